Source: an optimization exercise on an open RTL-to-GDS flow (aim: small area). Production flows keep margins and buffers that such runs may drop. RTL that was checked went through simulation tests only; none was proved equivalent to the original. Order is by start time. A run may have started before the one above it ended, and the first run may already hold edits. The series may have gaps, and a smaller design here may also do less where the tests do not look. Function not checked in runs 5 and 6: the RTL went through the layout flow alone. The flow treats the clock pin as an ideal source, which a real chip does not have. Power and IR drop assume default switching activity.

<file path="config.mk">
export PLATFORM = sky130hd
export DESIGN_NAME = mnemonic_device
export DESIGN_NICKNAME = mnemonic_device
export VERILOG_FILES = /design/flow/design.v
export SDC_FILE = /design/flow/constraint.sdc
export NUM_CORES = 4
export LEC_CHECK = 0
export CAP_MARGIN = 20
export CORE_MARGIN = 2
export CORE_UTILIZATION = 40
export PLACE_DENSITY = 0.6
export SLEW_MARGIN = 20
</file>
<file path="constraint.sdc">
create_clock -name core_clock -period 6.5 [get_ports {clk}]
set_input_delay 1.3000 -clock core_clock [delete_from_list [all_inputs] [get_ports {clk}]]
set_output_delay 1.3000 -clock core_clock [all_outputs]
set_load 0.01 [all_outputs]
</file>
<file path="design.v">
`timescale 1ns / 1ps
module mnemonic_device(
    input wire clk,
    input wire reset,
    input wire switch,
    input wire change_but,
    output wire sequence_o,
    output wire sequence_oe
    );
    parameter WIDTH = 16;  
    reg [WIDTH-1:0] count_clks;  
    reg [5:0] count_regs;  
    reg [WIDTH-1:0] sequence_reg[31:0];  
    reg previous_state;  
    reg [31:0] sequence_count;
    reg send_sequence;
    reg sequence_holder;
    integer i;
    always @(posedge clk) begin
        if (reset == 1) begin
            previous_state <= 0;
            count_clks <= 0;
            count_regs <= 0;
            sequence_count <= 0;
            sequence_holder <= 0;
            send_sequence <= 0;
            for(i = 0; i < 32; i = i + 1) begin
                sequence_reg[i] <= {WIDTH{1'b0}};
            end
        end
        else begin
            if (switch == 1) begin  
                send_sequence <= 0;
                if (previous_state != change_but) begin  
                    previous_state <= change_but;  
                    if (count_regs < 32) begin  
                        sequence_reg[count_regs[4:0]] <= count_clks;  
                        count_regs <= count_regs + 1;
                    end
                    count_clks <= 1;  
                end else begin
                    count_clks <= count_clks + 1;
                end
             end else begin  
                if (sequence_count < count_regs) begin
                    if (sequence_reg[sequence_count[4:0]] > 0 && sequence_count == 0) begin
                        sequence_reg[sequence_count[4:0]] <= sequence_reg[sequence_count[4:0]] - 1;
                    end
                    else if (sequence_reg[sequence_count[4:0]] > 1 && sequence_count > 0) begin
                        sequence_reg[sequence_count[4:0]] <= sequence_reg[sequence_count[4:0]] - 1;
                    end
                    else begin
                        sequence_count <= sequence_count + 1;
                        sequence_holder <= ~sequence_holder;
                    end
                    if (sequence_reg[0] != 0) begin
                        send_sequence <= 1;
                    end
                end
                else begin
                    send_sequence <= 0;
                    count_regs <= 0;
                    sequence_count <= 0;
                end
             end
        end
    end
    assign sequence_o = (send_sequence == 1) ? sequence_holder : 1'b0;
    assign sequence_oe = send_sequence;
endmodule
</file>
<file path="run.sh">
#!/bin/bash
# synth_recipe.tcl (not shown) runs the flow's synth.tcl, then flattens the netlist and writes it again
# the make line also repeats each setting of config.mk as NAME=value (left out here)
make -C /OpenROAD-flow-scripts/flow DESIGN_CONFIG=/design/flow/config.mk WORK_HOME=/design/flow/orfs CLKGATE_MAP_FILE= SYNTH_SCRIPT=/design/flow/synth_recipe.tcl finish
</file>
==> results of run 1 <==
-- logic make-up after synthesis --
kind of cell               after synthesis  share of synthesized area
and+or+nand+nor                        824                     0.1366
xor gates and xnor gates                36                    0.01215
DFF                                    574                     0.6403
adders and majority gates               12                   0.005786
buffers and inverters                  180                    0.03264
AOI/OAI and AO/OA                      229                    0.06071
muxes                                  264                     0.1118
-- power breakdown --
part	switching (W)	total [W]	internal (W)	leakage, nW
combinational	0.000239	0.000338	0.0000983	2.62
clock	0.00143	0.00331	0.00188	0.927
sequential	0.0000384	0.00416	0.00412	5.79
total	0.00171	0.00781	0.00610	9.34
-- worst paths after layout --
kind	cells past startpoint	endpoint	start	slack, ns
worst min-delay path	1	sequence_count[28]	sequence_count[28]	0.46
worst min register to register	1	sequence_count[28]	sequence_count[28]	0.46
worst max register to register	17	sequence_reg[18][4]	flop	0.93
worst max-delay path	17	sequence_reg[18][4]	flop	0.93
-- final cells by class --
type                    instances  area [sq um]  share of cell area
clock buffers                  79          1637             0.05570
clock inverters                36         242.7            0.008261
inverters                      17         63.81            0.002172
multi-input cells            1365          8696              0.2960
flip-flops and latches        574         16620              0.5656
well taps                     855          1070             0.03641
repair buffers                126          1054             0.03586
-- metrics by stage --
stage               area (sq um)  hold slack (ns)  std cells  worst slack (ns)
floorplan                  25950           0.4307       2119             1.543
global placement           27500           0.4446       2937             1.121
detailed placement         27500           0.4531       2937            0.9917
CTS                        29380           0.4674       3052            0.9842
global route               29380           0.4898       3052            0.6487
finish                     29380           0.4611       3052            0.9313
-- routing by layer --
layer | vias up | GRT usage | part of all wire
li1 | 7702 | - | -
met3 | 135 | 0.03531 | 0.076
met1 | 8666 | 0.3115 | 0.43
met5 | - | 0 | 0.00022
met2 | 710 | 0.3356 | 0.45
met4 | 2 | 0.08590 | 0.039
-- cells in the mapped netlist, drive strengths merged, types with 21 or more instances --
cell type    n  area share
nor2       577       0.084
edfxtp     512        0.59
mux2i      208       0.081
buf        100       0.021
a22oi       71       0.021
a21oi       64       0.015
clkbuf      63      0.0091
dfxtp       62       0.048
nand2       57      0.0082
mux2        42       0.018
nor3        41      0.0083
nand2b      37      0.0089
a211oi      29      0.0094
o22ai       29      0.0070
and2        25      0.0060
nand3       23      0.0044
nor4        21      0.0056
-- critical path, cell delays in order, from the launching register on --
cell and delay [ns]:
dfxtp_1 0.73, buf_4 0.23, nand2b_1 0.63, o21ai_0 0.20
a211oi_1 0.39, a211oi_2 0.10, buf_4 0.19, ha_1 0.17
or4_1 0.52, o31ai_1 0.10, nor2_1 0.08, nand4bb_1 0.19
nor4_4 0.09, nor2_4 0.50, buf_4 0.40, mux2i_4 0.28
buf_4 0.36, nor2_1 0.09
==> impl_metrics.env, run 1 <==
export IMPL_status="timing/DRC/antenna clean"
export IMPL_worstPathArrival_ns=5.93
export IMPL_initial_utilization=0.4033
export IMPL_core_sq_mm=0.06435
export IMPL_dpl_hpwl_mm=46.92
export IMPL_synth_flop_cell="edfxtp_1"
export IMPL_pin_count=6
export IMPL_critical_path_class="reg -> reg"
export IMPL_hold_class="reg -> reg"
export IMPL_synthesis_nets=2135
export IMPL_drt_total_wl_mm=73.27
export IMPL_largest_reg_flops=512
export IMPL_postCtsSetupRepairBufs=0
export IMPL_drive_gt1_frac=0.1361
export IMPL_grt_pass1_vias=16915
export IMPL_num_antenna_cells=0
export IMPL_die_h_microns=258.7
export IMPL_maxCapViolCount=0
export IMPL_async_flop_share=0
export IMPL_synth_avg_cell_area_sq_um=12.25
export IMPL_syn_cell_area_sq_mm=0.02595
export IMPL_gp_congestion=0.9228
export IMPL_synthCells=2119
export IMPL_hold_buffers=0
export IMPL_finalPower_w=0.007807
export IMPL_setup_viol=0
export IMPL_die_w_microns=258.7
export IMPL_maxSlewViolCount=0
export IMPL_cts_buffer_depth=3
export IMPL_cts_buffers=61
export IMPL_power_per_cell_area_mw_per_mm2=265.7
export IMPL_route_detailed_drc=0
export IMPL_cp_max_fo=24
export IMPL_cts_tree="yes"
export IMPL_antenna_found_initial=1
export IMPL_ant_nets=0
export IMPL_yosys_register_bits=574
export IMPL_hold_viol=0
export IMPL_ys_warn_count=1
export IMPL_overflow=0
export IMPL_syn_to_final_growth_pct=13.23
export IMPL_vias=17215
export IMPL_rsz0062_at_grt="no"
export IMPL_rows=93
export IMPL_fin_nets=2161
export IMPL_max_slew_margin=0.2535
export IMPL_drt_initial_drc_count=2035
export IMPL_final_common_cell="nor2_1"
export IMPL_tns_ns=0
export IMPL_grt_max_degree=57
export IMPL_clock_root_buffer="clkbuf_16"
export IMPL_ctsHtreeMaxLevel=2
export IMPL_synth_edf_count=512
export IMPL_first_pass_iters=6
export IMPL_p_leak_nw=9.341
export IMPL_fmax_mhz=179.6
export IMPL_clk_pin_slew_ns=0.06
export IMPL_required_ns=6.86
export IMPL_avgRoutedWirePerCell_microns=24.01
export IMPL_worstMarginPinSlew_ns=1.120
export IMPL_fillCellCount=5765
export IMPL_final_util=0.4566
export IMPL_grt_pass1_wl_mm=109.6
export IMPL_avgViaCountPerCell=5.641
export IMPL_fin_crit_ns=5.569
export IMPL_fin_crit_sh=0.8567
export IMPL_ctsResizeCount=0
export IMPL_die_area_sq_mm=0.06693
export IMPL_endpoint_kind="flop"
export IMPL_seq_area_frac_synth=0.6403
export IMPL_fin_skew_ns=0.01883
export IMPL_clock_sinks=574
export IMPL_synth_cell_type_count=58
export IMPL_grt_usage=0.2187
export IMPL_final_cell_mix="573 x nor2_1, 512 x edfxtp_1, 193 x mux2i_1"
export IMPL_startpoint_type="flop"
export IMPL_vdd_drop_max_mv=0.2235
export IMPL_clk_latency_ns=0.63
export IMPL_io_buffers=5
==> run 2: changes to the inputs <==
==> design.v (replaced) <==
module mnemonic_device(
    input wire clk,
    input wire reset,
    input wire switch,
    input wire change_but,
    output wire sequence_o,
    output wire sequence_oe
    );
    parameter WIDTH = 16;
    reg [WIDTH-1:0] count_clks;
    reg [5:0] count_regs;
    reg [5:0] sequence_count;    
    reg previous_state;
    reg send_sequence;
    reg sequence_holder;
    wire transition = previous_state != change_but;
    wire playing = sequence_count != count_regs;    
    wire seq_zero = sequence_count == 6'd0;
    wire [4:0] addr = switch ? count_regs[4:0] : sequence_count[4:0];
    wire [31:0] sel = 32'd1 << addr;
    wire [WIDTH-1:0] mem_q [0:31];
    reg  [WIDTH-1:0] rd;
    integer j;
    always @(*) begin
        rd = {WIDTH{1'b0}};
        for (j = 0; j < 32; j = j + 1)
            rd = rd | (mem_q[j] & {WIDTH{sel[j]}});
    end
    wire rd_nz  = |rd;
    wire rd_gt1 = |rd[WIDTH-1:1];
    wire dec = rd_gt1 | (seq_zero & rd[0]);
    wire [WIDTH-1:0] wdata = switch ? count_clks : rd - 1'b1;
    wire wen = switch ? (transition & ~count_regs[5]) : (playing & dec);
    genvar k;
    generate
        for (k = 0; k < 32; k = k + 1) begin : entry
            reg [WIDTH-1:0] q;
            always @(posedge clk)
                if (wen & sel[k]) q <= wdata;
            assign mem_q[k] = q;
        end
    endgenerate
    always @(posedge clk) begin
        if (reset) begin
            previous_state <= 1'b0;
            count_clks <= {WIDTH{1'b0}};
            count_regs <= 6'd0;
            sequence_count <= 6'd0;
            sequence_holder <= 1'b0;
            send_sequence <= 1'b0;
        end else if (switch) begin
            send_sequence <= 1'b0;
            if (transition) begin
                previous_state <= change_but;
                if (~count_regs[5])
                    count_regs <= count_regs + 1'b1;
                count_clks <= {{(WIDTH-1){1'b0}}, 1'b1};
            end else begin
                count_clks <= count_clks + 1'b1;
            end
        end else if (playing) begin
            if (~dec) begin
                sequence_count <= sequence_count + 1'b1;
                sequence_holder <= ~sequence_holder;
            end
            if (seq_zero & rd_nz)
                send_sequence <= 1'b1;
        end else begin
            send_sequence <= 1'b0;
            count_regs <= 6'd0;
            sequence_count <= 6'd0;
        end
    end
    assign sequence_o = send_sequence & sequence_holder;
    assign sequence_oe = send_sequence;
endmodule
==> run 2 against run 1 <==
Die area is 14% lower. Synthesized cell count decreased by 30%. Via count down 10%. Cell area down 9.5%. Maximum frequency down 0.38%. Cell count fell by 20%. Clock skew up 0.0054 ns. First-iteration DRC count increased by 15%.
==> impl_metrics.env, run 2 <==
export IMPL_status="timing/DRC/antenna clean"
export IMPL_dpl_hpwl_mm=53.94
export IMPL_place_area_sq_mm=0.02482
export IMPL_vdd_drop_max_mv=0.2184
export IMPL_synthTopCellsByCount="512 x edfxtp_1, 76 x nor2_1, 72 x nand2_1, 63 x o21ai_0, 59 x a22oi_1"
export IMPL_power_per_cell_area_mw_per_mm2=287.4
export IMPL_synth_most_common_cell="edfxtp_1"
export IMPL_endpoint_kind="flop"
export IMPL_drt_total_wl_mm=78.92
export IMPL_yosys_register_bits=543
export IMPL_pre_cts_slack_ns=0.4998
export IMPL_critical_path_class="in -> reg"
export IMPL_p_leak_nw=8.646
export IMPL_hold_viol=0
export IMPL_clock_sinks=543
export IMPL_final_cell_mix="512 x edfxtp_1, 155 x buf_4, 72 x nand2_1"
export IMPL_clock_root_buffer="clkbuf_16"
export IMPL_ctsResizeCount=0
export IMPL_final_common_cell="edfxtp_1"
export IMPL_avgViaCountPerCell=6.366
export IMPL_seq_area_frac_synth=0.7197
export IMPL_fin_area_sq_mm=0.02660
export IMPL_io_buffers=5
export IMPL_cts_buffers=55
export IMPL_final_util=0.4837
export IMPL_synth_area_leader_cell="edfxtp_1"
export IMPL_antenna_found_initial=0
export IMPL_gp_congestion=0.9762
export IMPL_grt_usage=0.2750
export IMPL_hold_class="reg -> reg"
export IMPL_synth_avg_cell_area_sq_um=14.93
export IMPL_worstPathArrival_ns=5.93
export IMPL_overflow=0
export IMPL_startpoint_type="primary input"
export IMPL_die_h_microns=239.7
export IMPL_vias=15489
export IMPL_cts_buffer_depth=3
export IMPL_num_antenna_cells=0
export IMPL_drt_initial_drc_count=2350
export IMPL_maxSlewViolCount=0
export IMPL_cp_max_fo=32
export IMPL_initial_utilization=0.4042
export IMPL_async_flop_share=0
export IMPL_synth_edf_count=512
export IMPL_grt_pass1_vias=14660
export IMPL_max_slew_margin=0.2394
export IMPL_postCtsSetupRepairBufs=0
export IMPL_syn_cell_area_sq_mm=0.02223
export IMPL_avgRoutedWirePerCell_microns=32.44
export IMPL_required_ns=6.84
export IMPL_grt_pass1_wl_mm=110.0
export IMPL_maxCapViolCount=0
export IMPL_synth_flop_cell="edfxtp_1"
export IMPL_tns_ns=0
export IMPL_die_w_microns=239.7
export IMPL_fin_nets=1652
export IMPL_clk_pin_slew_ns=0.06
export IMPL_synthesis_nets=1499
export IMPL_first_pass_iters=8
export IMPL_worstMarginPinSlew_ns=1.137
export IMPL_core_sq_mm=0.05499
export IMPL_rows=86
export IMPL_ys_top_cells_by_area="edfxtp_1 69%, dfxtp_1 2.8%, a22oi_1 2.0%, mux2i_1 1.7%, o21ai_0 1.4%"
export IMPL_setup_viol=0
export IMPL_largest_reg_flops=512
export IMPL_pin_count=6
export IMPL_fmax_mhz=178.9
export IMPL_fin_crit_sh=0.8600
export IMPL_fin_skew_ns=0.02422
export IMPL_syn_to_final_growth_pct=19.66
export IMPL_synth_cell_type_count=90
export IMPL_cts_tree="yes"
export IMPL_ctsHtreeMaxLevel=2
export IMPL_fin_crit_ns=5.590
export IMPL_post_synth_top_area_fraction=0.6918
export IMPL_hold_buffers=0
export IMPL_die_area_sq_mm=0.05746
export IMPL_ant_nets=0
export IMPL_setup_slack_ns=0.9099
export IMPL_synthCells=1489
export IMPL_drive_gt1_frac=0.2142
export IMPL_ys_warn_count=1
export IMPL_clk_latency_ns=0.62
export IMPL_grt_max_degree=40
export IMPL_route_detailed_drc=0
export IMPL_rsz0062_at_grt="no"
[run 2: power by group]
part | switching, W | total, W | leakage [nW] | internal, W
clock | 0.00135 | 0.00315 | 0.871 | 0.00180
combinational | 0.000400 | 0.000571 | 2.83 | 0.000172
sequential | 0.0000114 | 0.00392 | 4.94 | 0.00391
[run 2: layer usage]
| layer | global-route usage | share of wire | up-vias |
|---|---|---|---|
| met4 | 0.1545 | 0.067 | 0 |
| met2 | 0.4201 | 0.45 | 1173 |
| met3 | 0.06292 | 0.12 | 236 |
| met5 | 0 | 0 | - |
| li1 | - | - | 6362 |
| met1 | 0.3625 | 0.37 | 7718 |
[run 2: cell families (layout without fill, tap and decap cells)]
group	after synthesis	in the layout	share of synthesized area
flip-flops	543	543	0.7197
AO/OA/AOI/OAI	376	376	0.1253
AND/OR/NAND/NOR	369	369	0.09278
buffers and inverters	118	314	0.02539
multiplexers	45	45	0.02083
XOR/XNOR	32	32	0.01261
adder cells (fa/ha/maj)	6	6	0.003378
[run 2: path summary, 6_finish.rpt]
path | start | to | slack, ns | cells after the start
setup / recovery | switch | entry[8].q[14] | 0.91 | 15
hold / removal | count_clks[9] | count_clks[9] | 0.50 | 2
setup reg to reg | count_regs[1] | entry[8].q[14] | 1.29 | 14
hold reg to reg | count_clks[9] | count_clks[9] | 0.50 | 2
[run 2: cell type report]
cell class                      count  area (sq um)
Sequential cell                   543         16000
Clock buffer                       66          1460
Clock inverter                     34         316.6
Multi-Input combinational cell    828          5907
Tap cell                          748         935.9
Inverter                           19         71.32
Timing Repair Buffer              195          1909
Fill cell                        4651         28390
[run 2: stage by stage]
stage               std cells  hold WS, ns  power (W)
global placement         2333       0.4803   0.004550
CTS                      2433       0.5025   0.007662
global route             2433       0.5137   0.007808
finish                   2433       0.5006   0.007643
detailed placement       2333       0.4968   0.004557
floorplan                1489       0.4668   0.004244
[run 2: worst max-delay path, cell delays in order]
cell	delay (ns)
buf_2	0.39
nor3b_1	0.19
or2_2	0.54
a222oi_1	0.86
o22ai_1	0.15
or3_1	0.47
nor3_2	0.51
ha_1	0.26
inv_1	0.06
nor2_1	0.17
nand2_1	0.13
nor3_1	0.27
xnor2_1	0.08
mux2_2	0.30
buf_12	0.17
==> run 3: changes to the inputs <==
--- a/config.mk
+++ b/config.mk
@@ -6,7 +6,9 @@
 export NUM_CORES = 4
 export LEC_CHECK = 0
-export CAP_MARGIN = 20
+export CAP_MARGIN = 0
 export CORE_MARGIN = 2
 export CORE_UTILIZATION = 40
+export CTS_BUF_LIST = sky130_fd_sc_hd__clkbuf_4
+export GPL_TIMING_DRIVEN = 0
 export PLACE_DENSITY = 0.6
-export SLEW_MARGIN = 20
+export SLEW_MARGIN = 0
==> run 3 against run 2 <==
The layout now fails its checks (capacitance limit, slew limit, setup timing). Clock power up 3%. Sequential cell count unchanged. Clock-buffer cell count up 143. Non-clock buffer count down 13. Synthesized cell count unchanged. Die area unchanged. Utilization about the same. Critical endpoint is now entry[2].q[10]. Largest power group unchanged.
==> impl_metrics.env, run 3 <==
export IMPL_status="finished with violations"
export IMPL_violations="capacitance limit, slew limit, setup timing"
export IMPL_maxSlewViolCount=8
export IMPL_grt_pass1_vias=15240
export IMPL_dpl_hpwl_mm=54.93
export IMPL_ys_warn_count=1
export IMPL_clk_latency_ns=1.03
export IMPL_fin_nets=1725
export IMPL_fillCellCount=4745
export IMPL_drive_gt1_frac=0.2497
export IMPL_cts_buffers=141
export IMPL_clkPwrFrac=0.424
export IMPL_worstMarginPinSlew_ns=1.635
export IMPL_reg2reg_from="sequence_count[0]"
export IMPL_pin_count=6
export IMPL_startpoint_type="primary input"
export IMPL_min_from="send_sequence"
export IMPL_cp_max_fo=10
export IMPL_cts_tree="yes"
export IMPL_gp_congestion=0.9099
export IMPL_grt_pass1_wl_mm=111.7
export IMPL_cts_buffer_depth=3
export IMPL_synthTopCellsByCount="512 x edfxtp_1, 76 x nor2_1, 72 x nand2_1, 63 x o21ai_0, 59 x a22oi_1"
export IMPL_switching_share=0.2329
export IMPL_drt_total_wl_mm=80.26
export IMPL_clock_sinks=543
export IMPL_fin_crit_ns=6.596
export IMPL_worstPathArrival_ns=7.34
export IMPL_synth_avg_cell_area_sq_um=14.93
export IMPL_max_slew_margin=-0.09384
export IMPL_vdd_drop_max_mv=0.1562
export IMPL_clock_root_buffer="clkbuf_4"
export IMPL_fin_crit_sh=1.015
export IMPL_grt_max_degree=33
export IMPL_hold_path_end="send_sequence"
export IMPL_route_detailed_drc=0
export IMPL_synthesis_nets=1499
export IMPL_die_w_microns=239.7
export IMPL_hold_path_depth=1
export IMPL_seq_area_frac_synth=0.7197
export IMPL_die_area_sq_mm=0.05746
export IMPL_die_h_microns=239.7
export IMPL_rows=86
export IMPL_clk_pin_slew_ns=0.06
export IMPL_power_internal_w=0.005901
export IMPL_setup_viol=59
export IMPL_fin_skew_ns=0.05757
export IMPL_async_flop_share=0
export IMPL_required_ns=7.25
export IMPL_vias=16178
export IMPL_initial_utilization=0.4042
export IMPL_yosys_register_bits=543
export IMPL_maxCapViolCount=1
export IMPL_final_common_cell="edfxtp_1"
export IMPL_synthCells=1489
export IMPL_r2r_end="entry[2].q[10]"
export IMPL_io_buffers=5
export IMPL_synth_area_leader_cell="edfxtp_1"
export IMPL_antenna_found_initial=3
export IMPL_fmax_mhz=151.6
export IMPL_hold_class="reg -> reg"
export IMPL_hold_viol=0
export IMPL_syn_cell_area_sq_mm=0.02223
export IMPL_setup_slack_ns=-0.09603
export IMPL_endpoint_kind="flop"
export IMPL_overflow=0
export IMPL_switchingPower_w=0.001792
export IMPL_ctsHtreeMaxLevel=4
export IMPL_ant_nets=0
export IMPL_power_per_cell_area_mw_per_mm2=289.4
export IMPL_synth_most_common_cell="edfxtp_1"
export IMPL_ys_top_cells_by_area="edfxtp_1 69%, dfxtp_1 2.8%, a22oi_1 2.0%, mux2i_1 1.7%, o21ai_0 1.4%"
export IMPL_power_frac_seq=0.509
export IMPL_synth_flop_cell="edfxtp_1"
export IMPL_grt_usage=0.2821
export IMPL_drt_initial_drc_count=2854
export IMPL_final_cell_mix="512 x edfxtp_1, 209 x clkbuf_4, 72 x nand2_1"
export IMPL_post_synth_top_area_fraction=0.6918
export IMPL_avgRoutedWirePerCell_microns=31.38
export IMPL_p_leak_nw=8.765
export IMPL_avgViaCountPerCell=6.324
export IMPL_reg2reg_depth=18
export IMPL_tns_ns=-1.247
export IMPL_syn_to_final_growth_pct=19.59
export IMPL_hold_ws_ns=0.4956
export IMPL_core_sq_mm=0.05499
export IMPL_first_pass_iters=9
export IMPL_p_comb_frac=0.067
export IMPL_r2r_slack_ns=0.29
export IMPL_synth_edf_count=512
export IMPL_largest_reg_flops=512
export IMPL_critical_path_class="in -> reg"
export IMPL_synth_cell_type_count=90
-- run 3: worst max path at each step --
stage,cells after the start,start,slack [ns],endpoint
after floorplan,16,switch,0.75,entry[0].q[10]
after global placement,15,switch,-4.15,entry[0].q[2]
after detailed placement,19,switch,-1.55,entry[2].q[2]
after CTS,20,switch,0.02,entry[2].q[8]
after global routing,19,switch,-0.09,entry[2].q[8]
final,20,switch,-0.1,entry[2].q[10]
-- run 3: cells by family after synthesis --
group,Yosys count,share of synthesized area
flip-flops,543,0.7197
AND/OR/NAND/NOR,369,0.09278
multiplexers,45,0.02083
XOR/XNOR,32,0.01261
AO/OA/AOI/OAI,376,0.1253
buffers and inverters,118,0.02539
adder cells (fa/ha/maj),6,0.003378
-- run 3: power groups by stage --
stage,clock network [W],registers (W),logic (W)
2_1_floorplan,0,0.00400,0.000248
3_3_place_gp,0,0.00401,0.000417
3_5_place_dp,0,0.00399,0.000483
4_1_cts,0.00326,0.00392,0.000485
5_1_grt,0.00346,0.00391,0.000530
6_report,0.00326,0.00392,0.000516
-- run 3: repair_timing --
action | CTS | global route
gates resized for setup | 10 | 37
pin swaps | 0 | 2
endpoints found under the hold margin | 0 | 0
endpoints found under the setup margin | 744 | 466
buffers inserted | 0 | 3
hold buffers | 0 | 0
-- run 3: cell type report --
| type | instances | area, sq um | area share |
|---|---|---|---|
| antenna | 4 | 10.01 | 0.0003766 |
| buffer | 98 | 506.7 | 0.01907 |
| clock buffer | 209 | 1569 | 0.05903 |
| clock inverter | 25 | 362.8 | 0.01365 |
| inverter | 19 | 71.32 | 0.002683 |
| multi-input combinational | 828 | 6086 | 0.2290 |
| sequential | 543 | 16000 | 0.6018 |
| tap | 748 | 935.9 | 0.03521 |
| timing repair buffer | 84 | 1041 | 0.03917 |
-- run 3: per-layer routing --
metal	vias up	routed length, microns	track usage
li1	6572	-	-
met1	7989	29020	0.3676
met2	1344	35000	0.4125
met3	271	11490	0.09093
met4	2	4746	0.1657
met5	-	9	0
-- run 3: worst max-delay path, stage by stage --
cell	delay (ns)
clkdlybuf4s50_1	0.67
buf_6	0.19
buf_2	0.25
nor4b_1	0.13
nor2_1	0.48
clkbuf_2	0.55
nor2_1	0.26
a221oi_1	0.71
o2111ai_2	0.43
a211oi_4	0.37
buf_12	0.16
o211ai_1	0.12
nor4_4	0.39
or2_1	0.17
buf_6	0.19
buf_6	0.24
nor3_2	0.12
buf_6	0.23
buf_8	0.16
buf_6	0.15
-- run 3: stage by stage --
step / area [sq um] / utilization / total power, W / setup slack [ns] / instances
floorplan: 22230 / - / 0.004244 / 0.7525 / 1489
global placement: 23210 / 0.4221 / 0.004428 / -4.152 / 2242
detailed placement: 24410 / 0.4439 / 0.004474 / -1.547 / 2317
CTS: 26380 / 0.4798 / 0.007664 / 0.01885 / 2550
global route: 26580 / 0.4834 / 0.007904 / -0.08709 / 2558
finish: 26580 / 0.4834 / 0.007693 / -0.09603 / 2558
==> run 4: changes to the inputs <==
--- a/design.v
+++ b/design.v
@@ -20,11 +20,7 @@
     wire [31:0] sel = 32'd1 << addr;
     wire [WIDTH-1:0] mem_q [0:31];
-    reg  [WIDTH-1:0] rd;
-    integer j;
-    always @(*) begin
-        rd = {WIDTH{1'b0}};
-        for (j = 0; j < 32; j = j + 1)
-            rd = rd | (mem_q[j] & {WIDTH{sel[j]}});
-    end
+    wire [32*WIDTH-1:0] mem_flat;
+    wire [WIDTH-1:0] rd;
+    md_rdmux #(.WIDTH(WIDTH)) u_rd (.m(mem_flat), .sel(sel), .y(rd));
     wire rd_nz  = |rd;
     wire rd_gt1 = |rd[WIDTH-1:1];
@@ -39,4 +35,5 @@
                 if (wen & sel[k]) q <= wdata;
             assign mem_q[k] = q;
+            assign mem_flat[k*WIDTH +: WIDTH] = q;
         end
     endgenerate
@@ -75,2 +72,14 @@
     assign sequence_oe = send_sequence;
 endmodule
+module md_rdmux #(parameter WIDTH = 16) (
+    input wire [32*WIDTH-1:0] m,
+    input wire [31:0] sel,
+    output reg [WIDTH-1:0] y
+    );
+    integer j;
+    always @(*) begin
+        y = {WIDTH{1'b0}};
+        for (j = 0; j < 32; j = j + 1)
+            y = y | (m[j*WIDTH +: WIDTH] & {WIDTH{sel[j]}});
+    end
+endmodule
--- a/config.mk
+++ b/config.mk
@@ -6,9 +6,8 @@
 export NUM_CORES = 4
 export LEC_CHECK = 0
-export CAP_MARGIN = 0
+export CAP_MARGIN = 20
 export CORE_MARGIN = 2
 export CORE_UTILIZATION = 40
-export CTS_BUF_LIST = sky130_fd_sc_hd__clkbuf_4
-export GPL_TIMING_DRIVEN = 0
 export PLACE_DENSITY = 0.6
-export SLEW_MARGIN = 0
+export SLEW_MARGIN = 20
+export SYNTH_HIERARCHICAL = 1
==> run 4 against run 3 <==
Now clean on timing, DRC and antenna. Cell area down 11%. Sequential power about the same. Clock-buffer cell count down 145. Cell count shrank 18%. Sequential cell count stayed put.
==> impl_metrics.env, run 4 <==
export IMPL_synthTopCellsByCount="512 x edfxtp_1, 256 x a22oi_1, 98 x nor2_1, 75 x nand4_1, 42 x nand2_1"
export IMPL_power_per_cell_area_mw_per_mm2=302.8
export IMPL_syn_cell_area_sq_mm=0.02080
export IMPL_required_ns=6.91
export IMPL_synthesis_nets=1294
export IMPL_cpLargestDelayFamily="simple AND/OR/NAND/NOR gates"
export IMPL_grt_pass1_vias=11827
export IMPL_initial_utilization=0.4047
export IMPL_fin_crit_sh=0.9176
export IMPL_final_cell_mix="512 x edfxtp_1, 256 x a22oi_1, 96 x nor2_1, 96 x buf_4, 75 x nand4_1"
export IMPL_rows=83
export IMPL_dp_cells=1986
export IMPL_worstPathArrival_ns=6.37
export IMPL_p_leak_nw=7.488
export IMPL_synth_area_leader_cell="edfxtp_1"
export IMPL_grt_pass1_wl_mm=76.84
export IMPL_die_w_microns=232.1
export IMPL_drive_gt1_frac=0.1453
export IMPL_yosys_register_bits=543
export IMPL_gp_congestion=0.9730
export IMPL_fmax_mhz=167.7
export IMPL_crit_cells=15
export IMPL_fin_nets=1371
export IMPL_ys_warn_count=8
export IMPL_pin_count=6
export IMPL_postCtsSetupRepairBufs=0
export IMPL_crit_buf_inv=3
export IMPL_ctsResizeCount=0
export IMPL_avgRoutedWirePerCell_microns=25.03
export IMPL_largest_reg_flops=512
export IMPL_hold_viol=0
export IMPL_overflow=0
export IMPL_status="timing/DRC/antenna clean"
export IMPL_post_synth_top_area_fraction=0.7390
export IMPL_crit_top_cell="nand2_1"
export IMPL_core_sq_mm=0.05141
export IMPL_antenna_found_initial=3
export IMPL_ctsHtreeMaxLevel=2
export IMPL_crit_slowest_cell="or4_1"
export IMPL_reg2reg_depth=15
export IMPL_synth_cell_type_count=51
export IMPL_gr_usage_met2=0.2964
export IMPL_ant_nets=0
export IMPL_die_area_sq_mm=0.05385
export IMPL_syn_to_final_growth_pct=13.63
export IMPL_vdd_drop_max_mv=0.1855
export IMPL_rsz0062_at_grt="no"
export IMPL_grt_max_degree=40
export IMPL_route_detailed_drc=0
export IMPL_fin_skew_ns=0.03278
export IMPL_grt_busiest_layer="met2"
export IMPL_startpoint_type="primary input"
export IMPL_final_common_cell="edfxtp_1"
export IMPL_maxCapViolCount=0
export IMPL_grt_usage=0.1938
export IMPL_final_util=0.4599
export IMPL_hold_buffers=0
export IMPL_io_buffers=5
export IMPL_synth_edf_count=512
export IMPL_clock_root_buffer="clkbuf_16"
export IMPL_first_pass_iters=7
export IMPL_tns_ns=0
export IMPL_dpl_hpwl_mm=33.70
export IMPL_maxSlewViolCount=0
export IMPL_seq_area_frac_synth=0.7688
export IMPL_critical_path_class="in -> reg"
export IMPL_vias=12000
export IMPL_async_flop_share=0
export IMPL_endpoint_kind="flop"
export IMPL_synth_flop_cell="edfxtp_1"
export IMPL_clk_pin_slew_ns=0.06
export IMPL_hold_class="reg -> reg"
export IMPL_met3_usage=0.03806
export IMPL_fin_crit_ns=5.965
export IMPL_worstPathCellList="buf_2 > nand2_1 > a21boi_0 > nand2_1 > nor2_1 > buf_4 > a22oi_1 > nand4_1 > or4_1 > nor3_1 > nand2_1 > or3_1 > xor2_1 > o21ai_2 > buf_4"
export IMPL_setup_viol=0
export IMPL_finalPower_w=0.007157
export IMPL_clock_sinks=543
export IMPL_hold_ws_ns=0.5052
export IMPL_avgViaCountPerCell=5.753
export IMPL_stdcell_count=2086
export IMPL_hold_path_depth=2
export IMPL_cts_buffer_depth=3
export IMPL_cts_buffers=54
export IMPL_drt_total_wl_mm=52.21
export IMPL_worstMarginPinSlew_ns=1.132
export IMPL_synth_most_common_cell="edfxtp_1"
export IMPL_die_h_microns=232.1
export IMPL_cp_max_fo=22
export IMPL_synthCells=1285
export IMPL_use_met1=0.2744
export IMPL_cts_tree="yes"
export IMPL_drt_initial_drc_count=1212
export IMPL_ys_top_cells_by_area="edfxtp_1 74%, a22oi_1 9.2%, dfxtp_1 3.0%, nand4_1 2.3%, nor2_1 1.8%"
export IMPL_cp_slowest_stage_delay_ns=0.76
export IMPL_synth_avg_cell_area_sq_um=16.19
export IMPL_clk_latency_ns=0.61
export IMPL_max_slew_margin=0.2456
-- run 4: cell types whose count changed after synthesis, moves of 23 or more --
cell and change:
a21oi_1 -24, a222oi_1 -28, a22oi_1 +197, clkbuf_1 -24, mux2i_1 -37, nand2_1 -30
nand3_1 -23, nand4_1 +61, nor3_1 -41, o21ai_0 -44, o22ai_1 -35
-- run 4: layer usage --
metal | routed length, microns | vias up
met5 | 0 | -
met4 | 1842 | 0
met3 | 3901 | 98
met2 | 23720 | 464
met1 | 22740 | 6072
li1 | - | 5366
-- run 4: area by class of cell --
| class | instances | area [sq um] |
|---|---|---|
| Fill cell | 4389 | 27770 |
| Sequential cell | 543 | 16000 |
| Multi-Input combinational cell | 645 | 4242 |
| Clock buffer | 64 | 1410 |
| Tap cell | 680 | 850.8 |
| Timing Repair Buffer | 104 | 825.8 |
| Clock inverter | 34 | 259.0 |
| Inverter | 14 | 52.55 |
| Antenna cell | 2 | 5.005 |
-- run 4: final timing paths --
kind                                 startpoint               to  slack, ns
worst min register to register  sequence_holder  sequence_holder       0.51
worst min-delay path            sequence_holder  sequence_holder       0.51
worst max register to register    count_regs[1]   entry[26].q[7]       1.10
worst max-delay path                     switch   entry[26].q[7]       0.54
-- run 4: logic make-up after synthesis --
logic type,after synthesis,share of synthesized area
and+or+nand+nor,294,0.07313
muxes,3,0.001564
AOI/OAI and AO/OA,307,0.1079
DFF,543,0.7688
xor gates and xnor gates,36,0.01516
buffers and inverters,97,0.03043
adders and majority gates,5,0.003007
-- run 4: metrics by stage --
step	area, sq um	worst slack (ns)
3_5_place_dp	21960	0.1367
6_report	23640	0.5355
2_1_floorplan	20810	0.1159
5_1_grt	23640	0.3759
4_1_cts	23630	0.7546
3_3_place_gp	21960	0.1690
-- run 4: worst reg2reg max path, delay by kind of cell (launching register included) --
kind	cells	cell delay [ns]
compound gates	3	1.23
flops	1	0.57
xor+xnor	1	0.19
simple gates	7	2.28
buf+inv	4	0.93
-- run 4: report_power, final --
| part | internal (W) | switching [W] | total, W | leakage [nW] |
|---|---|---|---|---|
| sequential | 0.00389 | 0.00000632 | 0.00390 | 4.94 |
| clock | 0.00167 | 0.00129 | 0.00296 | 0.811 |
| combinational | 0.0000691 | 0.000229 | 0.000298 | 1.74 |
| total | 0.00563 | 0.00153 | 0.00716 | 7.49 |
==> run 5: changes to the inputs <==
--- a/design.v
+++ b/design.v
@@ -14,4 +14,12 @@
     reg send_sequence;
     reg sequence_holder;
+    function [WIDTH-1:0] cnt_inc;
+        input [WIDTH-1:0] s;
+        cnt_inc = {s[14:0], s[15] ^ s[13] ^ s[12] ^ s[10] ^ ~|s[14:0]};
+    endfunction
+    function [WIDTH-1:0] cnt_dec;
+        input [WIDTH-1:0] t;
+        cnt_dec = {t[0] ^ t[14] ^ t[13] ^ t[11] ^ ~|t[15:1], t[15:1]};
+    endfunction
     wire transition = previous_state != change_but;
     wire playing = sequence_count != count_regs;    
@@ -26,5 +34,5 @@
     wire rd_gt1 = |rd[WIDTH-1:1];
     wire dec = rd_gt1 | (seq_zero & rd[0]);
-    wire [WIDTH-1:0] wdata = switch ? count_clks : rd - 1'b1;
+    wire [WIDTH-1:0] wdata = switch ? count_clks : cnt_dec(rd);
     wire wen = switch ? (transition & ~count_regs[5]) : (playing & dec);
     genvar k;
@@ -54,5 +62,5 @@
                 count_clks <= {{(WIDTH-1){1'b0}}, 1'b1};
             end else begin
-                count_clks <= count_clks + 1'b1;
+                count_clks <= cnt_inc(count_clks);
             end
         end else if (playing) begin
==> flow/run.sh (new file) <==
#!/bin/bash
# Own flow: the standard layout, with clock tree synthesis told not to add
# dummy loads and to use smaller clock buffers.
set -o pipefail
export CTS_ARGS="-sink_clustering_enable -repair_clock_nets -dont_use_dummy_load -buf_list {sky130_fd_sc_hd__clkbuf_16} -sink_clustering_size 30 -sink_clustering_max_diameter 60"
bash standard.sh > standard.log 2>&1
==> standard.sh (new file) <==
#!/bin/bash
# synth_recipe.tcl (not shown) runs the flow's synth.tcl, then flattens the netlist and writes it again
# the make line also repeats each setting of config.mk as NAME=value (left out here)
make -C /OpenROAD-flow-scripts/flow DESIGN_CONFIG=/design/flow/config.mk WORK_HOME=/design/flow/orfs CLKGATE_MAP_FILE= SYNTH_SCRIPT=/design/flow/synth_recipe.tcl "${@:-finish}"
--- a/config.mk
+++ b/config.mk
@@ -8,6 +8,6 @@
 export CAP_MARGIN = 20
 export CORE_MARGIN = 2
-export CORE_UTILIZATION = 40
-export PLACE_DENSITY = 0.6
+export CORE_UTILIZATION = 65
+export PLACE_DENSITY = 0.75
 export SLEW_MARGIN = 20
 export SYNTH_HIERARCHICAL = 1
removed: run.sh
==> run 5 against run 4 <==
First-iteration DRC count up 80%. Sequential power about the same. Cell area down 7.5%. Non-clock buffer count down 48. Highest routed layer unchanged.
==> impl_metrics.env, run 5 <==
export IMPL_rows=65
export IMPL_drt_initial_drc_count=2177
export IMPL_final_cell_mix="512 x edfxtp_1, 270 x a22oi_1, 68 x nand4_1"
export IMPL_grt_pass1_vias=11049
export IMPL_place_area_sq_mm=0.02099
export IMPL_synthCells=1215
export IMPL_critPathLaunch="switch"
export IMPL_drive_gt1_frac=0.1106
export IMPL_clk_pin_slew_ns=0.07
export IMPL_syn_to_final_growth_pct=6.191
export IMPL_fin_area_sq_mm=0.02187
export IMPL_grt_usage=0.3180
export IMPL_route_detailed_drc=0
export IMPL_cts_buffer_depth=3
export IMPL_min_from="previous_state"
export IMPL_yosys_register_bits=543
export IMPL_crit_buf_inv=5
export IMPL_reg2reg_depth=14
export IMPL_pre_cts_slack_ns=-0.4203
export IMPL_hold_viol=0
export IMPL_required_ns=6.73
export IMPL_vdd_drop_max_mv=0.2728
export IMPL_first_pass_iters=6
export IMPL_r2r_slack_ns=1.10
export IMPL_overflow=0
export IMPL_clock_root_buffer="clkbuf_16"
export IMPL_final_common_cell="edfxtp_1"
export IMPL_critical_path_class="in -> reg"
export IMPL_setup_viol=0
export IMPL_p_leak_nw=6.816
export IMPL_synthTopCellsByCount="512 x edfxtp_1, 270 x a22oi_1, 89 x nor2_1, 68 x nand4_1, 34 x buf_6"
export IMPL_synth_cell_type_count=57
export IMPL_endpoint="entry[20].q[15]"
export IMPL_synth_edf_count=512
export IMPL_ys_top_cells_by_area="edfxtp_1 75%, a22oi_1 9.8%, dfxtp_1 3.0%, nand4_1 2.1%, buf_6 1.9%"
export IMPL_fmax_mhz=162.1
export IMPL_avgViaCountPerCell=7.371
export IMPL_crit_top_cell="buf_4"
export IMPL_synth_flop_cell="edfxtp_1"
export IMPL_synth_area_leader_cell="edfxtp_1"
export IMPL_io_buffers=5
export IMPL_ys_warn_count=8
export IMPL_cts_tree="yes"
export IMPL_cts_buffers=34
export IMPL_cp_slowest_stage_delay_ns=0.85
export IMPL_post_synth_top_area_fraction=0.7466
export IMPL_synth_most_common_cell="edfxtp_1"
export IMPL_cpLargestDelayFamily="simple AND/OR/NAND/NOR gates"
export IMPL_maxCapViolCount=0
export IMPL_antenna_found_initial=0
export IMPL_clk_latency_ns=0.54
export IMPL_ant_nets=0
export IMPL_fin_crit_sh=0.9491
export IMPL_syn_cell_area_sq_mm=0.02059
export IMPL_die_w_microns=182.0
export IMPL_fin_crit_ns=6.169
export IMPL_max_slew_margin=0.2713
export IMPL_postCtsSetupRepairBufs=0
export IMPL_die_area_sq_mm=0.03312
export IMPL_setup_slack_ns=0.3307
export IMPL_avgRoutedWirePerCell_microns=31.97
export IMPL_cp_max_fo=17
export IMPL_reg2reg_from="sequence_count[3]"
export IMPL_pin_count=6
export IMPL_synth_avg_cell_area_sq_um=16.95
export IMPL_vias=11970
export IMPL_maxSlewViolCount=0
export IMPL_die_h_microns=182.0
export IMPL_status="timing/DRC/antenna clean"
export IMPL_worstPathArrival_ns=6.39
export IMPL_fin_nets=1230
export IMPL_hold_class="reg -> reg"
export IMPL_grt_pass1_wl_mm=75.31
export IMPL_endpoint_kind="flop"
export IMPL_core_sq_mm=0.03139
export IMPL_hold_buffers=0
export IMPL_async_flop_share=0
export IMPL_power_per_cell_area_mw_per_mm2=278.3
export IMPL_initial_utilization=0.6560
export IMPL_ctsResizeCount=0
export IMPL_rsz0062_at_grt="no"
export IMPL_dpl_hpwl_mm=33.59
export IMPL_crit_cells=16
export IMPL_hold_path_depth=2
export IMPL_crit_slowest_cell="nor2_1"
export IMPL_largest_reg_flops=512
export IMPL_startpoint_type="primary input"
export IMPL_synthesis_nets=1222
export IMPL_seq_area_frac_synth=0.7768
export IMPL_worstMarginPinSlew_ns=1.089
export IMPL_grt_max_degree=33
export IMPL_fin_skew_ns=0.05934
export IMPL_drt_total_wl_mm=51.91
export IMPL_worstPathCellList="clkdlybuf4s50_1 > buf_4 > o32ai_1 > buf_4 > nand2_1 > nor2_1 > a22oi_1 > nand4_1 > or4_1 > nor4_1 > and4_1 > a32oi_2 > nand3_2 > buf_4 > nor2_1 > buf_4"
export IMPL_r2r_end="entry[20].q[15]"
export IMPL_gp_congestion=1.065
export IMPL_clock_sinks=543
export IMPL_ctsHtreeMaxLevel=2
-- run 5: report_power, final --
part           leakage (nW)  internal [W]  switching (W)  total (W)
logic                  1.44     0.0000601       0.000208   0.000268
clock network         0.419      0.000932        0.00101    0.00194
registers              4.96       0.00387     0.00000711    0.00388
-- run 5: worst min-delay path by stage --
stage | slack [ns] | end
after global routing | 0.58 | previous_state
after floorplan | 0.48 | previous_state
after global placement | 0.50 | previous_state
final | 0.52 | previous_state
after CTS | 0.53 | previous_state
after detailed placement | 0.52 | previous_state
-- run 5: layer usage --
layer	up-vias	routed length [microns]	GRT usage	share of wire
li1	4957	-	-	-
met1	5940	19610	0.4785	0.38
met2	923	22880	0.4624	0.44
met3	150	7259	0.08063	0.14
met4	0	2163	0.1087	0.042
met5	-	0	0	0
-- run 5: metrics by stage --
stage / power [W] / setup TNS, ns / cells / utilization / hold slack [ns]
after floorplan: 0.004088 / 0 / 1215 / - / 0.4819
after global placement: 0.004210 / -109.34 / 1589 / 0.6674 / 0.4962
after detailed placement: 0.004219 / -47.24 / 1589 / 0.6685 / 0.5155
after CTS: 0.006092 / 0 / 1623 / 0.6956 / 0.5316
after global routing: 0.006239 / 0 / 1623 / 0.6965 / 0.5756
final: 0.006086 / 0 / 1624 / 0.6966 / 0.5244
-- run 5: cell type report --
class / count / area, sq um
diodes: 1 / 2.502
clock buffers: 34 / 850.8
fillers: 1984 / 9525
inverters: 7 / 26.28
multi-input cells: 581 / 4019
flip-flops and latches: 543 / 16000
well taps: 402 / 503.0
repair buffers: 56 / 470.5
-- run 5: cell families (layout without fill, tap and decap cells) --
logic type	count (synthesis)	in the layout	synth area share
and+or+nand+nor	240	240	0.06210
AOI/OAI and AO/OA	305	305	0.1120
DFF	543	543	0.7768
muxes	17	17	0.009236
buffers and inverters	91	97	0.03129
other	0	1	0
xor gates and xnor gates	16	16	0.006805
adders and majority gates	3	3	0.001823
-- run 5: worst min-delay path, delay by kind of cell (launching register included) --
kind             cells  cell delay [ns]
AND/OR/NAND/NOR      1             0.07
flip-flops           1             0.35
multiplexers         1             0.07
==> run 6: changes to the inputs <==
==> flow/run.sh (replaced) <==
#!/bin/bash
# Own flow: the standard layout, with clock tree synthesis told not to add
# dummy loads and to use smaller clock buffers.
set -o pipefail
export CTS_ARGS="-sink_clustering_enable -repair_clock_nets -dont_use_dummy_load -buf_list {sky130_fd_sc_hd__clkbuf_8} -sink_clustering_size 20 -sink_clustering_max_diameter 50"
bash standard.sh > standard.log 2>&1
==> run 6 against run 5 <==
Still clean. Synthesized cell count unchanged. Total power decreased by 6.1%. Utilization fell by 0.84 points. Non-clock buffer count grew 1. Sequential cell count is the same. Wire length is 0.18% lower. Clock power is about 20% lower. Critical path type unchanged. Critical endpoint is now entry[20].q[3].
==> impl_metrics.env, run 6 <==
export IMPL_status="timing/DRC/antenna clean"
export IMPL_hold_viol=0
export IMPL_antenna_found_initial=1
export IMPL_cp_max_fo=17
export IMPL_ctsResizeCount=0
export IMPL_regArea_sq_mm=0.01600
export IMPL_hold_path_depth=2
export IMPL_setup_slack_ns=0.4216
export IMPL_yosys_register_bits=543
export IMPL_gp_congestion=1.065
export IMPL_synthTopCellsByCount="512 x edfxtp_1, 270 x a22oi_1, 89 x nor2_1, 68 x nand4_1, 34 x buf_6"
export IMPL_dpl_hpwl_mm=33.59
export IMPL_grt_max_degree=33
export IMPL_synthCells=1215
export IMPL_fin_crit_sh=0.9351
export IMPL_synth_edf_count=512
export IMPL_grt_usage=0.3160
export IMPL_synth_area_leader_cell="edfxtp_1"
export IMPL_ys_top_cells_by_area="edfxtp_1 75%, a22oi_1 9.8%, dfxtp_1 3.0%, nand4_1 2.1%, buf_6 1.9%"
export IMPL_synthesis_nets=1222
export IMPL_synth_avg_cell_area_sq_um=16.95
export IMPL_rows=65
export IMPL_hold_class="reg -> reg"
export IMPL_r2r_slack_ns=1.07
export IMPL_clock_root_buffer="clkbuf_8"
export IMPL_clk_pin_slew_ns=0.10
export IMPL_ys_warn_count=8
export IMPL_first_pass_iters=8
export IMPL_reg2reg_from="sequence_count[2]"
export IMPL_fin_skew_ns=0.07590
export IMPL_pin_count=6
export IMPL_place_area_sq_mm=0.02099
export IMPL_worstMarginPinSlew_ns=1.051
export IMPL_clock_sinks=543
export IMPL_vdd_drop_max_mv=0.1892
export IMPL_syn_to_final_growth_pct=4.904
export IMPL_cts_tree="yes"
export IMPL_min_from="previous_state"
export IMPL_async_flop_share=0
export IMPL_pre_cts_slack_ns=-0.4203
export IMPL_synth_flop_cell="edfxtp_1"
export IMPL_critPathLaunch="switch"
export IMPL_rsz0062_at_grt="no"
export IMPL_multiInputGateArea_sq_mm=0.004019
export IMPL_maxSlewViolCount=0
export IMPL_seq_area_frac_synth=0.7768
export IMPL_fmax_mhz=164.5
export IMPL_io_buffers=5
export IMPL_fin_crit_ns=6.078
export IMPL_tns_ns=0
export IMPL_post_synth_top_area_fraction=0.7466
export IMPL_route_detailed_drc=0
export IMPL_drive_gt1_frac=0.1171
export IMPL_max_slew_margin=0.2968
export IMPL_drt_total_wl_mm=51.82
export IMPL_cts_buffer_depth=3
export IMPL_fin_nets=1239
export IMPL_critical_path_class="in -> reg"
export IMPL_clk_latency_ns=0.60
export IMPL_p_leak_nw=6.705
export IMPL_vias=12129
export IMPL_largest_reg_flops=512
export IMPL_overflow=0
export IMPL_synth_cell_type_count=57
export IMPL_final_util=0.6881
export IMPL_reg2reg_depth=14
export IMPL_grt_pass1_vias=11027
export IMPL_startpoint_type="primary input"
export IMPL_syn_cell_area_sq_mm=0.02059
export IMPL_avgRoutedWirePerCell_microns=31.73
export IMPL_ant_nets=0
export IMPL_finalPower_w=0.005712
export IMPL_fillCellCount=1998
export IMPL_fin_area_sq_mm=0.02160
export IMPL_setup_viol=0
export IMPL_initial_utilization=0.6560
export IMPL_drt_initial_drc_count=2296
export IMPL_hold_buffers=0
export IMPL_die_area_sq_mm=0.03312
export IMPL_cts_buffers=42
export IMPL_power_per_cell_area_mw_per_mm2=264.4
export IMPL_grt_pass1_wl_mm=74.74
export IMPL_hold_path_end="previous_state"
export IMPL_required_ns=6.78
export IMPL_ctsHtreeMaxLevel=2
export IMPL_endpoint_kind="flop"
export IMPL_avgViaCountPerCell=7.427
export IMPL_synth_most_common_cell="edfxtp_1"
export IMPL_die_h_microns=182.0
export IMPL_core_sq_mm=0.03139
export IMPL_final_cell_mix="512 x edfxtp_1, 270 x a22oi_1, 68 x nand4_1"
export IMPL_die_w_microns=182.0
export IMPL_r2r_end="entry[20].q[3]"
export IMPL_final_common_cell="edfxtp_1"
export IMPL_postCtsSetupRepairBufs=0
export IMPL_maxCapViolCount=0
export IMPL_worstPathArrival_ns=6.36
## run 6: critical path: stages
cell and delay [ns]:
clkdlybuf4s50_1 0.40, buf_4 0.20, o32ai_1 0.46, buf_4 0.21
nand2_1 0.23, nor2_1 0.82, a22oi_1 0.37, nand4_1 0.24
or4_1 0.21, nor4_1 0.08, and4_1 0.24, a32oi_2 0.30
nand3_2 0.12, buf_4 0.23, nor2_1 0.61, buf_4 0.32
## run 6: worst max path at each step
| stage | slack, ns | endpoint |
|---|---|---|
| final | 0.42 | entry[20].q[3] |
| after global routing | 0.16 | entry[20].q[0] |
| after CTS | 0.13 | entry[28].q[0] |
| after detailed placement | -0.42 | entry[6].q[11] |
| after global placement | -0.48 | entry[17].q[11] |
| after floorplan | 0.87 | entry[0].q[15] |
## run 6: routing by layer
layer | up-vias | track usage | part of all wire
met5 | - | 0 | 0
met4 | 0 | 0.1216 | 0.044
met3 | 169 | 0.08584 | 0.15
met2 | 998 | 0.4481 | 0.43
met1 | 6004 | 0.4763 | 0.37
li1 | 4958 | - | -
## run 6: layout make-up
| class | count | area share |
|---|---|---|
| sequential | 543 | 0.7405 |
| inverter | 7 | 0.001216 |
| tap | 402 | 0.02328 |
| multi-input combinational | 581 | 0.1860 |
| antenna | 1 | 0.0001158 |
| clock buffer | 42 | 0.02676 |
| timing repair buffer | 57 | 0.02213 |
## run 6: power breakdown
group	total, W	internal, W	leakage [nW]	switching, W
clock	0.00156	0.000580	0.302	0.000984
combinational	0.000267	0.0000601	1.45	0.000207
sequential	0.00388	0.00387	4.96	0.00000703
## run 6: kinds of logic after synthesis
logic type               Yosys count  share of synthesized area
flip-flops                       543                     0.7768
AO/OA/AOI/OAI                    305                     0.1120
AND/OR/NAND/NOR                  240                    0.06210
buffers and inverters             91                    0.03129
multiplexers                      17                   0.009236
XOR/XNOR                          16                   0.006805
adder cells (fa/ha/maj)            3                   0.001823
## run 6: per-stage QoR
stage          hold slack, ns  instances
3_5_place_dp           0.5155       1589
3_3_place_gp           0.4962       1589
4_1_cts                0.5399       1631
5_1_grt                0.5810       1632
6_report               0.5328       1633
2_1_floorplan          0.4819       1215
==> run 7: changes to the inputs <==
--- a/design.v
+++ b/design.v
@@ -26,5 +26,4 @@
     wire seq_zero = sequence_count == 6'd0;
     wire [4:0] addr = switch ? count_regs[4:0] : sequence_count[4:0];
-    wire [31:0] sel = 32'd1 << addr;
     wire [WIDTH-1:0] mem_q [0:31];
     wire [32*WIDTH-1:0] mem_flat;
@@ -35,5 +34,6 @@
     wire dec = rd_gt1 | (seq_zero & rd[0]);
     wire [WIDTH-1:0] wdata = switch ? count_clks : cnt_dec(rd);
-    wire wen = switch ? (transition & ~count_regs[5]) : (playing & dec);
+    wire wen = ~(switch & count_regs[5]);
+    wire [31:0] sel = {31'd0, wen} << addr;
     genvar k;
     generate
@@ -41,5 +41,5 @@
             reg [WIDTH-1:0] q;
             always @(posedge clk)
-                if (wen & sel[k]) q <= wdata;
+                if (sel[k]) q <= wdata;
             assign mem_q[k] = q;
             assign mem_flat[k*WIDTH +: WIDTH] = q;
@@ -83,11 +83,39 @@
     input wire [32*WIDTH-1:0] m,
     input wire [31:0] sel,
-    output reg [WIDTH-1:0] y
+    output wire [WIDTH-1:0] y
     );
-    integer j;
-    always @(*) begin
-        y = {WIDTH{1'b0}};
-        for (j = 0; j < 32; j = j + 1)
-            y = y | (m[j*WIDTH +: WIDTH] & {WIDTH{sel[j]}});
-    end
+    genvar b, g;
+    generate
+        for (b = 0; b < WIDTH; b = b + 1) begin : col
+            wire [10:0] t;       
+            for (g = 0; g < 10; g = g + 1) begin : grp
+                md_aoi222 u (.a0(m[(3*g)*WIDTH+b]), .s0(sel[3*g]),
+                             .a1(m[(3*g+1)*WIDTH+b]), .s1(sel[3*g+1]),
+                             .a2(m[(3*g+2)*WIDTH+b]), .s2(sel[3*g+2]),
+                             .y(t[g]));
+            end
+            md_aoi22 u_last (.a0(m[30*WIDTH+b]), .s0(sel[30]),
+                             .a1(m[31*WIDTH+b]), .s1(sel[31]), .y(t[10]));
+            wire [2:0] p;
+            md_nand4 u_n0 (.a(t[0]), .b(t[1]), .c(t[2]), .d(t[3]), .y(p[0]));
+            md_nand4 u_n1 (.a(t[4]), .b(t[5]), .c(t[6]), .d(t[7]), .y(p[1]));
+            md_nand3 u_n2 (.a(t[8]), .b(t[9]), .c(t[10]), .y(p[2]));
+            md_or3 u_o (.a(p[0]), .b(p[1]), .c(p[2]), .y(y[b]));
+        end
+    endgenerate
 endmodule
+module md_aoi222 (input wire a0, s0, a1, s1, a2, s2, output wire y);
+    assign y = ~((a0 & s0) | (a1 & s1) | (a2 & s2));
+endmodule
+module md_aoi22 (input wire a0, s0, a1, s1, output wire y);
+    assign y = ~((a0 & s0) | (a1 & s1));
+endmodule
+module md_nand4 (input wire a, b, c, d, output wire y);
+    assign y = ~(a & b & c & d);
+endmodule
+module md_nand3 (input wire a, b, c, output wire y);
+    assign y = ~(a & b & c);
+endmodule
+module md_or3 (input wire a, b, c, output wire y);
+    assign y = a | b | c;
+endmodule
==> flow/run.sh (replaced) <==
#!/bin/bash
# Own flow: the standard layout (standard.sh, unchanged synthesis), with
# clock tree synthesis set to insert no dummy loads and to cluster more
# flip-flops on each clock buffer. ORFS writes each step's full log under
# orfs/logs/; make's own output goes to standard.log.
set -o pipefail
export CTS_ARGS="-sink_clustering_enable -repair_clock_nets -dont_use_dummy_load -buf_list {sky130_fd_sc_hd__clkbuf_16} -sink_clustering_size 30 -sink_clustering_max_diameter 60"
bash standard.sh > standard.log 2>&1
==> run 7 against run 6 <==
Critical endpoint is now entry[28].q[15]. Utilization rose by 3.7 points. Synthesized cell count down 16%. Via count shrank 10%. Register-to-register slack improved by 0.90 ns. Still clean on timing, DRC and antenna. Cell count decreased by 9.2%. Die area decreased by 4.4%. First-iteration DRC count is 14% lower. Maximum frequency increased by 16%. Clock skew is 0.025 ns lower. Total power rose by 2.5%. Critical path type unchanged. Sequential share of layout area increased by 0.23 points.
==> impl_metrics.env, run 7 <==
export IMPL_synth_flop_cell="edfxtp_1"
export IMPL_core_sq_mm=0.02972
export IMPL_post_synth_top_area_fraction=0.7816
export IMPL_route_detailed_drc=0
export IMPL_rsz0062_at_grt="no"
export IMPL_max_slew_margin=0.3322
export IMPL_maxSlewViolCount=0
export IMPL_synth_most_common_cell="edfxtp_1"
export IMPL_first_pass_iters=10
export IMPL_io_buffers=5
export IMPL_hold_viol=0
export IMPL_seq_area_frac_synth=0.8131
export IMPL_ys_warn_count=7
export IMPL_dpl_hpwl_mm=23.70
export IMPL_maxCapViolCount=0
export IMPL_synth_area_leader_cell="edfxtp_1"
export IMPL_hold_class="reg -> reg"
export IMPL_r2r_slack_ns=1.97
export IMPL_clk_pin_slew_ns=0.07
export IMPL_fin_crit_ns=5.234
export IMPL_clock_sinks=543
export IMPL_fin_nets=1102
export IMPL_initial_utilization=0.6620
export IMPL_cp_max_fo=32
export IMPL_async_flop_share=0
export IMPL_finalPower_w=0.005853
export IMPL_tns_ns=0
export IMPL_grt_pass1_vias=10220
export IMPL_final_common_cell="edfxtp_1"
export IMPL_die_w_microns=178.0
export IMPL_vias=10881
export IMPL_grt_max_degree=35
export IMPL_worstPathArrival_ns=5.50
export IMPL_synth_avg_cell_area_sq_um=19.17
export IMPL_reg2reg_depth=12
export IMPL_synthCells=1026
export IMPL_ys_top_cells_by_area="edfxtp_1 78%, a222oi_1 8.1%, dfxtp_1 3.2%, nand4_1 1.1%, nor2_1 1.1%"
export IMPL_syn_to_final_growth_pct=9.477
export IMPL_ant_nets=0
export IMPL_synthesis_nets=1033
export IMPL_ctsHtreeMaxLevel=1
export IMPL_syn_cell_area_sq_mm=0.01967
export IMPL_postCtsSetupRepairBufs=0
export IMPL_num_antenna_cells=0
export IMPL_fin_crit_sh=0.8052
export IMPL_avgRoutedWirePerCell_microns=27.27
export IMPL_r2r_end="entry[28].q[15]"
export IMPL_cts_buffers=29
export IMPL_reg2reg_from="sequence_count[3]"
export IMPL_avgViaCountPerCell=7.337
export IMPL_pin_count=6
export IMPL_cts_tree="yes"
export IMPL_cts_buffer_depth=3
export IMPL_overflow=0
export IMPL_drt_initial_drc_count=1976
export IMPL_fmax_mhz=191.1
export IMPL_rows=63
export IMPL_fin_skew_ns=0.05116
export IMPL_clk_latency_ns=0.59
export IMPL_status="timing/DRC/antenna clean"
export IMPL_grt_pass1_wl_mm=61.53
export IMPL_antenna_found_initial=0
export IMPL_synth_edf_count=512
export IMPL_hold_path_end="previous_state"
export IMPL_ctsResizeCount=0
export IMPL_synthTopCellsByCount="512 x edfxtp_1, 160 x a222oi_1, 57 x nor2_1, 35 x nand4_1, 31 x dfxtp_1"
export IMPL_required_ns=6.77
export IMPL_min_from="previous_state"
export IMPL_die_area_sq_mm=0.03167
export IMPL_largest_reg_flops=512
export IMPL_p_leak_nw=6.763
export IMPL_yosys_register_bits=543
export IMPL_hold_ws_ns=0.5220
export IMPL_drt_total_wl_mm=40.44
export IMPL_drive_gt1_frac=0.1418
export IMPL_hold_path_depth=2
export IMPL_setup_viol=0
export IMPL_grt_usage=0.2602
export IMPL_final_cell_mix="512 x edfxtp_1, 160 x a222oi_1, 36 x buf_4"
export IMPL_gp_congestion=0.8806
export IMPL_synth_cell_type_count=51
export IMPL_hold_buffers=0
export IMPL_worstMarginPinSlew_ns=0.9994
export IMPL_critical_path_class="in -> reg"
export IMPL_clock_root_buffer="clkbuf_16"
export IMPL_startpoint_type="primary input"
export IMPL_endpoint_kind="flop"
export IMPL_vdd_drop_max_mv=0.2120
export IMPL_power_per_cell_area_mw_per_mm2=271.8
export IMPL_die_h_microns=178.0
run 7: cell types whose count changed after synthesis, sizes merged, moves of 4 or more:
cell,previous run,this run
a22oi,271,34
a222oi,0,160
buf,61,12
nand4,68,35
nor2,89,57
or3,2,20
clkbuf,23,8
or4,16,1
nand3,10,23
a21oi,3,11
nand3b,5,0
nand2b,4,0
run 7: logic make-up (layout without fill, tap and decap cells):
kind of cell / count (synthesis) / after routing / share of synthesized area
adder cells (fa/ha/maj): 3 / 3 / 0.001908
AO/OA/AOI/OAI: 235 / 235 / 0.1121
flip-flops: 543 / 543 / 0.8131
XOR/XNOR: 14 / 14 / 0.006233
multiplexers: 18 / 18 / 0.01018
buffers and inverters: 30 / 97 / 0.008395
AND/OR/NAND/NOR: 183 / 183 / 0.04802
run 7: final cells by class:
cell class,instances,area [sq um]
flip-flops and latches,543,16000
fillers,1763,8182
multi-input cells,453,3617
clock buffers,29,725.7
repair buffers,59,675.6
well taps,390,488.0
inverters,9,33.78
run 7: how the worst max path moves through the flow:
| stage | startpoint | to | slack (ns) |
|---|---|---|---|
| 2_1_floorplan | switch | entry[0].q[15] | 0.23 |
| 3_3_place_gp | switch | entry[18].q[15] | 0.71 |
| 3_5_place_dp | switch | entry[20].q[15] | 0.59 |
| 4_1_cts | switch | entry[12].q[15] | 1.15 |
| 5_1_grt | switch | entry[12].q[15] | 1.09 |
| 6_report | switch | entry[28].q[15] | 1.27 |
run 7: report_power, final:
group	switching [W]	leakage, nW	internal, W
Combinational	0.000160	1.42	0.0000522
Clock	0.000962	0.357	0.000789
Sequential	0.00000906	4.99	0.00388
Total	0.00113	6.76	0.00472
run 7: Yosys stat by module (local to each module, per instance), a selection:
| module | cells inside | times used | flip-flops and latches | cell area [sq um] |
|---|---|---|---|---|
| md_or3 | 1 | 16 | 0 | 6.256 |
| md_aoi22 | 1 | 16 | 0 | 12.51 |
| mnemonic_device | 786 | 1 | 543 | 17490 |
| md_nand4 | 1 | 32 | 0 | 6.256 |
| md_nand3 | 1 | 16 | 0 | 5.005 |
| md_aoi222 | 1 | 160 | 0 | 10.01 |
run 7: critical path: stages:
cell,delay (ns)
buf_2,0.22
buf_4,0.35
nor2_1,0.11
a22oi_1,0.20
buf_4,0.22
nor2_2,0.04
buf_4,0.24
buf_4,0.21
a222oi_1,0.35
nand4_1,0.14
or3_1,0.39
nor4_1,0.46
and4_1,0.49
xor2_1,0.16
o21ai_4,0.57
run 7: metal layers:
layer	vias to the layer above	GRT usage	wire (microns)
li1	4663	-	-
met1	5553	0.3789	16430
met2	591	0.4091	19070
met3	74	0.04434	3663
met4	0	0.08402	1285
met5	-	0	0
run 7: through the flow:
step	setup WS, ns	util	std cells	cell area [sq um]
2_1_floorplan	0.2263	-	1026	19670
3_3_place_gp	0.7142	0.7000	1454	20800
3_5_place_dp	0.5882	0.7000	1454	20800
4_1_cts	1.148	0.7244	1483	21530
5_1_grt	1.088	0.7247	1483	21540
6_report	1.266	0.7247	1483	21540
==> run 8: changes to the inputs <==
==> flow/run.sh (replaced) <==
#!/bin/bash
# Own flow: the standard layout (standard.sh, unchanged synthesis), with
# clock tree synthesis set to insert no dummy loads and to cluster more
# flip-flops on each clock buffer. ORFS writes each step's full log under
# orfs/logs/; make's own output goes to standard.log.
set -o pipefail
export CTS_ARGS="-sink_clustering_enable -repair_clock_nets -dont_use_dummy_load -buf_list {sky130_fd_sc_hd__clkbuf_8} -sink_clustering_size 18 -sink_clustering_max_diameter 45"
bash standard.sh > standard.log 2>&1
==> run 8 against run 7 <==
Area after synthesis stayed put. Total power is 3.2% lower. Sequential share of layout area is 0.42 points higher. Worst hold slack hardly changed. Wire length is 0.34% lower. Critical path type unchanged. Highest routed layer unchanged. Largest power group unchanged.
==> impl_metrics.env, run 8 <==
export IMPL_status="timing/DRC/antenna clean"
export IMPL_endpoint_kind="flop"
export IMPL_hold_path_end="previous_state"
export IMPL_antenna_found_initial=0
export IMPL_setup_viol=0
export IMPL_final_util=0.7206
export IMPL_dp_cells=1454
export IMPL_post_synth_top_area_fraction=0.7816
export IMPL_finalPower_w=0.005664
export IMPL_final_cell_mix="512 x edfxtp_1, 160 x a222oi_1, 44 x clkbuf_8"
export IMPL_grt_pass1_vias=10320
export IMPL_seq_area_frac_synth=0.8131
export IMPL_first_pass_iters=14
export IMPL_grt_pass1_wl_mm=61.25
export IMPL_cp_max_fo=32
export IMPL_crit_top_cell="buf_4"
export IMPL_fin_nets=1117
export IMPL_async_flop_share=0
export IMPL_avgViaCountPerCell=7.207
export IMPL_vdd_drop_max_mv=0.2131
export IMPL_clk_latency_ns=0.58
export IMPL_drt_total_wl_mm=40.30
export IMPL_synth_edf_count=512
export IMPL_synth_area_leader_cell="edfxtp_1"
export IMPL_switchingPower_w=0.001125
export IMPL_pin_count=6
export IMPL_power_internal_w=0.004539
export IMPL_tns_ns=0
export IMPL_reg2reg_depth=12
export IMPL_synth_flop_cell="edfxtp_1"
export IMPL_min_from="previous_state"
export IMPL_worstMarginPinSlew_ns=0.9929
export IMPL_route_detailed_drc=0
export IMPL_fin_crit_ns=5.249
export IMPL_place_area_sq_mm=0.02080
export IMPL_worstPathCellList="buf_2 > buf_4 > nor3_1 > a31oi_1 > buf_4 > nor2_2 > buf_4 > a222oi_1 > nand4_1 > or3_1 > nor4_1 > and4_1 > xor2_1 > o21ai_4"
export IMPL_clkPwrFrac=0.276
export IMPL_power_frac_seq=0.687
export IMPL_hold_path_depth=2
export IMPL_grt_max_degree=35
export IMPL_cts_buffer_depth=3
export IMPL_r2r_slack_ns=1.91
export IMPL_fin_skew_ns=0.05238
export IMPL_stdcell_count=1498
export IMPL_maxCapViolCount=0
export IMPL_rows=63
export IMPL_cts_tree="yes"
export IMPL_fin_area_sq_mm=0.02142
export IMPL_synthCells=1026
export IMPL_power_per_cell_area_mw_per_mm2=264.5
export IMPL_gp_congestion=0.8806
export IMPL_vias=10796
export IMPL_synth_cell_type_count=51
export IMPL_drt_initial_drc_count=1841
export IMPL_switching_share=0.1986
export IMPL_rsz0062_at_grt="no"
export IMPL_initial_utilization=0.6620
export IMPL_hold_viol=0
export IMPL_largest_reg_flops=512
export IMPL_hold_buffers=0
export IMPL_die_h_microns=178.0
export IMPL_ant_nets=0
export IMPL_r2r_end="entry[25].q[15]"
export IMPL_ys_warn_count=7
export IMPL_final_common_cell="edfxtp_1"
export IMPL_io_buffers=5
export IMPL_ctsHtreeMaxLevel=2
export IMPL_clk_pin_slew_ns=0.08
export IMPL_die_w_microns=178.0
export IMPL_clock_sinks=543
export IMPL_critical_path_class="in -> reg"
export IMPL_num_antenna_cells=0
export IMPL_fillCellCount=1770
export IMPL_required_ns=6.76
export IMPL_reg2reg_from="sequence_count[3]"
export IMPL_syn_to_final_growth_pct=8.866
export IMPL_dpl_hpwl_mm=23.70
export IMPL_cts_buffers=44
export IMPL_fmax_mhz=190.5
export IMPL_cp_slowest_stage_delay_ns=0.58
export IMPL_drive_gt1_frac=0.1534
export IMPL_core_sq_mm=0.02972
export IMPL_max_slew_margin=0.3365
export IMPL_crit_slowest_cell="o21ai_4"
export IMPL_worstPathArrival_ns=5.51
export IMPL_fin_crit_sh=0.8076
export IMPL_p_leak_nw=6.722
export IMPL_ctsResizeCount=0
export IMPL_synth_most_common_cell="edfxtp_1"
export IMPL_grt_usage=0.2596
export IMPL_hold_class="reg -> reg"
export IMPL_die_area_sq_mm=0.03167
export IMPL_synthTopCellsByCount="512 x edfxtp_1, 160 x a222oi_1, 57 x nor2_1, 35 x nand4_1, 31 x dfxtp_1"
export IMPL_p_comb_frac=0.037
export IMPL_synth_avg_cell_area_sq_um=19.17
export IMPL_avgRoutedWirePerCell_microns=26.90
export IMPL_yosys_register_bits=543
export IMPL_ys_top_cells_by_area="edfxtp_1 78%, a222oi_1 8.1%, dfxtp_1 3.2%, nand4_1 1.1%, nor2_1 1.1%"
export IMPL_overflow=0
export IMPL_startpoint_type="primary input"
export IMPL_clock_root_buffer="clkbuf_8"
export IMPL_maxSlewViolCount=0
export IMPL_synthesis_nets=1033
export IMPL_postCtsSetupRepairBufs=0
export IMPL_syn_cell_area_sq_mm=0.01967
==> run 8: cell counts after synthesis <==
No cell type changed its count.
==> run 8: worst max path at each step <==
stage	start	to	depth (start not counted)
floorplan	switch	entry[0].q[15]	12
global placement	switch	entry[18].q[15]	14
detailed placement	switch	entry[20].q[15]	14
CTS	switch	entry[25].q[15]	14
global route	switch	entry[25].q[15]	15
finish	switch	entry[25].q[15]	14
==> run 8: logic make-up (layout without fill, tap and decap cells) <==
family,after synthesis,after routing,synth area share
simple gates,183,183,0.04802
compound gates,235,235,0.1121
mux,18,18,0.01018
fa+ha+maj,3,3,0.001908
buf+inv,30,112,0.008395
xor+xnor,14,14,0.006233
flops,543,543,0.8131
==> run 8: per-stage QoR <==
step	hold WS, ns	worst slack (ns)
after detailed placement	0.5081	0.5882
after floorplan	0.4820	0.2263
after global routing	0.5458	1.091
after global placement	0.4961	0.7142
final	0.5225	1.251
after CTS	0.5280	1.112
==> run 8: final cells by class <==
| cell class | instances | area (sq um) | area share |
|---|---|---|---|
| Sequential cell | 543 | 16000 | 0.7469 |
| Multi-Input combinational cell | 453 | 3617 | 0.1689 |
| Timing Repair Buffer | 59 | 675.6 | 0.03155 |
| Clock buffer | 44 | 605.6 | 0.02828 |
| Tap cell | 390 | 488.0 | 0.02279 |
| Inverter | 9 | 33.78 | 0.001577 |
==> run 8: power groups by stage <==
stage                     Sequential, W  Clock (W)  Combinational (W)
after floorplan                 0.00396          0           0.000133
final                           0.00389    0.00156           0.000212
after global routing            0.00389    0.00170           0.000228
after detailed placement        0.00397          0           0.000208
after global placement          0.00397          0           0.000201
after CTS                       0.00389    0.00159           0.000208
==> run 8: per-layer routing <==
layer  share of wire  track usage
met4           0.032      0.09392
met5               0            0
met2            0.47       0.4015
met1            0.41       0.3787
met3           0.087      0.04584
==> run 8: per-module statistics from Yosys, one instance, submodules excluded, a selection <==
module	cells inside	cell area (sq um)
md_or3	1	6.256
md_aoi222	1	10.01
mnemonic_device	786	17490
md_nand3	1	5.005
md_nand4	1	6.256
md_aoi22	1	12.51
==> run 8: critical path: cells and delay by family <==
family | cells | cell delay [ns]
simple gates | 6 | 1.93
compound gates | 3 | 1.07
buf+inv | 4 | 1.04
xor+xnor | 1 | 0.16
==> run 9: changes to the inputs <==
--- a/config.mk
+++ b/config.mk
@@ -9,4 +9,5 @@
 export CORE_MARGIN = 2
 export CORE_UTILIZATION = 65
+export GPL_TIMING_DRIVEN = 0
 export PLACE_DENSITY = 0.75
 export SLEW_MARGIN = 20
==> run 9 against run 8 <==
Combinational power rose by 18%. Area after synthesis unchanged. Highest routed layer is now met5. Sequential share of layout area fell by 1.9 points. Critical endpoint is now entry[24].q[15].
==> impl_metrics.env, run 9 <==
export IMPL_overflow=0
export IMPL_clock_root_buffer="clkbuf_8"
export IMPL_synthCells=1026
export IMPL_die_h_microns=178.0
export IMPL_min_from="previous_state"
export IMPL_reg2reg_depth=13
export IMPL_synth_avg_cell_area_sq_um=19.17
export IMPL_power_per_cell_area_mw_per_mm2=259.5
export IMPL_cts_buffers=44
export IMPL_clock_sinks=543
export IMPL_ys_warn_count=7
export IMPL_synth_area_leader_cell="edfxtp_1"
export IMPL_fin_crit_ns=6.243
export IMPL_rsz0062_at_grt="no"
export IMPL_yosys_register_bits=543
export IMPL_num_antenna_cells=0
export IMPL_cts_buffer_depth=3
export IMPL_seq_area_frac_synth=0.8131
export IMPL_cts_tree="yes"
export IMPL_first_pass_iters=10
export IMPL_reg2reg_from="count_regs[0]"
export IMPL_rows=63
export IMPL_grt_pass1_wl_mm=64.02
export IMPL_avgRoutedWirePerCell_microns=28.05
export IMPL_grt_usage=0.2728
export IMPL_synth_cell_type_count=51
export IMPL_regArea_sq_mm=0.01600
export IMPL_avgViaCountPerCell=7.340
export IMPL_route_detailed_drc=0
export IMPL_die_w_microns=178.0
export IMPL_drt_total_wl_mm=42.07
export IMPL_vias=11010
export IMPL_clk_pin_slew_ns=0.07
export IMPL_hold_viol=0
export IMPL_fin_skew_ns=0.07128
export IMPL_vdd_drop_max_mv=0.2045
export IMPL_max_slew_margin=0.2300
export IMPL_cp_max_fo=32
export IMPL_worstPathArrival_ns=6.47
export IMPL_largest_reg_flops=512
export IMPL_initial_utilization=0.6620
export IMPL_fillCellCount=1658
export IMPL_ys_top_cells_by_area="edfxtp_1 78%, a222oi_1 8.1%, dfxtp_1 3.2%, nand4_1 1.1%, nor2_1 1.1%"
export IMPL_grt_pass1_vias=10339
export IMPL_required_ns=6.73
export IMPL_final_common_cell="edfxtp_1"
export IMPL_hold_path_depth=2
export IMPL_fmax_mhz=160.2
export IMPL_synth_flop_cell="edfxtp_1"
export IMPL_syn_to_final_growth_pct=11.64
export IMPL_drt_initial_drc_count=2019
export IMPL_clk_latency_ns=0.60
export IMPL_hold_path_end="previous_state"
export IMPL_io_buffers=4
export IMPL_status="timing/DRC/antenna clean"
export IMPL_core_sq_mm=0.02972
export IMPL_grt_max_degree=33
export IMPL_place_area_sq_mm=0.02132
export IMPL_multiInputGateArea_sq_mm=0.003794
export IMPL_hold_class="reg -> reg"
export IMPL_critical_path_class="in -> reg"
export IMPL_startpoint_type="primary input"
export IMPL_fin_crit_sh=0.9605
export IMPL_fin_nets=1119
export IMPL_async_flop_share=0
export IMPL_ant_nets=0
export IMPL_endpoint_kind="flop"
export IMPL_r2r_end="entry[24].q[15]"
export IMPL_worstMarginPinSlew_ns=1.151
export IMPL_r2r_slack_ns=1.29
export IMPL_p_leak_nw=6.840
export IMPL_synth_most_common_cell="edfxtp_1"
export IMPL_synthesis_nets=1033
export IMPL_maxCapViolCount=0
export IMPL_syn_cell_area_sq_mm=0.01967
export IMPL_die_area_sq_mm=0.03167
export IMPL_setup_viol=0
export IMPL_synth_edf_count=512
export IMPL_finalPower_w=0.005699
export IMPL_post_synth_top_area_fraction=0.7816
export IMPL_gp_congestion=0.9025
export IMPL_maxSlewViolCount=0
export IMPL_dpl_hpwl_mm=25.91
export IMPL_drive_gt1_frac=0.1495
export IMPL_ctsHtreeMaxLevel=2
export IMPL_pin_count=6
export IMPL_antenna_found_initial=2
export IMPL_fin_area_sq_mm=0.02196
export IMPL_synthTopCellsByCount="512 x edfxtp_1, 160 x a222oi_1, 57 x nor2_1, 35 x nand4_1, 31 x dfxtp_1"
export IMPL_final_cell_mix="512 x edfxtp_1, 160 x a222oi_1, 44 x clkbuf_8"
run 9: timing repair:
action | 4_1_cts | 5_1_grt
hold buffers | 0 | 0
gates resized for setup | 0 | 0
setup endpoints to repair | 0 | 8
setup buffers | 0 | 4
run 9: logic make-up after synthesis:
logic type               share of synthesized area
multiplexers                               0.01018
flip-flops                                  0.8131
adder cells (fa/ha/maj)                   0.001908
buffers and inverters                     0.008395
AO/OA/AOI/OAI                               0.1121
XOR/XNOR                                  0.006233
AND/OR/NAND/NOR                            0.04802
run 9: per-layer routing:
layer / GRT usage / routed length, microns / up-vias / share of wire
met1: 0.4063 / 17170 / 5601 / 0.41
li1: - / - / 4703 / -
met3: 0.03963 / 3540 / 102 / 0.084
met2: 0.4144 / 19680 / 602 / 0.47
met5: 0 / 11 / - / 0.00026
met4: 0.1103 / 1665 / 2 / 0.040
run 9: worst max-delay path by stage:
| stage | from | end | slack, ns | depth (start not counted) |
|---|---|---|---|---|
| 2_1_floorplan | switch | entry[0].q[15] | 0.23 | 12 |
| 6_report | switch | entry[24].q[15] | 0.26 | 14 |
| 3_3_place_gp | switch | entry[12].q[15] | -2.91 | 14 |
| 3_5_place_dp | switch | entry[15].q[15] | -0.20 | 14 |
| 4_1_cts | switch | entry[29].q[15] | 0.34 | 14 |
| 5_1_grt | switch | entry[29].q[15] | 0.03 | 14 |
run 9: final cells by class:
| class | instances | share of cell area |
|---|---|---|
| multi-input combinational | 453 | 0.1727 |
| tap | 390 | 0.02222 |
| sequential | 543 | 0.7283 |
| buffer | 21 | 0.005982 |
| timing repair buffer | 40 | 0.04159 |
| inverter | 9 | 0.001538 |
| clock buffer | 44 | 0.02758 |
run 9: critical path, stage by stage:
cell	delay [ns]
clkdlybuf4s50_1	0.57
buf_2	0.32
nor3_1	0.12
a31oi_2	0.90
nor2_4	0.21
buf_16	0.25
a222oi_1	0.32
nand4_1	0.29
or3_1	0.51
nor4_1	0.41
and4_1	0.26
buf_6	0.14
xor2_1	0.11
o21ai_4	0.73
run 9: where the power goes:
group	leakage, nW	internal (W)	switching, W
clock	0.316	0.000606	0.000955
sequential	4.99	0.00388	0.00000699
combinational	1.54	0.0000606	0.000190
run 9: modules after synthesis, one instance, submodules excluded, excerpt:
module | flops+latches | cells | cell area [sq um] | times used
md_or3 | 0 | 1 | 6.256 | 16
md_nand4 | 0 | 1 | 6.256 | 32
md_aoi222 | 0 | 1 | 10.01 | 160
mnemonic_device | 543 | 786 | 17490 | 1
md_aoi22 | 0 | 1 | 12.51 | 16
md_nand3 | 0 | 1 | 5.005 | 16
run 9: per-stage QoR:
| stage | std cells | hold WS [ns] | util | setup TNS, ns | worst slack, ns |
|---|---|---|---|---|---|
| global route | 1500 | 0.5537 | 0.7390 | 0 | 0.03406 |
| detailed placement | 1452 | 0.5163 | 0.7173 | -6.407 | -0.2019 |
| global placement | 1420 | 0.4994 | 0.6797 | -119.60 | -2.907 |
| floorplan | 1026 | 0.4820 | - | 0 | 0.2263 |
| CTS | 1496 | 0.5046 | 0.7377 | 0 | 0.3396 |
| finish | 1500 | 0.5296 | 0.7390 | 0 | 0.2569 |
==> run 10: changes to the inputs <==
--- a/config.mk
+++ b/config.mk
@@ -6,9 +6,9 @@
 export NUM_CORES = 4
 export LEC_CHECK = 0
-export CAP_MARGIN = 20
+export CAP_MARGIN = 10
 export CORE_MARGIN = 2
 export CORE_UTILIZATION = 65
 export GPL_TIMING_DRIVEN = 0
 export PLACE_DENSITY = 0.75
-export SLEW_MARGIN = 20
+export SLEW_MARGIN = 10
 export SYNTH_HIERARCHICAL = 1
==> run 10 against run 9 <==
Still clean. Sequential power is essentially flat. Critical path depth grew 1. Global-route usage shrank 0.24 points. First-iteration DRC count shrank 9.2%. Sequential share of layout area grew 0.38 points. Total power is essentially flat. Clock skew shrank 0.017 ns. Critical path type unchanged. Critical endpoint is now entry[27].q[15]. Highest routed layer is now met4.
==> impl_metrics.env, run 10 <==
export IMPL_worstMarginPinSlew_ns=1.272
export IMPL_vias=10945
export IMPL_cp_max_fo=20
export IMPL_grt_max_degree=33
export IMPL_vdd_drop_max_mv=0.1716
export IMPL_synth_most_common_cell="edfxtp_1"
export IMPL_synth_avg_cell_area_sq_um=19.17
export IMPL_postCtsSetupRepairBufs=0
export IMPL_synth_flop_cell="edfxtp_1"
export IMPL_avgViaCountPerCell=7.316
export IMPL_largest_reg_flops=512
export IMPL_worstPathCellList="clkdlybuf4s50_1 > buf_2 > nor3_1 > a31oi_2 > nor2_4 > buf_16 > a222oi_1 > nand4_1 > or3_1 > nor4_1 > and4_1 > buf_6 > xor2_1 > o21ai_2 > buf_8"
export IMPL_fin_crit_ns=6.241
export IMPL_grt_pass1_wl_mm=63.59
export IMPL_maxCapViolCount=0
export IMPL_worstPathArrival_ns=6.64
export IMPL_p_leak_nw=6.789
export IMPL_crit_buf_inv=5
export IMPL_io_buffers=4
export IMPL_hold_ws_ns=0.5296
export IMPL_drt_total_wl_mm=41.50
export IMPL_ctsResizeCount=0
export IMPL_clk_pin_slew_ns=0.08
export IMPL_yosys_register_bits=543
export IMPL_gp_congestion=0.9025
export IMPL_pin_count=6
export IMPL_syn_to_final_growth_pct=11.06
export IMPL_hold_buffers=0
export IMPL_first_pass_iters=8
export IMPL_post_synth_top_area_fraction=0.7816
export IMPL_clock_sinks=543
export IMPL_synth_cell_type_count=51
export IMPL_max_slew_margin=0.1494
export IMPL_synth_edf_count=512
export IMPL_core_sq_mm=0.02972
export IMPL_hold_class="reg -> reg"
export IMPL_cts_tree="yes"
export IMPL_drive_gt1_frac=0.1457
export IMPL_fin_crit_sh=0.9601
export IMPL_startpoint_type="primary input"
export IMPL_muxShareOfSynthArea=0.01018
export IMPL_avgRoutedWirePerCell_microns=27.74
export IMPL_fin_skew_ns=0.05409
export IMPL_status="timing/DRC/antenna clean"
export IMPL_rows=63
export IMPL_ant_nets=0
export IMPL_ys_warn_count=7
export IMPL_fin_nets=1114
export IMPL_final_cell_mix="512 x edfxtp_1, 160 x a222oi_1, 44 x clkbuf_8"
export IMPL_hold_viol=0
export IMPL_ctsHtreeMaxLevel=2
export IMPL_die_h_microns=178.0
export IMPL_async_flop_share=0
export IMPL_synth_top_family_by_area="compound AO/OA/AOI/OAI gates"
export IMPL_synthesis_nets=1033
export IMPL_maxSlewViolCount=0
export IMPL_required_ns=6.90
export IMPL_fmax_mhz=160.2
export IMPL_tns_ns=0
export IMPL_synth_area_leader_cell="edfxtp_1"
export IMPL_clock_root_buffer="clkbuf_8"
export IMPL_synth_xor_area_frac=0.006233
export IMPL_die_area_sq_mm=0.03167
export IMPL_antenna_found_initial=1
export IMPL_syn_cell_area_sq_mm=0.01967
export IMPL_synthCells=1026
export IMPL_power_per_cell_area_mw_per_mm2=260.7
export IMPL_endpoint_kind="flop"
export IMPL_seq_area_frac_synth=0.8131
export IMPL_critical_path_class="in -> reg"
export IMPL_cpLargestDelayFamily="simple AND/OR/NAND/NOR gates"
export IMPL_drt_initial_drc_count=1834
export IMPL_synthTopCellsByCount="512 x edfxtp_1, 160 x a222oi_1, 57 x nor2_1, 35 x nand4_1, 31 x dfxtp_1"
export IMPL_crit_slowest_cell="a31oi_2"
export IMPL_yosys_area_share_adder=0.001908
export IMPL_die_w_microns=178.0
export IMPL_rsz0062_at_grt="no"
export IMPL_route_detailed_drc=0
export IMPL_clk_latency_ns=0.59
export IMPL_initial_utilization=0.6620
export IMPL_ys_top_cells_by_area="edfxtp_1 78%, a222oi_1 8.1%, dfxtp_1 3.2%, nand4_1 1.1%, nor2_1 1.1%"
export IMPL_setup_viol=0
export IMPL_overflow=0
export IMPL_dpl_hpwl_mm=25.36
export IMPL_synth_compound_area_frac=0.1121
export IMPL_grt_pass1_vias=10408
export IMPL_cp_slowest_stage_delay_ns=0.98
export IMPL_cts_buffers=44
export IMPL_final_common_cell="edfxtp_1"
export IMPL_grt_usage=0.2704
export IMPL_synth_simple_area_share=0.04802
export IMPL_cts_buffer_depth=3
-- run 10: cell count changes in the layout (fill, tap and decap cells not counted), sizes merged --
cell   previous run  this run
buf              48        43
diode             0         1
-- run 10: layout make-up --
class	count	area (sq um)
Antenna cell	1	2.502
Buffer	21	131.4
Fill cell	1705	7870
Tap cell	390	488.0
Inverter	9	33.78
Multi-Input combinational cell	453	3777
Sequential cell	543	16000
Clock buffer	44	605.6
Timing Repair Buffer	35	813.3
-- run 10: layer usage --
metal  share of wire  global-route usage  vias up
met5               0                   0        -
met4           0.028             0.09495        0
met3           0.084             0.03513       77
met2            0.48              0.4173      612
met1            0.41              0.4063     5563
li1                -                   -     4693
-- run 10: worst reg2reg max path, cell delays in order, from the launching register on --
cell and delay [ns]:
dfxtp_1 0.39, inv_1 0.18, nor3_1 0.08, a31oi_2 0.98, nor2_4 0.32, buf_16 0.28, a222oi_1 0.37, nand4_1 0.22
or3_1 0.49, nor4_1 0.44, and4_1 0.28, buf_6 0.14, xor2_1 0.08, o21ai_2 0.50, buf_8 0.25
-- run 10: through the flow --
stage          cell area, sq um  instances  power (W)  setup slack, ns  utilization
2_1_floorplan             19670       1026   0.004098           0.2263            -
3_3_place_gp              20200       1420   0.004181           -2.907       0.6797
3_5_place_dp              21240       1451   0.004210          -0.2033       0.7147
4_1_cts                   21840       1495   0.005719           0.3749       0.7351
5_1_grt                   21840       1495   0.005854          0.09724       0.7351
6_report                  21850       1496   0.005695           0.2593       0.7352
-- run 10: modules after synthesis, one instance, submodules excluded, excerpt --
module           flip-flops and latches  cells inside  times used  area, sq um
md_nand3                              0             1          16        5.005
md_aoi22                              0             1          16        12.51
md_aoi222                             0             1         160        10.01
md_or3                                0             1          16        6.256
md_nand4                              0             1          32        6.256
mnemonic_device                     543           786           1        17490
-- run 10: final timing paths --
path,startpoint,to,slack (ns),cells past startpoint
worst min register to register,previous_state,previous_state,0.53,2
worst min-delay path,previous_state,previous_state,0.53,2
worst max-delay path,switch,entry[27].q[15],0.26,15
worst max register to register,sequence_count[0],entry[27].q[15],1.33,14
-- run 10: kinds of logic after synthesis --
logic type      count (synthesis)
fa+ha+maj                       3
simple gates                  183
compound gates                235
flops                         543
xor+xnor                       14
mux                            18
buf+inv                        30
-- run 10: where the power goes --
part	internal [W]	leakage, nW	switching [W]
combinational	0.0000621	1.48	0.000184
clock	0.000607	0.316	0.000955
sequential	0.00388	4.99	0.00000674
==> run 11: changes to the inputs <==
==> flow/run.sh (replaced) <==
#!/bin/bash
# Own flow: the standard layout (standard.sh, unchanged synthesis), with
#  - clock tree synthesis set to insert no dummy loads and to cluster more
#    flip-flops on each clock buffer;
#  - a hook before the post-placement repair that sizes up the drivers of
#    nets with many loads (upsize.tcl).
# ORFS writes each step's full log under orfs/logs/; make's output goes to
# standard.log.
set -o pipefail
here=$(cd "$(dirname "$0")" && pwd)
export CTS_ARGS="-sink_clustering_enable -repair_clock_nets -dont_use_dummy_load -buf_list {sky130_fd_sc_hd__clkbuf_8} -sink_clustering_size 18 -sink_clustering_max_diameter 45"
export PRE_RESIZE_TCL="$here/upsize.tcl"
bash standard.sh > standard.log 2>&1
==> flow/upsize.tcl (new file) <==
# Before repair_design: give the drivers of nets with many loads a stronger
# cell of the same function, so that repair_design does not split those nets
# with large buffers.
set db [ord::get_db]
set block [ord::get_db_block]
set n 0
foreach net [$block getNets] {
  if {[$net getSigType] ne "SIGNAL"} continue
  set loads 0
  set drv ""
  foreach it [$net getITerms] {
    if {[$it isOutputSignal]} {
      set drv $it
    } elseif {[$it isInputSignal]} {
      incr loads
    }
  }
  if {$drv eq "" || $loads < 12} continue
  set inst [$drv getInst]
  set m [[$inst getMaster] getName]
  if {![regexp {^sky130_fd_sc_hd__([a-z0-9]+)_([0-9]+)$} $m -> base sz]} continue
  if {[regexp {^(df|edf|sdf|dl|clk|conb)} $base]} continue
  set want [expr {$loads >= 20 ? 4 : 2}]
  foreach cand [list $want 4 2] {
    if {$cand <= $sz} continue
    set nm sky130_fd_sc_hd__${base}_$cand
    if {[$db findMaster $nm] ne "NULL"} {
      replace_cell [$inst getName] $nm
      incr n
      break
    }
  }
}
puts "upsize.tcl: upsized $n drivers"
--- a/config.mk
+++ b/config.mk
@@ -6,9 +6,9 @@
 export NUM_CORES = 4
 export LEC_CHECK = 0
-export CAP_MARGIN = 10
+export CAP_MARGIN = 20
 export CORE_MARGIN = 2
 export CORE_UTILIZATION = 65
 export GPL_TIMING_DRIVEN = 0
 export PLACE_DENSITY = 0.75
-export SLEW_MARGIN = 10
+export SLEW_MARGIN = 20
 export SYNTH_HIERARCHICAL = 1
==> run 11 against run 10 <==
Still clean on timing, DRC and antenna. Die area stayed put. Clock power hardly changed. Cell area is 2.8% lower. Clock skew is 0.0083 ns lower. Sequential cell count stayed put. Wire length is 2.0% lower. Sequential share of layout area is 2.1 points higher. Critical endpoint is now entry[5].q[15]. Largest cell class unchanged. Largest power group unchanged. Highest routed layer unchanged.
==> impl_metrics.env, run 11 <==
export IMPL_reg2reg_depth=13
export IMPL_synth_area_leader_cell="edfxtp_1"
export IMPL_fin_skew_ns=0.04583
export IMPL_syn_to_final_growth_pct=7.906
export IMPL_pre_cts_slack_ns=0.1876
export IMPL_synth_simple_area_share=0.04802
export IMPL_ant_nets=0
export IMPL_synthCells=1026
export IMPL_reg2reg_from="count_regs[5]"
export IMPL_async_flop_share=0
export IMPL_worstPathArrival_ns=6.20
export IMPL_synth_flop_cell="edfxtp_1"
export IMPL_core_sq_mm=0.02972
export IMPL_fin_nets=1089
export IMPL_final_util=0.7143
export IMPL_final_common_cell="edfxtp_1"
export IMPL_power_per_cell_area_mw_per_mm2=268.3
export IMPL_post_synth_top_area_fraction=0.7816
export IMPL_cts_tree="yes"
export IMPL_finalPower_w=0.005696
export IMPL_synthesis_nets=1033
export IMPL_setup_viol=0
export IMPL_final_cell_mix="512 x edfxtp_1, 160 x a222oi_1, 44 x clkbuf_8"
export IMPL_clk_pin_slew_ns=0.07
export IMPL_avgViaCountPerCell=7.233
export IMPL_grt_pass1_vias=10258
export IMPL_postCtsSetupRepairBufs=0
export IMPL_hold_ws_ns=0.5303
export IMPL_cts_buffer_depth=3
export IMPL_vias=10640
export IMPL_endpoint_kind="flop"
export IMPL_p_leak_nw=6.553
export IMPL_ys_top_cells_by_area="edfxtp_1 78%, a222oi_1 8.1%, dfxtp_1 3.2%, nand4_1 1.1%, nor2_1 1.1%"
export IMPL_status="timing/DRC/antenna clean"
export IMPL_tns_ns=0
export IMPL_largest_reg_flops=512
export IMPL_rsz0062_at_grt="no"
export IMPL_hold_path_depth=2
export IMPL_maxCapViolCount=0
export IMPL_max_slew_margin=0.3200
export IMPL_synthTopCellsByCount="512 x edfxtp_1, 160 x a222oi_1, 57 x nor2_1, 35 x nand4_1, 31 x dfxtp_1"
export IMPL_rows=63
export IMPL_synth_compound_area_frac=0.1121
export IMPL_clock_root_buffer="clkbuf_8"
export IMPL_antenna_found_initial=0
export IMPL_cp_max_fo=32
export IMPL_avgRoutedWirePerCell_microns=27.65
export IMPL_min_from="previous_state"
export IMPL_maxSlewViolCount=0
export IMPL_ctsResizeCount=0
export IMPL_r2r_end="entry[5].q[15]"
export IMPL_grt_usage=0.2614
export IMPL_fin_crit_ns=5.973
export IMPL_vdd_drop_max_mv=0.1907
export IMPL_fin_crit_sh=0.9189
export IMPL_fmax_mhz=167.4
export IMPL_synth_top_family_by_area="compound AO/OA/AOI/OAI gates"
export IMPL_setup_slack_ns=0.5269
export IMPL_r2r_slack_ns=1.59
export IMPL_syn_cell_area_sq_mm=0.01967
export IMPL_dpl_hpwl_mm=22.83
export IMPL_grt_max_degree=33
export IMPL_hold_viol=0
export IMPL_yosys_register_bits=543
export IMPL_hold_class="reg -> reg"
export IMPL_die_area_sq_mm=0.03167
export IMPL_startpoint_type="primary input"
export IMPL_seq_area_frac_synth=0.8131
export IMPL_die_w_microns=178.0
export IMPL_route_detailed_drc=0
export IMPL_synth_cell_type_count=51
export IMPL_clk_latency_ns=0.58
export IMPL_die_h_microns=178.0
export IMPL_fillCellCount=1788
export IMPL_hold_path_end="previous_state"
export IMPL_drive_gt1_frac=0.1259
export IMPL_io_buffers=4
export IMPL_synth_most_common_cell="edfxtp_1"
export IMPL_muxShareOfSynthArea=0.01018
export IMPL_ys_warn_count=7
export IMPL_clock_sinks=543
export IMPL_hold_buffers=0
export IMPL_pin_count=6
export IMPL_gp_congestion=0.9025
export IMPL_critical_path_class="in -> reg"
export IMPL_yosys_area_share_adder=0.001908
export IMPL_initial_utilization=0.6620
export IMPL_drt_initial_drc_count=1810
export IMPL_ctsHtreeMaxLevel=2
export IMPL_required_ns=6.72
export IMPL_cts_buffers=44
export IMPL_worstMarginPinSlew_ns=1.018
export IMPL_drt_total_wl_mm=40.67
export IMPL_grt_pass1_wl_mm=61.71
export IMPL_synth_xor_area_frac=0.006233
export IMPL_synth_edf_count=512
export IMPL_overflow=0
export IMPL_first_pass_iters=14
export IMPL_synth_avg_cell_area_sq_um=19.17
run 11: cell counts after synthesis:
Identical to the previous run, type by type.
run 11: area by class of cell:
class / count / area (sq um) / share of cell area
clock buffers: 44 / 605.6 / 0.02853
diodes: 1 / 2.502 / 0.0001179
well taps: 390 / 488.0 / 0.02299
inverters: 9 / 33.78 / 0.001592
flip-flops and latches: 543 / 16000 / 0.7535
repair buffers: 10 / 128.9 / 0.006071
multi-input cells: 453 / 3841 / 0.1810
plain buffers: 21 / 131.4 / 0.006189
run 11: worst max path at each step:
stage | startpoint | endpoint | slack (ns)
floorplan | switch | entry[0].q[15] | 0.23
global placement | switch | entry[12].q[15] | -2.91
detailed placement | switch | entry[7].q[15] | 0.19
CTS | switch | entry[5].q[15] | 0.68
global route | switch | entry[5].q[15] | 0.37
finish | switch | entry[5].q[15] | 0.53
run 11: critical path, cell delays in order:
cell             delay, ns
clkdlybuf4s50_1       0.57
buf_2                 0.31
nor3_1                0.11
a31oi_2               0.58
buf_6                 0.25
nor2_4                0.17
a222oi_1              0.49
nand4_1               0.23
or3_1                 0.49
nor4_1                0.42
and4_1                0.28
buf_6                 0.14
xor2_1                0.11
o21ai_4               0.71
run 11: stage by stage:
step	instance area, sq um	std cells
3_3_place_gp	20200	1420
2_1_floorplan	19670	1026
4_1_cts	21200	1469
5_1_grt	21220	1470
3_5_place_dp	20600	1425
6_report	21230	1471
run 11: cell families after synthesis:
group                      count (synthesis)
and+or+nand+nor                          183
AOI/OAI and AO/OA                        235
buffers and inverters                     30
xor gates and xnor gates                  14
DFF                                      543
muxes                                     18
adders and majority gates                  3
run 11: power breakdown:
group | leakage, nW | switching (W) | internal, W
clock | 0.316 | 0.000959 | 0.000607
sequential | 4.99 | 0.00000668 | 0.00388
combinational | 1.25 | 0.000184 | 0.0000594
total | 6.55 | 0.00115 | 0.00455
run 11: per-layer routing:
layer / track usage / vias up / share of wire
li1: - / 4636 / -
met1: 0.3931 / 5422 / 0.42
met2: 0.3945 / 506 / 0.46
met3: 0.04177 / 76 / 0.089
met4: 0.09699 / 0 / 0.034
met5: 0 / - / 0
run 11: modules after synthesis (local to each module, per instance), excerpt:
module	flip-flops and latches	area, sq um	times used
md_aoi222	0	10.01	160
md_nand4	0	6.256	32
md_or3	0	6.256	16
md_nand3	0	5.005	16
mnemonic_device	543	17490	1
md_aoi22	0	12.51	16
==> run 12: changes to the inputs <==
==> flow/run.sh (replaced) <==
#!/bin/bash
# Own flow: the standard layout (standard.sh, unchanged synthesis), with
#  - synthesis buffers removed before global placement (remove_buffers.tcl);
#  - ports buffered with the smallest buffer, sized later like other cells;
#  - clock tree synthesis set to insert no dummy loads and to cluster more
#    flip-flops on each clock buffer.
# ORFS writes each step's full log under orfs/logs/; make's output goes to
# standard.log.
set -o pipefail
here=$(cd "$(dirname "$0")" && pwd)
export PRE_GLOBAL_PLACE_TCL="$here/remove_buffers.tcl"
export BUFFER_PORTS_ARGS="-buffer_cell sky130_fd_sc_hd__buf_1"
export PRE_RESIZE_TCL="$here/size.tcl"
export CTS_ARGS="-sink_clustering_enable -repair_clock_nets -dont_use_dummy_load -buf_list {sky130_fd_sc_hd__clkbuf_8} -sink_clustering_size 18 -sink_clustering_max_diameter 45"
bash standard.sh > standard.log 2>&1
==> flow/cells.tcl (new file) <==
# Generated from the sky130hd liberty: cell footprint, area, max capacitance of the output
set ::cellinfo {
  a2111o_1 {a2111o 11.2608 0.17579}
  a2111o_2 {a2111o 12.5120 0.32411}
  a2111o_4 {a2111o 21.2704 0.53559}
  a2111oi_0 {a2111oi 8.7584 0.02107}
  a2111oi_1 {a2111oi 10.0096 0.03114}
  a2111oi_2 {a2111oi 15.0144 0.05677}
  a2111oi_4 {a2111oi 27.5264 0.10530}
  a211o_1 {a211o 8.7584 0.17671}
  a211o_2 {a211o 10.0096 0.32502}
  a211o_4 {a211o 17.5168 0.55940}
  a211oi_1 {a211oi 7.5072 0.04762}
  a211oi_2 {a211oi 12.5120 0.08882}
  a211oi_4 {a211oi 20.0192 0.14192}
  a21bo_1 {a21bo 10.0096 0.18311}
  a21bo_2 {a21bo 10.0096 0.28840}
  a21bo_4 {a21bo 16.2656 0.47517}
  a21boi_0 {a21boi 7.5072 0.04853}
  a21boi_1 {a21boi 7.5072 0.07600}
  a21boi_2 {a21boi 11.2608 0.12910}
  a21boi_4 {a21boi 18.7680 0.21516}
  a21o_1 {a21o 7.5072 0.17762}
  a21o_2 {a21o 8.7584 0.30946}
  a21o_4 {a21o 15.0144 0.56855}
  a21oi_1 {a21oi 5.0048 0.07417}
  a21oi_2 {a21oi 8.7584 0.12818}
  a21oi_4 {a21oi 16.2656 0.22157}
  a221o_1 {a221o 10.0096 0.15840}
  a221o_2 {a221o 11.2608 0.29939}
  a221o_4 {a221o 21.2704 0.53742}
  a221oi_1 {a221oi 8.7584 0.05494}
  a221oi_2 {a221oi 15.0144 0.09614}
  a221oi_4 {a221oi 26.2752 0.16664}
  a222oi_1 {a222oi 10.0096 0.06593}
  a22o_1 {a22o 8.7584 0.15931}
  a22o_2 {a22o 10.0096 0.30122}
  a22o_4 {a22o 17.5168 0.55665}
  a22oi_1 {a22oi 7.5072 0.08882}
  a22oi_2 {a22oi 12.5120 0.17030}
  a22oi_4 {a22oi 21.2704 0.29389}
  a2bb2o_1 {a2bb2o 10.0096 0.15840}
  a2bb2o_2 {a2bb2o 11.2608 0.30030}
  a2bb2o_4 {a2bb2o 20.0192 0.50263}
  a2bb2oi_1 {a2bb2oi 8.7584 0.06959}
  a2bb2oi_2 {a2bb2oi 15.0144 0.13001}
  a2bb2oi_4 {a2bb2oi 26.2752 0.22615}
  a311o_1 {a311o 10.0096 0.14283}
  a311o_2 {a311o 11.2608 0.29847}
  a311o_4 {a311o 20.0192 0.45320}
  a311oi_1 {a311oi 8.7584 0.04396}
  a311oi_2 {a311oi 15.0144 0.08424}
  a311oi_4 {a311oi 26.2752 0.13368}
  a31o_1 {a31o 8.7584 0.16023}
  a31o_2 {a31o 8.7584 0.27192}
  a31o_4 {a31o 17.5168 0.49897}
  a31oi_1 {a31oi 6.2560 0.06593}
  a31oi_2 {a31oi 12.5120 0.11811}
  a31oi_4 {a31oi 21.2704 0.21150}
  a32o_1 {a32o 10.0096 0.15107}
  a32o_2 {a32o 11.2608 0.26460}
  a32o_4 {a32o 21.2704 0.53651}
  a32oi_1 {a32oi 8.7584 0.08515}
  a32oi_2 {a32oi 16.2656 0.15565}
  a32oi_4 {a32oi 27.5264 0.25178}
  a41o_1 {a41o 10.0096 0.16572}
  a41o_2 {a41o 11.2608 0.32502}
  a41o_4 {a41o 21.2704 0.56031}
  a41oi_1 {a41oi 8.7584 0.06593}
  a41oi_2 {a41oi 16.2656 0.12452}
  a41oi_4 {a41oi 27.5264 0.19410}
  and2_0 {and2 6.2560 0.10896}
  and2_1 {and2 6.2560 0.15840}
  and2_2 {and2 7.5072 0.30305}
  and2_4 {and2 8.7584 0.53926}
  and2b_1 {and2b 7.5072 0.16938}
  and2b_2 {and2b 8.7584 0.31037}
  and2b_4 {and2b 10.0096 0.46876}
  and3_1 {and3 6.2560 0.15748}
  and3_2 {and3 7.5072 0.30946}
  and3_4 {and3 11.2608 0.53285}
  and3b_1 {and3b 8.7584 0.15748}
  and3b_2 {and3b 10.0096 0.30946}
  and3b_4 {and3b 12.5120 0.46052}
  and4_1 {and4 8.7584 0.16114}
  and4_2 {and4 10.0096 0.30030}
  and4_4 {and4 11.2608 0.53193}
  and4b_1 {and4b 10.0096 0.15565}
  and4b_2 {and4b 11.2608 0.29756}
  and4b_4 {and4b 13.7632 0.46327}
  and4bb_1 {and4bb 12.5120 0.15657}
  and4bb_2 {and4bb 12.5120 0.27009}
  and4bb_4 {and4bb 16.2656 0.46144}
  buf_1 {buf 3.7536 0.13001}
  buf_12 {buf 20.0192 5.00000}
  buf_16 {buf 27.5264 5.00000}
  buf_2 {buf 5.0048 0.31587}
  buf_4 {buf 7.5072 0.56123}
  buf_6 {buf 11.2608 0.78553}
  buf_8 {buf 15.0144 5.00000}
  bufbuf_16 {buf 32.5312 1.49415}
  bufbuf_8 {buf 18.7680 0.94117}
  bufinv_16 {inv 30.0288 1.50971}
  bufinv_8 {inv 17.5168 0.94209}
  clkbuf_1 {clkbuf 3.7536 0.13001}
  clkbuf_16 {clkbuf 25.0240 1.53169}
  clkbuf_2 {clkbuf 5.0048 0.28108}
  clkbuf_4 {clkbuf 7.5072 0.51728}
  clkbuf_8 {clkbuf 13.7632 0.90913}
  clkdlybuf4s15_1 {buf 10.0096 0.16023}
  clkdlybuf4s15_2 {buf 11.2608 0.28016}
  clkdlybuf4s18_1 {buf 10.0096 0.16023}
  clkdlybuf4s18_2 {buf 10.0096 0.29756}
  clkdlybuf4s25_1 {buf 10.0096 0.15199}
  clkdlybuf4s25_2 {buf 10.0096 0.29847}
  clkdlybuf4s50_1 {buf 10.0096 0.15657}
  clkdlybuf4s50_2 {buf 11.2608 0.29298}
  clkinv_1 {clkinv 3.7536 0.19044}
  clkinv_16 {clkinv 30.0288 2.34834}
  clkinv_2 {clkinv 5.0048 0.39552}
  clkinv_4 {clkinv 8.7584 0.78279}
  clkinv_8 {clkinv 16.2656 1.38154}
  clkinvlp_2 {inv 5.0048 0.15473}
  clkinvlp_4 {inv 7.5072 0.32136}
  dlygate4sd1_1 {buf 8.7584 0.15931}
  dlygate4sd2_1 {buf 8.7584 0.15931}
  dlygate4sd3_1 {buf 10.0096 0.15473}
  dlymetal6s2s_1 {delay 12.5120 0.15748}
  dlymetal6s4s_1 {delay 12.5120 0.15657}
  dlymetal6s6s_1 {delay 12.5120 0.16023}
  inv_1 {inv 3.7536 0.18128}
  inv_12 {inv 16.2656 1.41725}
  inv_16 {inv 20.0192 1.68183}
  inv_2 {inv 3.7536 0.33143}
  inv_4 {inv 6.2560 0.56306}
  inv_6 {inv 8.7584 0.78279}
  inv_8 {inv 11.2608 1.03547}
  maj3_1 {maj3 10.0096 0.15565}
  maj3_2 {maj3 11.2608 0.30488}
  maj3_4 {maj3 13.7632 0.53468}
  mux2_1 {mux2 11.2608 0.17305}
  mux2_2 {mux2 11.2608 0.29756}
  mux2_4 {mux2 15.0144 0.53651}
  mux2_8 {mux2 26.2752 0.93110}
  mux2i_1 {mux2i 10.0096 0.06867}
  mux2i_2 {mux2i 13.7632 0.10804}
  mux2i_4 {mux2i 22.5216 0.19044}
  mux4_1 {mux4 26.2752 0.16114}
  mux4_2 {mux4 22.5216 0.30122}
  mux4_4 {mux4 25.0240 0.54841}
  nand2_1 {nand2 3.7536 0.16664}
  nand2_2 {nand2 6.2560 0.29573}
  nand2_4 {nand2 11.2608 0.53010}
  nand2_8 {nand2 20.0192 0.93385}
  nand2b_1 {nand2b 6.2560 0.15016}
  nand2b_2 {nand2b 8.7584 0.28565}
  nand2b_4 {nand2b 13.7632 0.52186}
  nand3_1 {nand3 5.0048 0.14649}
  nand3_2 {nand3 10.0096 0.26002}
  nand3_4 {nand3 17.5168 0.46968}
  nand3b_1 {nand3b 7.5072 0.14375}
  nand3b_2 {nand3b 11.2608 0.26368}
  nand3b_4 {nand3b 20.0192 0.47975}
  nand4_1 {nand4 6.2560 0.12452}
  nand4_2 {nand4 12.5120 0.20051}
  nand4_4 {nand4 21.2704 0.35798}
  nand4b_1 {nand4b 8.7584 0.12452}
  nand4b_2 {nand4b 15.0144 0.20051}
  nand4b_4 {nand4b 23.7728 0.36439}
  nand4bb_1 {nand4bb 11.2608 0.12361}
  nand4bb_2 {nand4bb 16.2656 0.20051}
  nand4bb_4 {nand4bb 27.5264 0.35615}
  nor2_1 {nor2 3.7536 0.08607}
  nor2_2 {nor2 6.2560 0.14192}
  nor2_4 {nor2 11.2608 0.25178}
  nor2_8 {nor2 20.0192 0.43305}
  nor2b_1 {nor2b 6.2560 0.08241}
  nor2b_2 {nor2b 8.7584 0.14283}
  nor2b_4 {nor2b 13.7632 0.25453}
  nor3_1 {nor3 5.0048 0.05219}
  nor3_2 {nor3 10.0096 0.09248}
  nor3_4 {nor3 16.2656 0.15382}
  nor3b_1 {nor3b 7.5072 0.04945}
  nor3b_2 {nor3b 12.5120 0.09339}
  nor3b_4 {nor3b 18.7680 0.14649}
  nor4_1 {nor4 6.2560 0.03663}
  nor4_2 {nor4 12.5120 0.06410}
  nor4_4 {nor4 21.2704 0.11262}
  nor4b_1 {nor4b 8.7584 0.03388}
  nor4b_2 {nor4b 15.0144 0.06501}
  nor4b_4 {nor4b 23.7728 0.11353}
  nor4bb_1 {nor4bb 10.0096 0.03663}
  nor4bb_2 {nor4bb 16.2656 0.06044}
  nor4bb_4 {nor4bb 25.0240 0.11170}
  o2111a_1 {o2111a 11.2608 0.16114}
  o2111a_2 {o2111a 12.5120 0.29939}
  o2111a_4 {o2111a 20.0192 0.55116}
  o2111ai_1 {o2111ai 8.7584 0.07142}
  o2111ai_2 {o2111ai 15.0144 0.12910}
  o2111ai_4 {o2111ai 26.2752 0.21516}
  o211a_1 {o211a 10.0096 0.18311}
  o211a_2 {o211a 10.0096 0.26826}
  o211a_4 {o211a 17.5168 0.50904}
  o211ai_1 {o211ai 7.5072 0.07417}
  o211ai_2 {o211ai 12.5120 0.13368}
  o211ai_4 {o211ai 21.2704 0.21516}
  o21a_1 {o21a 7.5072 0.16297}
  o21a_2 {o21a 8.7584 0.29481}
  o21a_4 {o21a 15.0144 0.50996}
  o21ai_0 {o21ai 5.0048 0.05036}
  o21ai_1 {o21ai 5.0048 0.08058}
  o21ai_2 {o21ai 8.7584 0.13917}
  o21ai_4 {o21ai 16.2656 0.22431}
  o21ba_1 {o21ba 10.0096 0.15657}
  o21ba_2 {o21ba 10.0096 0.26460}
  o21ba_4 {o21ba 16.2656 0.45228}
  o21bai_1 {o21bai 7.5072 0.07783}
  o21bai_2 {o21bai 11.2608 0.14009}
  o21bai_4 {o21bai 18.7680 0.24537}
  o221a_1 {o221a 11.2608 0.15290}
  o221a_2 {o221a 11.2608 0.28108}
  o221a_4 {o221a 20.0192 0.48799}
  o221ai_1 {o221ai 8.7584 0.07051}
  o221ai_2 {o221ai 15.0144 0.12818}
  o221ai_4 {o221ai 26.2752 0.21607}
  o22a_1 {o22a 8.7584 0.16206}
  o22a_2 {o22a 10.0096 0.30488}
  o22a_4 {o22a 17.5168 0.53010}
  o22ai_1 {o22ai 6.2560 0.07325}
  o22ai_2 {o22ai 12.5120 0.13734}
  o22ai_4 {o22ai 20.0192 0.21699}
  o2bb2a_1 {o2bb2a 10.0096 0.15657}
  o2bb2a_2 {o2bb2a 11.2608 0.29481}
  o2bb2a_4 {o2bb2a 20.0192 0.49714}
  o2bb2ai_1 {o2bb2ai 8.7584 0.07600}
  o2bb2ai_2 {o2bb2ai 15.0144 0.13459}
  o2bb2ai_4 {o2bb2ai 27.5264 0.24629}
  o311a_1 {o311a 10.0096 0.15565}
  o311a_2 {o311a 11.2608 0.29389}
  o311a_4 {o311a 21.2704 0.53926}
  o311ai_0 {o311ai 8.7584 0.02931}
  o311ai_1 {o311ai 8.7584 0.04579}
  o311ai_2 {o311ai 16.2656 0.08241}
  o311ai_4 {o311ai 26.2752 0.14283}
  o31a_1 {o31a 8.7584 0.14924}
  o31a_2 {o31a 10.0096 0.28565}
  o31a_4 {o31a 17.5168 0.54475}
  o31ai_1 {o31ai 7.5072 0.04762}
  o31ai_2 {o31ai 12.5120 0.08058}
  o31ai_4 {o31ai 21.2704 0.14466}
  o32a_1 {o32a 10.0096 0.15016}
  o32a_2 {o32a 11.2608 0.30030}
  o32a_4 {o32a 22.5216 0.55665}
  o32ai_1 {o32ai 8.7584 0.04670}
  o32ai_2 {o32ai 16.2656 0.08882}
  o32ai_4 {o32ai 27.5264 0.15382}
  o41a_1 {o41a 11.2608 0.14741}
  o41a_2 {o41a 12.5120 0.30580}
  o41a_4 {o41a 21.2704 0.54475}
  o41ai_1 {o41ai 8.7584 0.03388}
  o41ai_2 {o41ai 16.2656 0.06227}
  o41ai_4 {o41ai 27.5264 0.10896}
  or2_0 {or2 6.2560 0.10072}
  or2_1 {or2 6.2560 0.16481}
  or2_2 {or2 6.2560 0.29939}
  or2_4 {or2 8.7584 0.51454}
  or2b_1 {or2b 7.5072 0.16938}
  or2b_2 {or2b 8.7584 0.31221}
  or2b_4 {or2b 11.2608 0.51545}
  or3_1 {or3 6.2560 0.16755}
  or3_2 {or3 7.5072 0.31037}
  or3_4 {or3 11.2608 0.53193}
  or3b_1 {or3b 8.7584 0.16755}
  or3b_2 {or3b 8.7584 0.26917}
  or3b_4 {or3b 11.2608 0.46968}
  or4_1 {or4 7.5072 0.16755}
  or4_2 {or4 8.7584 0.31037}
  or4_4 {or4 11.2608 0.53468}
  or4b_1 {or4b 10.0096 0.16755}
  or4b_2 {or4b 10.0096 0.26551}
  or4b_4 {or4b 13.7632 0.53376}
  or4bb_1 {or4bb 11.2608 0.16755}
  or4bb_2 {or4bb 12.5120 0.31221}
  or4bb_4 {or4bb 15.0144 0.53285}
  xnor2_1 {xnor2 8.7584 0.06959}
  xnor2_2 {xnor2 16.2656 0.12177}
  xnor2_4 {xnor2 27.5264 0.21150}
  xnor3_1 {xnor3 22.5216 0.15473}
  xnor3_2 {xnor3 23.7728 0.30122}
  xnor3_4 {xnor3 26.2752 0.55482}
  xor2_1 {xor2 8.7584 0.07691}
  xor2_2 {xor2 16.2656 0.13001}
  xor2_4 {xor2 27.5264 0.21974}
  xor3_1 {xor3 23.7728 0.15107}
  xor3_2 {xor3 25.0240 0.28565}
  xor3_4 {xor3 27.5264 0.50630}
}
==> flow/remove_buffers.tcl (new file) <==
# Before global placement: take out the buffers synthesis inserted (ORFS does
# the same when timing-driven placement is on); the port buffers are added
# after this.
remove_buffers
==> flow/size.tcl (new file) <==
source [file join [file dirname [info script]] cells.tcl]

set margin 0.75
set by_fp [dict create]
dict for {c info} $::cellinfo {
  lassign $info fp area mc
  dict lappend by_fp $fp [list $c $area $mc]
}
estimate_parasitics -placement
set scene [sta::cmd_scene]
set up 0
set down 0
set delta 0.0
foreach net [get_nets *] {
  set drv ""
  foreach p [get_pins -quiet -of_objects $net] {
    if {[get_property $p direction] eq "output"} { set drv $p }
  }
  if {$drv eq ""} continue
  set inst [$drv instance]
  set ref [get_property $inst ref_name]
  if {![regexp {^sky130_fd_sc_hd__(.+)$} $ref -> short]} continue
  if {![dict exists $::cellinfo $short]} continue
  lassign [dict get $::cellinfo $short] fp area mc
  set load [expr {1e12 * ([$net wire_capacitance $scene max] + [$net pin_capacitance $scene max])}]
  set best ""
  foreach cand [lsort -real -index 1 [dict get $by_fp $fp]] {
    lassign $cand c a m
    if {[lsearch -exact $::env(DONT_USE_CELLS) "sky130_fd_sc_hd__$c"] >= 0} continue
    if {$m * $margin >= $load} {
      if {$best eq "" || $a < [lindex $best 1] || ($a == [lindex $best 1] && $m > [lindex $best 2])} {
        set best [list $c $a $m]
      }
    }
  }
  if {$best eq "" || [lindex $best 0] eq $short} continue
  replace_cell [get_full_name $inst] sky130_fd_sc_hd__[lindex $best 0]
  set delta [expr {$delta + [lindex $best 1] - $area}]
  if {[lindex $best 1] > $area} { incr up } else { incr down }
}
puts [format "size.tcl: %d cells sized up, %d down, area change %.1f um2" $up $down $delta]
removed: flow/upsize.tcl
==> run 12 against run 11 <==
Sequential share of layout area rose by 1.2 points. Combinational power fell by 14%. Area after synthesis did not move. Sequential power barely moved. Utilization fell by 1.1 points. Global-route usage fell by 2.0 points. Sequential cell count did not move. Cell area fell by 1.6%. Synthesized cell count did not move. First-iteration DRC count fell by 7.3%.
==> impl_metrics.env, run 12 <==
export IMPL_status="timing/DRC/antenna clean"
export IMPL_fin_crit_sh=0.9373
export IMPL_drt_initial_drc_count=1678
export IMPL_drt_total_wl_mm=37.64
export IMPL_vias=10548
export IMPL_clk_latency_ns=0.59
export IMPL_maxCapViolCount=0
export IMPL_startpoint_type="primary input"
export IMPL_synthCells=1026
export IMPL_fin_nets=1067
export IMPL_switchingPower_w=0.001124
export IMPL_power_per_cell_area_mw_per_mm2=270.9
export IMPL_synth_edf_count=512
export IMPL_endpoint_kind="flop"
export IMPL_finalPower_w=0.005659
export IMPL_drive_gt1_frac=0.1078
export IMPL_seq_area_frac_synth=0.8131
export IMPL_switching_share=0.1986
export IMPL_grt_busiest_layer="met2"
export IMPL_stdcell_count=1448
export IMPL_rsz0062_at_grt="no"
export IMPL_synth_avg_cell_area_sq_um=19.17
export IMPL_ys_top_cells_by_area="edfxtp_1 78%, a222oi_1 8.1%, dfxtp_1 3.2%, nand4_1 1.1%, nor2_1 1.1%"
export IMPL_antenna_found_initial=1
export IMPL_avgRoutedWirePerCell_microns=25.99
export IMPL_route_detailed_drc=0
export IMPL_setup_viol=0
export IMPL_fin_crit_ns=6.093
export IMPL_synth_cell_type_count=51
export IMPL_p_leak_nw=6.450
export IMPL_core_sq_mm=0.02972
export IMPL_overflow=0
export IMPL_clock_sinks=543
export IMPL_syn_to_final_growth_pct=6.195
export IMPL_dpl_hpwl_mm=20.45
export IMPL_met3_usage=0.03385
export IMPL_synth_most_common_cell="edfxtp_1"
export IMPL_largest_reg_flops=512
export IMPL_max_slew_margin=0.2933
export IMPL_initial_utilization=0.6620
export IMPL_hold_class="reg -> reg"
export IMPL_clkPwrFrac=0.276
export IMPL_post_synth_top_area_fraction=0.7816
export IMPL_die_h_microns=178.0
export IMPL_synth_flop_cell="edfxtp_1"
export IMPL_ys_warn_count=7
export IMPL_maxSlewViolCount=0
export IMPL_cp_max_fo=50
export IMPL_clk_pin_slew_ns=0.07
export IMPL_grt_pass1_vias=10051
export IMPL_vdd_drop_max_mv=0.1593
export IMPL_gp_congestion=0.8578
export IMPL_worstMarginPinSlew_ns=1.058
export IMPL_num_antenna_cells=0
export IMPL_synthesis_nets=1033
export IMPL_yosys_register_bits=543
export IMPL_dp_cells=1404
export IMPL_rows=63
export IMPL_place_area_sq_mm=0.02027
export IMPL_power_internal_w=0.004535
export IMPL_cts_tree="yes"
export IMPL_postCtsSetupRepairBufs=0
export IMPL_synthTopCellsByCount="512 x edfxtp_1, 160 x a222oi_1, 57 x nor2_1, 35 x nand4_1, 31 x dfxtp_1"
export IMPL_ant_nets=0
export IMPL_grt_usage=0.2416
export IMPL_synth_area_leader_cell="edfxtp_1"
export IMPL_ctsHtreeMaxLevel=2
export IMPL_fin_area_sq_mm=0.02089
export IMPL_hold_viol=0
export IMPL_critical_path_class="in -> reg"
export IMPL_use_met1=0.3586
export IMPL_cts_buffers=44
export IMPL_final_cell_mix="512 x edfxtp_1, 160 x a222oi_1, 44 x clkbuf_8"
export IMPL_syn_cell_area_sq_mm=0.01967
export IMPL_fmax_mhz=164.1
export IMPL_die_w_microns=178.0
export IMPL_cts_buffer_depth=3
export IMPL_first_pass_iters=8
export IMPL_async_flop_share=0
export IMPL_final_common_cell="edfxtp_1"
export IMPL_power_frac_seq=0.687
export IMPL_hold_buffers=0
export IMPL_clock_root_buffer="clkbuf_8"
export IMPL_ctsResizeCount=0
export IMPL_grt_pass1_wl_mm=58.33
export IMPL_gr_usage_met2=0.3744
export IMPL_io_buffers=5
export IMPL_avgViaCountPerCell=7.285
export IMPL_pre_cts_slack_ns=-0.5071
export IMPL_setup_slack_ns=0.4075
export IMPL_required_ns=6.74
export IMPL_fin_skew_ns=0.06442
export IMPL_p_comb_frac=0.037
export IMPL_grt_max_degree=51
export IMPL_worstPathArrival_ns=6.34
export IMPL_pin_count=6
export IMPL_die_area_sq_mm=0.03167
==> run 12: kinds of logic (layout without fill, tap and decap cells) <==
logic type / Yosys count / count (layout) / share of synthesized area
simple gates: 183 / 183 / 0.04802
mux: 18 / 18 / 0.01018
fa+ha+maj: 3 / 3 / 0.001908
compound gates: 235 / 235 / 0.1121
buf+inv: 30 / 62 / 0.008395
flops: 543 / 543 / 0.8131
xor+xnor: 14 / 14 / 0.006233
==> run 12: worst max-delay path: stages <==
cell and delay, ns:
buf_2 0.78, clkinvlp_4 0.68, nor2_1 0.34, a22oi_2 0.21, buf_6 0.21, nor2_4 0.77, a222oi_1 0.29, nand4_1 0.26
or3_1 0.22, nor4_1 0.07, and4_1 0.29, xor2_1 0.23, o21ai_4 0.61
==> run 12: path summary, 6_finish.rpt <==
kind                     startpoint           endpoint  slack (ns)  cells past startpoint
hold reg to reg   sequence_count[5]  sequence_count[5]        0.52                      2
hold / removal    sequence_count[5]  sequence_count[5]        0.52                      2
setup / recovery             switch     entry[8].q[15]        0.41                     13
setup reg to reg  sequence_count[0]     entry[8].q[15]        1.72                     11
==> run 12: cell type report <==
class | instances | area (sq um)
Clock buffer | 44 | 605.6
Timing Repair Buffer | 9 | 70.07
Multi-Input combinational cell | 453 | 3694
Sequential cell | 543 | 16000
Inverter | 9 | 37.54
Tap cell | 390 | 488.0
Fill cell | 1785 | 8827
==> run 12: stage by stage <==
stage               hold WS (ns)  setup TNS, ns  utilization
CTS                       0.5288              0       0.7026
detailed placement        0.5174         -16.17       0.6822
global placement          0.5044       -1409.64       0.6746
floorplan                 0.4820              0            -
global route              0.5612              0       0.7030
finish                    0.5240              0       0.7030
==> run 12: layer usage <==
layer	vias up	part of all wire
met5	-	0.00035
met4	2	0.031
met3	74	0.068
met2	453	0.47
met1	5434	0.43
li1	4585	-
==> run 12: power groups by stage <==
stage	combinational (W)	sequential, W	clock, W
2_1_floorplan	0.000133	0.00396	0
3_3_place_gp	0.000191	0.00397	0
3_5_place_dp	0.000207	0.00397	0
4_1_cts	0.000208	0.00389	0.00158
5_1_grt	0.000229	0.00389	0.00170
6_report	0.000210	0.00389	0.00156
==> run 12: modules after synthesis, one instance, submodules excluded, excerpt <==
module / cell area [sq um] / flip-flops and latches
md_aoi22: 12.51 / 0
md_aoi222: 10.01 / 0
md_nand3: 5.005 / 0
md_nand4: 6.256 / 0
md_or3: 6.256 / 0
mnemonic_device: 17490 / 543
==> run 13: changes to the inputs <==
--- a/flow/run.sh
+++ b/flow/run.sh
@@ -12,4 +12,4 @@
 export BUFFER_PORTS_ARGS="-buffer_cell sky130_fd_sc_hd__buf_1"
 export PRE_RESIZE_TCL="$here/size.tcl"
-export CTS_ARGS="-sink_clustering_enable -repair_clock_nets -dont_use_dummy_load -buf_list {sky130_fd_sc_hd__clkbuf_8} -sink_clustering_size 18 -sink_clustering_max_diameter 45"
+export CTS_ARGS="-sink_clustering_enable -repair_clock_nets -dont_use_dummy_load -buf_list {sky130_fd_sc_hd__clkbuf_4} -sink_clustering_size 10 -sink_clustering_max_diameter 35"
 bash standard.sh > standard.log 2>&1
==> run 13 against run 12 <==
Maximum frequency is 0.93% lower. Register-to-register slack got worse by 0.04 ns. Cell area fell by 0.17%. Worst hold slack improved by 0.0014 ns. Non-clock buffer count unchanged. Die area is the same. Sequential power about the same. Wire length rose by 0.59%. Worst setup slack worse by 0.057 ns. Critical path type unchanged. First-iteration DRC count barely moved. Total power decreased by 0.80%.
==> impl_metrics.env, run 13 <==
export IMPL_antenna_found_initial=2
export IMPL_overflow=0
export IMPL_endpoint_kind="flop"
export IMPL_ctsResizeCount=0
export IMPL_worstPathArrival_ns=6.47
export IMPL_stdcell_count=1481
export IMPL_grt_pass1_vias=10301
export IMPL_startpoint_type="primary input"
export IMPL_final_cell_mix="512 x edfxtp_1, 160 x a222oi_1, 76 x clkbuf_4"
export IMPL_synthesis_nets=1033
export IMPL_syn_to_final_growth_pct=6.011
export IMPL_worstMarginPinSlew_ns=1.030
export IMPL_rsz0062_at_grt="no"
export IMPL_clock_sinks=543
export IMPL_ctsHtreeMaxLevel=3
export IMPL_synth_avg_cell_area_sq_um=19.17
export IMPL_fin_nets=1099
export IMPL_hold_buffers=0
export IMPL_synthTopCellsByCount="512 x edfxtp_1, 160 x a222oi_1, 57 x nor2_1, 35 x nand4_1, 31 x dfxtp_1"
export IMPL_regArea_sq_mm=0.01600
export IMPL_die_w_microns=178.0
export IMPL_ys_top_cells_by_area="edfxtp_1 78%, a222oi_1 8.1%, dfxtp_1 3.2%, nand4_1 1.1%, nor2_1 1.1%"
export IMPL_avgRoutedWirePerCell_microns=25.56
export IMPL_async_flop_share=0
export IMPL_fmax_mhz=162.6
export IMPL_clk_latency_ns=0.72
export IMPL_cts_tree="yes"
export IMPL_power_per_cell_area_mw_per_mm2=269.2
export IMPL_cts_buffer_depth=3
export IMPL_io_buffers=5
export IMPL_first_pass_iters=8
export IMPL_drt_total_wl_mm=37.86
export IMPL_synth_area_leader_cell="edfxtp_1"
export IMPL_fin_crit_sh=0.9461
export IMPL_synth_most_common_cell="edfxtp_1"
export IMPL_hold_viol=0
export IMPL_fin_crit_ns=6.150
export IMPL_ant_nets=0
export IMPL_setup_slack_ns=0.3504
export IMPL_synth_flop_cell="edfxtp_1"
export IMPL_vias=10631
export IMPL_cts_buffers=76
export IMPL_die_area_sq_mm=0.03167
export IMPL_gp_congestion=0.8578
export IMPL_yosys_register_bits=543
export IMPL_synth_edf_count=512
export IMPL_hold_class="reg -> reg"
export IMPL_status="timing/DRC/antenna clean"
export IMPL_largest_reg_flops=512
export IMPL_core_sq_mm=0.02972
export IMPL_maxCapViolCount=0
export IMPL_drive_gt1_frac=0.1330
export IMPL_final_common_cell="edfxtp_1"
export IMPL_final_util=0.7017
export IMPL_postCtsSetupRepairBufs=0
export IMPL_initial_utilization=0.6620
export IMPL_clock_root_buffer="clkbuf_4"
export IMPL_required_ns=6.82
export IMPL_avgViaCountPerCell=7.178
export IMPL_vdd_drop_max_mv=0.1299
export IMPL_rows=63
export IMPL_maxSlewViolCount=0
export IMPL_fillCellCount=1831
export IMPL_synthCells=1026
export IMPL_max_slew_margin=0.3118
export IMPL_drt_initial_drc_count=1679
export IMPL_grt_usage=0.2462
export IMPL_seq_area_frac_synth=0.8131
export IMPL_grt_max_degree=51
export IMPL_pre_cts_slack_ns=-0.5071
export IMPL_synth_cell_type_count=51
export IMPL_die_h_microns=178.0
export IMPL_ys_warn_count=7
export IMPL_fin_skew_ns=0.1029
export IMPL_multiInputGateArea_sq_mm=0.003694
export IMPL_p_leak_nw=6.485
export IMPL_critical_path_class="in -> reg"
export IMPL_dpl_hpwl_mm=20.45
export IMPL_cp_max_fo=50
export IMPL_post_synth_top_area_fraction=0.7816
export IMPL_route_detailed_drc=0
export IMPL_syn_cell_area_sq_mm=0.01967
export IMPL_setup_viol=0
export IMPL_dp_cells=1404
export IMPL_grt_pass1_wl_mm=59.04
export IMPL_pin_count=6
export IMPL_clk_pin_slew_ns=0.07
[run 13: cell type report]
class,count,share of cell area
diodes,1,0.0001200
inverters,9,0.001620
repair buffers,9,0.003360
well taps,390,0.02340
multi-input cells,453,0.1771
clock buffers,76,0.02736
flip-flops and latches,543,0.7670
[run 13: worst paths after layout]
kind                                   startpoint                 to  slack, ns  cells after the start
worst min register to register  sequence_count[5]  sequence_count[5]       0.53                      2
worst max-delay path                       switch    entry[10].q[15]       0.35                     13
worst max register to register  sequence_count[1]    entry[10].q[15]       1.68                     11
worst min-delay path            sequence_count[5]  sequence_count[5]       0.53                      2
[run 13: power by group]
group          internal [W]  total [W]  switching, W
logic             0.0000482   0.000210      0.000162
clock network      0.000538    0.00151      0.000976
registers           0.00388    0.00389    0.00000887
total               0.00447    0.00561       0.00115
[run 13: logic make-up (layout without fill, tap and decap cells)]
kind of cell / Yosys count / after routing / share of synthesized area
buffers and inverters: 30 / 94 / 0.008395
DFF: 543 / 543 / 0.8131
AOI/OAI and AO/OA: 235 / 235 / 0.1121
adders and majority gates: 3 / 3 / 0.001908
xor gates and xnor gates: 14 / 14 / 0.006233
other: 0 / 1 / 0
and+or+nand+nor: 183 / 183 / 0.04802
muxes: 18 / 18 / 0.01018
[run 13: routing by layer]
layer	global-route usage	up-vias	part of all wire
li1	-	4693	-
met1	0.3583	5356	0.42
met2	0.3740	478	0.48
met3	0.03899	102	0.067
met4	0.1124	2	0.037
met5	0	-	0.00034
[run 13: modules after synthesis (local to each module, per instance), a selection]
module	flops+latches	cells	area (sq um)
md_nand3	0	1	5.005
md_or3	0	1	6.256
md_aoi222	0	1	10.01
md_aoi22	0	1	12.51
md_nand4	0	1	6.256
mnemonic_device	543	786	17490
[run 13: per-stage QoR]
stage	cell area, sq um	hold slack [ns]	TNS, ns	power (W)
after floorplan	19670	0.4820	0	0.004098
after global placement	20050	0.5044	-1409.64	0.004161
after detailed placement	20270	0.5174	-16.17	0.004176
after CTS	20840	0.5200	0	0.005660
after global routing	20850	0.5617	0	0.005813
final	20850	0.5254	0	0.005614
[run 13: worst max-delay path, cell delays in order]
cell,delay (ns)
buf_2,0.76
clkinv_1,0.82
nor2_1,0.39
a22oi_2,0.22
buf_6,0.21
nor2_4,0.75
a222oi_1,0.28
nand4_1,0.26
or3_1,0.22
nor4_1,0.07
and4_1,0.29
xor2_1,0.23
o21ai_4,0.61
==> run 14: changes to the inputs <==
--- a/design.v
+++ b/design.v
@@ -22,26 +22,37 @@
         cnt_dec = {t[0] ^ t[14] ^ t[13] ^ t[11] ^ ~|t[15:1], t[15:1]};
     endfunction
+    function [5:0] ptr_inc;
+        input [5:0] p;
+        ptr_inc = {p[4:0] == 5'b10000, p[3:0], p[4] ^ p[2] ^ ~|p[3:0]};
+    endfunction
     wire transition = previous_state != change_but;
     wire playing = sequence_count != count_regs;    
     wire seq_zero = sequence_count == 6'd0;
     wire [4:0] addr = switch ? count_regs[4:0] : sequence_count[4:0];
-    wire [WIDTH-1:0] mem_q [0:31];
+    wire wen;
+    wire [31:0] sel;
     wire [32*WIDTH-1:0] mem_flat;
-    wire [WIDTH-1:0] rd;
+    wire [WIDTH-1:0] rd;         
     md_rdmux #(.WIDTH(WIDTH)) u_rd (.m(mem_flat), .sel(sel), .y(rd));
     wire rd_nz  = |rd;
     wire rd_gt1 = |rd[WIDTH-1:1];
     wire dec = rd_gt1 | (seq_zero & rd[0]);
-    wire [WIDTH-1:0] wdata = switch ? count_clks : cnt_dec(rd);
-    wire wen = ~(switch & count_regs[5]);
-    wire [31:0] sel = {31'd0, wen} << addr;
+    wire [WIDTH-1:0] wdata_n = ~(switch ? count_clks : cnt_dec(rd));
+    assign wen = ~(switch & count_regs[5]);
+    wire [3:0] sel_lo = {3'd0, wen} << addr[1:0];
+    wire [7:0] sel_hi = 8'd1 << addr[4:2];
+    genvar d;
+    generate
+        for (d = 0; d < 32; d = d + 1) begin : dec_sel
+            md_and2 u (.a(sel_lo[d % 4]), .b(sel_hi[d / 4]), .y(sel[d]));
+        end
+    endgenerate
     genvar k;
     generate
         for (k = 0; k < 32; k = k + 1) begin : entry
-            reg [WIDTH-1:0] q;
+            reg [WIDTH-1:0] q_n;
             always @(posedge clk)
-                if (sel[k]) q <= wdata;
-            assign mem_q[k] = q;
-            assign mem_flat[k*WIDTH +: WIDTH] = q;
+                if (sel[k]) q_n <= wdata_n;
+            assign mem_flat[k*WIDTH +: WIDTH] = q_n;
         end
     endgenerate
@@ -59,5 +70,5 @@
                 previous_state <= change_but;
                 if (~count_regs[5])
-                    count_regs <= count_regs + 1'b1;
+                    count_regs <= ptr_inc(count_regs);
                 count_clks <= {{(WIDTH-1){1'b0}}, 1'b1};
             end else begin
@@ -66,5 +77,5 @@
         end else if (playing) begin
             if (~dec) begin
-                sequence_count <= sequence_count + 1'b1;
+                sequence_count <= ptr_inc(sequence_count);
                 sequence_holder <= ~sequence_holder;
             end
@@ -101,5 +112,5 @@
             md_nand4 u_n1 (.a(t[4]), .b(t[5]), .c(t[6]), .d(t[7]), .y(p[1]));
             md_nand3 u_n2 (.a(t[8]), .b(t[9]), .c(t[10]), .y(p[2]));
-            md_or3 u_o (.a(p[0]), .b(p[1]), .c(p[2]), .y(y[b]));
+            md_nor3 u_o (.a(p[0]), .b(p[1]), .c(p[2]), .y(y[b]));
         end
     endgenerate
@@ -117,5 +128,8 @@
     assign y = ~(a & b & c);
 endmodule
-module md_or3 (input wire a, b, c, output wire y);
-    assign y = a | b | c;
+module md_and2 (input wire a, b, output wire y);
+    assign y = a & b;
 endmodule
+module md_nor3 (input wire a, b, c, output wire y);
+    assign y = ~(a | b | c);
+endmodule
--- a/flow/size.tcl
+++ b/flow/size.tcl
@@ -25,7 +25,11 @@
   set load [expr {1e12 * ([$net wire_capacitance $scene max] + [$net pin_capacitance $scene max])}]
   set best ""
+  set strongest ""
   foreach cand [lsort -real -index 1 [dict get $by_fp $fp]] {
     lassign $cand c a m
     if {[lsearch -exact $::env(DONT_USE_CELLS) "sky130_fd_sc_hd__$c"] >= 0} continue
+    if {$strongest eq "" || $m > [lindex $strongest 2]} {
+      set strongest [list $c $a $m]
+    }
     if {$m * $margin >= $load} {
       if {$best eq "" || $a < [lindex $best 1] || ($a == [lindex $best 1] && $m > [lindex $best 2])} {
@@ -34,4 +38,7 @@
     }
   }
+  # no cell of the footprint is strong enough: take the strongest, and leave
+  # the rest to repair_design
+  if {$best eq ""} { set best $strongest }
   if {$best eq "" || [lindex $best 0] eq $short} continue
   replace_cell [get_full_name $inst] sky130_fd_sc_hd__[lindex $best 0]
==> run 14 against run 13 <==
Total power is 0.17% higher. Register-to-register slack worse by 0.31 ns. Clock-buffer cell count shrank 3. Worst setup slack better by 0.076 ns. Non-clock buffer count shrank 4. Critical path type unchanged. Largest power group unchanged. Highest routed layer is now met4.
==> impl_metrics.env, run 14 <==
export IMPL_synth_simple_area_share=0.05565
export IMPL_final_common_cell="edfxtp_1"
export IMPL_p_leak_nw=6.157
export IMPL_die_area_sq_mm=0.03189
export IMPL_clk_pin_slew_ns=0.09
export IMPL_fmax_mhz=164.6
export IMPL_final_cell_mix="512 x edfxtp_1, 160 x a222oi_1, 73 x clkbuf_4"
export IMPL_pin_count=6
export IMPL_grt_max_degree=44
export IMPL_synth_most_common_cell="edfxtp_1"
export IMPL_regArea_sq_mm=0.01600
export IMPL_clock_root_buffer="clkbuf_4"
export IMPL_ys_top_cells_by_area="edfxtp_1 78%, a222oi_1 8.1%, dfxtp_1 3.1%, and2_1 1.1%, nand4_1 1.1%"
export IMPL_vdd_drop_max_mv=0.1662
export IMPL_setup_viol=0
export IMPL_ctsHtreeMaxLevel=3
export IMPL_synth_edf_count=512
export IMPL_dp_cells=1404
export IMPL_core_sq_mm=0.02980
export IMPL_synth_avg_cell_area_sq_um=19.34
export IMPL_synth_xor_area_frac=0.007706
export IMPL_largest_reg_flops=512
export IMPL_finalPower_w=0.005624
export IMPL_route_detailed_drc=0
export IMPL_fin_crit_sh=0.9344
export IMPL_stdcell_count=1478
export IMPL_seq_area_frac_synth=0.8075
export IMPL_ant_nets=0
export IMPL_synth_area_leader_cell="edfxtp_1"
export IMPL_grt_pass1_vias=10172
export IMPL_cts_buffer_depth=3
export IMPL_async_flop_share=0
export IMPL_postCtsSetupRepairBufs=0
export IMPL_worstMarginPinSlew_ns=1.039
export IMPL_die_h_microns=178.6
export IMPL_synth_top_family_by_area="compound AO/OA/AOI/OAI gates"
export IMPL_met3_usage=0.05712
export IMPL_required_ns=6.82
export IMPL_max_slew_margin=0.2923
export IMPL_drt_initial_drc_count=1603
export IMPL_fin_nets=1093
export IMPL_cp_max_fo=43
export IMPL_synth_compound_area_frac=0.1140
export IMPL_post_synth_top_area_fraction=0.7762
export IMPL_antenna_found_initial=1
export IMPL_power_per_cell_area_mw_per_mm2=270.8
export IMPL_status="timing/DRC/antenna clean"
export IMPL_synth_cell_type_count=57
export IMPL_overflow=0
export IMPL_grt_busiest_layer="met1"
export IMPL_fin_crit_ns=6.074
export IMPL_hold_viol=0
export IMPL_cts_buffers=73
export IMPL_rows=63
export IMPL_vias=10661
export IMPL_yosys_area_share_adder=0
export IMPL_endpoint_kind="flop"
export IMPL_gr_usage_met2=0.3760
export IMPL_grt_usage=0.2593
export IMPL_use_met1=0.3834
export IMPL_muxShareOfSynthArea=0.009349
export IMPL_synthCells=1024
export IMPL_worstPathArrival_ns=6.39
export IMPL_avgRoutedWirePerCell_microns=27.03
export IMPL_drive_gt1_frac=0.1270
export IMPL_synth_flop_cell="edfxtp_1"
export IMPL_rsz0062_at_grt="no"
export IMPL_maxCapViolCount=0
export IMPL_synthTopCellsByCount="512 x edfxtp_1, 160 x a222oi_1, 35 x and2_1, 35 x nand4_1, 34 x nand2_1"
export IMPL_setup_slack_ns=0.4262
export IMPL_first_pass_iters=7
export IMPL_drt_total_wl_mm=39.96
export IMPL_hold_ws_ns=0.5040
export IMPL_synthesis_nets=1028
export IMPL_yosys_register_bits=543
export IMPL_cts_tree="yes"
export IMPL_syn_cell_area_sq_mm=0.01981
export IMPL_avgViaCountPerCell=7.213
export IMPL_pre_cts_slack_ns=-0.4801
export IMPL_startpoint_type="primary input"
export IMPL_io_buffers=5
export IMPL_critical_path_class="in -> reg"
export IMPL_syn_to_final_growth_pct=4.851
export IMPL_die_w_microns=178.6
export IMPL_multiInputGateArea_sq_mm=0.003674
export IMPL_gp_congestion=0.8721
export IMPL_clock_sinks=543
export IMPL_hold_class="reg -> reg"
export IMPL_ys_warn_count=7
export IMPL_dpl_hpwl_mm=21.49
export IMPL_fin_skew_ns=0.07744
export IMPL_maxSlewViolCount=0
export IMPL_fillCellCount=1941
export IMPL_clk_latency_ns=0.71
export IMPL_grt_pass1_wl_mm=60.77
export IMPL_initial_utilization=0.6648
[run 14: metal layers]
metal / wire length, microns / share of wire
met5: 0 / 0
met4: 1760 / 0.044
met3: 3531 / 0.088
met2: 17800 / 0.45
met1: 16860 / 0.42
[run 14: path summary, 6_finish.rpt]
check	from	to	slack [ns]	depth (start not counted)
worst max register to register	count_regs[5]	entry[9].q_n[15]	1.37	10
worst min register to register	count_clks[3]	count_clks[4]	0.50	2
worst min-delay path	count_clks[3]	count_clks[4]	0.50	2
worst max-delay path	switch	entry[9].q_n[15]	0.43	11
[run 14: worst max-delay path, stage by stage]
cell and delay [ns]:
buf_4 0.59, inv_2 0.43, o32ai_2 0.58, and2_2 0.75, a222oi_1 0.25, nand4_1 0.26
nor3_1 0.15, nor4_1 0.69, nand4_1 0.33, xnor2_1 0.25, mux2i_4 0.72
[run 14: kinds of logic after synthesis]
kind of cell | Yosys count
buffers and inverters | 25
AND/OR/NAND/NOR | 186
XOR/XNOR | 14
flip-flops | 543
multiplexers | 18
AO/OA/AOI/OAI | 238
[run 14: cell type report]
| cell class | count | area share |
|---|---|---|
| clock buffer | 73 | 0.02639 |
| sequential | 543 | 0.7702 |
| tap | 390 | 0.02350 |
| antenna | 1 | 0.0001205 |
| timing repair buffer | 5 | 0.001145 |
| multi-input combinational | 456 | 0.1769 |
| inverter | 10 | 0.001807 |
[run 14: what timing repair did]
| action | CTS | global route |
|---|---|---|
| resized for setup | 0 | 4 |
| hold buffers | 0 | 0 |
| endpoints found under the setup margin | 0 | 32 |
[run 14: stage by stage]
step	util	setup TNS [ns]	cell area (sq um)
after floorplan	-	0	19810
after global placement	0.6792	-1326.64	20240
after detailed placement	0.6780	-15.34	20200
after CTS	0.6964	0	20750
after global routing	0.6970	0	20770
final	0.6970	0	20770
[run 14: Yosys stat by module (local to each module, per instance), excerpt]
module           times used  cell area, sq um
mnemonic_device           1             17370
md_nand4                 32             6.256
md_aoi222               160             10.01
md_and2                  32             6.256
md_nand3                 16             5.005
md_nor3                  16             10.01
md_aoi22                 16             12.51
[run 14: power breakdown]
part	leakage (nW)	total, W	internal [W]	switching, W
Sequential	4.81	0.00390	0.00389	0.00000637
Clock	0.336	0.00149	0.000518	0.000973
Combinational	1.01	0.000232	0.0000496	0.000182
==> run 15: changes to the inputs <==
--- a/config.mk
+++ b/config.mk
@@ -8,7 +8,7 @@
 export CAP_MARGIN = 20
 export CORE_MARGIN = 2
-export CORE_UTILIZATION = 65
+export CORE_UTILIZATION = 75
 export GPL_TIMING_DRIVEN = 0
-export PLACE_DENSITY = 0.75
+export PLACE_DENSITY = 0.85
 export SLEW_MARGIN = 20
 export SYNTH_HIERARCHICAL = 1
==> run 15 against run 14 <==
Clock skew increased by 0.0094 ns. Still clean on timing, DRC and antenna. Largest cell class unchanged. Combinational power about the same. Sequential cell count stayed put. Sequential power is essentially flat.
==> impl_metrics.env, run 15 <==
export IMPL_ys_top_cells_by_area="edfxtp_1 78%, a222oi_1 8.1%, dfxtp_1 3.1%, and2_1 1.1%, nand4_1 1.1%"
export IMPL_p_leak_nw=6.153
export IMPL_dp_cells=1349
export IMPL_setup_slack_ns=0.3282
export IMPL_fin_crit_sh=0.9495
export IMPL_power_per_cell_area_mw_per_mm2=271.6
export IMPL_async_flop_share=0
export IMPL_io_buffers=5
export IMPL_r2r_end="entry[8].q_n[15]"
export IMPL_largest_reg_flops=512
export IMPL_p_comb_frac=0.041
export IMPL_vdd_drop_max_mv=0.1673
export IMPL_core_sq_mm=0.02598
export IMPL_fin_crit_ns=6.172
export IMPL_synthCells=1024
export IMPL_switching_share=0.2070
export IMPL_die_w_microns=166.5
export IMPL_clk_pin_slew_ns=0.08
export IMPL_fin_skew_ns=0.08681
export IMPL_post_synth_top_area_fraction=0.7762
export IMPL_gp_congestion=0.8982
export IMPL_synth_avg_cell_area_sq_um=19.34
export IMPL_grt_max_degree=44
export IMPL_status="timing/DRC/antenna clean"
export IMPL_fmax_mhz=162.0
export IMPL_setup_viol=0
export IMPL_synthesis_nets=1028
export IMPL_drive_gt1_frac=0.1252
export IMPL_grt_pass1_vias=10494
export IMPL_hold_viol=0
export IMPL_r2r_slack_ns=1.23
export IMPL_hold_path_end="count_clks[10]"
export IMPL_ctsHtreeMaxLevel=3
export IMPL_drt_total_wl_mm=40.87
export IMPL_required_ns=6.81
export IMPL_avgRoutedWirePerCell_microns=28.74
export IMPL_worstPathArrival_ns=6.48
export IMPL_final_common_cell="edfxtp_1"
export IMPL_synth_cell_type_count=57
export IMPL_ant_nets=0
export IMPL_ys_warn_count=7
export IMPL_clock_root_buffer="clkbuf_4"
export IMPL_rsz0062_at_grt="no"
export IMPL_die_h_microns=166.5
export IMPL_route_detailed_drc=0
export IMPL_grt_usage=0.2936
export IMPL_avgViaCountPerCell=7.710
export IMPL_vias=10964
export IMPL_fin_nets=1092
export IMPL_yosys_register_bits=543
export IMPL_final_cell_mix="512 x edfxtp_1, 160 x a222oi_1, 72 x clkbuf_4"
export IMPL_syn_to_final_growth_pct=4.447
export IMPL_critical_path_class="in -> reg"
export IMPL_switchingPower_w=0.001163
export IMPL_stdcell_count=1422
export IMPL_endpoint_kind="flop"
export IMPL_min_from="count_clks[9]"
export IMPL_cp_max_fo=43
export IMPL_die_area_sq_mm=0.02773
export IMPL_worstMarginPinSlew_ns=1.024
export IMPL_pre_cts_slack_ns=-0.4317
export IMPL_hold_buffers=0
export IMPL_synth_most_common_cell="edfxtp_1"
export IMPL_cts_tree="yes"
export IMPL_finalPower_w=0.005618
export IMPL_multiInputGateArea_sq_mm=0.003670
export IMPL_maxCapViolCount=0
export IMPL_synth_flop_cell="edfxtp_1"
export IMPL_cts_buffer_depth=3
export IMPL_power_internal_w=0.004455
export IMPL_rows=59
export IMPL_final_util=0.7962
export IMPL_synthTopCellsByCount="512 x edfxtp_1, 160 x a222oi_1, 35 x and2_1, 35 x nand4_1, 34 x nand2_1"
export IMPL_clkPwrFrac=0.264
export IMPL_drt_initial_drc_count=2093
export IMPL_synth_edf_count=512
export IMPL_first_pass_iters=11
export IMPL_overflow=0
export IMPL_reg2reg_from="count_regs[5]"
export IMPL_postCtsSetupRepairBufs=0
export IMPL_hold_path_depth=2
export IMPL_max_slew_margin=0.3025
export IMPL_regArea_sq_mm=0.01600
export IMPL_hold_class="reg -> reg"
export IMPL_startpoint_type="primary input"
export IMPL_power_frac_seq=0.694
export IMPL_synth_area_leader_cell="edfxtp_1"
export IMPL_grt_pass1_wl_mm=61.29
export IMPL_antenna_found_initial=1
export IMPL_dpl_hpwl_mm=22.11
export IMPL_clk_latency_ns=0.72
export IMPL_clock_sinks=543
export IMPL_maxSlewViolCount=0
export IMPL_pin_count=6
export IMPL_initial_utilization=0.7623
export IMPL_reg2reg_depth=10
export IMPL_syn_cell_area_sq_mm=0.01981
export IMPL_fillCellCount=1327
export IMPL_cts_buffers=72
export IMPL_seq_area_frac_synth=0.8075
-- run 15: cell counts after synthesis --
Identical to the previous run, type by type.
-- run 15: repair_timing --
item,4_1_cts,5_1_grt
resized for setup,0,4
setup endpoints to repair,0,32
endpoints found under the hold margin,0,0
-- run 15: per-layer routing --
metal / part of all wire / vias to the layer above / GRT usage
met5: 0 / - / 0
met2: 0.47 / 735 / 0.4438
met1: 0.38 / 5453 / 0.4243
met4: 0.040 / 0 / 0.1297
li1: - / 4675 / -
met3: 0.11 / 101 / 0.06559
-- run 15: cell type report --
class	instances	share of cell area
inverters	10	0.001814
repair buffers	5	0.001149
diodes	1	0.0001210
clock buffers	72	0.02613
well taps	335	0.02026
flip-flops and latches	543	0.7731
multi-input cells	456	0.1774
-- run 15: metrics by stage --
step | area [sq um] | hold slack (ns) | setup TNS, ns
2_1_floorplan | 19810 | 0.4572 | 0
3_3_place_gp | 20170 | 0.4658 | -1262.01
3_5_place_dp | 20130 | 0.4833 | -13.77
4_1_cts | 20670 | 0.4806 | 0
5_1_grt | 20690 | 0.5065 | 0
6_report | 20690 | 0.4871 | 0
-- run 15: how the worst max path moves through the flow --
stage                start                 to  slack, ns  cells after the start
detailed placement  switch  entry[20].q_n[15]      -0.43                     11
global route        switch   entry[8].q_n[15]       0.01                     11
finish              switch   entry[8].q_n[15]       0.33                     11
global placement    switch  entry[15].q_n[15]      -3.40                     11
floorplan           switch   entry[0].q_n[15]       0.95                     13
CTS                 switch   entry[8].q_n[15]       0.23                     11
-- run 15: per-module statistics from Yosys, one instance, submodules excluded, excerpt --
module           copies in the design  cell area, sq um  flip-flops and latches
md_nand3                           16             5.005                       0
mnemonic_device                     1             17370                     543
md_nand4                           32             6.256                       0
md_aoi222                         160             10.01                       0
md_aoi22                           16             12.51                       0
md_nor3                            16             10.01                       0
md_and2                            32             6.256                       0
-- run 15: worst max-delay path, stage by stage --
cell      delay, ns
buf_4          0.60
nand2b_1       0.33
o31ai_1        0.73
and2_2         0.93
a222oi_1       0.22
nand4_1        0.24
nor3_1         0.16
nor4_1         0.65
nand4_1        0.32
xnor2_1        0.24
mux2i_4        0.72
-- run 15: kinds of logic after synthesis --
logic type / after synthesis / synth area share
xor gates and xnor gates: 14 / 0.007707
and+or+nand+nor: 186 / 0.05565
AOI/OAI and AO/OA: 238 / 0.1140
buffers and inverters: 25 / 0.005748
DFF: 543 / 0.8075
muxes: 18 / 0.009348
-- run 15: power by group through the flow --
| stage | combinational (W) | sequential [W] | clock, W |
|---|---|---|---|
| finish | 0.000232 | 0.00390 | 0.00148 |
| global route | 0.000247 | 0.00390 | 0.00164 |
| CTS | 0.000229 | 0.00390 | 0.00151 |
| detailed placement | 0.000229 | 0.00398 | 0 |
| global placement | 0.000201 | 0.00399 | 0 |
| floorplan | 0.000133 | 0.00398 | 0 |
==> run 16: changes to the inputs <==
--- a/flow/run.sh
+++ b/flow/run.sh
@@ -12,4 +12,4 @@
 export BUFFER_PORTS_ARGS="-buffer_cell sky130_fd_sc_hd__buf_1"
 export PRE_RESIZE_TCL="$here/size.tcl"
-export CTS_ARGS="-sink_clustering_enable -repair_clock_nets -dont_use_dummy_load -buf_list {sky130_fd_sc_hd__clkbuf_4} -sink_clustering_size 10 -sink_clustering_max_diameter 35"
+export CTS_ARGS="-sink_clustering_enable -repair_clock_nets -dont_use_dummy_load -buf_list {sky130_fd_sc_hd__clkbuf_4} -sink_clustering_size 12 -sink_clustering_max_diameter 36"
 bash standard.sh > standard.log 2>&1
--- a/config.mk
+++ b/config.mk
@@ -8,7 +8,7 @@
 export CAP_MARGIN = 20
 export CORE_MARGIN = 2
-export CORE_UTILIZATION = 75
+export CORE_UTILIZATION = 65
 export GPL_TIMING_DRIVEN = 0
-export PLACE_DENSITY = 0.85
+export PLACE_DENSITY = 0.75
 export SLEW_MARGIN = 20
 export SYNTH_HIERARCHICAL = 1
==> run 16 against run 15 <==
Cell count up 3.8%. Critical path depth is the same. Die area up 15%. Worst setup slack gained 0.10 ns. Largest power group unchanged. Highest routed layer unchanged. Clock power is essentially flat. Still clean on timing, DRC and antenna.
==> impl_metrics.env, run 16 <==
export IMPL_status="timing/DRC/antenna clean"
export IMPL_largest_reg_flops=512
export IMPL_synth_flop_cell="edfxtp_1"
export IMPL_maxSlewViolCount=0
export IMPL_grt_pass1_vias=10168
export IMPL_die_w_microns=178.6
export IMPL_synthesis_nets=1028
export IMPL_critical_path_class="in -> reg"
export IMPL_syn_to_final_growth_pct=4.725
export IMPL_core_sq_mm=0.02980
export IMPL_syn_cell_area_sq_mm=0.01981
export IMPL_power_frac_seq=0.699
export IMPL_drt_total_wl_mm=39.79
export IMPL_hold_class="reg -> reg"
export IMPL_synth_avg_cell_area_sq_um=19.34
export IMPL_avgRoutedWirePerCell_microns=26.96
export IMPL_die_h_microns=178.6
export IMPL_synthCells=1024
export IMPL_synth_area_leader_cell="edfxtp_1"
export IMPL_rows=63
export IMPL_drive_gt1_frac=0.1237
export IMPL_fin_crit_ns=6.071
export IMPL_post_synth_top_area_fraction=0.7762
export IMPL_fmax_mhz=164.7
export IMPL_overflow=0
export IMPL_setup_viol=0
export IMPL_power_per_cell_area_mw_per_mm2=269.2
export IMPL_reg2reg_depth=10
export IMPL_fin_nets=1089
export IMPL_async_flop_share=0
export IMPL_rsz0062_at_grt="no"
export IMPL_worstMarginPinSlew_ns=1.056
export IMPL_stdcell_count=1476
export IMPL_p_comb_frac=0.042
export IMPL_ctsHtreeMaxLevel=3
export IMPL_antenna_found_initial=2
export IMPL_setup_slack_ns=0.4292
export IMPL_final_common_cell="edfxtp_1"
export IMPL_clk_pin_slew_ns=0.07
export IMPL_dpl_hpwl_mm=21.49
export IMPL_final_cell_mix="512 x edfxtp_1, 160 x a222oi_1, 69 x clkbuf_4"
export IMPL_grt_max_degree=44
export IMPL_ant_nets=0
export IMPL_synthTopCellsByCount="512 x edfxtp_1, 160 x a222oi_1, 35 x and2_1, 35 x nand4_1, 34 x nand2_1"
export IMPL_initial_utilization=0.6648
export IMPL_vias=10678
export IMPL_first_pass_iters=9
export IMPL_route_detailed_drc=0
export IMPL_hold_ws_ns=0.5129
export IMPL_fin_skew_ns=0.1103
export IMPL_synth_edf_count=512
export IMPL_hold_path_depth=2
export IMPL_ys_warn_count=7
export IMPL_pin_count=6
export IMPL_grt_pass1_wl_mm=60.75
export IMPL_clkPwrFrac=0.260
export IMPL_clock_root_buffer="clkbuf_4"
export IMPL_ys_top_cells_by_area="edfxtp_1 78%, a222oi_1 8.1%, dfxtp_1 3.1%, and2_1 1.1%, nand4_1 1.1%"
export IMPL_gp_congestion=0.8721
export IMPL_max_slew_margin=0.2809
export IMPL_startpoint_type="primary input"
export IMPL_avgViaCountPerCell=7.234
export IMPL_cts_buffer_depth=3
export IMPL_postCtsSetupRepairBufs=0
export IMPL_switchingPower_w=0.001149
export IMPL_clock_sinks=543
export IMPL_cts_tree="yes"
export IMPL_power_internal_w=0.004435
export IMPL_synth_most_common_cell="edfxtp_1"
export IMPL_pre_cts_slack_ns=-0.4801
export IMPL_p_leak_nw=6.139
export IMPL_switching_share=0.2057
export IMPL_drt_initial_drc_count=1734
export IMPL_hold_viol=0
export IMPL_maxCapViolCount=0
export IMPL_seq_area_frac_synth=0.8075
export IMPL_final_util=0.6962
export IMPL_die_area_sq_mm=0.03189
export IMPL_cts_buffers=69
export IMPL_cp_max_fo=43
export IMPL_synth_cell_type_count=57
export IMPL_yosys_register_bits=543
export IMPL_dp_cells=1404
export IMPL_vdd_drop_max_mv=0.1653
export IMPL_grt_usage=0.2591
export IMPL_required_ns=6.79
export IMPL_fin_crit_sh=0.9340
export IMPL_clk_latency_ns=0.72
export IMPL_endpoint_kind="flop"
export IMPL_worstPathArrival_ns=6.36
export IMPL_io_buffers=5
[run 16: cell counts after synthesis]
Identical to the previous run, type by type.
[run 16: worst max-delay path, cell delays in order]
cell and delay [ns]:
buf_4 0.60, inv_2 0.42, o32ai_2 0.60, and2_2 0.76
a222oi_1 0.25, nand4_1 0.26, nor3_1 0.15, nor4_1 0.66
nand4_1 0.32, xnor2_1 0.24, mux2i_4 0.71
[run 16: cell type report]
type                       instances  area, sq um
sequential                       543        16000
fill                            1939         9052
multi-input combinational        456         3674
clock buffer                      69        518.0
tap                              390        488.0
inverter                          10        37.54
timing repair buffer               5        23.77
antenna                            3        7.507
[run 16: kinds of logic after synthesis]
group                  count (synthesis)  share of synthesized area
flip-flops                           543                     0.8075
AO/OA/AOI/OAI                        238                     0.1140
AND/OR/NAND/NOR                      186                    0.05565
buffers and inverters                 25                   0.005748
multiplexers                          18                   0.009348
XOR/XNOR                              14                   0.007707
[run 16: layer usage]
| layer | vias up | wire, microns | global-route usage | share of wire |
|---|---|---|---|---|
| met2 | 528 | 18020 | 0.3840 | 0.45 |
| met5 | - | 0 | 0 | 0 |
| li1 | 4666 | - | - | - |
| met4 | 0 | 1527 | 0.1148 | 0.038 |
| met1 | 5396 | 16830 | 0.3812 | 0.42 |
| met3 | 88 | 3409 | 0.05030 | 0.086 |
[run 16: stage by stage]
stage               power (W)  TNS (ns)  cell area (sq um)
floorplan            0.004113         0              19810
global placement     0.004194  -1326.64              20240
detailed placement   0.004210    -15.34              20200
CTS                  0.005620         0              20720
global route         0.005770         0              20740
finish               0.005584         0              20740
[run 16: modules after synthesis, one instance, submodules excluded, a selection]
module | copies in the design | cell area [sq um] | flops+latches
md_and2 | 32 | 6.256 | 0
md_aoi22 | 16 | 12.51 | 0
md_aoi222 | 160 | 10.01 | 0
md_nand3 | 16 | 5.005 | 0
md_nand4 | 32 | 6.256 | 0
md_nor3 | 16 | 10.01 | 0
mnemonic_device | 1 | 17370 | 543
[run 16: worst paths after layout]
path,start,endpoint,slack [ns]
setup / recovery,switch,entry[0].q_n[15],0.43
hold / removal,send_sequence,send_sequence,0.51
hold reg to reg,send_sequence,send_sequence,0.51
setup reg to reg,count_regs[5],entry[0].q_n[15],1.47
[run 16: timing repair]
item / 4_1_cts / 5_1_grt
setup endpoints to repair: 0 / 32
hold buffers: 0 / 0
endpoints found under the hold margin: 0 / 0
resized for setup: 0 / 4
[run 16: power groups by stage]
stage	registers [W]	logic, W	clock network, W
floorplan	0.00398	0.000133	0
global placement	0.00399	0.000205	0
detailed placement	0.00398	0.000229	0
CTS	0.00390	0.000229	0.00149
global route	0.00390	0.000247	0.00162
finish	0.00390	0.000232	0.00145
==> run 17: changes to the inputs <==
--- a/design.v
+++ b/design.v
@@ -8,5 +8,6 @@
     );
     parameter WIDTH = 16;
-    reg [WIDTH-1:0] count_clks;
+    reg [WIDTH-1:0] count_clks_n;    
+    wire [WIDTH-1:0] count_clks = ~count_clks_n;
     reg [5:0] count_regs;
     reg [5:0] sequence_count;    
@@ -33,10 +34,18 @@
     wire [31:0] sel;
     wire [32*WIDTH-1:0] mem_flat;
-    wire [WIDTH-1:0] rd;         
-    md_rdmux #(.WIDTH(WIDTH)) u_rd (.m(mem_flat), .sel(sel), .y(rd));
+    wire [WIDTH-1:0] rd_n;       
+    md_rdmux #(.WIDTH(WIDTH)) u_rd (.m(mem_flat), .sel(sel), .y(rd_n));
+    wire [WIDTH-1:0] rd = ~rd_n;
     wire rd_nz  = |rd;
     wire rd_gt1 = |rd[WIDTH-1:1];
     wire dec = rd_gt1 | (seq_zero & rd[0]);
-    wire [WIDTH-1:0] wdata_n = ~(switch ? count_clks : cnt_dec(rd));
+    wire [WIDTH-1:0] wdata_n;
+    wire [WIDTH-1:0] dec_n = ~cnt_dec(rd);
+    genvar w;
+    generate
+        for (w = 0; w < WIDTH; w = w + 1) begin : wbus
+            md_mux2 u (.s(switch), .a1(count_clks_n[w]), .a0(dec_n[w]), .y(wdata_n[w]));
+        end
+    endgenerate
     assign wen = ~(switch & count_regs[5]);
     wire [3:0] sel_lo = {3'd0, wen} << addr[1:0];
@@ -60,5 +69,5 @@
         if (reset) begin
             previous_state <= 1'b0;
-            count_clks <= {WIDTH{1'b0}};
+            count_clks_n <= {WIDTH{1'b1}};
             count_regs <= 6'd0;
             sequence_count <= 6'd0;
@@ -71,7 +80,7 @@
                 if (~count_regs[5])
                     count_regs <= ptr_inc(count_regs);
-                count_clks <= {{(WIDTH-1){1'b0}}, 1'b1};
+                count_clks_n <= ~{{(WIDTH-1){1'b0}}, 1'b1};
             end else begin
-                count_clks <= cnt_inc(count_clks);
+                count_clks_n <= ~cnt_inc(count_clks);
             end
         end else if (playing) begin
@@ -112,5 +121,5 @@
             md_nand4 u_n1 (.a(t[4]), .b(t[5]), .c(t[6]), .d(t[7]), .y(p[1]));
             md_nand3 u_n2 (.a(t[8]), .b(t[9]), .c(t[10]), .y(p[2]));
-            md_nor3 u_o (.a(p[0]), .b(p[1]), .c(p[2]), .y(y[b]));
+            md_or3 u_o (.a(p[0]), .b(p[1]), .c(p[2]), .y(y[b]));
         end
     endgenerate
@@ -128,8 +137,11 @@
     assign y = ~(a & b & c);
 endmodule
+module md_mux2 (input wire s, a1, a0, output wire y);
+    assign y = s ? a1 : a0;
+endmodule
 module md_and2 (input wire a, b, output wire y);
     assign y = a & b;
 endmodule
-module md_nor3 (input wire a, b, c, output wire y);
-    assign y = ~(a | b | c);
+module md_or3 (input wire a, b, c, output wire y);
+    assign y = a | b | c;
 endmodule
--- a/flow/run.sh
+++ b/flow/run.sh
@@ -12,4 +12,4 @@
 export BUFFER_PORTS_ARGS="-buffer_cell sky130_fd_sc_hd__buf_1"
 export PRE_RESIZE_TCL="$here/size.tcl"
-export CTS_ARGS="-sink_clustering_enable -repair_clock_nets -dont_use_dummy_load -buf_list {sky130_fd_sc_hd__clkbuf_4} -sink_clustering_size 12 -sink_clustering_max_diameter 36"
+export CTS_ARGS="-sink_clustering_enable -repair_clock_nets -dont_use_dummy_load -buf_list {sky130_fd_sc_hd__clkbuf_4} -sink_clustering_size 10 -sink_clustering_max_diameter 35"
 bash standard.sh > standard.log 2>&1
==> run 17 against run 16 <==
Still clean. Non-clock buffer count unchanged. Sequential cell count is the same. First-iteration DRC count up 4.0%. Sequential power barely moved. Cell area down 0.70%. Worst hold slack got worse by 0.017 ns. Register-to-register slack improved by 0.26 ns. Critical path depth increased by 2. Via count shrank 2.9%. Critical path type unchanged. Largest cell class unchanged. Largest power group unchanged.
==> impl_metrics.env, run 17 <==
export IMPL_clkPwrFrac=0.267
export IMPL_synthTopCellsByCount="512 x edfxtp_1, 160 x a222oi_1, 39 x nand4_1, 33 x and2_1, 31 x dfxtp_1"
export IMPL_worstPathArrival_ns=6.02
export IMPL_status="timing/DRC/antenna clean"
export IMPL_fin_skew_ns=0.07968
export IMPL_avgViaCountPerCell=7.132
export IMPL_initial_utilization=0.6633
export IMPL_die_h_microns=178.1
export IMPL_hold_class="reg -> reg"
export IMPL_yosys_register_bits=543
export IMPL_grt_pass1_vias=9906
export IMPL_final_common_cell="edfxtp_1"
export IMPL_maxCapViolCount=0
export IMPL_fmax_mhz=177.4
export IMPL_io_buffers=5
export IMPL_fin_area_sq_mm=0.02060
export IMPL_p_comb_frac=0.039
export IMPL_first_pass_iters=12
export IMPL_grt_max_degree=52
export IMPL_ctsResizeCount=0
export IMPL_synth_most_common_cell="edfxtp_1"
export IMPL_synth_flop_cell="edfxtp_1"
export IMPL_dpl_hpwl_mm=21.14
export IMPL_cts_tree="yes"
export IMPL_syn_to_final_growth_pct=4.507
export IMPL_place_area_sq_mm=0.02004
export IMPL_avgRoutedWirePerCell_microns=26.97
export IMPL_maxSlewViolCount=0
export IMPL_ys_top_cells_by_area="edfxtp_1 78%, a222oi_1 8.1%, dfxtp_1 3.1%, mux2_4 1.3%, nand4_1 1.2%"
export IMPL_crit_top_cell="nand4_1"
export IMPL_met3_usage=0.04604
export IMPL_largest_reg_flops=512
export IMPL_cts_buffer_depth=3
export IMPL_cts_buffers=73
export IMPL_p_leak_nw=6.284
export IMPL_worstPathCellList="buf_4 > clkinv_1 > nor3_1 > a21oi_1 > nor2_1 > and2_2 > a222oi_1 > nand4_1 > or3_1 > nand4_1 > or4_1 > xnor2_1 > mux2_2"
export IMPL_ant_nets=0
export IMPL_power_per_cell_area_mw_per_mm2=272.7
export IMPL_vdd_drop_max_mv=0.1803
export IMPL_hold_buffers=0
export IMPL_rsz0062_at_grt="no"
export IMPL_grt_pass1_wl_mm=58.68
export IMPL_clock_root_buffer="clkbuf_4"
export IMPL_fin_nets=1068
export IMPL_required_ns=6.88
export IMPL_gr_usage_met2=0.3748
export IMPL_crit_slowest_cell="and2_2"
export IMPL_final_cell_mix="512 x edfxtp_1, 160 x a222oi_1, 73 x clkbuf_4"
export IMPL_max_slew_margin=0.4087
export IMPL_switchingPower_w=0.001158
export IMPL_grt_usage=0.2499
export IMPL_postCtsSetupRepairBufs=0
export IMPL_final_util=0.6932
export IMPL_use_met1=0.3750
export IMPL_critical_path_class="in -> reg"
export IMPL_synthCells=998
export IMPL_endpoint_kind="flop"
export IMPL_die_w_microns=178.1
export IMPL_tns_ns=0
export IMPL_pin_count=6
export IMPL_cp_max_fo=51
export IMPL_clk_pin_slew_ns=0.10
export IMPL_post_synth_top_area_fraction=0.7800
export IMPL_ys_warn_count=7
export IMPL_gp_congestion=0.8180
export IMPL_syn_cell_area_sq_mm=0.01971
export IMPL_fin_crit_ns=5.637
export IMPL_synth_edf_count=512
export IMPL_power_internal_w=0.004460
export IMPL_route_detailed_drc=0
export IMPL_drt_total_wl_mm=39.21
export IMPL_clk_latency_ns=0.73
export IMPL_vias=10370
export IMPL_core_sq_mm=0.02972
export IMPL_async_flop_share=0
export IMPL_synth_area_leader_cell="edfxtp_1"
export IMPL_worstMarginPinSlew_ns=0.8842
export IMPL_synth_cell_type_count=43
export IMPL_setup_viol=0
export IMPL_hold_viol=0
export IMPL_cp_slowest_stage_delay_ns=0.74
export IMPL_switching_share=0.2061
export IMPL_rows=63
export IMPL_synth_avg_cell_area_sq_um=19.75
export IMPL_hold_ws_ns=0.4962
export IMPL_startpoint_type="primary input"
export IMPL_drive_gt1_frac=0.1224
export IMPL_drt_initial_drc_count=1804
export IMPL_fin_crit_sh=0.8672
export IMPL_overflow=0
export IMPL_die_area_sq_mm=0.03173
export IMPL_grt_busiest_layer="met1"
export IMPL_power_frac_seq=0.694
export IMPL_seq_area_frac_synth=0.8115
export IMPL_synthesis_nets=1002
export IMPL_ctsHtreeMaxLevel=3
export IMPL_antenna_found_initial=2
export IMPL_clock_sinks=543
run 17: changes by cell type in the layout (fill, tap and decap cells not counted), sizes merged, moves of 5 or more:
cell    before  now
nor2        25   14
a21oi       20    5
inv         10    4
o22ai        1   10
nand2       34   24
nor3        24    5
mux2         1   18
o21ai        9    3
or3          0   18
nor4         6    1
nand2b       2    8
run 17: worst paths after layout:
kind,start,slack (ns),cells past startpoint,endpoint
worst min register to register,count_clks_n[11],0.50,2,count_clks_n[12]
worst max-delay path,switch,0.86,13,entry[6].q_n[15]
worst min-delay path,count_clks_n[11],0.50,2,count_clks_n[12]
worst max register to register,sequence_count[1],1.73,10,entry[6].q_n[15]
run 17: final cells by class:
cell class | count | area, sq um
repair buffers | 5 | 22.52
flip-flops and latches | 543 | 16000
fillers | 1884 | 9119
inverters | 5 | 18.77
clock buffers | 73 | 548.0
well taps | 390 | 488.0
diodes | 2 | 5.005
multi-input cells | 436 | 3521
run 17: per-layer routing:
layer | wire length [microns] | share of wire | up-vias
met3 | 3679 | 0.094 | 59
met4 | 935 | 0.024 | 0
met1 | 16640 | 0.42 | 5231
met5 | 0 | 0 | -
li1 | - | - | 4586
met2 | 17950 | 0.46 | 494
run 17: stage by stage:
| step | total power, W | instances | setup WS (ns) |
|---|---|---|---|
| global placement | 0.004197 | 1379 | -2.461 |
| CTS | 0.005655 | 1452 | 0.5102 |
| global route | 0.005821 | 1453 | 0.6334 |
| finish | 0.005617 | 1454 | 0.8634 |
| floorplan | 0.004113 | 998 | 1.117 |
| detailed placement | 0.004197 | 1379 | -0.1977 |
run 17: cell families after synthesis:
logic type      count (synthesis)  share of synthesized area
mux                            39                    0.02419
flops                         543                     0.8115
xor+xnor                       14                   0.006221
compound gates                211                     0.1052
simple gates                  172                    0.04913
buf+inv                        19                   0.003745
run 17: critical path, delay by kind of cell:
| kind | cells | cell delay [ns] |
|---|---|---|
| AND/OR/NAND/NOR | 7 | 2.49 |
| buffers and inverters | 2 | 0.96 |
| multiplexers | 1 | 0.64 |
| AO/OA/AOI/OAI | 2 | 0.39 |
| XOR/XNOR | 1 | 0.18 |
run 17: power groups by stage:
| stage | combinational (W) | clock, W | sequential, W |
|---|---|---|---|
| 5_1_grt | 0.000233 | 0.00169 | 0.00390 |
| 3_5_place_dp | 0.000216 | 0 | 0.00398 |
| 6_report | 0.000217 | 0.00150 | 0.00390 |
| 2_1_floorplan | 0.000137 | 0 | 0.00398 |
| 4_1_cts | 0.000216 | 0.00154 | 0.00390 |
| 3_3_place_gp | 0.000219 | 0 | 0.00398 |
run 17: Yosys stat by module (local to each module, per instance), excerpt:
module           flip-flops and latches  area, sq um
md_aoi22                              0        12.51
mnemonic_device                     543        17090
md_nand4                              0        6.256
md_nand3                              0        5.005
md_aoi222                             0        10.01
md_mux2                               0        15.01
md_and2                               0        6.256
md_or3                                0        6.256
==> run 18: changes to the inputs <==
--- a/flow/run.sh
+++ b/flow/run.sh
@@ -1,8 +1,8 @@
 #!/bin/bash
-# Own flow: the standard layout (standard.sh, unchanged synthesis), with
+# Own flow: the standard layout (standard.sh, synthesis unchanged), with
 #  - synthesis buffers removed before global placement (remove_buffers.tcl);
 #  - ports buffered with the smallest buffer, sized later like other cells;
-#  - clock tree synthesis set to insert no dummy loads and to cluster more
-#    flip-flops on each clock buffer.
+#  - clock tree synthesis with small clock buffers (clkbuf_4) on small
+#    clusters of flip-flops, and no dummy loads.
 # ORFS writes each step's full log under orfs/logs/; make's output goes to
 # standard.log.
==> run 18 against run 17 <==
Die area unchanged. Non-clock buffer count unchanged. Largest cell class unchanged. Total power unchanged. Worst hold slack unchanged. Sequential power about the same. Cell area unchanged. Register-to-register slack about the same. Critical path type unchanged. Wire length unchanged. Worst setup slack unchanged. Sequential share of layout area unchanged. Utilization unchanged. Maximum frequency unchanged.
==> impl_metrics.env, run 18 <==
export IMPL_status="timing/DRC/antenna clean"
export IMPL_async_flop_share=0
export IMPL_synth_edf_count=512
export IMPL_postCtsSetupRepairBufs=0
export IMPL_worstPathArrival_ns=6.02
export IMPL_avgRoutedWirePerCell_microns=26.97
export IMPL_power_per_cell_area_mw_per_mm2=272.7
export IMPL_hold_buffers=0
export IMPL_cp_max_fo=51
export IMPL_post_synth_top_area_fraction=0.7800
export IMPL_grt_max_degree=52
export IMPL_drt_total_wl_mm=39.21
export IMPL_syn_cell_area_sq_mm=0.01971
export IMPL_fin_nets=1068
export IMPL_required_ns=6.88
export IMPL_ys_warn_count=7
export IMPL_final_util=0.6932
export IMPL_synth_flop_cell="edfxtp_1"
export IMPL_clock_root_buffer="clkbuf_4"
export IMPL_avgViaCountPerCell=7.132
export IMPL_rsz0062_at_grt="no"
export IMPL_dpl_hpwl_mm=21.14
export IMPL_max_slew_margin=0.4087
export IMPL_ys_top_cells_by_area="edfxtp_1 78%, a222oi_1 8.1%, dfxtp_1 3.1%, mux2_4 1.3%, nand4_1 1.2%"
export IMPL_critical_path_class="in -> reg"
export IMPL_vdd_drop_max_mv=0.1803
export IMPL_p_leak_nw=6.284
export IMPL_synth_avg_cell_area_sq_um=19.75
export IMPL_synth_area_leader_cell="edfxtp_1"
export IMPL_vias=10370
export IMPL_core_sq_mm=0.02972
export IMPL_fmax_mhz=177.4
export IMPL_synth_most_common_cell="edfxtp_1"
export IMPL_final_cell_mix="512 x edfxtp_1, 160 x a222oi_1, 73 x clkbuf_4"
export IMPL_reg2reg_from="sequence_count[1]"
export IMPL_r2r_slack_ns=1.73
export IMPL_grt_usage=0.2499
export IMPL_place_area_sq_mm=0.02004
export IMPL_yosys_register_bits=543
export IMPL_regArea_sq_mm=0.01600
export IMPL_die_w_microns=178.1
export IMPL_drt_initial_drc_count=1804
export IMPL_grt_pass1_vias=9906
export IMPL_clk_pin_slew_ns=0.10
export IMPL_hold_viol=0
export IMPL_clock_sinks=543
export IMPL_clk_latency_ns=0.73
export IMPL_ctsResizeCount=0
export IMPL_gp_congestion=0.8180
export IMPL_route_detailed_drc=0
export IMPL_synthesis_nets=1002
export IMPL_fin_crit_ns=5.637
export IMPL_multiInputGateArea_sq_mm=0.003521
export IMPL_r2r_end="entry[6].q_n[15]"
export IMPL_hold_class="reg -> reg"
export IMPL_wl_met3_mm=3.679
export IMPL_synth_cell_type_count=43
export IMPL_final_common_cell="edfxtp_1"
export IMPL_die_area_sq_mm=0.03173
export IMPL_antenna_found_initial=2
export IMPL_wl_met2_mm=17.95
export IMPL_fin_area_sq_mm=0.02060
export IMPL_reg2reg_depth=10
export IMPL_fillCellCount=1884
export IMPL_worstMarginPinSlew_ns=0.8842
export IMPL_cts_buffer_depth=3
export IMPL_overflow=0
export IMPL_cts_buffers=73
export IMPL_first_pass_iters=12
export IMPL_maxCapViolCount=0
export IMPL_synthCells=998
export IMPL_ctsHtreeMaxLevel=3
export IMPL_fin_crit_sh=0.8672
export IMPL_grt_pass1_wl_mm=58.68
export IMPL_endpoint="entry[6].q_n[15]"
export IMPL_drive_gt1_frac=0.1224
export IMPL_top_layer="met4"
export IMPL_endpoint_kind="flop"
export IMPL_syn_to_final_growth_pct=4.507
export IMPL_drt_met1_wl_mm=16.64
export IMPL_cts_tree="yes"
export IMPL_pin_count=6
export IMPL_setup_viol=0
export IMPL_die_h_microns=178.1
export IMPL_rows=63
export IMPL_initial_utilization=0.6633
export IMPL_io_buffers=5
export IMPL_ant_nets=0
export IMPL_fin_skew_ns=0.07968
export IMPL_largest_reg_flops=512
export IMPL_critPathLaunch="switch"
export IMPL_maxSlewViolCount=0
export IMPL_startpoint_type="primary input"
export IMPL_synthTopCellsByCount="512 x edfxtp_1, 160 x a222oi_1, 39 x nand4_1, 33 x and2_1, 31 x dfxtp_1"
export IMPL_seq_area_frac_synth=0.8115
## run 18: cell counts after synthesis
No cell type changed its count.
## run 18: critical path: stages
cell      delay (ns)
buf_4           0.51
clkinv_1        0.45
nor3_1          0.29
a21oi_1         0.09
nor2_1          0.23
and2_2          0.74
a222oi_1        0.30
nand4_1         0.25
or3_1           0.21
nand4_1         0.16
or4_1           0.61
xnor2_1         0.18
mux2_2          0.64
## run 18: cells by family after synthesis
| group | Yosys count | synth area share |
|---|---|---|
| flip-flops | 543 | 0.8115 |
| XOR/XNOR | 14 | 0.006221 |
| AO/OA/AOI/OAI | 211 | 0.1052 |
| multiplexers | 39 | 0.02419 |
| buffers and inverters | 19 | 0.003745 |
| AND/OR/NAND/NOR | 172 | 0.04913 |
## run 18: through the flow
step | total power, W | cells | hold slack (ns) | setup TNS [ns] | setup slack (ns)
CTS | 0.005655 | 1452 | 0.5001 | 0 | 0.5102
finish | 0.005617 | 1454 | 0.4962 | 0 | 0.8634
global placement | 0.004197 | 1379 | 0.4823 | -807.91 | -2.461
global route | 0.005821 | 1453 | 0.5151 | 0 | 0.6334
detailed placement | 0.004197 | 1379 | 0.5113 | -6.569 | -0.1977
floorplan | 0.004113 | 998 | 0.4847 | 0 | 1.117
## run 18: worst min path at each step
stage | from | end | slack [ns] | cells past startpoint
after floorplan | count_clks_n[15] | count_clks_n[15] | 0.48 | 2
after global placement | send_sequence | send_sequence | 0.48 | 2
after detailed placement | send_sequence | send_sequence | 0.51 | 2
after CTS | count_clks_n[11] | count_clks_n[12] | 0.50 | 2
after global routing | count_clks_n[11] | count_clks_n[12] | 0.52 | 2
final | count_clks_n[11] | count_clks_n[12] | 0.50 | 2
## run 18: final cells by class
class | count | area share
Sequential cell | 543 | 0.7765
Timing Repair Buffer | 5 | 0.001093
Clock buffer | 73 | 0.02661
Multi-Input combinational cell | 436 | 0.1709
Antenna cell | 2 | 0.0002430
Inverter | 5 | 0.0009111
Tap cell | 390 | 0.02369
## run 18: modules after synthesis, one instance, submodules excluded, a selection
module,times used,flops+latches,cells inside
md_aoi22,16,0,1
mnemonic_device,1,543,710
md_aoi222,160,0,1
md_nand3,16,0,1
md_nand4,32,0,1
md_mux2,16,0,1
md_or3,16,0,1
md_and2,32,0,1
## run 18: layer usage
metal	vias to the layer above	global-route usage
li1	4586	-
met1	5231	0.3750
met2	494	0.3748
met3	59	0.04604
met4	0	0.08982
met5	-	0
## run 18: power by group
group / switching, W / leakage, nW / internal, W
registers: 0.00000586 / 4.81 / 0.00389
logic: 0.000171 / 1.14 / 0.0000466
clock network: 0.000981 / 0.336 / 0.000518
==> run 19: changes to the inputs <==
--- a/flow/run.sh
+++ b/flow/run.sh
@@ -12,4 +12,5 @@
 export BUFFER_PORTS_ARGS="-buffer_cell sky130_fd_sc_hd__buf_1"
 export PRE_RESIZE_TCL="$here/size.tcl"
-export CTS_ARGS="-sink_clustering_enable -repair_clock_nets -dont_use_dummy_load -buf_list {sky130_fd_sc_hd__clkbuf_4} -sink_clustering_size 10 -sink_clustering_max_diameter 35"
+export POST_CTS_TCL="$here/clk_fix.tcl"
+export CTS_ARGS="-sink_clustering_enable -repair_clock_nets -dont_use_dummy_load -buf_list {sky130_fd_sc_hd__clkbuf_2} -sink_clustering_size 8 -sink_clustering_max_diameter 30"
 bash standard.sh > standard.log 2>&1
==> flow/clk_fix.tcl (new file) <==
set target_ps 100.0
set chain {sky130_fd_sc_hd__clkbuf_1 sky130_fd_sc_hd__clkbuf_2 sky130_fd_sc_hd__clkbuf_4 sky130_fd_sc_hd__clkbuf_8 sky130_fd_sc_hd__clkbuf_16}
proc clk_pin_slew_ps {pin} {
  set worst 0.0
  foreach edge {rise fall} {
    foreach a {min max} {
      set s [get_property $pin slew_${a}_$edge]
      set worst [expr {max($worst, [sta::time_ui_sta $s] * 1e12)}]
    }
  }
  return $worst
}
set_propagated_clock [all_clocks]
set total 0
for {set pass 0} {$pass < 4} {incr pass} {
  estimate_parasitics -placement
  set bad [dict create]
  set worst 0.0
  foreach p [all_registers -clock_pins -edge_triggered] {
    set s [clk_pin_slew_ps $p]
    set worst [expr {max($worst, $s)}]
    if {$s <= $target_ps} continue
    foreach d [get_pins -of_objects [get_nets -of_objects $p]] {
      if {[get_property $d direction] eq "output"} {
        dict set bad [get_full_name [$d instance]] 1
      }
    }
  }
  puts [format "clk_fix.tcl: pass %d, worst clock pin slew %.1f ps, %d buffers to size up" $pass $worst [dict size $bad]]
  if {[dict size $bad] == 0} break
  set n 0
  foreach i [dict keys $bad] {
    set ref [get_property [get_cells $i] ref_name]
    set k [lsearch -exact $chain $ref]
    if {$k < 0 || $k + 1 >= [llength $chain]} continue
    replace_cell $i [lindex $chain [expr {$k + 1}]]
    incr n
  }
  set total [expr {$total + $n}]
  if {$n == 0} break
}
puts "clk_fix.tcl: sized up $total clock buffers"
if {$total > 0} {
  detailed_placement
  check_placement -verbose
  estimate_parasitics -placement
}
==> run 19 against run 18 <==
Cell area rose by 0.28%. Die area is the same. Via count rose by 1.6%. Global-route usage rose by 0.056 points. First-iteration DRC count is 4.6% higher. Cell count rose by 1.2%. Synthesized cell count unchanged. Utilization increased by 0.19 points. Area after synthesis unchanged. Non-clock buffer count is the same. Maximum frequency rose by 2.9%. Largest cell class unchanged. Highest routed layer unchanged.
==> impl_metrics.env, run 19 <==
export IMPL_status="timing/DRC/antenna clean"
export IMPL_setup_viol=0
export IMPL_cp_slowest_stage_delay_ns=0.73
export IMPL_initial_utilization=0.6633
export IMPL_clk_latency_ns=0.92
export IMPL_drt_total_wl_mm=39.35
export IMPL_final_common_cell="edfxtp_1"
export IMPL_die_h_microns=178.1
export IMPL_grt_max_degree=52
export IMPL_fin_crit_sh=0.8428
export IMPL_tns_ns=0
export IMPL_syn_cell_area_sq_mm=0.01971
export IMPL_power_per_cell_area_mw_per_mm2=274.4
export IMPL_post_synth_top_area_fraction=0.7800
export IMPL_ys_warn_count=7
export IMPL_vias=10541
export IMPL_maxCapViolCount=0
export IMPL_avgViaCountPerCell=7.161
export IMPL_p_leak_nw=6.353
export IMPL_maxSlewViolCount=0
export IMPL_largest_reg_flops=512
export IMPL_synth_simple_area_share=0.04913
export IMPL_synth_xor_area_frac=0.006221
export IMPL_dp_cells=1379
export IMPL_die_area_sq_mm=0.03173
export IMPL_final_cell_mix="512 x edfxtp_1, 160 x a222oi_1, 60 x clkbuf_4"
export IMPL_finalPower_w=0.005668
export IMPL_cp_max_fo=51
export IMPL_yosys_area_share_adder=0
export IMPL_fin_skew_ns=0.1594
export IMPL_io_buffers=5
export IMPL_gp_congestion=0.8180
export IMPL_synth_area_leader_cell="edfxtp_1"
export IMPL_stdcell_count=1472
export IMPL_yosys_register_bits=543
export IMPL_required_ns=7.21
export IMPL_overflow=0
export IMPL_fillCellCount=1874
export IMPL_ys_top_cells_by_area="edfxtp_1 78%, a222oi_1 8.1%, dfxtp_1 3.1%, mux2_4 1.3%, nand4_1 1.2%"
export IMPL_synth_compound_area_frac=0.1052
export IMPL_synth_flop_cell="edfxtp_1"
export IMPL_critical_path_class="in -> reg"
export IMPL_rsz0062_at_grt="no"
export IMPL_synth_cell_type_count=43
export IMPL_worstMarginPinSlew_ns=0.9295
export IMPL_vdd_drop_max_mv=0.1877
export IMPL_ant_nets=0
export IMPL_avgRoutedWirePerCell_microns=26.73
export IMPL_muxShareOfSynthArea=0.02419
export IMPL_synthesis_nets=1002
export IMPL_synth_avg_cell_area_sq_um=19.75
export IMPL_rows=63
export IMPL_syn_to_final_growth_pct=4.799
export IMPL_grt_usage=0.2504
export IMPL_pin_count=6
export IMPL_synth_top_family_by_area="compound AO/OA/AOI/OAI gates"
export IMPL_die_w_microns=178.1
export IMPL_hold_viol=0
export IMPL_async_flop_share=0
export IMPL_drive_gt1_frac=0.1370
export IMPL_cts_tree="yes"
export IMPL_worstPathCellList="buf_4 > clkinv_1 > nor3_1 > a21oi_1 > nor2_1 > and2_2 > a222oi_1 > nand4_1 > or3_1 > nand4_1 > nor4_1 > o2111ai_1 > mux2_2"
export IMPL_fmax_mhz=182.5
export IMPL_synthCells=998
export IMPL_synth_most_common_cell="edfxtp_1"
export IMPL_clock_sinks=543
export IMPL_fin_nets=1086
export IMPL_seq_area_frac_synth=0.8115
export IMPL_endpoint_kind="flop"
export IMPL_place_area_sq_mm=0.02004
export IMPL_fin_area_sq_mm=0.02066
export IMPL_crit_top_cell="nand4_1"
export IMPL_synth_edf_count=512
export IMPL_synthTopCellsByCount="512 x edfxtp_1, 160 x a222oi_1, 39 x nand4_1, 33 x and2_1, 31 x dfxtp_1"
export IMPL_fin_crit_ns=5.478
export IMPL_startpoint_type="primary input"
export IMPL_first_pass_iters=10
export IMPL_antenna_found_initial=1
export IMPL_worstPathArrival_ns=6.19
export IMPL_max_slew_margin=0.3784
export IMPL_route_detailed_drc=0
export IMPL_grt_pass1_vias=9969
export IMPL_grt_pass1_wl_mm=59.00
export IMPL_drt_initial_drc_count=1887
export IMPL_core_sq_mm=0.02972
export IMPL_dpl_hpwl_mm=21.14
export IMPL_hold_class="reg -> reg"
export IMPL_crit_slowest_cell="and2_2"
export IMPL_clk_pin_slew_ns=0.09
run 19: logic make-up (layout without fill, tap and decap cells):
family	count (synthesis)	after routing
DFF	543	543
AOI/OAI and AO/OA	211	211
and+or+nand+nor	172	172
muxes	39	39
buffers and inverters	19	101
xor gates and xnor gates	14	14
other	0	2
run 19: worst max-delay path, delay by kind of cell:
family / cells / cell delay (ns)
compound gates: 3 / 0.91
buf+inv: 2 / 0.94
mux: 1 / 0.41
simple gates: 7 / 2.53
run 19: area by class of cell:
class                      count  area, sq um  area share
inverter                       5        18.77   0.0009086
sequential                   543        16000      0.7744
tap                          390        488.0     0.02362
antenna                        2        5.005   0.0002423
clock buffer                  91        605.6     0.02932
timing repair buffer           5        22.52    0.001090
multi-input combinational    436         3521      0.1705
run 19: per-stage QoR:
step	util	hold WS, ns	worst slack (ns)
global placement	0.6785	0.4823	-2.461
finish	0.6951	0.5136	1.022
floorplan	-	0.4847	1.117
detailed placement	0.6745	0.5113	-0.1977
global route	0.6950	0.5312	0.8355
run 19: Yosys stat by module (local to each module, per instance), a selection:
module           copies in the design  flip-flops and latches  cells inside
md_aoi222                         160                       0             1
md_aoi22                           16                       0             1
md_mux2                            16                       0             1
md_nand3                           16                       0             1
mnemonic_device                     1                     543           710
md_nand4                           32                       0             1
md_or3                             16                       0             1
md_and2                            32                       0             1
run 19: worst paths after layout:
check / slack (ns) / cells past startpoint / to / from
setup reg to reg: 1.72 / 10 / sequence_holder / sequence_count[1]
hold reg to reg: 0.51 / 2 / count_clks_n[12] / count_clks_n[11]
setup / recovery: 1.02 / 13 / sequence_holder / switch
hold / removal: 0.51 / 2 / count_clks_n[12] / count_clks_n[11]
run 19: power breakdown:
| part | internal [W] | switching (W) | total [W] |
|---|---|---|---|
| Clock | 0.000540 | 0.00101 | 0.00155 |
| Combinational | 0.0000466 | 0.000172 | 0.000218 |
| Sequential | 0.00389 | 0.00000594 | 0.00390 |
| Total | 0.00448 | 0.00119 | 0.00567 |
run 19: routing by layer:
layer / track usage / routed length (microns) / vias up / part of all wire
met1: 0.3818 / 16900 / 5307 / 0.43
met3: 0.04923 / 3579 / 54 / 0.091
li1: - / - / 4630 / -
met4: 0.07548 / 785 / 0 / 0.020
met2: 0.3740 / 18080 / 550 / 0.46
met5: 0 / 0 / - / 0
==> run 20: changes to the inputs <==
--- a/flow/run.sh
+++ b/flow/run.sh
@@ -13,4 +13,4 @@
 export PRE_RESIZE_TCL="$here/size.tcl"
 export POST_CTS_TCL="$here/clk_fix.tcl"
-export CTS_ARGS="-sink_clustering_enable -repair_clock_nets -dont_use_dummy_load -buf_list {sky130_fd_sc_hd__clkbuf_2} -sink_clustering_size 8 -sink_clustering_max_diameter 30"
+export CTS_ARGS="-sink_clustering_enable -repair_clock_nets -dont_use_dummy_load -buf_list {sky130_fd_sc_hd__clkbuf_4} -sink_clustering_size 14 -sink_clustering_max_diameter 40"
 bash standard.sh > standard.log 2>&1
==> run 20 against run 19 <==
Area after synthesis stayed put. Clock skew is 0.088 ns lower. Register-to-register slack hardly changed. Via count is 1.7% lower. Total power is 0.33% lower. Sequential cell count stayed put. Utilization hardly changed.
==> impl_metrics.env, run 20 <==
export IMPL_startpoint_type="primary input"
export IMPL_pin_count=6
export IMPL_syn_to_final_growth_pct=4.742
export IMPL_crit_buf_inv=2
export IMPL_synthesis_nets=1002
export IMPL_post_synth_top_area_fraction=0.7800
export IMPL_p_leak_nw=6.273
export IMPL_gp_congestion=0.8180
export IMPL_async_flop_share=0
export IMPL_first_pass_iters=9
export IMPL_die_w_microns=178.1
export IMPL_largest_reg_flops=512
export IMPL_clk_latency_ns=0.75
export IMPL_final_util=0.6947
export IMPL_required_ns=6.89
export IMPL_die_h_microns=178.1
export IMPL_grt_usage=0.2462
export IMPL_synth_most_common_cell="edfxtp_1"
export IMPL_core_sq_mm=0.02972
export IMPL_drive_gt1_frac=0.1047
export IMPL_synth_flop_cell="edfxtp_1"
export IMPL_crit_top_cell="nand4_1"
export IMPL_critical_path_class="in -> reg"
export IMPL_die_area_sq_mm=0.03173
export IMPL_synth_edf_count=512
export IMPL_synth_cell_type_count=43
export IMPL_hold_viol=0
export IMPL_cp_max_fo=51
export IMPL_ys_top_cells_by_area="edfxtp_1 78%, a222oi_1 8.1%, dfxtp_1 3.1%, mux2_4 1.3%, nand4_1 1.2%"
export IMPL_clk_pin_slew_ns=0.08
export IMPL_endpoint_kind="flop"
export IMPL_grt_pass1_vias=9636
export IMPL_yosys_register_bits=543
export IMPL_max_slew_margin=0.3833
export IMPL_antenna_found_initial=2
export IMPL_final_common_cell="edfxtp_1"
export IMPL_ant_nets=0
export IMPL_synthTopCellsByCount="512 x edfxtp_1, 160 x a222oi_1, 39 x nand4_1, 33 x and2_1, 31 x dfxtp_1"
export IMPL_drt_total_wl_mm=38.93
export IMPL_final_cell_mix="512 x edfxtp_1, 160 x a222oi_1, 39 x nand4_1"
export IMPL_overflow=0
export IMPL_fin_skew_ns=0.07177
export IMPL_cp_slowest_stage_delay_ns=0.73
export IMPL_avgViaCountPerCell=7.238
export IMPL_rows=63
export IMPL_cts_tree="yes"
export IMPL_cpLargestDelayFamily="simple AND/OR/NAND/NOR gates"
export IMPL_pre_cts_slack_ns=-0.1977
export IMPL_synth_avg_cell_area_sq_um=19.75
export IMPL_io_buffers=5
export IMPL_avgRoutedWirePerCell_microns=27.19
export IMPL_route_detailed_drc=0
export IMPL_clock_sinks=543
export IMPL_initial_utilization=0.6633
export IMPL_vias=10365
export IMPL_power_per_cell_area_mw_per_mm2=273.6
export IMPL_grt_pass1_wl_mm=58.16
export IMPL_fin_nets=1047
export IMPL_synth_area_leader_cell="edfxtp_1"
export IMPL_fin_crit_ns=5.622
export IMPL_dpl_hpwl_mm=21.14
export IMPL_setup_slack_ns=0.8777
export IMPL_maxSlewViolCount=0
export IMPL_syn_cell_area_sq_mm=0.01971
export IMPL_worstPathArrival_ns=6.02
export IMPL_maxCapViolCount=0
export IMPL_crit_slowest_cell="and2_2"
export IMPL_status="timing/DRC/antenna clean"
export IMPL_hold_class="reg -> reg"
export IMPL_fmax_mhz=177.9
export IMPL_seq_area_frac_synth=0.8115
export IMPL_synthCells=998
export IMPL_setup_viol=0
export IMPL_ys_warn_count=7
export IMPL_rsz0062_at_grt="no"
export IMPL_drt_initial_drc_count=1801
export IMPL_worstMarginPinSlew_ns=0.9222
export IMPL_grt_max_degree=52
export IMPL_vdd_drop_max_mv=0.1598
export IMPL_fin_crit_sh=0.8650
export IMPL_worstPathCellList="buf_4 > clkinv_1 > nor3_1 > a21oi_1 > nor2_1 > and2_2 > a222oi_1 > nand4_1 > or3_1 > nand4_1 > or4_1 > xnor2_1 > mux2_2"
## run 20: cell counts after synthesis
No cell type changed its count.
## run 20: layout make-up
class,count,area [sq um]
Clock buffer,52,596.8
Sequential cell,543,16000
Antenna cell,1,2.502
Timing Repair Buffer,5,22.52
Inverter,5,18.77
Fill cell,1836,9072
Tap cell,390,488.0
Multi-Input combinational cell,436,3521
## run 20: worst min-delay path: stages, from the launching register on
cell,delay (ns)
dfxtp_1,0.34
inv_2,0.05
a2111oi_0,0.07
## run 20: cells by family (layout without fill, tap and decap cells)
family,Yosys count,count (layout),share of synthesized area
flip-flops,543,543,0.8115
AO/OA/AOI/OAI,211,211,0.1052
AND/OR/NAND/NOR,172,172,0.04913
multiplexers,39,39,0.02419
buffers and inverters,19,62,0.003745
XOR/XNOR,14,14,0.006221
other,0,1,0
## run 20: worst paths after layout
| path | slack (ns) | depth (start not counted) | start | end |
|---|---|---|---|---|
| worst min-delay path | 0.52 | 2 | send_sequence | send_sequence |
| worst max-delay path | 0.88 | 13 | switch | entry[0].q_n[15] |
| worst min register to register | 0.52 | 2 | send_sequence | send_sequence |
| worst max register to register | 1.71 | 10 | sequence_count[1] | entry[0].q_n[15] |
## run 20: layer usage
layer / up-vias / global-route usage / share of wire
met2: 497 / 0.3766 / 0.46
met1: 5289 / 0.3798 / 0.43
met5: - / 0 / 0
li1: 4523 / - / -
met4: 0 / 0.06250 / 0.020
met3: 56 / 0.03751 / 0.084
## run 20: per-module statistics from Yosys (local to each module, per instance), excerpt
| module | cells | copies in the design | cell area (sq um) |
|---|---|---|---|
| md_aoi222 | 1 | 160 | 10.01 |
| md_mux2 | 1 | 16 | 15.01 |
| md_and2 | 1 | 32 | 6.256 |
| md_nand4 | 1 | 32 | 6.256 |
| md_nand3 | 1 | 16 | 5.005 |
| md_aoi22 | 1 | 16 | 12.51 |
| md_or3 | 1 | 16 | 6.256 |
| mnemonic_device | 710 | 1 | 17090 |
## run 20: power by group
part,switching [W],internal (W),total [W],leakage (nW)
clock,0.000951,0.000579,0.00153,0.325
combinational,0.000171,0.0000466,0.000218,1.14
sequential,0.00000591,0.00389,0.00390,4.81
## run 20: through the flow
step	cell area (sq um)	setup TNS (ns)	hold slack (ns)	total power (W)	std cells
finish	20640	0	0.5196	0.005649	1432
detailed placement	20040	-6.569	0.5113	0.004197	1379
global route	20640	0	0.5574	0.005848	1432
floorplan	19710	0	0.4847	0.004113	998
global placement	20160	-807.91	0.4823	0.004197	1379
==> run 21: changes to the inputs <==
--- a/flow/run.sh
+++ b/flow/run.sh
@@ -13,4 +13,4 @@
 export PRE_RESIZE_TCL="$here/size.tcl"
 export POST_CTS_TCL="$here/clk_fix.tcl"
-export CTS_ARGS="-sink_clustering_enable -repair_clock_nets -dont_use_dummy_load -buf_list {sky130_fd_sc_hd__clkbuf_4} -sink_clustering_size 14 -sink_clustering_max_diameter 40"
+export CTS_ARGS="-sink_clustering_enable -repair_clock_nets -dont_use_dummy_load -buf_list {sky130_fd_sc_hd__clkbuf_4} -sink_clustering_size 12 -sink_clustering_max_diameter 36"
 bash standard.sh > standard.log 2>&1
==> run 21 against run 20 <==
Cell area up 0.24%. Worst setup slack lost 0.017 ns. Largest power group unchanged. Total power up 1.2%. Sequential cell count unchanged. Highest routed layer unchanged. Clock skew up 0.016 ns. Global-route usage up 0.25 points. Cell count rose by 1.2%. Critical endpoint is now entry[20].q_n[15]. Die area is the same. Still clean on timing, DRC and antenna.
==> impl_metrics.env, run 21 <==
export IMPL_syn_to_final_growth_pct=4.990
export IMPL_grt_pass1_vias=9838
export IMPL_grt_pass1_wl_mm=58.48
export IMPL_use_met1=0.3745
export IMPL_met3_usage=0.04710
export IMPL_fmax_mhz=177.3
export IMPL_ys_top_cells_by_area="edfxtp_1 78%, a222oi_1 8.1%, dfxtp_1 3.1%, mux2_4 1.3%, nand4_1 1.2%"
export IMPL_dp_cells=1379
export IMPL_endpoint_kind="flop"
export IMPL_grt_max_degree=52
export IMPL_core_sq_mm=0.02972
export IMPL_fin_crit_ns=5.640
export IMPL_clock_sinks=543
export IMPL_regArea_sq_mm=0.01600
export IMPL_status="timing/DRC/antenna clean"
export IMPL_fin_skew_ns=0.08813
export IMPL_synth_edf_count=512
export IMPL_initial_utilization=0.6633
export IMPL_max_slew_margin=0.3931
export IMPL_gr_usage_met2=0.3773
export IMPL_vdd_drop_max_mv=0.1686
export IMPL_synthesis_nets=1002
export IMPL_power_per_cell_area_mw_per_mm2=276.3
export IMPL_die_w_microns=178.1
export IMPL_critical_path_class="in -> reg"
export IMPL_stdcell_count=1449
export IMPL_startpoint_type="primary input"
export IMPL_worstPathArrival_ns=6.00
export IMPL_ant_nets=0
export IMPL_drt_total_wl_mm=38.99
export IMPL_rows=63
export IMPL_drive_gt1_frac=0.1174
export IMPL_final_common_cell="edfxtp_1"
export IMPL_hold_class="reg -> reg"
export IMPL_cp_max_fo=51
export IMPL_synth_most_common_cell="edfxtp_1"
export IMPL_maxSlewViolCount=0
export IMPL_hold_ws_ns=0.5217
export IMPL_post_synth_top_area_fraction=0.7800
export IMPL_die_area_sq_mm=0.03173
export IMPL_drt_initial_drc_count=1896
export IMPL_synth_area_leader_cell="edfxtp_1"
export IMPL_clk_latency_ns=0.71
export IMPL_hold_viol=0
export IMPL_setup_viol=0
export IMPL_rsz0062_at_grt="no"
export IMPL_multiInputGateArea_sq_mm=0.003521
export IMPL_final_cell_mix="512 x edfxtp_1, 160 x a222oi_1, 45 x clkbuf_4"
export IMPL_vias=10343
export IMPL_setup_slack_ns=0.8605
export IMPL_fillCellCount=1851
export IMPL_pin_count=6
export IMPL_grt_busiest_layer="met2"
export IMPL_overflow=0
export IMPL_avgRoutedWirePerCell_microns=26.91
export IMPL_synthTopCellsByCount="512 x edfxtp_1, 160 x a222oi_1, 39 x nand4_1, 33 x and2_1, 31 x dfxtp_1"
export IMPL_pre_cts_slack_ns=-0.1977
export IMPL_clk_pin_slew_ns=0.07
export IMPL_yosys_register_bits=543
export IMPL_largest_reg_flops=512
export IMPL_seq_area_frac_synth=0.8115
export IMPL_worstMarginPinSlew_ns=0.9076
export IMPL_maxCapViolCount=0
export IMPL_io_buffers=5
export IMPL_required_ns=6.87
export IMPL_synthCells=998
export IMPL_ys_warn_count=7
export IMPL_syn_cell_area_sq_mm=0.01971
export IMPL_die_h_microns=178.1
export IMPL_antenna_found_initial=2
export IMPL_synth_cell_type_count=43
export IMPL_route_detailed_drc=0
export IMPL_tns_ns=0
export IMPL_async_flop_share=0
export IMPL_synth_avg_cell_area_sq_um=19.75
export IMPL_first_pass_iters=9
export IMPL_synth_flop_cell="edfxtp_1"
export IMPL_grt_usage=0.2487
export IMPL_dpl_hpwl_mm=21.14
export IMPL_fin_crit_sh=0.8676
export IMPL_gp_congestion=0.8180
export IMPL_avgViaCountPerCell=7.138
export IMPL_fin_nets=1062
export IMPL_cts_tree="yes"
export IMPL_p_leak_nw=6.314
run 21: cell count changes in the layout (fill, tap and decap cells not counted):
cell      delta
diode_2      +2
clkbuf_4    +26
clkbuf_8    -11
run 21: cell families after synthesis:
kind of cell / share of synthesized area
compound gates: 0.1052
xor+xnor: 0.006221
buf+inv: 0.003745
flops: 0.8115
mux: 0.02419
simple gates: 0.04913
run 21: worst paths after layout:
path                                   startpoint           endpoint  slack, ns  cells past startpoint
worst max-delay path                       switch  entry[20].q_n[15]       0.86                     13
worst min-delay path                send_sequence      send_sequence       0.52                      2
worst max register to register  sequence_count[1]  entry[20].q_n[15]       1.75                     10
worst min register to register      send_sequence      send_sequence       0.52                      2
run 21: final cells by class:
class                      count  share of cell area
sequential                   543              0.7730
multi-input combinational    436              0.1701
clock buffer                  67             0.03096
tap                          390             0.02358
timing repair buffer           5            0.001088
inverter                       5           0.0009069
antenna                        3           0.0003628
run 21: power breakdown:
part	switching, W	total [W]	internal [W]
combinational	0.000170	0.000217	0.0000466
clock	0.000980	0.00160	0.000619
sequential	0.00000587	0.00390	0.00390
total	0.00116	0.00572	0.00456
run 21: stage by stage:
stage          total power [W]  instance area, sq um    util
2_1_floorplan         0.004113                 19710       -
3_3_place_gp          0.004197                 20160  0.6785
3_5_place_dp          0.004197                 20040  0.6745
5_1_grt               0.005923                 20690  0.6962
6_report              0.005717                 20690  0.6964
run 21: critical path: stages:
cell,delay (ns)
buf_4,0.51
clkinv_1,0.45
nor3_1,0.29
a21oi_1,0.09
nor2_1,0.23
and2_2,0.74
a222oi_1,0.29
nand4_1,0.26
or3_1,0.21
nand4_1,0.16
or4_1,0.62
xnor2_1,0.18
mux2_2,0.62
run 21: per-layer routing:
metal	routed length [microns]	share of wire	vias to the layer above
met5	0	0	-
met4	853	0.022	0
met3	3674	0.094	66
met2	18010	0.46	499
met1	16460	0.42	5213
li1	-	-	4565
run 21: Yosys stat by module (local to each module, per instance), a selection:
module	flops+latches	cells
mnemonic_device	543	710
md_mux2	0	1
md_aoi22	0	1
md_aoi222	0	1
md_and2	0	1
md_nand4	0	1
md_or3	0	1
md_nand3	0	1
==> run 22: changes to the inputs <==
--- a/flow/run.sh
+++ b/flow/run.sh
@@ -12,5 +12,4 @@
 export BUFFER_PORTS_ARGS="-buffer_cell sky130_fd_sc_hd__buf_1"
 export PRE_RESIZE_TCL="$here/size.tcl"
-export POST_CTS_TCL="$here/clk_fix.tcl"
-export CTS_ARGS="-sink_clustering_enable -repair_clock_nets -dont_use_dummy_load -buf_list {sky130_fd_sc_hd__clkbuf_4} -sink_clustering_size 12 -sink_clustering_max_diameter 36"
+export CTS_ARGS="-sink_clustering_enable -repair_clock_nets -dont_use_dummy_load -buf_list {sky130_fd_sc_hd__clkbuf_4} -sink_clustering_size 10 -sink_clustering_max_diameter 35"
 bash standard.sh > standard.log 2>&1
--- a/config.mk
+++ b/config.mk
@@ -8,7 +8,7 @@
 export CAP_MARGIN = 20
 export CORE_MARGIN = 2
-export CORE_UTILIZATION = 65
+export CORE_UTILIZATION = 60
 export GPL_TIMING_DRIVEN = 0
-export PLACE_DENSITY = 0.75
+export PLACE_DENSITY = 0.7
 export SLEW_MARGIN = 20
 export SYNTH_HIERARCHICAL = 1
removed: flow/clk_fix.tcl
==> run 22 against run 21 <==
Utilization down 5.9 points. Via count down 0.45%. Critical endpoint is now entry[8].q_n[15]. Cell count up 4.1%. Sequential power about the same. Register-to-register slack worse by 0.14 ns. Cell area about the same. Highest routed layer unchanged.
==> impl_metrics.env, run 22 <==
export IMPL_status="timing/DRC/antenna clean"
export IMPL_grt_pass1_vias=9699
export IMPL_drive_gt1_frac=0.1257
export IMPL_fmax_mhz=176.4
export IMPL_ctsResizeCount=0
export IMPL_overflow=0
export IMPL_stdcell_count=1509
export IMPL_hold_class="reg -> reg"
export IMPL_required_ns=6.90
export IMPL_synth_avg_cell_area_sq_um=19.75
export IMPL_cts_tree="yes"
export IMPL_antenna_found_initial=2
export IMPL_route_detailed_drc=0
export IMPL_maxSlewViolCount=0
export IMPL_worstMarginPinSlew_ns=0.9629
export IMPL_pin_count=6
export IMPL_drt_initial_drc_count=1791
export IMPL_hold_buffers=0
export IMPL_clk_latency_ns=0.74
export IMPL_ant_nets=0
export IMPL_p_comb_frac=0.038
export IMPL_power_internal_w=0.004487
export IMPL_hold_viol=0
export IMPL_switching_share=0.2058
export IMPL_syn_to_final_growth_pct=4.977
export IMPL_final_common_cell="edfxtp_1"
export IMPL_dp_cells=1431
export IMPL_synthesis_nets=1002
export IMPL_endpoint_kind="flop"
export IMPL_final_cell_mix="512 x edfxtp_1, 160 x a222oi_1, 77 x clkbuf_4"
export IMPL_clock_root_buffer="clkbuf_4"
export IMPL_worstPathArrival_ns=6.07
export IMPL_seq_area_frac_synth=0.8115
export IMPL_dpl_hpwl_mm=20.77
export IMPL_die_w_microns=185.2
export IMPL_grt_max_degree=52
export IMPL_fin_skew_ns=0.06948
export IMPL_async_flop_share=0
export IMPL_rows=66
export IMPL_synth_cell_type_count=43
export IMPL_rsz0062_at_grt="no"
export IMPL_synth_flop_cell="edfxtp_1"
export IMPL_fin_nets=1072
export IMPL_ctsHtreeMaxLevel=3
export IMPL_clk_pin_slew_ns=0.09
export IMPL_grt_pass1_wl_mm=58.53
export IMPL_synth_edf_count=512
export IMPL_ys_top_cells_by_area="edfxtp_1 78%, a222oi_1 8.1%, dfxtp_1 3.1%, mux2_4 1.3%, nand4_1 1.2%"
export IMPL_startpoint_type="primary input"
export IMPL_power_per_cell_area_mw_per_mm2=273.0
export IMPL_gp_congestion=0.8189
export IMPL_cp_max_fo=51
export IMPL_die_h_microns=185.2
export IMPL_avgRoutedWirePerCell_microns=25.83
export IMPL_cts_buffer_depth=3
export IMPL_cts_buffers=77
export IMPL_p_leak_nw=6.303
export IMPL_final_util=0.6376
export IMPL_synth_most_common_cell="edfxtp_1"
export IMPL_setup_viol=0
export IMPL_fin_crit_sh=0.8721
export IMPL_avgViaCountPerCell=6.823
export IMPL_vdd_drop_max_mv=0.1720
export IMPL_core_sq_mm=0.03245
export IMPL_initial_utilization=0.6073
export IMPL_synthCells=998
export IMPL_maxCapViolCount=0
export IMPL_postCtsSetupRepairBufs=0
export IMPL_largest_reg_flops=512
export IMPL_synth_area_leader_cell="edfxtp_1"
export IMPL_fin_crit_ns=5.669
export IMPL_io_buffers=5
export IMPL_grt_usage=0.2311
export IMPL_first_pass_iters=9
export IMPL_max_slew_margin=0.3561
export IMPL_synthTopCellsByCount="512 x edfxtp_1, 160 x a222oi_1, 39 x nand4_1, 33 x and2_1, 31 x dfxtp_1"
export IMPL_drt_total_wl_mm=38.97
export IMPL_clock_sinks=543
export IMPL_power_frac_seq=0.690
export IMPL_critical_path_class="in -> reg"
export IMPL_syn_cell_area_sq_mm=0.01971
export IMPL_post_synth_top_area_fraction=0.7800
export IMPL_switchingPower_w=0.001163
export IMPL_vias=10296
export IMPL_die_area_sq_mm=0.03432
export IMPL_yosys_register_bits=543
export IMPL_ys_warn_count=7
export IMPL_clkPwrFrac=0.271
run 22: cell counts after synthesis:
Identical to the previous run, type by type.
run 22: layer usage:
metal	share of wire	vias up	track usage
met1	0.44	5225	0.3442
met5	0	-	0
met4	0.020	0	0.07810
met3	0.084	49	0.04444
met2	0.46	415	0.3475
li1	-	4607	-
run 22: layout make-up:
cell class | count | area, sq um
flip-flops and latches | 543 | 16000
fillers | 2249 | 11760
multi-input cells | 436 | 3521
clock buffers | 77 | 578.1
well taps | 442 | 553.0
repair buffers | 5 | 22.52
inverters | 5 | 18.77
diodes | 1 | 2.502
run 22: cell families (layout without fill, tap and decap cells):
| logic type | Yosys count | count (layout) | synth area share |
|---|---|---|---|
| AO/OA/AOI/OAI | 211 | 211 | 0.1052 |
| XOR/XNOR | 14 | 14 | 0.006221 |
| buffers and inverters | 19 | 87 | 0.003745 |
| flip-flops | 543 | 543 | 0.8115 |
| multiplexers | 39 | 39 | 0.02419 |
| other | 0 | 1 | 0 |
| AND/OR/NAND/NOR | 172 | 172 | 0.04913 |
run 22: per-stage QoR:
step / hold WS, ns / TNS, ns / power, W / setup WS [ns] / area [sq um]
after floorplan: 0.4847 / 0 / 0.004113 / 1.117 / 19710
after global placement: 0.4906 / -811.02 / 0.004197 / -2.506 / 20230
after detailed placement: 0.5060 / -8.087 / 0.004195 / -0.2541 / 20110
after CTS: 0.5194 / 0 / 0.005704 / 0.4607 / 20690
after global routing: 0.5550 / 0 / 0.005860 / 0.5627 / 20690
final: 0.5199 / 0 / 0.005650 / 0.8313 / 20690
run 22: critical path, stage by stage:
cell,delay [ns]
buf_4,0.53
clkinv_1,0.45
nor3_1,0.29
a21oi_1,0.08
nor2_1,0.26
and2_2,0.74
a222oi_1,0.26
nand4_1,0.25
or3_1,0.22
nand4_1,0.20
or4_1,0.62
xnor2_1,0.18
mux2_2,0.62
run 22: final timing paths:
kind | slack (ns) | endpoint | cells past startpoint | start
max reg2reg | 1.61 | entry[8].q_n[15] | 10 | sequence_count[1]
min | 0.52 | send_sequence | 2 | send_sequence
min reg2reg | 0.52 | send_sequence | 2 | send_sequence
max | 0.83 | entry[8].q_n[15] | 13 | switch
run 22: power by group through the flow:
stage,Combinational [W],Clock (W),Sequential (W)
2_1_floorplan,0.000137,0,0.00398
3_3_place_gp,0.000219,0,0.00398
3_5_place_dp,0.000215,0,0.00398
4_1_cts,0.000215,0.00159,0.00390
5_1_grt,0.000234,0.00172,0.00390
6_report,0.000216,0.00153,0.00390
run 22: per-module statistics from Yosys (local to each module, per instance), a selection:
module / cells inside / flops+latches / copies in the design
md_nand3: 1 / 0 / 16
md_aoi22: 1 / 0 / 16
md_nand4: 1 / 0 / 32
md_aoi222: 1 / 0 / 160
mnemonic_device: 710 / 543 / 1
md_and2: 1 / 0 / 32
md_or3: 1 / 0 / 16
md_mux2: 1 / 0 / 16
==> run 23: changes to the inputs <==
--- a/flow/size.tcl
+++ b/flow/size.tcl
@@ -1,5 +1,5 @@
 source [file join [file dirname [info script]] cells.tcl]
 
-set margin 0.75
+set margin 0.85
 set by_fp [dict create]
 dict for {c info} $::cellinfo {
--- a/config.mk
+++ b/config.mk
@@ -6,9 +6,9 @@
 export NUM_CORES = 4
 export LEC_CHECK = 0
-export CAP_MARGIN = 20
+export CAP_MARGIN = 10
 export CORE_MARGIN = 2
-export CORE_UTILIZATION = 60
+export CORE_UTILIZATION = 65
 export GPL_TIMING_DRIVEN = 0
-export PLACE_DENSITY = 0.7
-export SLEW_MARGIN = 20
+export PLACE_DENSITY = 0.75
+export SLEW_MARGIN = 10
 export SYNTH_HIERARCHICAL = 1
==> run 23 against run 22 <==
Combinational power is essentially flat. First-iteration DRC count grew 0.73%. Global-route usage grew 1.9 points. Total power shrank 0.57%. Clock power is essentially flat. Via count grew 0.69%. Sequential power is essentially flat. Maximum frequency shrank 7.2%. Clock-buffer cell count shrank 4.
==> impl_metrics.env, run 23 <==
export IMPL_status="timing/DRC/antenna clean"
export IMPL_drt_total_wl_mm=39.19
export IMPL_use_met1=0.3750
export IMPL_clk_pin_slew_ns=0.10
export IMPL_seq_area_frac_synth=0.8115
export IMPL_synth_edf_count=512
export IMPL_ctsHtreeMaxLevel=3
export IMPL_worstMarginPinSlew_ns=1.170
export IMPL_cts_tree="yes"
export IMPL_gp_congestion=0.8180
export IMPL_final_common_cell="edfxtp_1"
export IMPL_fmax_mhz=163.7
export IMPL_required_ns=6.88
export IMPL_grt_pass1_vias=9906
export IMPL_route_detailed_drc=0
export IMPL_rows=63
export IMPL_cts_buffers=73
export IMPL_maxSlewViolCount=0
export IMPL_die_area_sq_mm=0.03173
export IMPL_power_per_cell_area_mw_per_mm2=272.7
export IMPL_hold_buffers=0
export IMPL_io_buffers=5
export IMPL_synth_flop_cell="edfxtp_1"
export IMPL_ys_warn_count=7
export IMPL_hold_class="reg -> reg"
export IMPL_worstPathArrival_ns=6.49
export IMPL_final_util=0.6931
export IMPL_core_sq_mm=0.02972
export IMPL_synth_area_leader_cell="edfxtp_1"
export IMPL_largest_reg_flops=512
export IMPL_ant_nets=0
export IMPL_ctsResizeCount=0
export IMPL_antenna_found_initial=2
export IMPL_rsz0062_at_grt="no"
export IMPL_p_leak_nw=6.283
export IMPL_fin_nets=1068
export IMPL_power_frac_seq=0.694
export IMPL_syn_to_final_growth_pct=4.494
export IMPL_clock_root_buffer="clkbuf_4"
export IMPL_min_from="count_clks_n[11]"
export IMPL_yosys_register_bits=543
export IMPL_post_synth_top_area_fraction=0.7800
export IMPL_cp_max_fo=51
export IMPL_syn_cell_area_sq_mm=0.01971
export IMPL_grt_max_degree=52
export IMPL_r2r_slack_ns=1.71
export IMPL_fin_skew_ns=0.07673
export IMPL_synth_avg_cell_area_sq_um=19.75
export IMPL_initial_utilization=0.6633
export IMPL_postCtsSetupRepairBufs=0
export IMPL_overflow=0
export IMPL_startpoint_type="primary input"
export IMPL_pin_count=6
export IMPL_r2r_end="entry[6].q_n[15]"
export IMPL_p_comb_frac=0.039
export IMPL_power_internal_w=0.004460
export IMPL_fin_crit_sh=0.9399
export IMPL_vdd_drop_max_mv=0.1802
export IMPL_hold_viol=0
export IMPL_met3_usage=0.04604
export IMPL_die_h_microns=178.1
export IMPL_dpl_hpwl_mm=21.14
export IMPL_vias=10367
export IMPL_grt_pass1_wl_mm=58.68
export IMPL_tns_ns=0
export IMPL_ys_top_cells_by_area="edfxtp_1 78%, a222oi_1 8.1%, dfxtp_1 3.1%, mux2_4 1.3%, nand4_1 1.2%"
export IMPL_cts_buffer_depth=3
export IMPL_endpoint_kind="flop"
export IMPL_synthTopCellsByCount="512 x edfxtp_1, 160 x a222oi_1, 39 x nand4_1, 33 x and2_1, 31 x dfxtp_1"
export IMPL_synth_most_common_cell="edfxtp_1"
export IMPL_grt_busiest_layer="met1"
export IMPL_fillCellCount=1883
export IMPL_gr_usage_met2=0.3748
export IMPL_clkPwrFrac=0.267
export IMPL_avgViaCountPerCell=7.130
export IMPL_clk_latency_ns=0.73
export IMPL_drive_gt1_frac=0.1224
export IMPL_dp_cells=1379
export IMPL_setup_viol=0
export IMPL_avgRoutedWirePerCell_microns=26.95
export IMPL_max_slew_margin=0.2200
export IMPL_synthCells=998
export IMPL_async_flop_share=0
export IMPL_switching_share=0.2061
export IMPL_fin_crit_ns=6.110
export IMPL_die_w_microns=178.1
export IMPL_switchingPower_w=0.001158
export IMPL_maxCapViolCount=0
export IMPL_hold_path_end="count_clks_n[12]"
export IMPL_synth_cell_type_count=43
export IMPL_critical_path_class="in -> reg"
export IMPL_stdcell_count=1454
export IMPL_synthesis_nets=1002
export IMPL_reg2reg_depth=10
export IMPL_grt_usage=0.2499
export IMPL_first_pass_iters=7
export IMPL_reg2reg_from="sequence_count[1]"
export IMPL_hold_path_depth=2
export IMPL_drt_initial_drc_count=1804
export IMPL_final_cell_mix="512 x edfxtp_1, 160 x a222oi_1, 73 x clkbuf_4"
export IMPL_clock_sinks=543
==> run 23: cell counts after synthesis <==
Identical to the previous run, type by type.
==> run 23: worst max-delay path by stage <==
stage / from / slack [ns] / endpoint / cells after the start
2_1_floorplan: switch / 1.12 / entry[0].q_n[15] / 13
3_3_place_gp: switch / -2.46 / sequence_holder / 13
3_5_place_dp: switch / -0.20 / entry[7].q_n[15] / 13
4_1_cts: switch / 0.51 / entry[31].q_n[15] / 13
5_1_grt: switch / 0.1 / entry[31].q_n[15] / 13
6_report: switch / 0.39 / entry[6].q_n[15] / 13
==> run 23: area by class of cell <==
type                            instances  area (sq um)  share of cell area
Sequential cell                       543         16000              0.7766
Multi-Input combinational cell        436          3521              0.1709
Timing Repair Buffer                    5         20.02           0.0009720
Antenna cell                            2         5.005           0.0002430
Inverter                                5         18.77           0.0009112
Clock buffer                           73         548.0             0.02661
Tap cell                              390         488.0             0.02369
==> run 23: routing by layer <==
metal	up-vias	wire (microns)
li1	4584	-
met1	5230	16530
met2	494	17980
met3	59	3737
met4	0	936
met5	-	0
==> run 23: through the flow <==
step           total power, W  hold slack (ns)  setup slack [ns]  area (sq um)
3_3_place_gp         0.004197           0.4823            -2.461         20160
3_5_place_dp         0.004197           0.5113           -0.1977         20040
5_1_grt              0.005821           0.5160           0.09639         20590
2_1_floorplan        0.004113           0.4847             1.117         19710
4_1_cts              0.005655           0.5001            0.5102         20590
6_report             0.005617           0.4975            0.3904         20600
==> run 23: Yosys stat by module, one instance, submodules excluded, excerpt <==
module	cell area (sq um)	flip-flops and latches
md_nand4	6.256	0
md_mux2	15.01	0
md_or3	6.256	0
md_aoi222	10.01	0
md_and2	6.256	0
md_nand3	5.005	0
mnemonic_device	17090	543
md_aoi22	12.51	0
==> run 23: kinds of logic (layout without fill, tap and decap cells) <==
| kind of cell | after synthesis | count (layout) | share of synthesized area |
|---|---|---|---|
| AOI/OAI and AO/OA | 211 | 211 | 0.1052 |
| xor gates and xnor gates | 14 | 14 | 0.006221 |
| buffers and inverters | 19 | 83 | 0.003745 |
| DFF | 543 | 543 | 0.8115 |
| muxes | 39 | 39 | 0.02419 |
| other | 0 | 2 | 0 |
| and+or+nand+nor | 172 | 172 | 0.04913 |
==> run 23: critical path, stage by stage <==
cell and delay [ns]:
buf_2 0.84, clkinv_1 0.57, nor3_1 0.31, a21oi_1 0.09, nor2_1 0.22, and2_2 0.74, a222oi_1 0.30, nand4_1 0.25
or3_1 0.21, nand4_1 0.16, or4_1 0.61, xnor2_1 0.18, mux2_2 0.63
==> run 23: power groups by stage <==
stage / sequential (W) / combinational (W) / clock [W]
3_5_place_dp: 0.00398 / 0.000216 / 0
2_1_floorplan: 0.00398 / 0.000137 / 0
5_1_grt: 0.00390 / 0.000233 / 0.00169
4_1_cts: 0.00390 / 0.000216 / 0.00154
3_3_place_gp: 0.00398 / 0.000219 / 0
6_report: 0.00390 / 0.000218 / 0.00150

## static timing again, ports no longer ideal
In the flow no input, the clock included, has a driving cell. The finished layouts below were timed again as built, in two steps.
Step 1, drivers: a clkbuf_16 drives clk and a buf_2 each remaining input, both assumed.
Step 2 times the ports against the registers' clock, not the clock port: input delays grow and output delays shrink by t, the midpoint of the rising clock arrivals with the driver on.
Slacks: ideal / step 1 / step 2; pairs: ideal / step 1.
run	t (ns)	setup WS [ns]	hold slack, ns	cell pins on the clock port's net
run 1	0.679	0.931 / 0.931 / 0.931	0.461 / 0.461 / 0.461	1
run 2	0.669	0.910 / 0.945 / 0.276	0.501 / 0.501 / 0.501	1
run 3	1.053	-0.096 / -0.070 / -1.123	0.496 / 0.496 / 0.496	1
run 4	0.649	0.535 / 0.573 / -0.076	0.505 / 0.505 / 0.505	1
run 5	0.559	0.331 / 0.357 / -0.202	0.524 / 0.524 / 0.524	1
run 6	0.614	0.422 / 0.449 / -0.165	0.533 / 0.533 / 0.533	1
run 7	0.613	1.266 / 1.287 / 0.675	0.522 / 0.522 / 0.522	1
run 8	0.599	1.251 / 1.268 / 0.670	0.523 / 0.523 / 0.523	1
run 9	0.621	0.257 / 0.284 / -0.337	0.530 / 0.530 / 0.530	1
run 10	0.609	0.259 / 0.281 / -0.328	0.530 / 0.530 / 0.530	1
run 11	0.611	0.527 / 0.553 / -0.058	0.530 / 0.530 / 0.530	1
run 12	0.605	0.407 / 0.428 / -0.177	0.524 / 0.524 / 0.524	1
run 13	0.711	0.350 / 0.368 / -0.342	0.525 / 0.525 / 0.525	1
run 14	0.720	0.426 / 0.442 / -0.278	0.504 / 0.504 / 0.504	1
run 15	0.727	0.328 / 0.348 / -0.378	0.487 / 0.487 / 0.487	1
run 16	0.714	0.429 / 0.446 / -0.268	0.513 / 0.513 / 0.513	1
run 17	0.738	0.863 / 0.886 / 0.148	0.496 / 0.496 / 0.496	1
run 18	0.738	0.863 / 0.886 / 0.148	0.496 / 0.496 / 0.496	1
run 19	0.889	1.022 / 1.040 / 0.151	0.514 / 0.514 / 0.514	1
run 20	0.762	0.878 / 0.898 / 0.137	0.520 / 0.520 / 0.520	1
run 21	0.719	0.860 / 0.882 / 0.164	0.522 / 0.522 / 0.522	1
run 22	0.750	0.831 / 0.828 / 0.079	0.520 / 0.520 / 0.520	1
run 23	0.738	0.390 / 0.412 / -0.327	0.497 / 0.497 / 0.497	1
Met with ideal ports but missed after step 2: setup timing in 12 of these runs. The setup slack of run 3, which loses most, moves by +0.026 ns with the drivers and by -1.027 ns with both steps.
